Source: an optimization exercise on an open RTL-to-GDS flow (aim: small area). Production flows keep margins and buffers that such runs may drop. Function was checked by simulation only, so behaviour that the tests miss may differ from the original. Runs are listed by start time; runs that overlapped did not see each other's results, and the first one shown may already differ from the original design. Some runs may be left out. An edit can pass the tests and still lose a function that they never use. No driver is modelled on the clock port, so clocking that relies on it looks cheaper here than on a real chip. No activity file was given, so power comes from the tool's default toggle rates.

==> flow/design.v <==
`timescale 1ns / 10ps
module tx(
	clock, reset, SYN_GEN_LD, halt_tx_shift, TX_LOAD, TX_DATA, CRC_16, 
        TX_LAST_BYTE, TDO, TCS, TX_READY_LD, T_lastbit, 
        shift_tx_crc16, shift_tx_crc5);
input CRC_16 ;                    
input clock; 			 
input reset;			 
input SYN_GEN_LD;		 
input TX_LOAD;		         
input halt_tx_shift;		 
input [7:0] TX_DATA;	         
input TX_LAST_BYTE;              
output  shift_tx_crc16, shift_tx_crc5;
output T_lastbit;              
output TDO;		 
output TCS;  
output TX_READY_LD;
wire TCS;
wire T_lastbit1; 
reg  T_lastbit2;
reg [7:0] shifter1;		 
reg [7:0] shifter2;		 
reg[4:0] cnt_shift1;             
reg[4:0] cnt_shift2;             
wire TX_READY_LD ;               
reg last_byte_flag;
reg[3:0] CRC_cnt;
reg CRC_flag;
wire CRC_done, shift_tx_crc16, shift_tx_crc5;
wire shift1_done;                 
wire shift2_done;                 
wire shift1_active_ser;           
wire shift2_active_ser;           
wire shift1_active_par;           
wire shift2_active_par;           
reg active_ser_shift2_shift1_z;   
reg active_par_shift2_shift1_z;   
reg shift1_wait_shift;           
reg shift2_wait_shift;           
    assign shift1_active_ser = (shift1_wait_shift  & !active_ser_shift2_shift1_z);
    assign shift2_active_ser = (shift2_wait_shift  &  active_ser_shift2_shift1_z);
    assign shift1_active_par = (shift1_wait_shift  & !active_par_shift2_shift1_z);
    assign shift2_active_par = (shift2_wait_shift  &  active_par_shift2_shift1_z);
    assign TX_READY_LD           = ((!shift1_wait_shift | !shift2_wait_shift) & !halt_tx_shift);
     always@(posedge clock or posedge reset)
          begin
            if(reset)
                begin
                  shift1_wait_shift <= 0;
                  shift2_wait_shift <= 0;
                end
            else if((TX_LOAD  | SYN_GEN_LD) & !shift1_wait_shift)      
                begin
                  shift1_wait_shift <= 1;
                  shift2_wait_shift <= shift2_wait_shift;
                end
            else if(TX_LOAD & !shift2_wait_shift)      
                begin
                  shift2_wait_shift <= 1;
                  shift1_wait_shift <= shift1_wait_shift;
                end
            else if(shift1_done)
                begin
                  shift1_wait_shift <= 0;
                  shift2_wait_shift <= shift2_wait_shift;
                end
            else if(shift2_done)
                begin
                  shift2_wait_shift <= 0;
                  shift1_wait_shift <= shift1_wait_shift;
                end
            else
                begin
                  shift1_wait_shift <= shift1_wait_shift;
                  shift2_wait_shift <= shift2_wait_shift;
                end
          end
     always@(posedge clock or posedge reset)
      begin
        if(reset)
           active_ser_shift2_shift1_z <= 0;
        else if(shift2_done)
           active_ser_shift2_shift1_z <= 0;
        else if(shift1_done)
           active_ser_shift2_shift1_z <= 1;
        else active_ser_shift2_shift1_z <= active_ser_shift2_shift1_z;
      end
      always@(negedge clock)
       begin
         active_par_shift2_shift1_z <= active_ser_shift2_shift1_z;
       end
always @(posedge clock or posedge reset)
  if (reset)
         shifter1[7:0] <= 8'h00;
  else if (halt_tx_shift)                           
         shifter1[7:0] <= shifter1;
  else if (SYN_GEN_LD)                             
         shifter1[7:0] <= 8'h80;	            
  else if (TX_LOAD & !shift1_wait_shift)            
         shifter1[7:0] <= TX_DATA;
  else if (shift1_active_par)                           
    shifter1[7:0] <= {1'b0, shifter1[7:1]};		
  else
         shifter1 <= shifter1;
always @(posedge clock or posedge reset)
  if (reset)
         shifter2[7:0] <= 8'h00;
  else if (halt_tx_shift)                           
         shifter2[7:0] <= shifter2;
  else if (TX_LOAD & !shift2_wait_shift & shift1_wait_shift)           
         shifter2[7:0] <= TX_DATA;
  else if (shift2_active_par)                            
    shifter2[7:0] <= {1'b0, shifter2[7:1]};		
  else
         shifter2 <= shifter2;
assign TDO = (active_ser_shift2_shift1_z)? shifter2[0] : shifter1[0];    
always @(negedge clock or posedge reset)      
  if (reset)
      cnt_shift1 <= 4'h0;
  else if(halt_tx_shift)
      cnt_shift1 <= cnt_shift1;                  
  else if(shift1_active_ser)
      cnt_shift1 <= cnt_shift1 + 1;              
  else if(shift1_done)
      cnt_shift1 <= 4'h0;                       
always @(negedge clock or posedge reset)      
  if (reset)
      cnt_shift2 <= 4'h0;
  else if(halt_tx_shift)
      cnt_shift2 <= cnt_shift2;                  
  else if(shift2_active_ser)
      cnt_shift2 <= cnt_shift2 + 1;              
  else if(shift2_done)
      cnt_shift2 <= 4'h0;                       
 assign TCS = (shift1_active_ser | shift2_active_ser);
 assign shift1_done = (cnt_shift1 == 5'h08);
 assign shift2_done = (cnt_shift2 == 5'h08) ;
 always@(posedge clock or posedge reset)
        if(reset)
          begin
             last_byte_flag <= 0;
          end
        else if (TX_LAST_BYTE)
          begin
             last_byte_flag <=  1;
          end
        else if (T_lastbit)               
          begin
             last_byte_flag <= 0;
          end
        else 
          begin
             last_byte_flag <= last_byte_flag;
          end
 assign T_lastbit1 = (last_byte_flag & !(shift1_wait_shift | shift2_wait_shift));
 always @(negedge clock or posedge reset)
   begin
       if (reset)
          T_lastbit2 <= 0;
       else
          T_lastbit2 <=  T_lastbit1;
   end
 assign T_lastbit = (T_lastbit1 | T_lastbit2) ;
 always @ (posedge clock )
     begin
        if(reset)
          CRC_flag <= 0;
        else if (T_lastbit)
          CRC_flag <= 1;
        else if(CRC_done)
          CRC_flag <= 0;
        else CRC_flag <= CRC_flag;
     end
 always @ (posedge clock or posedge reset)
    begin
        if(reset)
          CRC_cnt <= 4'h0;
        else if(CRC_done)
          CRC_cnt <= 4'h0;
        else if (CRC_flag)
          CRC_cnt <= CRC_cnt + 1;
    end
  assign CRC_done = ( (CRC_16 & (CRC_cnt == 4'hE) )  | (!CRC_16 & (CRC_cnt == 4'h3) ));
reg [4:0] pid_crc_cnt;
always @ (posedge clock or posedge reset)
  begin
    if (reset)
      pid_crc_cnt <= 0;
    else begin
      if (TCS & (~CRC_16) & (~halt_tx_shift))
        pid_crc_cnt <= pid_crc_cnt +1;
    end
  end
  assign shift_tx_crc5 = pid_crc_cnt >= 27 & pid_crc_cnt == 31;
  assign shift_tx_crc16 = ( (T_lastbit & CRC_16)  | (CRC_flag & CRC_16) );
endmodule
`timescale 1ns / 10ps
module bit_stuff(
	gclk, reset_l, start_bit_stuff, stuff_din, shift_tx_crc5, 
	shift_tx_crc16, tx_crc5_out, tx_crc16_out, halt_tx_shift, stuff_dout, cs1_l, start_txd);
input gclk;               	 
input reset_l;              	 
input start_bit_stuff;		 
input stuff_din;		 
input shift_tx_crc5;		 
input shift_tx_crc16;		 
input tx_crc5_out;		 
input tx_crc16_out;		 
input cs1_l;                      
output halt_tx_shift;		 
output stuff_dout;		 
output start_txd;
reg [5:0] data_shift;		 
reg start_txd;
always @(posedge gclk )
  if (!reset_l||!cs1_l)
    data_shift <= 6'h0;
  else if (!start_bit_stuff)
    data_shift <= 6'h0;
  else if (halt_tx_shift)			 
    data_shift <= {data_shift[4:0], 1'b0};
  else if (shift_tx_crc5)
    data_shift <= {data_shift[4:0], tx_crc5_out};	 
  else if (shift_tx_crc16)
    data_shift <= {data_shift[4:0],  tx_crc16_out};
  else
      data_shift <= {data_shift[4:0], stuff_din};
always @(posedge gclk )
  if (!reset_l||!cs1_l)
       start_txd <= 0;
  else 
       start_txd <= start_bit_stuff;   
assign halt_tx_shift = (data_shift == 6'b111111);
assign stuff_dout = data_shift[0];
endmodule
`timescale 1ns / 10ps
module nrzi_encode_ap(
	gclk, reset_l, start_txd, tx_data_in, tx_data_out, tx_data_valid);
input gclk;               	 
input reset_l;              	 
input start_txd;		 
input tx_data_in;		 
output tx_data_out;		 
output tx_data_valid;		 
reg tx_data_out;		 
reg tx_data_valid;		 
always @(posedge gclk or negedge reset_l)
begin
  if (!reset_l)
    tx_data_valid <= 1'b0;
  else
    tx_data_valid <= start_txd;
end
always @(posedge gclk or negedge reset_l)
begin
  if (!reset_l)
    tx_data_out <= 1'b1;		 
  else if (!start_txd)			 
    tx_data_out <= 1'b1;
  else if (start_txd && !tx_data_in)	 
    tx_data_out <= !tx_data_out;
  else
    tx_data_out <= tx_data_out;
end
endmodule
`timescale 1ns/10ps
module nrzi_decode_ap(
	rx_data_out, gclk, reset_l, start_rxd, rx_data_in, rx_data_valid,
        idle_or_sync_n, pid_n, dev_address_n, end_point_address_n, crc5_n,
        frame_number_n, data_crc_eop_n, eop_n, error_n,
        idle_or_sync, pid, dev_address, end_point_address, crc5,
        frame_number, data_crc_eop, eop, error);
input gclk;               	 
input reset_l;              	 
input start_rxd;		 
input rx_data_in;		 
input idle_or_sync;             
input pid;                      
input dev_address;              
input end_point_address;        
input crc5;                     
input frame_number;             
input data_crc_eop;             
input eop;                      
input error;                    
output rx_data_out;		 
output rx_data_valid;		 
output idle_or_sync_n;             
output pid_n;                      
output dev_address_n;              
output end_point_address_n;        
output crc5_n;                     
output frame_number_n;             
output data_crc_eop_n;             
output eop_n;                      
output error_n;                    
reg rx_data_out;		 
reg rx_data_valid;		 
reg last_data;			 
reg idle_or_sync_n;             
reg pid_n;                      
reg dev_address_n;              
reg end_point_address_n;        
reg crc5_n;                     
reg frame_number_n;             
reg data_crc_eop_n;             
reg eop_n;             
reg error_n;                    
always @(posedge gclk or negedge reset_l)
begin
  if (!reset_l)
  begin
    rx_data_valid <= 1'b0;
    last_data <= 1'b1;
    idle_or_sync_n <= 1'b0;
    pid_n <= 1'b0;
    dev_address_n <= 1'b0;
    end_point_address_n <= 1'b0;
    crc5_n <= 1'b0;  
    frame_number_n <= 1'b0;
    data_crc_eop_n <= 1'b0;
    eop_n <= 1'b0;
    error_n <= 1'b0;
  end
  else
  begin
    rx_data_valid <= start_rxd;
    last_data <= rx_data_in;
    idle_or_sync_n <= idle_or_sync;
    pid_n <= pid;
    dev_address_n <= dev_address;
    end_point_address_n <= end_point_address;
    crc5_n <= crc5;
    frame_number_n <= frame_number;
    data_crc_eop_n <= data_crc_eop;
    eop_n <= eop;
    error_n <= error;
  end
end
always @(posedge gclk or negedge reset_l)
begin
  if (!reset_l)
    rx_data_out <= 1'b1;	 
  else if (!start_rxd)		 
    rx_data_out <= 1'b1;
  else if (last_data==rx_data_in)	 
    rx_data_out <= 1'b1;
  else
    rx_data_out <= 1'b0;
end
endmodule
`timescale 1ns / 10ps
module bit_unstuff(gclk, reset_l, unstuff_din, halt_rx_shift, 
        	unstuff_dout, cs2_l,cs2_out_l,idle_or_sync,pid,dev_address,end_point_address,crc5,frame_number,data_crc_eop ,error,eop,qualify_out); 
input gclk;               	 
input reset_l;              	 
input unstuff_din;		 
input  cs2_l;
input  idle_or_sync,pid,dev_address,end_point_address,crc5,frame_number,data_crc_eop ,error,eop;  
output cs2_out_l;
output halt_rx_shift;		 
output unstuff_dout;		 
output[8:0]  qualify_out;
wire[8:0]qualify ={idle_or_sync,pid,dev_address,end_point_address,crc5,frame_number,data_crc_eop ,error,eop};
wire halt_rx_shift;
reg [6:0] data_shift;		 
reg cs2_out_l;
reg [8:0] qualify_out;
always@(posedge gclk)
   begin
   cs2_out_l <= cs2_l; 
   qualify_out[8:0] <= qualify[8:0];
   end
always @(posedge gclk)
  if (!reset_l||!cs2_l)
     begin
       data_shift <=  7'h00;
    end
  else
     data_shift <=  {data_shift[5:0], unstuff_din};
assign unstuff_dout =  data_shift[0];
 assign halt_rx_shift =  (data_shift == 7'b111_1110);
endmodule
`timescale 1ns / 10ps
module RX(
	clock, reset, RCS, RDI, halt_rx, 
        RX_LOAD, DATA, RX_READY_LD, RX_LAST_BYTE); 
input clock;
input reset;
input halt_rx;                  
input RCS;                      
input RDI;                      
input RX_LOAD;                  
output[7:0] DATA;                     
output RX_READY_LD;             
output RX_LAST_BYTE;
wire clock, reset, halt_rx, RCS, RDI, RX_LOAD; 
reg RX_READY_LD;
reg RX_LAST_BYTE;
wire[7:0] DATA;  
reg[7:0] rx_shifter;                
reg[3:0] counter;                
reg[7:0] data_out;               
wire qual_zero;
   always@(posedge clock or posedge reset)
       begin
            if(reset)
               rx_shifter <= 8'h00;      
            else if(halt_rx)
               rx_shifter <= rx_shifter;    
            else if(RCS)
                 rx_shifter[7:0] <= {RDI, rx_shifter[7:1]};  
            else
                 rx_shifter <= rx_shifter;    
       end
   always@(negedge clock or posedge reset)
       begin
            if(reset)
               counter <= 4'hF;            
            else if(halt_rx)
                counter <= counter;
            else if(!RCS)
               counter <= 4'hF;            
            else if(qual_zero)
               counter <= 4'h0;            
            else if(RCS)
               counter <= counter + 1;     
            else
               counter <= counter;         
      end
   assign qual_zero = (counter == 4'h7);           
   always @(negedge clock or posedge reset)
       begin
             if( reset)
                begin
                    data_out    <= 8'h00;
                    RX_READY_LD <= 0;              
                end
             else if( qual_zero)
                begin
                    data_out    <= rx_shifter;
                    RX_READY_LD <= 1;              
                end
             else if (RX_LOAD)
                begin
                    data_out    <= data_out;
                    RX_READY_LD <= 0;              
                end
       end
      assign DATA = data_out;         
  reg rcs_d;
  always@(posedge clock or posedge reset)
      begin
             if (reset)
               rcs_d <= 1'b1;
             else
               rcs_d <= RCS;
      end
  always@(*)
      RX_LAST_BYTE = !(RCS & rcs_d);
endmodule
`timescale 1ns / 10ps
module tx_diff(gclk, reset_l, txd_pos, txd_neg, tx_data_valid, nrzi_data);
input gclk;			 
input reset_l;			 
input nrzi_data;		 
input tx_data_valid;		 
output txd_pos;			 
output txd_neg;			 
reg tx_data_valid_d;
reg tx_data_valid_2d;
wire send_eop;
always @(posedge gclk or negedge reset_l)
begin
  if(!reset_l)
  begin
    tx_data_valid_d <= 1'b0;
    tx_data_valid_2d <= 1'b0;
  end
  else
  begin
    tx_data_valid_d <= tx_data_valid;
    tx_data_valid_2d <= tx_data_valid_d;
  end
end
assign send_eop = !tx_data_valid && tx_data_valid_d;
assign txd_pos = !send_eop && nrzi_data;
assign txd_neg = !send_eop && !nrzi_data;
endmodule
`timescale 1ns /10ps
module rx_diff(gclk, reset_l, rxd_pos, rxd_neg, rx_diff_out, rx_diff_valid, idle_or_sync, pid,
               dev_address, end_point_address, crc5, frame_number, data_crc_eop, eop, error);
input gclk;			 
input reset_l;			 
output rx_diff_valid;		 
output rx_diff_out;		 
output idle_or_sync;		 
output pid;			 
output dev_address;		 
output end_point_address;	 
output crc5;			 
output frame_number;		 
output data_crc_eop;		 
output eop;		 
output error;			 
input rxd_pos;			 
input rxd_neg;			 
reg [7:0] sync_detect;		 
reg [7:0] pid_reg;		 
wire sync_found;			 
reg packet_active;		 
wire sof_pid;			 
wire in_pid;			 
wire out_pid;			 
wire setup_pid;			 
wire data0_pid;			 
wire data1_pid;			 
wire ack_pid;			 
wire nak_pid;			 
wire stall_pid;			 
wire preamble_pid;		 
wire error_pid;			 
reg idle_or_sync;             
reg pid;                      
reg dev_address;              
reg end_point_address;        
reg crc5;                     
reg frame_number;             
reg data_crc_eop;             
reg eop;             
reg error;                    
reg [2:0] state;
reg [2:0] next_state;
reg [6:0] go_to_end_address;	 
reg [3:0] go_to_address_crc;	 
reg [10:0] go_to_frame_crc;	 
reg rx_diff_out;		 
reg rx_diff_valid;		 
reg rx_diff_valid_i;		 
reg [7:0] shift_pid_reg;	 
wire shift_pid_eb;		 
reg [6:0] in_reg;                
wire delay_cycle;
wire eop_d = !rxd_pos && !rxd_neg;
always @(posedge gclk or negedge reset_l)
  if (!reset_l)
    in_reg <= 7'b1010101;
  else
    in_reg <= packet_active ? ({in_reg[5:0], rxd_pos}) : 7'b000000;
assign delay_cycle = (dev_address || end_point_address || frame_number) && ((in_reg == 7'b0000000) || (in_reg == 7'b1111111));
always @(posedge gclk or negedge reset_l)
  if (!reset_l)
    rx_diff_valid <= 1'b0;
  else if (eop_d)
    rx_diff_valid <= 1'b0;
  else if ((state == 3'd0) && (next_state != 3'd0))
    rx_diff_valid <= 1'b1;
always @(posedge gclk or negedge reset_l)
  if (!reset_l)
    sync_detect <= 8'b11111111;
  else if (!packet_active)
    sync_detect <= {sync_detect[6:0], rxd_pos};
assign sync_found = ((sync_detect == 8'b01010100) & (!packet_active)) ? 1'b1 : 1'b0;
always @(posedge gclk or negedge reset_l)
  if (!reset_l)
      packet_active <= 1'b0;
  else if (sync_found)
      packet_active <= 1'b1;
  else if (eop)
      packet_active <= 1'b0;
always @(posedge gclk)
  eop <= eop_d;
always @(posedge gclk or negedge reset_l)
  if (!reset_l)
    shift_pid_reg <= 8'b00000000;
  else
  begin
    shift_pid_reg <= {shift_pid_reg[6:0], sync_found};  
  end
assign  shift_pid_eb = (shift_pid_reg[0] || shift_pid_reg[1] || 
       shift_pid_reg[2] || shift_pid_reg[3] || shift_pid_reg[4] ||
       shift_pid_reg[5] || shift_pid_reg[6] );
always @(posedge gclk or negedge reset_l)
  if (!reset_l)
    pid_reg <= 8'b00000000;
  else if (shift_pid_eb || sync_found)
    pid_reg <= {pid_reg[6:0], rxd_pos};
assign sof_pid      = (shift_pid_reg == 8'h80) && (pid_reg == 8'h6c);
assign in_pid       = (shift_pid_reg == 8'h80) && (pid_reg == 8'h4e);
assign out_pid      = (shift_pid_reg == 8'h80) && (pid_reg == 8'h50);
assign setup_pid    = (shift_pid_reg == 8'h80) && (pid_reg == 8'h72);
assign data0_pid    = (shift_pid_reg == 8'h80) && (pid_reg == 8'h28);
assign data1_pid    = (shift_pid_reg == 8'h80) && (pid_reg == 8'h36);
assign ack_pid      = (shift_pid_reg == 8'h80) && (pid_reg == 8'hd8);
assign nak_pid      = (shift_pid_reg == 8'h80) && (pid_reg == 8'hc6);
assign stall_pid    = (shift_pid_reg == 8'h80) && (pid_reg == 8'hfa);
assign preamble_pid = (shift_pid_reg == 8'h80) && (pid_reg == 8'h82);
assign error_pid    = (shift_pid_reg == 8'h80) && ((pid_reg != 8'h6c) 
                                                && (pid_reg != 8'h4e)
                                                && (pid_reg != 8'h50)
                                                && (pid_reg != 8'h72)
                                                && (pid_reg != 8'h28)
                                                && (pid_reg != 8'h36)
                                                && (pid_reg != 8'hd8)
                                                && (pid_reg != 8'hc6)
                                                && (pid_reg != 8'hfa)
                                                && (pid_reg != 8'h82));
always @(posedge gclk or negedge reset_l)
  if (!reset_l)
    go_to_frame_crc <= 11'b00000000000;
  else
    go_to_frame_crc <= ~delay_cycle ? ({go_to_frame_crc[9:0], sof_pid}) : go_to_frame_crc;
always @(posedge gclk or negedge reset_l)
  if (!reset_l)
    go_to_end_address <= 7'b0000000;
  else
    go_to_end_address <= ~delay_cycle ? ({go_to_end_address[5:0], (in_pid || out_pid || setup_pid)}) : go_to_end_address;
always @(posedge gclk or negedge reset_l)
  if (!reset_l)
    go_to_address_crc <= 4'b0000;
  else
    go_to_address_crc <= ~delay_cycle ? ({go_to_address_crc[2:0], go_to_end_address[6]}) : go_to_address_crc;
always @(posedge gclk)
  rx_diff_out <= rxd_pos;
always @(posedge gclk or negedge reset_l)
  if (!reset_l)
    state <= 3'd0;
  else
    state <= next_state;
always @(*)
begin
  case(state)
    3'd0 : begin
                         idle_or_sync = 1'b1;
                         pid = 1'b0;
                         dev_address = 1'b0;
                         end_point_address = 1'b0;
                         crc5 = 1'b0;
                         frame_number = 1'b0;
                         data_crc_eop = 1'b0;
                         error = 1'b0;
                         rx_diff_valid_i = 1'b0;
                       end
    3'd1 : begin
                         idle_or_sync = 1'b0;
                         pid = 1'b1;
                         dev_address = 1'b0;
                         end_point_address = 1'b0;
                         crc5 = 1'b0;
                         frame_number = 1'b0;
                         data_crc_eop = 1'b0;
                         error = 1'b0;
                         rx_diff_valid_i = 1'b1;
                       end
    3'd2 : begin
                         idle_or_sync = 1'b0;
                         pid = 1'b0;
                         dev_address = 1'b0;
                         end_point_address = 1'b0;
                         crc5 = 1'b0;
                         frame_number = 1'b1;
                         data_crc_eop = 1'b0;
                         error = 1'b0;
                         rx_diff_valid_i = 1'b1;
                       end
    3'd3 : begin
                         idle_or_sync = 1'b0;
                         pid = 1'b0;
                         dev_address = 1'b1;
                         end_point_address = 1'b0;
                         crc5 = 1'b0;
                         frame_number = 1'b0;
                         data_crc_eop = 1'b0;
                         error = 1'b0;
                         rx_diff_valid_i = 1'b1;
                       end
    3'd4 : begin
                         idle_or_sync = 1'b0;
                         pid = 1'b0;
                         dev_address = 1'b0;
                         end_point_address = 1'b0;
                         crc5 = 1'b0;
                         frame_number = 1'b0;
                         data_crc_eop = 1'b1;
                         error = 1'b0;
                         rx_diff_valid_i = 1'b1;
                       end
    3'd5 : begin
                         idle_or_sync = 1'b0;
                         pid = 1'b0;
                         dev_address = 1'b0;
                         end_point_address = 1'b1;
                         crc5 = 1'b0;
                         frame_number = 1'b0;
                         data_crc_eop = 1'b0;
                         error = 1'b0;
                         rx_diff_valid_i = 1'b1;
                       end
    3'd6 : begin
                         idle_or_sync = 1'b0;
                         pid = 1'b0;
                         dev_address = 1'b0;
                         end_point_address = 1'b0;
                         crc5 = 1'b1;
                         frame_number = 1'b0;
                         data_crc_eop = 1'b0;
                         error = 1'b0;
                         rx_diff_valid_i = 1'b1;
                       end
    3'd7 : begin
                         idle_or_sync = 1'b0;
                         pid = 1'b0;
                         dev_address = 1'b0;
                         end_point_address = 1'b0;
                         crc5 = 1'b0;
                         frame_number = 1'b0;
                         data_crc_eop = 1'b0;
                         error = 1'b1;
                         rx_diff_valid_i = 1'b1;
                       end
  endcase
end
always @(*)
begin
  if(!reset_l)
    next_state = 3'd0;
  else
    case (state)
      3'd0 : if(sync_found == 1'b1)
                           next_state = 3'd1;
                         else
                           next_state = 3'd0;
      3'd1 : if (eop)
                           next_state = 3'd0;
                         else if (preamble_pid && !eop)
                           next_state = 3'd1;
                         else if (data0_pid || data1_pid)
                           next_state = 3'd4;
                         else if (in_pid || out_pid || setup_pid)
                           next_state = 3'd3;
                         else if (sof_pid)
                           next_state = 3'd2;
                         else if (error_pid)
                           next_state = 3'd7;
                         else
                           next_state = 3'd1;
      3'd3 : if (eop) 
                           next_state = 3'd0;
                         else if (go_to_end_address[6])
                           next_state = 3'd5;
                         else
                           next_state = 3'd3;
      3'd5 : if (eop) 
                           next_state = 3'd0;
                         else if (go_to_address_crc[3])
                           next_state = 3'd6;
                         else
                           next_state = 3'd5;
      3'd2 : if (eop) 
                           next_state = 3'd0;
                         else if (go_to_frame_crc[10])
                           next_state = 3'd6;
                         else
                           next_state = 3'd2;
      3'd4 : if (eop)
                           next_state = 3'd0;
                         else
                           next_state = 3'd4;
      3'd6 : if (eop)
                           next_state = 3'd0;
                         else
                           next_state = 3'd6;
      3'd7 : if (eop)
                           next_state = 3'd0;
                         else
                           next_state = 3'd7;
      default : next_state = 3'd0;
    endcase
end
endmodule
`timescale 1ns / 10ps
module	crc_5(clk_c,reset,halt_tx,cwe_z,chck_enbl,data_in,data_out,error);
input	clk_c;			 
input	reset;			 
input	halt_tx;		 
input	cwe_z;			 
input	chck_enbl;		 
input	data_in;		 
output	data_out;		 
output	error;			 
reg		[4:0] data_q;		 
wire	[4:0] data_d;		 
reg		error_q;
wire	error_d;
wire	shift_in;		 
wire	d0_shift;
wire	d2_shift;
reg     chck_enbl_d;
parameter
TIME		=	1;
assign	data_out = (~data_q[4] & ~cwe_z) | (data_in & cwe_z);	
assign	error_d = (chck_enbl & ((data_q != 5'b01100)));			 
assign	error = error_d;		 
assign shift_in = (data_in ^ data_q[4]) & cwe_z;
assign d0_shift = cwe_z ? shift_in : 1'b1;
assign d2_shift = cwe_z ? (data_q[1] ^ shift_in) : data_q[1];
assign	data_d[0] = (~halt_tx) ?  d0_shift    : data_q[0];
assign	data_d[1] = (~halt_tx) ?  data_q[0]   : data_q[1];
assign	data_d[2] = (~halt_tx) ?  d2_shift    : data_q[2];
assign	data_d[3] = (~halt_tx) ?  data_q[2]   : data_q[3];
assign	data_d[4] = (~halt_tx) ?  data_q[3]    : data_q[4];
always @(posedge clk_c, posedge reset)
begin
	if (reset)
	begin
		data_q <= 5'h1F;		 
		error_q <= 1'b0;
		chck_enbl_d <= 1'b0;
	end
	else
	begin
		data_q  <= data_d;
		error_q <= error_d;
		chck_enbl_d <= chck_enbl;
	end	
end
endmodule
`timescale 1ns / 10ps
module	crc_16(clk_c,reset,halt_tx,cwe_z,chck_enbl,data_in,data_out,error,int_data);
input	clk_c;			 
input	reset;			 
input	halt_tx;		 
input	cwe_z;			 
input	chck_enbl;		 
input	data_in;		 
output	data_out;		 
output	error;			 
output	[15:0] int_data;		
reg	[15:0] data_q;		 
wire	[15:0] data_d;		 
reg	error_q;
wire	error_d;
wire	shift_in;		 
wire	d0_shift;
wire	d2_shift;
wire	d15_shift;
parameter
TIME		=	1;
assign	data_out = (~data_q[15] & ~cwe_z) | (data_in & cwe_z);	
assign	error_d = (chck_enbl & ((data_q != 16'b1000000000001101))) |
			error_q;
assign	error = error_q;		 
assign	int_data = data_q;
assign	shift_in = (data_in ^ data_q[15]) & cwe_z;
assign	d0_shift  = cwe_z ? shift_in : 1'b1;
assign	d2_shift  = cwe_z ? (data_q[1]  ^ shift_in) : data_q[1];
assign	d15_shift = cwe_z ? (data_q[14] ^ shift_in) : data_q[14];
assign	data_d[0]  = (~halt_tx) ?  d0_shift    : data_q[0];
assign	data_d[1]  = (~halt_tx) ?  data_q[0]   : data_q[1];
assign	data_d[2]  = (~halt_tx) ?  d2_shift    : data_q[2];
assign	data_d[3]  = (~halt_tx) ?  data_q[2]   : data_q[3];
assign	data_d[4]  = (~halt_tx) ?  data_q[3]   : data_q[4];
assign	data_d[5]  = (~halt_tx) ?  data_q[4]   : data_q[5];
assign	data_d[6]  = (~halt_tx) ?  data_q[5]   : data_q[6];
assign	data_d[7]  = (~halt_tx) ?  data_q[6]   : data_q[7];
assign	data_d[8]  = (~halt_tx) ?  data_q[7]   : data_q[8];
assign	data_d[9]  = (~halt_tx) ?  data_q[8]   : data_q[9];
assign	data_d[10] = (~halt_tx) ?  data_q[9]   : data_q[10];
assign	data_d[11] = (~halt_tx) ?  data_q[10]  : data_q[11];
assign	data_d[12] = (~halt_tx) ?  data_q[11]  : data_q[12];
assign	data_d[13] = (~halt_tx) ?  data_q[12]  : data_q[13];
assign	data_d[14] = (~halt_tx) ?  data_q[13]  : data_q[14];
assign	data_d[15] = (~halt_tx) ?  d15_shift   : data_q[15];
always @(posedge clk_c , posedge reset)
begin
	if (reset)
	begin
		data_q <= 16'hffff;
		error_q <= 1'b0;
	end
	else
	begin
		data_q  <= data_d;
		error_q <= error_d;
	end	
end
endmodule
`timescale 1ns / 10ps
module  crc_tx(clk_c,reset,halt_tx,cwe_z,data_in,data_out_5bit,
			data_out_16bit);
input   clk_c;                   
input   reset;                   
input   halt_tx;                 
input   cwe_z;                   
input   data_in;                 
output  data_out_5bit;           
output  data_out_16bit;          
wire error_5bit;
wire error_16bit;
wire	[15:0] tx16_int;
crc_5 tx5(
        .clk_c(clk_c),
        .reset(reset),
        .halt_tx(halt_tx),
        .cwe_z(cwe_z),
        .chck_enbl(1'b0),
        .data_in(data_in),
        .data_out(data_out_5bit),
        .error(error_5bit));
crc_16 tx16(
        .clk_c(clk_c),
        .reset(reset),
        .halt_tx(halt_tx),
        .cwe_z(cwe_z),
        .chck_enbl(1'b0),
        .data_in(data_in),
        .data_out(data_out_16bit),
        .int_data(tx16_int),	
        .error(error_16bit));
endmodule
`timescale 1ns / 10ps
module  crc_rx(clk_c,reset,rcs,cwe_z,chck_enbl,data_in,select16,
		error, rx16_int);
input   clk_c;                   
input   reset;                   
input   rcs;                	 
input   cwe_z;                   
input   chck_enbl;               
input   data_in;                 
input	select16;		 
output  error;                   
output	[15:0] rx16_int;
wire	error_5bit;
wire	error_16bit;
wire    [15:0] rx16_int;
assign	error	=	(select16) ? error_16bit : error_5bit;
crc_5 rx5(
        .clk_c(clk_c),
        .reset(reset),
        .halt_tx(~rcs),
        .cwe_z(cwe_z),
        .chck_enbl(chck_enbl),
        .data_in(data_in),
        .data_out(data_out_5bit),
        .error(error_5bit));
crc_16 rx16(
        .clk_c(clk_c),
        .reset(reset),
        .halt_tx(~rcs),
        .cwe_z(cwe_z),
        .chck_enbl(chck_enbl),
        .data_in(data_in),
        .data_out(data_out_16bit),
	.int_data(rx16_int),
        .error(error_16bit));
endmodule
module usb_top  (gclk,
                 reset_l,
                 cs1_l,
                 SYN_GEN_LD,
                 CRC_16,
                 TX_LOAD,
                 TX_DATA,
                 TX_LAST_BYTE,
                 RX_LOAD,
                 error_crc_rx,
                 TX_READY_LD,
                 T_lastbit,
                 qualify_out,
                 DATA,
                 RX_READY_LD,
                 RX_LAST_BYTE 
                );
input gclk;
input reset_l;
input cs1_l;
input SYN_GEN_LD;
input CRC_16;
input TX_LOAD;
input [7:0] TX_DATA;
input TX_LAST_BYTE;
input RX_LOAD;
output TX_READY_LD;
output T_lastbit;
output [8:0] qualify_out;  
output [7:0] DATA;
output RX_READY_LD;
output RX_LAST_BYTE;
output error_crc_rx;
wire gclk;               	
wire reset_l;              	
wire cs1_l;    
wire SYN_GEN_LD;
wire TX_LOAD;
wire CRC_16;
wire [7:0] TX_DATA;
wire TX_LAST_BYTE;
wire            halt_rx_shift;
wire		    halt_tx_shift;
wire            unstuff_dout;
wire 	        stuff_dout;	
wire [8:0]      qualify_out;
wire            cs2_out_l;
wire            rx_data_out;
wire            rx_data_valid;
wire            TDO;
wire            TCS;
wire            tx_data_out ;
wire            tx_data_valid ;
wire            start_txd1;
wire            RX_LOAD;
wire            RX_READY_LD;
wire    [7:0]   DATA;
wire            RX_LAST_BYTE;
wire 			error_crc_rx;
wire            tx_crc5_out;
wire            tx_crc16_out;
wire            shift_tx_crc5;
wire            shift_tx_crc16;
wire 			txd_pos;
wire 			txd_neg;
wire  			rx_diff_valid;
wire 			rx_diff_out;
wire 			idle_or_sync_rx_d;           
wire 			pid_rx_d;  		   	    
wire 			dev_address_rx_d; 	    
wire 			end_point_address_rx_d;  
wire 			crc5_rx_d;  		   	    
wire 			frame_number_rx_d;  	     
wire 			data_crc_eop_rx_d;  	     
wire 			eop_rx_d;  		   	     
wire			error_rx_d;
wire idle_or_sync_n; 
wire pid_n; 
wire dev_address_n; 
wire end_point_address_n; 
wire crc5_n;
wire frame_number_n;
wire data_crc_eop_n; 
wire eop_n; 
wire error_n;
tx         t_x(.clock(gclk),
            .reset(~reset_l),
            .SYN_GEN_LD(SYN_GEN_LD),
            .halt_tx_shift(halt_tx_shift),  
            .CRC_16(CRC_16),			
            .TX_LOAD(TX_LOAD),
            .TX_DATA(TX_DATA),
            .TX_LAST_BYTE(TX_LAST_BYTE),
            .TDO(TDO),   
            .TCS(TCS),  
            .TX_READY_LD(TX_READY_LD),  
            .T_lastbit(T_lastbit), 
            .shift_tx_crc16(shift_tx_crc16), 
            .shift_tx_crc5(shift_tx_crc5)
       		);
			reg [15:0] cwe_z;
always @(posedge gclk or negedge reset_l)
begin
  if (~reset_l)
    cwe_z <= 16'h0000;
  else
    cwe_z <= {cwe_z[14:0],TCS};  
end
crc_tx c_t	(.clk_c(gclk),
		.reset(~reset_l),
		.halt_tx(halt_tx_shift),  
		.cwe_z((cwe_z[15]&TCS)),
		.data_in(TDO),
		.data_out_5bit(tx_crc5_out),  
		.data_out_16bit(tx_crc16_out)
		);  
bit_stuff bit_stuff_inst0(
			.gclk 			(gclk),
	       	.reset_l		(reset_l),
	       	.start_bit_stuff	(TCS|shift_tx_crc16|shift_tx_crc5),
	       	.stuff_din		(TDO),
	       	.shift_tx_crc5		(1'b0), 
			.shift_tx_crc16		(1'b0),
	       	.tx_crc5_out		(tx_crc5_out),
	       	.tx_crc16_out		(tx_crc16_out),
	       	.cs1_l			(cs1_l),
	       	.halt_tx_shift		(halt_tx_shift),
	       	.stuff_dout		(stuff_dout),
	       	.start_txd		(start_txd1)
			);
nrzi_encode_ap nrzi_encode_ap_inst0(
			.gclk			(gclk),
			.reset_l		(reset_l), 
			.start_txd		(start_txd1), 
			.tx_data_in		(stuff_dout), 
			.tx_data_out		(tx_data_out),
			.tx_data_valid		(tx_data_valid)
			);
tx_diff    	tx_d_inst0(
					.gclk			(gclk),
               		.reset_l		(reset_l),
               		.txd_pos		(txd_pos),   		 
                	.txd_neg		(txd_neg),   		 
               		.tx_data_valid		(tx_data_valid),         
               		.nrzi_data		(tx_data_out)
			);
rx_diff 	rx_d_inst0(
			.gclk(gclk),
                	.reset_l(reset_l),
                	.rxd_pos(txd_pos),  		   	      
                	.rxd_neg(txd_neg),  		   	      
                	.rx_diff_out(rx_diff_out),  	   	      
               		.rx_diff_valid(rx_diff_valid),     	      
                	.idle_or_sync(idle_or_sync_rx_d),             
                	.pid(pid_rx_d),  		   	      
                	.dev_address(dev_address_rx_d),    	      
                	.end_point_address(end_point_address_rx_d),   
                	.crc5(crc5_rx_d),  		   	      
                	.frame_number(frame_number_rx_d),  	      
                	.data_crc_eop(data_crc_eop_rx_d),  	      
                	.eop(eop_rx_d),  		   	      
                	.error(error_rx_d)
			);  				    
nrzi_decode_ap nrzi_decode_ap_inst0(
			.gclk			(gclk),
			.reset_l		(reset_l),
			.rx_data_out		(rx_data_out),
			.start_rxd		(rx_diff_valid),
			.rx_data_in		(rx_diff_out),
			.rx_data_valid		(rx_data_valid),
        	.idle_or_sync_n		(idle_or_sync_n),
			.pid_n			(pid_n),
			.dev_address_n		(dev_address_n),
			.end_point_address_n	(end_point_address_n),
			.crc5_n			(crc5_n),
			.frame_number_n 	(frame_number_n),
			.data_crc_eop_n		(data_crc_eop_n), 
			.eop_n			(eop_n),
			.error_n		(error_n),
        	.idle_or_sync		(idle_or_sync_rx_d),
			.pid			(pid_rx_d),
			.dev_address		(dev_address_rx_d),
			.end_point_address	(end_point_address_rx_d),
			.crc5			(crc5_rx_d),
		    .frame_number		(frame_number_rx_d),
			.data_crc_eop		(data_crc_eop_rx_d),
			.eop			(eop_rx_d),
			.error			(error_rx_d)
			 );
bit_unstuff bit_unstuff_inst0(
			.gclk			(gclk),
       		.reset_l		(reset_l),
		    .unstuff_din		(rx_data_out),
		    .cs2_l			(rx_data_valid),
			.idle_or_sync		(idle_or_sync_n),
			.pid			(pid_n),
			.dev_address		(dev_address_n),
			.end_point_address	(end_point_address_n),
			.crc5			(crc5_n),
			.frame_number		(frame_number_n),
			.data_crc_eop		(data_crc_eop_n),
			.error			(error_n),
			.eop			(eop_n),
			.cs2_out_l		(cs2_out_l),
		    .halt_rx_shift		(halt_rx_shift), 
        	.unstuff_dout		(unstuff_dout),
			.qualify_out		(qualify_out)
		         ); 
reg [7:0] rx_cwe_z;
always @(posedge gclk or negedge reset_l)
begin
  if (~reset_l)
    rx_cwe_z <= 8'b0;
  else
    rx_cwe_z <= {rx_cwe_z[6:0],cs2_out_l};
end
crc_rx c_r	(.clk_c(gclk),
		.reset(~reset_l),
		.rcs(~halt_rx_shift),
		.cwe_z((rx_cwe_z[7]&cs2_out_l)),
		.chck_enbl(qualify_out[0]),
		.data_in(unstuff_dout),
		.select16(qualify_out[2]),
		.error(error_crc_rx),
		.rx16_int()
		);
RX        r_x(.clock(gclk),
              .reset(~reset_l),
              .RCS(cs2_out_l),
              .RDI(unstuff_dout),
              .halt_rx(halt_rx_shift),
              .RX_LOAD(RX_LOAD),
              .DATA(DATA),
              .RX_READY_LD(RX_READY_LD),
              .RX_LAST_BYTE(RX_LAST_BYTE)
             );                  
endmodule
==> flow/run.sh <==
#!/bin/bash
# synth_recipe.tcl (not shown) runs the flow's synth.tcl, then flattens the netlist and writes it again
# the make line also repeats each setting of config.mk as NAME=value (left out here)
make -C /OpenROAD-flow-scripts/flow DESIGN_CONFIG=/design/flow/config.mk WORK_HOME=/design/flow/orfs CLKGATE_MAP_FILE= SYNTH_SCRIPT=/design/flow/synth_recipe.tcl finish
==> flow/config.mk <==
export PLATFORM = sky130hd
export DESIGN_NAME = usb_top
export DESIGN_NICKNAME = usb_top
export VERILOG_FILES = /design/flow/design.v
export SDC_FILE = /design/flow/constraint.sdc
export NUM_CORES = 4
export LEC_CHECK = 0
export CAP_MARGIN = 20
export CORE_MARGIN = 2
export CORE_UTILIZATION = 40
export SLEW_MARGIN = 20
==> flow/constraint.sdc <==
create_clock -name core_clock -period 6.0 [get_ports {gclk}]
set_input_delay 1.2000 -clock core_clock [delete_from_list [all_inputs] [get_ports {gclk}]]
set_output_delay 1.2000 -clock core_clock [all_outputs]
set_load 0.01 [all_outputs]
==> results.tsv, run 1 <==
stage	metric	value	unit
run_status	outcome	finished clean	
floorplanning	io-pin-count	38	
synthesis	yosys_warnings	13	
final_layout	top_register	c_r.rx16.data_q	
setup_path	cpMaxStageDelayCell	clkdlybuf4s50_1	
clock_tree	tritoncts	built	
final_layout	largest_reg_flops	16	
clock_tree	cts_resized	0	
synthesis	ys_types	64	
pwr	p_per_area	344	nW/um^2
clock_tree	htree_levels	4	
floorplanning	std_cell_rows	51	
pwr	p_int	2260	uW
setup_path	required	4.80	ns
routing	ant_nets	0	
setup_path	critPathMaxStageDelay	0.53	ns
clock_tree	post-cts-setup-buffers	0	
setup_path	r2r_setup_slack	1.16	ns
setup_path	crit_path_end	T_lastbit	
routing	drc_errors	0	
clock_tree	cts_hold_buf	0	
setup_path	r2r_cells	3	
floorplanning	die_w	144	microns
setup_path	crit_fanout	3	
routing	via_per_inst	4.89	
clock_tree	clkTransAtPathRegs	0.06	ns
setup_path	reg2reg_from	bit_unstuff_inst0.data_shift[0]	
sta	finalClockSkew	0.0633	ns
synthesis	synth.avg_cell_area	12.1	sq um
sta	worst-slew-pin-transition	0.953	ns
final_layout	drive_gt1_share	20.6	%
floorplanning	die_area	20700	sq um
pwr	comb_power_share	13.0	%
synthesis	synth_edf_count	0	
grt	grt_pass1_wl	23300	microns
final_layout	nFillCells	1711	
sta	drv_slew	0	
final_layout	final_cell_mix	104 x dfrtp_1, 97 x nand2_1, 41 x dfstp_2, 38 x mux2_2, 36 x clkdlybuf4s50_1	
pwr	pwr-share-clk	35.8	%
setup_path	r2r_end	r_x.counter[2]	
final_layout	final_common_cell	dfrtp_1	
sta	setup_tns	0	ns
floorplanning	die_y	144	microns
clock_tree	clock_path_buffers	2	
floorplanning	initial_utilization	40.4	%
pwr	p_leak	0.00416	uW
sta	slew_headroom	36.4	%
final_layout	top_regs	c_r.rx16.data_q x16, rx_d_inst0.go_to_frame_crc x11, bit_unstuff_inst0.qualify_out x9	
grt	grt_max_degree	65	
setup_path	worstPathArrival	4.48	ns
final_layout	stdcell_area	8990	sq um
synthesis	synth.net_count	673	
placed_design	place_hpwl	8830	microns
setup_path	setup.worst_path.class	flop to output pin	
grt	antenna_found_initial	0	
sta	rsz0062_at_grt	false	
sta	setup_viol	0	
sta	finalHoldViolCount	0	
pwr	ir_drop	0.222	mV
routing	drtIter0Drc	207	
run	maxCapViolCount	0	
clock_tree	cts_made_buffers	17	
routing	num_vias	4683	
clock_tree	cts.sinks	193	
grt	grt.total_usage	14.1	%
floorplanning	core	19300	sq um
grt	overflow	0	
setup_path	end_kind	output pin	
pwr	seqPwrFrac	51.3	%
grt	grt_pass1_vias	4819	
synthesis	ys_ff_latch	193	
placed_design	portBuffers	37	
min_path	min_path_type	flop to flop	
routing	firstDrtPassIters	5	
final_layout	areaGrowthSynthToFinish	15.1	%
setup_path	startpoint	t_x.T_lastbit2	
synthesis	syn_area	7810	sq um
final_layout	antenna_cells	0	
clock_tree	cts-root-buf	clkbuf_16	
synthesis	synth_ff_type	dfrtp_1	
synthesis	syn_inst	648	
pwr	p_total	3090	uW
setup_path	crit_chain	nor2_1 > inv_1 > clkdlybuf4s50_1	
synthesis	seq_area_frac_synth	60.7	%
placed_design	routabilityCongestion	0.786	
synthesis	async_reset_ff_share	85.5	%
clock_tree	worstSkewPairLatency	0.46	ns
placed_design	place_area	8400	sq um
routing	avgRoutedWirePerCell	13.8	microns
setup_path	crit_path_start_kind	flop	
pwr	swShare	26.9	%
final_layout	nets	705	
routing	routed_wirelength	13300	microns
pwr	power_switching	832	uW
[logic make-up after synthesis]
family	count (synthesis)	share of synthesized area (%)
compound gates	82	7.09
flops	193	60.7
xor+xnor	17	1.91
buf+inv	51	2.82
simple gates	222	14.7
mux	74	11.4
fa+ha+maj	9	1.44
[per-stage QoR]
stage          util [%]  setup slack [ns]  hold WS [ns]  cells
4_1_cts            46.5             0.303         0.326    958
3_5_place_dp       43.5             0.742         0.322    922
5_1_grt            46.5             0.247         0.330    958
2_1_floorplan         -              1.25         0.306    648
6_report           46.5             0.319         0.322    958
3_3_place_gp       43.5             0.743         0.314    922
[cell usage after synthesis (7+ instances only)]
library cell  number  area [sq um]
dfrtp_1          104          2600
nand2_1           97           364
dfstp_2           41          1080
mux2_2            38           428
dfxtp_1           28           561
nor2_1            24          90.1
clkbuf_1          23          86.3
o21ai_0           23           115
dfrtn_1           20           500
mux2_4            20           300
inv_1             19          71.3
and2_1            17           106
mux2i_1           16           160
and3_1            11          68.8
a21oi_1           10          50.1
o31ai_1           10          75.1
a31oi_1            9          56.3
ha_1               9           113
nand3_1            9          45.0
nand4_1            9          56.3
xnor2_1            9          78.8
xor2_1             8          70.1
nor2b_1            7          43.8
[worst min-delay path by stage]
stage                           startpoint                              to  depth (start not counted)
2_1_floorplan  bit_unstuff_inst0.cs2_out_l                       r_x.rcs_d                          0
3_3_place_gp        rx_d_inst0.rx_diff_out  nrzi_decode_ap_inst0.last_data                          0
3_5_place_dp        rx_d_inst0.rx_diff_out  nrzi_decode_ap_inst0.last_data                          0
4_1_cts             rx_d_inst0.rx_diff_out  nrzi_decode_ap_inst0.last_data                          0
5_1_grt             rx_d_inst0.rx_diff_out  nrzi_decode_ap_inst0.last_data                          0
6_report            rx_d_inst0.rx_diff_out  nrzi_decode_ap_inst0.last_data                          0
[final cells by class]
type,count,area (sq um),share of cell area (%)
flip-flops and latches,193,4740,52.7
well taps,265,332,3.69
clock buffers,22,485,5.40
clock inverters,15,105,1.17
repair buffers,41,402,4.47
inverters,18,67.6,0.752
multi-input cells,404,2860,31.8
[power by group through the flow]
stage / sequential [uW] / clock (uW) / combinational (uW)
after global placement: 1600 / 6.22 / 385
final: 1590 / 1110 / 401
after detailed placement: 1610 / 6.22 / 408
after CTS: 1580 / 1140 / 410
after floorplan: 1560 / 6.22 / 318
after global routing: 1610 / 1190 / 462
[critical path: cells and delay by family (launching register included)]
kind          cells  cell delay [ns]
buf+inv           2             0.60
flops             1             0.41
simple gates      1             0.07
[metal layers]
layer	track usage, %	wire length, microns	vias to the layer above
met5	0	0	-
met4	5.11	196	0
met3	3.10	349	13
met2	22.3	6260	57
met1	19.2	6450	2306
li1	-	-	2307
==> inputs of run 2 (changes only) <==
==> flow/design.v (replaced) <==
module usb_top (gclk, reset_l, cs1_l, SYN_GEN_LD, CRC_16, TX_LOAD, TX_DATA,
                TX_LAST_BYTE, RX_LOAD, error_crc_rx, TX_READY_LD, T_lastbit,
                qualify_out, DATA, RX_READY_LD, RX_LAST_BYTE);
input        gclk;
input        reset_l;
input        cs1_l;
input        SYN_GEN_LD;
input        CRC_16;
input        TX_LOAD;
input  [7:0] TX_DATA;
input        TX_LAST_BYTE;
input        RX_LOAD;
output       error_crc_rx;
output       TX_READY_LD;
output       T_lastbit;
output [8:0] qualify_out;
output [7:0] DATA;
output       RX_READY_LD;
output       RX_LAST_BYTE;
reg        w1, w2, act2;           
reg  [7:0] sh1, sh2;
reg  [4:0] c1, c2;                 
reg        lbf, crcf;
reg  [3:0] crccnt;
reg  [4:0] pcc;
reg  [5:0] ds;                     
wire       halt = &ds;
wire       done1 = (c1 == 5'd8);
wire       done2 = (c2 == 5'd8);
wire       a1 = w1 & ~act2;
wire       a2 = w2 & act2;
wire       tcs = a1 | a2;
wire       tdo_bit = act2 ? sh2[0] : sh1[0];
wire       crc_done = CRC_16 ? (crccnt == 4'd14) : (crccnt == 4'd3);
assign     T_lastbit = lbf & ~(w1 | w2);
assign     TX_READY_LD = ~(w1 & w2) & ~halt;
wire       start = tcs | (CRC_16 & (T_lastbit | crcf)) | (&pcc);
always @(posedge gclk or negedge reset_l)
  if (!reset_l) begin
    w1 <= 1'b0; w2 <= 1'b0;
  end else if ((TX_LOAD | SYN_GEN_LD) & ~w1) w1 <= 1'b1;
  else if (TX_LOAD & ~w2) w2 <= 1'b1;
  else if (done1) w1 <= 1'b0;
  else if (done2) w2 <= 1'b0;
always @(posedge gclk or negedge reset_l)
  if (!reset_l) act2 <= 1'b0;
  else if (done2) act2 <= 1'b0;
  else if (done1) act2 <= 1'b1;
always @(posedge gclk or negedge reset_l)
  if (!reset_l) sh1[0] <= 1'b0;
  else if (~halt) begin
    if (SYN_GEN_LD) sh1[0] <= 1'b0;
    else if (TX_LOAD & ~w1) sh1[0] <= TX_DATA[0];
    else if (a1) sh1[0] <= sh1[1];
  end
always @(posedge gclk)
  if (~halt) begin
    if (SYN_GEN_LD) sh1[7:1] <= 7'h40;
    else if (TX_LOAD & ~w1) sh1[7:1] <= TX_DATA[7:1];
    else if (a1) sh1[7:1] <= {1'b0, sh1[7:2]};
  end
always @(posedge gclk or negedge reset_l)
  if (!reset_l) sh2 <= 8'h00;
  else if (~halt) begin
    if (TX_LOAD & ~w2 & w1) sh2 <= TX_DATA;
    else if (a2) sh2 <= {1'b0, sh2[7:1]};
  end
always @(negedge gclk or negedge reset_l)
  if (!reset_l) c1 <= 5'd0;
  else if (~halt) begin
    if (a1) c1 <= c1 + 5'd1;
    else if (done1) c1 <= 5'd0;
  end
always @(negedge gclk or negedge reset_l)
  if (!reset_l) c2 <= 5'd0;
  else if (~halt) begin
    if (a2) c2 <= c2 + 5'd1;
    else if (done2) c2 <= 5'd0;
  end
always @(posedge gclk or negedge reset_l)
  if (!reset_l) lbf <= 1'b0;
  else if (TX_LAST_BYTE) lbf <= 1'b1;
  else if (T_lastbit) lbf <= 1'b0;
always @(posedge gclk or negedge reset_l)
  if (!reset_l) crcf <= 1'b0;
  else if (T_lastbit) crcf <= 1'b1;
  else if (crc_done) crcf <= 1'b0;
always @(posedge gclk or negedge reset_l)
  if (!reset_l) crccnt <= 4'd0;
  else if (crc_done) crccnt <= 4'd0;
  else if (crcf) crccnt <= crccnt + 4'd1;
always @(posedge gclk or negedge reset_l)
  if (!reset_l) pcc <= 5'd0;
  else if (tcs & ~CRC_16 & ~halt) pcc <= pcc + 5'd1;
reg start_txd, tdv, tdo, vd;
always @(posedge gclk) begin
  if (~cs1_l | ~start) ds <= 6'd0;
  else ds <= {ds[4:0], tdo_bit & ~halt};
  start_txd <= cs1_l & start;
  tdv <= start_txd;
  if (~start_txd) tdo <= 1'b1;
  else if (~ds[0]) tdo <= ~tdo;
end
always @(posedge gclk or negedge reset_l)
  if (!reset_l) vd <= 1'b0;
  else vd <= tdv;
wire send_eop = vd & ~tdv;
wire rxd = tdo & ~send_eop;
localparam S_WAIT = 3'd0, S_PID = 3'd1, S_FRAME = 3'd2, S_DEV = 3'd3,
           S_DATA = 3'd4, S_EP = 3'd5, S_CRC5 = 3'd6, S_ERR = 3'd7;
reg  [7:0] in8;                    
reg  [7:0] sync_detect;
reg        eop;
reg  [2:0] state, next_state;
reg  [3:0] xc;                     
reg        js;                     
reg  [1:0] gg;                     
wire       pa = (state != S_WAIT);
wire       sync_found = ~pa & (sync_detect == 8'h54);
wire       kmode = (state == S_DEV) | (state == S_EP) | (state == S_FRAME);
wire       dc = kmode & ((in8[6:0] == 7'h00) | (in8[6:0] == 7'h7f));
wire       dec = (xc == 4'd8) & ~kmode;
wire       p_sof = (in8 == 8'h6c);
wire       p_ios = (in8 == 8'h4e) | (in8 == 8'h50) | (in8 == 8'h72);
wire       p_dat = (in8 == 8'h28) | (in8 == 8'h36);
wire       p_pre = (in8 == 8'h82);
wire       p_known = p_sof | p_ios | p_dat | p_pre | (in8 == 8'hd8) | (in8 == 8'hc6) | (in8 == 8'hfa);
wire       jfire = (xc == (4'd2 - {2'b00, gg}));
wire       rdv = pa & ~eop;
always @(posedge gclk) begin
  in8 <= {in8[6:0], rxd};
  eop <= send_eop;
end
always @(posedge gclk or negedge reset_l)
  if (!reset_l) sync_detect <= 8'hff;
  else if (~pa) sync_detect <= {sync_detect[6:0], rxd};
always @(*) begin
  next_state = state;
  case (state)
    S_WAIT:  if (sync_found) next_state = S_PID;
    S_PID:   if (eop) next_state = S_WAIT;
             else if (dec) begin
               if (p_pre) next_state = S_PID;
               else if (p_dat) next_state = S_DATA;
               else if (p_ios) next_state = S_DEV;
               else if (p_sof) next_state = S_FRAME;
               else if (~p_known) next_state = S_ERR;
             end
    S_DEV:   if (eop) next_state = S_WAIT; else if (xc == 4'd6) next_state = S_EP;
    S_EP:    if (eop) next_state = S_WAIT; else if (xc == 4'd10) next_state = S_CRC5;
    S_FRAME: if (eop) next_state = S_WAIT; else if ((xc == 4'd10) | jfire) next_state = S_CRC5;
    default: if (eop) next_state = S_WAIT;
  endcase
end
always @(posedge gclk or negedge reset_l)
  if (!reset_l) state <= S_WAIT;
  else state <= next_state;
always @(posedge gclk or negedge reset_l)
  if (!reset_l) xc <= 4'd0;
  else if (sync_found) xc <= 4'd1;
  else if (kmode) xc <= eop ? 4'd0 : (dc ? xc : xc + 4'd1);
  else if ((state == S_PID) & dec & ~eop & (p_sof | p_ios)) xc <= 4'd0;
  else if (xc != 4'd0) xc <= xc + 4'd1;
always @(posedge gclk) begin
  if (dec) js <= p_sof;
  if (sync_found)
    gg <= (dec & p_sof) ? 2'd0 : ((xc == 4'd9) & js) ? 2'd1 : ((xc == 4'd10) & js) ? 2'd2 : 2'd3;
end
reg  [2:0] sd1, sd2;
reg        v1, v2, en1, q0;
always @(posedge gclk) begin
  sd1 <= state; sd2 <= sd1;
  en1 <= eop; q0 <= en1;
end
always @(posedge gclk or negedge reset_l)
  if (!reset_l) begin v1 <= 1'b0; v2 <= 1'b0; end
  else begin v1 <= 1'b1; v2 <= v1; end
assign qualify_out[8] = v2 & (sd2 == S_WAIT);
assign qualify_out[7] = v2 & (sd2 == S_PID);
assign qualify_out[6] = v2 & (sd2 == S_DEV);
assign qualify_out[5] = v2 & (sd2 == S_EP);
assign qualify_out[4] = v2 & (sd2 == S_CRC5);
assign qualify_out[3] = v2 & (sd2 == S_FRAME);
assign qualify_out[2] = v2 & (sd2 == S_DATA);
assign qualify_out[1] = v2 & (sd2 == S_ERR);
assign qualify_out[0] = q0;
reg        rdv1, rdo, cs2;
reg  [6:0] dsu;
reg  [3:0] wc;                     
always @(posedge gclk) begin
  rdv1 <= rdv;
  rdo <= ~rdv | (in8[0] == in8[1]);
  cs2 <= rdv1;
  dsu <= rdv1 ? {dsu[5:0], rdo} : 7'd0;
  wc <= ~cs2 ? 4'd0 : (wc[3] ? wc : wc + 4'd1);
end
wire halt_rx = (dsu == 7'b1111110);
wire rdi = dsu[0];
wire cwe = cs2 & wc[3];
assign RX_LAST_BYTE = ~(cs2 & (wc != 4'd0));
reg  [4:0]  q5;
reg  [15:0] q16;
reg         err16;
wire        chk = qualify_out[0];
wire        si5 = (rdi ^ q5[4]) & cwe;
wire        si16 = (rdi ^ q16[15]) & cwe;
always @(posedge gclk or negedge reset_l)
  if (!reset_l) begin
    q5 <= 5'h1f; q16 <= 16'hffff; err16 <= 1'b0;
  end else begin
    if (~halt_rx) begin
      q5 <= {q5[3], q5[2], q5[1] ^ si5, q5[0], cwe ? si5 : 1'b1};
      q16 <= {q16[14] ^ si16, q16[13:2], q16[1] ^ si16, q16[0], cwe ? si16 : 1'b1};
    end
    if (chk & (q16 != 16'h800d)) err16 <= 1'b1;
  end
wire err5 = chk & (q5 != 5'b01100);
assign error_crc_rx = qualify_out[2] ? err16 : err5;
reg [7:0] rsh;
reg [3:0] rcnt;
reg [7:0] data_out;
reg       rdy;
always @(posedge gclk)
  if (~halt_rx & cs2) rsh <= {rdi, rsh[7:1]};
always @(negedge gclk)
  if (~halt_rx) begin
    if (~cs2) rcnt <= 4'hf;
    else if (rcnt == 4'd7) rcnt <= 4'd0;
    else rcnt <= rcnt + 4'd1;
  end
always @(negedge gclk or negedge reset_l)
  if (!reset_l) begin
    data_out <= 8'h00; rdy <= 1'b0;
  end else if (rcnt == 4'd7) begin
    data_out <= rsh; rdy <= 1'b1;
  end else if (RX_LOAD) rdy <= 1'b0;
assign DATA = data_out;
assign RX_READY_LD = rdy;
endmodule
==> results.tsv, run 2 <==
stage	metric	value	unit	change
run_status	outcome	finished clean		unchanged
routing	num_vias	4381		was 4683
clock_tree	cts-root-buf	clkbuf_16		unchanged
placed_design	place_hpwl	7850	microns	was 8830 microns
sta	finalClockSkew	0.0569	ns	was 0.0633 ns
placed_design	portBuffers	37		unchanged
sta	timing.final.ws_setup	0.464	ns	was 0.319 ns
synthesis	synth_area_leaders	dfrtp_1 13%, dfxtp_1 13%, dfstp_2 12%		was dfrtp_1 33%, dfstp_2 14%, dfxtp_1 7.2%
setup_path	critPathTopFamily	buffers and inverters		unchanged
floorplanning	std_cell_rows	45		was 51
clock_tree	worstSkewPairLatency	0.45	ns	was 0.46 ns
final_layout	stdcell_area	7510	sq um	was 8990 sq um
clock_tree	tritoncts	built		unchanged
synthesis	synth.net_count	657		was 673
final_layout	final_common_cell	nand2_1		was dfrtp_1
grt	grt_max_degree	56		was 65
pwr	pwr-share-clk	27.6	%	was 35.8%
floorplanning	die_w	130	microns	was 144 microns
setup_path	end_kind	output pin		unchanged
synthesis	synth_area_leader_cell	dfrtp_1		unchanged
synthesis	ys_top_cells_by_count	148 x nand2_1, 40 x dfxtp_1, 37 x nor2_1, 34 x dfrtp_1, 29 x dfstp_2		was 104 x dfrtp_1, 97 x nand2_1, 41 x dfstp_2, 38 x mux2_2, 28 x dfxtp_1
min_path	min_path_type	flop to flop		unchanged
final_layout	nFillCells	1403		was 1711
pwr	swShare	33.0	%	was 26.9%
grt	overflow	0		unchanged
grt	grt_pass1_vias	4363		was 4819
sta	setup_tns	0	ns	unchanged
pwr	p_per_area	523	nW/um^2	was 344 nW/um^2
setup_path	worstPathArrival	4.34	ns	was 4.48 ns
setup_path	setup.worst_path.class	flop to output pin		unchanged
sta	slew_headroom	44.0	%	was 36.4%
synthesis	synth_edf_count	22		was 0
routing	via_per_inst	4.93		was 4.89
sta	worst-slew-pin-transition	0.828	ns	was 0.953 ns
floorplanning	core	15300	sq um	was 19300 sq um
pwr	power_switching	1300	uW	was 832 uW
pwr	p_total	3930	uW	was 3090 uW
grt	grt_pass1_wl	19900	microns	was 23300 microns
clock_tree	cts_hold_buf	0		unchanged
sta	rsz0062_at_grt	false		unchanged
placed_design	routabilityCongestion	0.796		was 0.786
synthesis	ys_types	65		was 64
clock_tree	cts.sinks	144		was 193
pwr	comb_power_share	27.4	%	was 13.0%
routing	drc_errors	0		unchanged
setup_path	crit_chain	clkdlybuf4s50_1		was nor2_1 > inv_1 > clkdlybuf4s50_1
final_layout	largest_reg_flops	16		unchanged
sta	finalHoldViolCount	0		unchanged
run	maxCapViolCount	0		unchanged
final_layout	areaGrowthSynthToFinish	18.8	%	was 15.1%
grt	antenna_found_initial	0		unchanged
final_layout	final_cell_mix	148 x nand2_1, 40 x dfxtp_1, 37 x nor2_1, 36 x clkdlybuf4s50_1, 34 x dfrtp_1		was 104 x dfrtp_1, 97 x nand2_1, 41 x dfstp_2, 38 x mux2_2, 36 x clkdlybuf4s50_1
pwr	p_int	2630	uW	was 2260 uW
synthesis	syn_area	6320	sq um	was 7810 sq um
final_layout	nets	698		was 705
sta	finalHoldWorstSlack	0.327	ns	was 0.322 ns
floorplanning	io-pin-count	38		unchanged
synthesis	yosys_warnings	1		was 13
setup_path	crit_path_start_kind	flop		unchanged
synthesis	synth.avg_cell_area	10.1	sq um	was 12.1 sq um
clock_tree	clkTransAtPathRegs	0.06	ns	about the same
floorplanning	die_y	130	microns	was 144 microns
clock_tree	clock_path_buffers	2		unchanged
synthesis	synth_ff_type	dfxtp_1		was dfrtp_1
clock_tree	htree_levels	4		unchanged
final_layout	drive_gt1_share	12.3	%	was 20.6%
sta	drv_slew	0		unchanged
placed_design	place_area	6870	sq um	was 8400 sq um
setup_path	cpMaxStageDelayCell	clkdlybuf4s50_1		unchanged
final_layout	top_register	q16		was c_r.rx16.data_q
setup_path	critPathMaxStageDelay	0.54	ns	was 0.53 ns
synthesis	syn_inst	623		was 648
setup_path	crit_fanout	2		was 3
routing	ant_nets	0		unchanged
pwr	seqPwrFrac	45.0	%	was 51.3%
setup_path	required	4.80	ns	about the same
floorplanning	initial_utilization	41.3	%	was 40.4%
synthesis	synth.top_cell.area_share	13.5	%	was 33.3%
routing	firstDrtPassIters	4		was 5
pwr	p_leak	0.00323	uW	was 0.00416 uW
synthesis	seq_area_frac_synth	56.1	%	was 60.7%
synthesis	yosysMostFrequentCell	nand2_1		was dfrtp_1
routing	drtIter0Drc	190		was 207
synthesis	async_reset_ff_share	56.9	%	was 85.5%
pwr	ir_drop	0.256	mV	was 0.222 mV
routing	routed_wirelength	11300	microns	was 13300 microns
clock_tree	cts_resized	0		unchanged
placed_design	place_ws	0.863	ns	was 0.742 ns
floorplanning	die_area	16800	sq um	was 20700 sq um
routing	avgRoutedWirePerCell	12.7	microns	was 13.8 microns
final_layout	antenna_cells	0		unchanged
grt	grt.total_usage	15.0	%	was 14.1%
setup_path	timing.critical_path.buf_inv	1		was 2
clock_tree	cts_made_buffers	17		unchanged
clock_tree	post-cts-setup-buffers	0		unchanged
sta	setup_viol	0		unchanged
synthesis	ys_ff_latch	144		was 193
run 2: cell count changes after synthesis, moves of 12 or more:
cell / previous run / this run
dfrtp_1: 104 / 34
nand2_1: 97 / 148
mux2_2: 38 / 6
edfxtp_1: 0 / 22
mux2_4: 20 / 0
nor2_1: 24 / 37
dfstp_2: 41 / 29
dfxtp_1: 28 / 40
run 2: final cells by class:
cell class                 count  area (sq um)  share of cell area, %
sequential                   144          3550                   47.3
multi-input combinational    435          2580                   34.4
clock buffer                  24           569                   7.58
timing repair buffer          41           398                   5.30
tap                          211           264                   3.52
inverter                      21          78.8                   1.05
clock inverter                12          67.6                  0.900
run 2: logic make-up after synthesis:
group	share of synthesized area, %
mux	2.97
xor+xnor	2.91
other cells	0.0593
flops	56.1
buf+inv	3.11
simple gates	22.6
fa+ha+maj	3.56
compound gates	8.67
run 2: final timing paths:
kind,startpoint,depth (start not counted),endpoint,slack [ns]
max reg2reg,c1[0],6,w2,1.16
max,data_out[4],1,DATA[4],0.46
max in group asynchronous,reset_l,1,data_out[7],1.76
min reg2reg,sd1[0],0,sd2[0],0.33
min,sd1[0],0,sd2[0],0.33
min in group asynchronous,reset_l,1,sh1[0],0.84
run 2: per-layer routing:
metal	share of wire [%]	global-route usage [%]	vias to the layer above
met5	0	0	-
li1	-	-	2213
met4	2.1	7.27	0
met2	47	24.1	55
met1	48	18.8	2092
met3	2.8	3.98	21
run 2: per-stage QoR:
step,instances,util (%)
after floorplan,623,-
after global placement,853,44.9
after detailed placement,853,44.9
after CTS,888,49.0
after global routing,888,49.0
final,888,49.0
run 2: power by group through the flow:
stage / Combinational (uW) / Clock, uW / Sequential (uW)
floorplan: 873 / 5.11 / 1650
global placement: 1050 / 5.11 / 1760
detailed placement: 1090 / 5.11 / 1780
CTS: 1090 / 1110 / 1770
global route: 1230 / 1150 / 1840
finish: 1080 / 1080 / 1770
==> inputs of run 3 (changes only) <==
--- a/flow/design.v
+++ b/flow/design.v
@@ -33,5 +33,7 @@
 wire       tdo_bit = act2 ? sh2[0] : sh1[0];
 wire       crc_done = CRC_16 ? (crccnt == 4'd14) : (crccnt == 4'd3);
-assign     T_lastbit = lbf & ~(w1 | w2);
+wire       tl1 = lbf & ~(w1 | w2);
+reg        tl2;
+assign     T_lastbit = tl1 | tl2;
 assign     TX_READY_LD = ~(w1 & w2) & ~halt;
 wire       start = tcs | (CRC_16 & (T_lastbit | crcf)) | (&pcc);
@@ -78,4 +80,7 @@
     else if (done2) c2 <= 5'd0;
   end
+always @(negedge gclk or negedge reset_l)
+  if (!reset_l) tl2 <= 1'b0;
+  else tl2 <= tl1;
 always @(posedge gclk or negedge reset_l)
   if (!reset_l) lbf <= 1'b0;
@@ -109,30 +114,28 @@
 localparam S_WAIT = 3'd0, S_PID = 3'd1, S_FRAME = 3'd2, S_DEV = 3'd3,
            S_DATA = 3'd4, S_EP = 3'd5, S_CRC5 = 3'd6, S_ERR = 3'd7;
-reg  [7:0] in8;                    
-reg  [7:0] sync_detect;
+reg  [9:0] in8;                    
+reg  [7:0] nsync;                  
 reg        eop;
 reg  [2:0] state, next_state;
 reg  [3:0] xc;                     
-reg        js;                     
-reg  [1:0] gg;                     
 wire       pa = (state != S_WAIT);
-wire       sync_found = ~pa & (sync_detect == 8'h54);
+wire       sync_found = ~pa & (nsync == 8'hab);
 wire       kmode = (state == S_DEV) | (state == S_EP) | (state == S_FRAME);
 wire       dc = kmode & ((in8[6:0] == 7'h00) | (in8[6:0] == 7'h7f));
 wire       dec = (xc == 4'd8) & ~kmode;
-wire       p_sof = (in8 == 8'h6c);
-wire       p_ios = (in8 == 8'h4e) | (in8 == 8'h50) | (in8 == 8'h72);
-wire       p_dat = (in8 == 8'h28) | (in8 == 8'h36);
-wire       p_pre = (in8 == 8'h82);
-wire       p_known = p_sof | p_ios | p_dat | p_pre | (in8 == 8'hd8) | (in8 == 8'hc6) | (in8 == 8'hfa);
-wire       jfire = (xc == (4'd2 - {2'b00, gg}));
+wire [7:0] pid = in8[7:0];
+wire       p_sof = (pid == 8'h6c);
+wire       p_ios = (pid == 8'h4e) | (pid == 8'h50) | (pid == 8'h72);
+wire       p_dat = (pid == 8'h28) | (pid == 8'h36);
+wire       p_pre = (pid == 8'h82);
+wire       p_known = p_sof | p_ios | p_dat | p_pre | (pid == 8'hd8) | (pid == 8'hc6) | (pid == 8'hfa);
 wire       rdv = pa & ~eop;
 always @(posedge gclk) begin
-  in8 <= {in8[6:0], rxd};
+  in8 <= {in8[8:0], rxd};
   eop <= send_eop;
 end
 always @(posedge gclk or negedge reset_l)
-  if (!reset_l) sync_detect <= 8'hff;
-  else if (~pa) sync_detect <= {sync_detect[6:0], rxd};
+  if (!reset_l) nsync <= 8'h00;
+  else if (~pa) nsync <= {nsync[6:0], ~rxd};
 always @(*) begin
   next_state = state;
@@ -149,5 +152,5 @@
     S_DEV:   if (eop) next_state = S_WAIT; else if (xc == 4'd6) next_state = S_EP;
     S_EP:    if (eop) next_state = S_WAIT; else if (xc == 4'd10) next_state = S_CRC5;
-    S_FRAME: if (eop) next_state = S_WAIT; else if ((xc == 4'd10) | jfire) next_state = S_CRC5;
+    S_FRAME: if (eop) next_state = S_WAIT; else if (xc == 4'd10) next_state = S_CRC5;
     default: if (eop) next_state = S_WAIT;
   endcase
@@ -162,9 +165,4 @@
   else if ((state == S_PID) & dec & ~eop & (p_sof | p_ios)) xc <= 4'd0;
   else if (xc != 4'd0) xc <= xc + 4'd1;
-always @(posedge gclk) begin
-  if (dec) js <= p_sof;
-  if (sync_found)
-    gg <= (dec & p_sof) ? 2'd0 : ((xc == 4'd9) & js) ? 2'd1 : ((xc == 4'd10) & js) ? 2'd2 : 2'd3;
-end
 reg  [2:0] sd1, sd2;
 reg        v1, v2, en1, q0;
@@ -185,35 +183,33 @@
 assign qualify_out[1] = v2 & (sd2 == S_ERR);
 assign qualify_out[0] = q0;
-reg        rdv1, rdo, cs2;
-reg  [6:0] dsu;
+reg        rdv1, cs2;
 reg  [3:0] wc;                     
 always @(posedge gclk) begin
   rdv1 <= rdv;
-  rdo <= ~rdv | (in8[0] == in8[1]);
   cs2 <= rdv1;
-  dsu <= rdv1 ? {dsu[5:0], rdo} : 7'd0;
   wc <= ~cs2 ? 4'd0 : (wc[3] ? wc : wc + 4'd1);
 end
-wire halt_rx = (dsu == 7'b1111110);
-wire rdi = dsu[0];
+wire halt_rx = cs2 & (wc[3] | (wc[2] & wc[1])) & (in8[2] != in8[3]) &
+               (in8[9:3] == 7'h00 | in8[9:3] == 7'h7f);
+wire rdi = (in8[2] == in8[3]);
 wire cwe = cs2 & wc[3];
 assign RX_LAST_BYTE = ~(cs2 & (wc != 4'd0));
-reg  [4:0]  q5;
-reg  [15:0] q16;
+reg  [4:0]  n5;
+reg  [15:0] n16;
 reg         err16;
 wire        chk = qualify_out[0];
-wire        si5 = (rdi ^ q5[4]) & cwe;
-wire        si16 = (rdi ^ q16[15]) & cwe;
+wire        si5 = ~(rdi ^ n5[4]) & cwe;
+wire        si16 = ~(rdi ^ n16[15]) & cwe;
 always @(posedge gclk or negedge reset_l)
   if (!reset_l) begin
-    q5 <= 5'h1f; q16 <= 16'hffff; err16 <= 1'b0;
+    n5 <= 5'h00; n16 <= 16'h0000; err16 <= 1'b0;
   end else begin
     if (~halt_rx) begin
-      q5 <= {q5[3], q5[2], q5[1] ^ si5, q5[0], cwe ? si5 : 1'b1};
-      q16 <= {q16[14] ^ si16, q16[13:2], q16[1] ^ si16, q16[0], cwe ? si16 : 1'b1};
+      n5 <= {n5[3], n5[2], n5[1] ^ si5, n5[0], cwe & ~si5};
+      n16 <= {n16[14] ^ si16, n16[13:2], n16[1] ^ si16, n16[0], cwe & ~si16};
     end
-    if (chk & (q16 != 16'h800d)) err16 <= 1'b1;
-  end
-wire err5 = chk & (q5 != 5'b01100);
+    if (chk & (n16 != 16'h7ff2)) err16 <= 1'b1;
+  end
+wire err5 = chk & (n5 != 5'b10011);
 assign error_crc_rx = qualify_out[2] ? err16 : err5;
 reg [7:0] rsh;
==> results.tsv, run 3 <==
stage	metric	value	unit	change
floorplanning	io-pin-count	38		unchanged
synthesis	yosysMostFrequentCell	nand2_1		unchanged
sta	worst-slew-pin-transition	0.685	ns	was 0.828 ns
grt	grt_pass1_wl	18900	microns	was 19900 microns
setup_path	worstPathArrival	4.44	ns	was 4.34 ns
routing	drc_errors	0		unchanged
placed_design	portBuffers	37		unchanged
synthesis	synth_area_leader_cell	dfrtp_1		unchanged
synthesis	synth.net_count	578		was 657
sta	slew_headroom	53.7	%	was 44.0%
final_layout	stdcell_area	7160	sq um	was 7510 sq um
clock_tree	cts_hold_buf	0		unchanged
grt	grt.total_usage	14.8	%	was 15.0%
pwr	p_total	3700	uW	was 3930 uW
clock_tree	clkTransAtPathRegs	0.06	ns	about the same
routing	via_per_inst	5.13		was 4.93
final_layout	largest_reg_flops	16		unchanged
routing	avgRoutedWirePerCell	13.6	microns	was 12.7 microns
sta	finalClockSkew	0.0528	ns	was 0.0569 ns
synthesis	synth_edf_count	19		was 22
final_layout	areaGrowthSynthToFinish	18.8	%	about the same
final_layout	fin_util	48.9	%	was 49.0%
synthesis	ys_ff_latch	136		was 144
routing	drtIter0Drc	194		was 190
run_status	outcome	finished clean		unchanged
final_layout	final_common_cell	nand2_1		unchanged
floorplanning	die_w	127	microns	was 130 microns
grt	antenna_found_initial	0		unchanged
floorplanning	die_y	127	microns	was 130 microns
routing	routed_wirelength	10700	microns	was 11300 microns
placed_design	place_area	6540	sq um	was 6870 sq um
routing	num_vias	4022		was 4381
clock_tree	clock_path_buffers	2		unchanged
placed_design	place_hpwl	7210	microns	was 7850 microns
floorplanning	core	14600	sq um	was 15300 sq um
synthesis	ys_types	67		was 65
clock_tree	worstSkewPairLatency	0.44	ns	was 0.45 ns
clock_tree	cts_made_buffers	17		unchanged
pwr	p_per_area	516	nW/um^2	was 523 nW/um^2
grt	overflow	0		unchanged
synthesis	synth.top_cell.area_share	26.1	%	was 13.5%
setup_path	critPathTopFamily	buffers and inverters		unchanged
routing	ant_nets	0		unchanged
synthesis	synth_area_leaders	dfrtp_1 26%, dfxtp_1 11%, edfxtp_1 9.5%		was dfrtp_1 13%, dfxtp_1 13%, dfstp_2 12%
sta	drv_slew	0		unchanged
sta	setup_viol	0		unchanged
final_layout	antenna_cells	0		unchanged
synthesis	seq_area_frac_synth	55.2	%	was 56.1%
min_path	min_path_type	flop to flop		unchanged
sta	setup_tns	0	ns	unchanged
synthesis	ys_top_cells_by_count	75 x nand2_1, 63 x dfrtp_1, 39 x nor2_1, 34 x dfxtp_1, 22 x o21ai_0		was 148 x nand2_1, 40 x dfxtp_1, 37 x nor2_1, 34 x dfrtp_1, 29 x dfstp_2
clock_tree	htree_levels	4		unchanged
setup_path	setup.worst_path.class	flop to output pin		unchanged
floorplanning	initial_utilization	41.2	%	was 41.3%
synthesis	yosys_warnings	1		unchanged
floorplanning	die_area	16100	sq um	was 16800 sq um
setup_path	crit_path_start_kind	flop		unchanged
setup_path	critPathMaxStageDelay	0.47	ns	was 0.54 ns
sta	finalHoldViolCount	0		unchanged
synthesis	syn_area	6030	sq um	was 6320 sq um
synthesis	async_reset_ff_share	61.0	%	was 56.9%
final_layout	final_cell_mix	75 x nand2_1, 63 x dfrtp_1, 39 x nor2_1, 36 x clkdlybuf4s50_1, 34 x dfxtp_1		was 148 x nand2_1, 40 x dfxtp_1, 37 x nor2_1, 36 x clkdlybuf4s50_1, 34 x dfrtp_1
setup_path	timing.critical_path.buf_inv	2		was 1
final_layout	nets	620		was 698
clock_tree	tritoncts	built		unchanged
pwr	ir_drop	0.213	mV	was 0.256 mV
floorplanning	std_cell_rows	44		was 45
run	maxCapViolCount	0		unchanged
clock_tree	post-cts-setup-buffers	0		unchanged
synthesis	synth_ff_type	dfrtp_1		was dfxtp_1
final_layout	drive_gt1_share	13.2	%	was 12.3%
final_layout	top_register	n16		was q16
clock_tree	cts-root-buf	clkbuf_16		unchanged
final_layout	top_regs	n16 x16, in8 x10		
grt	grt_pass1_vias	4029		was 4363
setup_path	crit_fanout	4		was 2
setup_path	end_kind	output pin		unchanged
synthesis	synth.avg_cell_area	11.1	sq um	was 10.1 sq um
clock_tree	cts_resized	0		unchanged
routing	firstDrtPassIters	4		unchanged
pwr	p_leak	0.00310	uW	was 0.00323 uW
grt	grt_max_degree	46		was 56
setup_path	cpMaxStageDelayCell	clkdlybuf4s50_1		unchanged
placed_design	routabilityCongestion	0.797		was 0.796
sta	rsz0062_at_grt	false		unchanged
synthesis	syn_inst	545		was 623
clock_tree	cts.sinks	136		was 144
setup_path	crit_chain	nor2_1 > inv_1 > clkdlybuf4s50_1		was clkdlybuf4s50_1
setup_path	required	4.80	ns	about the same
[run 3: changes by cell type in the layout (fill, tap and decap cells not counted), sizes merged, moves of 6 or more]
cell	delta
clkbuf	-6
nand4	+8
dfstp	-29
nand2	-73
and2	-7
dfxtp	-6
mux2	+23
dfrtp	+29
[run 3: metal layers]
layer  up-vias  track usage (%)  share of wire (%)
met5         -                0                  0
li1       1992                -                  -
met1      1956             18.7                 47
met4         0             5.56                1.3
met3        12             4.39                3.5
met2        62             24.0                 48
[run 3: final timing paths]
path / from / endpoint / slack, ns / depth (start not counted)
min reg2reg: sd1[2] / sd2[2] / 0.33 / 0
min: sd1[2] / sd2[2] / 0.33 / 0
min in group asynchronous: reset_l / v2 / 0.79 / 1
max in group asynchronous: reset_l / c2[0] / 1.85 / 1
max reg2reg: ds[0] / c1[0] / 1.34 / 4
max: tl2 / T_lastbit / 0.36 / 3
[run 3: area by class of cell]
class / count / area [sq um]
Tap cell: 184 / 230
Inverter: 21 / 78.8
Clock buffer: 18 / 450
Sequential cell: 136 / 3330
Fill cell: 1345 / 7480
Clock inverter: 18 / 174
Timing Repair Buffer: 40 / 390
Multi-Input combinational cell: 367 / 2510
[run 3: kinds of logic (layout without fill, tap and decap cells)]
logic type,after synthesis,count (layout),synth area share (%)
AO/OA/AOI/OAI,75,75,8.65
XOR/XNOR,18,18,2.61
adder cells (fa/ha/maj),17,17,3.53
buffers and inverters,42,97,3.15
flip-flops,136,136,55.2
multiplexers,39,39,7.64
other,1,1,0.0622
AND/OR/NAND/NOR,217,217,19.2
[run 3: where the power goes]
| group | internal (uW) | total [uW] | switching, uW |
|---|---|---|---|
| registers | 1300 | 1620 | 319 |
| clock network | 651 | 1080 | 424 |
| logic | 515 | 1000 | 488 |
[run 3: metrics by stage]
step	setup WS [ns]	instances	hold WS [ns]
after floorplan	1.24	545	0.310
after global placement	0.773	749	0.314
after detailed placement	0.768	749	0.313
after CTS	0.334	784	0.327
after global routing	0.240	784	0.335
final	0.361	784	0.327
==> inputs of run 4 (changes only) <==
--- a/flow/config.mk
+++ b/flow/config.mk
@@ -6,4 +6,5 @@
 export NUM_CORES = 4
 export LEC_CHECK = 0
+export ABC_AREA = 1
 export CAP_MARGIN = 20
 export CORE_MARGIN = 2
==> results.tsv, run 4 <==
stage	metric	value	unit	change
clock_tree	cts.sinks	136		unchanged
synthesis	synth_area_leader_cell	dfrtp_1		unchanged
synthesis	yosys_warnings	1		unchanged
synthesis	ys_ff_latch	136		unchanged
final_layout	stdcell_area	7220	sq um	was 7160 sq um
pwr	p_total	3710	uW	was 3700 uW
final_layout	areaGrowthSynthToFinish	18.7	%	was 18.8%
setup_path	worstPathArrival	4.51	ns	was 4.44 ns
synthesis	syn_inst	674		was 545
final_layout	regArea	3330	sq um	unchanged
final_layout	drive_gt1_share	11.0	%	was 13.2%
sta	drv_slew	0		unchanged
synthesis	ys_types	47		was 67
pwr	p_per_area	514	nW/um^2	was 516 nW/um^2
sta	setup_viol	0		unchanged
synthesis	synth_edf_count	19		unchanged
final_layout	final_cell_mix	159 x nand2_1, 81 x inv_1, 73 x nor2_1, 63 x dfrtp_1, 36 x clkdlybuf4s50_1		was 75 x nand2_1, 63 x dfrtp_1, 39 x nor2_1, 36 x clkdlybuf4s50_1, 34 x dfxtp_1
clock_tree	clkTransAtPathRegs	0.05	ns	was 0.06 ns
setup_path	reg2reg_from	in8[3]		was ds[0]
run_status	outcome	finished clean		unchanged
placed_design	routabilityCongestion	0.841		was 0.797
floorplanning	die_y	127	microns	about the same
synthesis	syn_area	6080	sq um	was 6030 sq um
clock_tree	cts-root-buf	clkbuf_16		unchanged
clock_tree	cts_made_buffers	17		unchanged
synthesis	synth_area_leaders	dfrtp_1 26%, dfxtp_1 11%, nand2_1 9.8%		was dfrtp_1 26%, dfxtp_1 11%, edfxtp_1 9.5%
sta	finalHoldWorstSlack	0.325	ns	was 0.327 ns
setup_path	r2r_cells	5		was 4
routing	via_per_inst	4.85		was 5.13
synthesis	synth.net_count	707		was 578
synthesis	seq_area_frac_synth	54.7	%	was 55.2%
synthesis	synth_ff_type	dfrtp_1		unchanged
floorplanning	die_area	16200	sq um	was 16100 sq um
clock_tree	worstSkewPairLatency	0.44	ns	about the same
min_path	min_path_type	flop to flop		unchanged
placed_design	portBuffers	37		unchanged
placed_design	place_ws	0.686	ns	was 0.768 ns
setup_path	crit_path_start_kind	flop		unchanged
floorplanning	die_w	127	microns	about the same
synthesis	ys_top_cells_by_count	159 x nand2_1, 78 x inv_1, 73 x nor2_1, 63 x dfrtp_1, 34 x dfxtp_1		was 75 x nand2_1, 63 x dfrtp_1, 39 x nor2_1, 34 x dfxtp_1, 22 x o21ai_0
setup_path	r2r_setup_slack	1.18	ns	was 1.34 ns
grt	grt_max_degree	48		was 46
final_layout	largest_reg_flops	16		unchanged
grt	antenna_found_initial	0		unchanged
final_layout	final_common_cell	nand2_1		unchanged
routing	avgRoutedWirePerCell	12.1	microns	was 13.6 microns
synthesis	synth.avg_cell_area	9.02	sq um	was 11.1 sq um
grt	grt_pass1_vias	4456		was 4029
clock_tree	clock_path_buffers	2		unchanged
sta	slew_headroom	48.8	%	was 53.7%
clock_tree	cts_hold_buf	0		unchanged
min_path	worstHoldPathCells	0		unchanged
grt	overflow	0		unchanged
synthesis	synth.top_cell.area_share	25.9	%	was 26.1%
setup_path	setup.worst_path.class	flop to output pin		unchanged
synthesis	async_reset_ff_share	61.0	%	unchanged
min_path	whs_endpoint	cs2		was sd2[2]
floorplanning	core	15000	sq um	was 14600 sq um
routing	routed_wirelength	11200	microns	was 10700 microns
setup_path	crit_fanout	4		unchanged
setup_path	required	4.80	ns	about the same
floorplanning	initial_utilization	40.4	%	was 41.2%
routing	ant_nets	0		unchanged
routing	drc_errors	0		unchanged
min_path	hp-start	rdv1		was sd1[2]
final_layout	nFillCells	1386		was 1345
floorplanning	io-pin-count	38		unchanged
final_layout	antenna_cells	0		unchanged
clock_tree	htree_levels	4		unchanged
routing	firstDrtPassIters	7		was 4
final_layout	top_register	n16		unchanged
clock_tree	tritoncts	built		unchanged
pwr	p_leak	0.00327	uW	was 0.00310 uW
final_layout	multi_input_area	2340	sq um	was 2510 sq um
setup_path	r2r_end	rcnt[3]		was c1[0]
grt	grt.total_usage	15.0	%	was 14.8%
routing	drtIter0Drc	288		was 194
placed_design	place_area	6610	sq um	was 6540 sq um
floorplanning	std_cell_rows	45		was 44
grt	grt_pass1_wl	19700	microns	was 18900 microns
setup_path	end_kind	output pin		unchanged
placed_design	place_hpwl	7980	microns	was 7210 microns
sta	setup_tns	0	ns	unchanged
sta	finalHoldViolCount	0		unchanged
clock_tree	cts_resized	0		unchanged
routing	num_vias	4491		was 4022
run	maxCapViolCount	0		unchanged
sta	finalClockSkew	0.0461	ns	was 0.0528 ns
pwr	ir_drop	0.201	mV	was 0.213 mV
synthesis	yosysMostFrequentCell	nand2_1		unchanged
sta	worst-slew-pin-transition	0.768	ns	was 0.685 ns
sta	rsz0062_at_grt	false		unchanged
final_layout	nets	758		was 620
clock_tree	post-cts-setup-buffers	0		unchanged
sta	timing.final.ws_setup	0.289	ns	was 0.361 ns
final_layout	top_regs	n16 x16, in8 x10		unchanged
## run 4: changes by cell type after synthesis, moves of 20 or more
cell	change
inv_1	+57
nor2_1	+34
nand3_1	+20
mux2_2	-20
nand2_1	+84
## run 4: critical path, stage by stage (launching register included)
cell	delay [ns]
dfrtn_1	0.31
or2_2	0.32
clkdlybuf4s50_1	0.49
## run 4: area by class of cell
| class | count | share of cell area (%) |
|---|---|---|
| clock buffers | 21 | 6.24 |
| clock inverters | 15 | 2.25 |
| inverters | 85 | 4.42 |
| multi-input cells | 442 | 32.4 |
| flip-flops and latches | 136 | 46.1 |
| well taps | 188 | 3.26 |
| repair buffers | 39 | 5.31 |
## run 4: cell families after synthesis
| logic type | count (synthesis) | synth area share, % |
|---|---|---|
| compound gates | 88 | 9.43 |
| xor+xnor | 14 | 2.02 |
| fa+ha+maj | 17 | 3.50 |
| buf+inv | 96 | 6.81 |
| flops | 136 | 54.7 |
| mux | 2 | 0.494 |
| other cells | 1 | 0.0617 |
| simple gates | 320 | 22.9 |
## run 4: worst max-delay path by stage
stage / startpoint / end / slack [ns]
2_1_floorplan: tl2 / T_lastbit / 1.17
5_1_grt: tl2 / T_lastbit / 0.23
6_report: tl2 / T_lastbit / 0.29
3_5_place_dp: tl2 / T_lastbit / 0.69
4_1_cts: tl2 / T_lastbit / 0.27
3_3_place_gp: tl2 / T_lastbit / 0.69
## run 4: report_power, final
part           internal [uW]  total (uW)  switching (uW)
registers               1300        1570             268
clock network            668        1060             388
logic                    450        1090             639
total                   2420        3710            1300
## run 4: layer usage
layer | GRT usage [%] | wire (microns)
met1 | 19.0 | 5300
met2 | 24.5 | 5250
met3 | 4.27 | 460
met4 | 5.82 | 194
met5 | 0 | 0
## run 4: metrics by stage
stage | util [%] | instances
floorplan | - | 674
CTS | 48.0 | 926
global placement | 43.9 | 891
global route | 48.0 | 926
finish | 48.0 | 926
detailed placement | 43.9 | 891
==> inputs of run 5 (changes only) <==
--- a/flow/design.v
+++ b/flow/design.v
@@ -130,5 +130,4 @@
 wire       p_pre = (pid == 8'h82);
 wire       p_known = p_sof | p_ios | p_dat | p_pre | (pid == 8'hd8) | (pid == 8'hc6) | (pid == 8'hfa);
-wire       rdv = pa & ~eop;
 always @(posedge gclk) begin
   in8 <= {in8[8:0], rxd};
@@ -175,17 +174,15 @@
   else begin v1 <= 1'b1; v2 <= v1; end
 assign qualify_out[8] = v2 & (sd2 == S_WAIT);
-assign qualify_out[7] = v2 & (sd2 == S_PID);
-assign qualify_out[6] = v2 & (sd2 == S_DEV);
-assign qualify_out[5] = v2 & (sd2 == S_EP);
-assign qualify_out[4] = v2 & (sd2 == S_CRC5);
-assign qualify_out[3] = v2 & (sd2 == S_FRAME);
-assign qualify_out[2] = v2 & (sd2 == S_DATA);
-assign qualify_out[1] = v2 & (sd2 == S_ERR);
+assign qualify_out[7] = (sd2 == S_PID);
+assign qualify_out[6] = (sd2 == S_DEV);
+assign qualify_out[5] = (sd2 == S_EP);
+assign qualify_out[4] = (sd2 == S_CRC5);
+assign qualify_out[3] = (sd2 == S_FRAME);
+assign qualify_out[2] = (sd2 == S_DATA);
+assign qualify_out[1] = (sd2 == S_ERR);
 assign qualify_out[0] = q0;
-reg        rdv1, cs2;
+wire       cs2 = (sd2 != S_WAIT) & ~q0;
 reg  [3:0] wc;                     
 always @(posedge gclk) begin
-  rdv1 <= rdv;
-  cs2 <= rdv1;
   wc <= ~cs2 ? 4'd0 : (wc[3] ? wc : wc + 4'd1);
 end
--- a/flow/config.mk
+++ b/flow/config.mk
@@ -6,5 +6,4 @@
 export NUM_CORES = 4
 export LEC_CHECK = 0
-export ABC_AREA = 1
 export CAP_MARGIN = 20
 export CORE_MARGIN = 2
==> results.tsv, run 5 <==
stage	metric	value	unit	change
final_layout	drive_gt1_share	12.7	%	was 11.0%
setup_path	worstPathArrival	4.47	ns	was 4.51 ns
final_layout	top_regs	n16 x16, in8 x10		unchanged
setup_path	required	4.80	ns	about the same
sta	rsz0062_at_grt	false		unchanged
final_layout	final_cell_mix	74 x nand2_1, 63 x dfrtp_1, 36 x clkdlybuf4s50_1, 32 x nor2_1, 32 x dfxtp_1		was 159 x nand2_1, 81 x inv_1, 73 x nor2_1, 63 x dfrtp_1, 36 x clkdlybuf4s50_1
pwr	ir_drop	0.215	mV	was 0.201 mV
floorplanning	die_y	126	microns	was 127 microns
floorplanning	io-pin-count	38		unchanged
clock_tree	worstSkewPairLatency	0.44	ns	about the same
synthesis	seq_area_frac_synth	55.3	%	was 54.7%
synthesis	syn_area	5950	sq um	was 6080 sq um
placed_design	routabilityCongestion	0.756		was 0.841
pwr	p_leak	0.00311	uW	was 0.00327 uW
final_layout	final_common_cell	nand2_1		unchanged
placed_design	dp.cells	741		was 891
grt	antenna_found_initial	0		unchanged
clock_tree	cts-root-buf	clkbuf_16		unchanged
grt	grt_max_degree	52		was 48
routing	ant_nets	0		unchanged
setup_path	crit_path_start_kind	flop		unchanged
routing	drc_errors	0		unchanged
floorplanning	std_cell_rows	44		was 45
placed_design	place_hpwl	7220	microns	was 7980 microns
clock_tree	htree_levels	4		unchanged
grt	grt_pass1_wl	18300	microns	was 19700 microns
final_layout	top_register	n16		unchanged
synthesis	synth.avg_cell_area	11.1	sq um	was 9.02 sq um
setup_path	critPathMaxStageDelay	0.47	ns	was 0.49 ns
final_layout	antenna_cells	0		unchanged
grt	grt.total_usage	14.2	%	was 15.0%
run_status	outcome	finished clean		unchanged
routing	avgRoutedWirePerCell	13.7	microns	was 12.1 microns
pwr	p_per_area	522	nW/um^2	was 514 nW/um^2
setup_path	crit_fanout	4		unchanged
routing	routed_wirelength	10600	microns	was 11200 microns
clock_tree	cts_hold_buf	0		unchanged
clock_tree	cts_resized	0		unchanged
setup_path	crit_chain	nor2_1 > inv_1 > clkdlybuf4s50_1		was or2_2 > clkdlybuf4s50_1
floorplanning	core	14500	sq um	was 15000 sq um
synthesis	yosys_warnings	1		unchanged
placed_design	portBuffers	37		unchanged
synthesis	syn_inst	534		was 674
setup_path	end_kind	output pin		unchanged
synthesis	synth.net_count	567		was 707
routing	via_per_inst	5.11		was 4.85
floorplanning	die_area	15900	sq um	was 16200 sq um
synthesis	ys_types	64		was 47
sta	setup_tns	0	ns	unchanged
setup_path	r2r_setup_slack	1.10	ns	was 1.18 ns
synthesis	yosysMostFrequentCell	nand2_1		unchanged
final_layout	areaGrowthSynthToFinish	18.1	%	was 18.7%
final_layout	nets	612		was 758
clock_tree	cts.sinks	134		was 136
clock_tree	cts_made_buffers	17		unchanged
final_layout	largest_reg_flops	16		unchanged
synthesis	synth_area_leader_cell	dfrtp_1		unchanged
sta	worst-slew-pin-transition	0.754	ns	was 0.768 ns
routing	firstDrtPassIters	4		was 7
setup_path	setup.worst_path.class	flop to output pin		unchanged
synthesis	async_reset_ff_share	61.9	%	was 61.0%
min_path	min_path_type	flop to flop		unchanged
floorplanning	die_w	126	microns	was 127 microns
routing	drtIter0Drc	195		was 288
run	maxCapViolCount	0		unchanged
clock_tree	tritoncts	built		unchanged
sta	finalClockSkew	0.0489	ns	was 0.0461 ns
synthesis	ys_top_cells_by_count	74 x nand2_1, 63 x dfrtp_1, 32 x dfxtp_1, 32 x nor2_1, 21 x o21ai_0		was 159 x nand2_1, 78 x inv_1, 73 x nor2_1, 63 x dfrtp_1, 34 x dfxtp_1
synthesis	synth.top_cell.area_share	26.5	%	was 25.9%
setup_path	cpMaxStageDelayCell	clkdlybuf4s50_1		unchanged
sta	finalHoldViolCount	0		unchanged
sta	slew_headroom	49.0	%	was 48.8%
final_layout	final-instance-count-excl-fill	776		was 926
routing	num_vias	3963		was 4491
sta	drv_slew	0		unchanged
clock_tree	post-cts-setup-buffers	0		unchanged
synthesis	synth_ff_type	dfrtp_1		unchanged
clock_tree	clkTransAtPathRegs	0.05	ns	about the same
clock_tree	clock_path_buffers	2		unchanged
synthesis	synth_edf_count	19		unchanged
synthesis	ys_ff_latch	134		was 136
grt	overflow	0		unchanged
floorplanning	initial_utilization	40.9	%	was 40.4%
synthesis	synth_area_leaders	dfrtp_1 27%, dfxtp_1 11%, edfxtp_1 9.6%		was dfrtp_1 26%, dfxtp_1 11%, nand2_1 9.8%
grt	grt_pass1_vias	3966		was 4456
sta	setup_viol	0		unchanged
## run 5: changes by cell type after synthesis, moves of 13 or more
cell,change
nand3_1,-17
nand2_1,-85
mux2i_1,+13
inv_1,-58
nor2_1,-41
mux2_2,+17
## run 5: cell type report
class,count,area [sq um]
clock inverter,16,88.8
multi-input combinational,361,2480
tap,184,230
sequential,134,3290
fill,1333,7510
inverter,20,75.1
clock buffer,20,458
timing repair buffer,41,398
## run 5: where the power goes
part | internal [uW] | total (uW) | switching, uW
combinational | 556 | 1080 | 529
sequential | 1310 | 1640 | 332
clock | 553 | 942 | 389
total | 2420 | 3670 | 1250
## run 5: final timing paths
check	startpoint	endpoint	depth (start not counted)
worst max-delay path	tl2	T_lastbit	3
worst min-delay path	sd1[0]	sd2[0]	0
worst max register to register	c2[0]	w2	6
worst min register to register	sd1[0]	sd2[0]	0
max in group asynchronous	reset_l	c1[3]	1
min in group asynchronous	reset_l	n16[9]	1
## run 5: kinds of logic (layout without fill, tap and decap cells)
group | after synthesis | count (layout) | share of synthesized area, %
flops | 134 | 134 | 55.3
simple gates | 204 | 204 | 18.2
mux | 43 | 43 | 8.69
buf+inv | 39 | 97 | 2.97
fa+ha+maj | 17 | 17 | 3.58
other cells | 1 | 1 | 0.0631
compound gates | 78 | 78 | 8.61
xor+xnor | 18 | 18 | 2.65
## run 5: metrics by stage
| step | hold WS, ns | worst slack [ns] | total power (uW) | instance area [sq um] | util [%] |
|---|---|---|---|---|---|
| 2_1_floorplan | 0.310 | 1.20 | 2390 | 5950 | - |
| 3_3_place_gp | 0.310 | 0.762 | 2700 | 6480 | 44.6 |
| 3_5_place_dp | 0.312 | 0.718 | 2760 | 6480 | 44.6 |
| 4_1_cts | 0.326 | 0.292 | 3710 | 7020 | 48.3 |
| 5_1_grt | 0.332 | 0.243 | 3940 | 7020 | 48.3 |
| 6_report | 0.324 | 0.330 | 3670 | 7020 | 48.3 |
## run 5: per-layer routing
layer  GRT usage [%]  up-vias  part of all wire (%)
li1                -     1978                     -
met4            5.43        0                   1.2
met5               0        -                     0
met3            4.12       10                   3.9
met2            22.8       61                    46
met1            18.1     1914                    49
## run 5: critical path: cells and delay by family (launching register included)
| family | cells | cell delay, ns |
|---|---|---|
| and+or+nand+nor | 1 | 0.22 |
| buffers and inverters | 2 | 0.53 |
| DFF | 1 | 0.33 |
==> inputs of run 6 (changes only) <==
--- a/flow/config.mk
+++ b/flow/config.mk
@@ -9,3 +9,5 @@
 export CORE_MARGIN = 2
 export CORE_UTILIZATION = 40
+export CTS_CLUSTER_DIAMETER = 500
+export CTS_CLUSTER_SIZE = 100
 export SLEW_MARGIN = 20
==> results.tsv, run 6 <==
stage	metric	value	unit	change
final_layout	fin_util	48.3	%	unchanged
grt	antenna_found_initial	0		unchanged
pwr	p_per_area	522	nW/um^2	unchanged
final_layout	nets	612		unchanged
placed_design	place_hpwl	7220	microns	unchanged
clock_tree	htree_levels	4		unchanged
routing	firstDrtPassIters	4		unchanged
setup_path	setup.worst_path.class	flop to output pin		unchanged
floorplanning	io-pin-count	38		unchanged
synthesis	synth.avg_cell_area	11.1	sq um	unchanged
floorplanning	die_y	126	microns	unchanged
run_status	outcome	finished clean		unchanged
sta	rsz0062_at_grt	false		unchanged
setup_path	critPathMaxStageDelay	0.47	ns	about the same
synthesis	synthXorXnorAreaFrac	2.65	%	unchanged
routing	via_per_inst	5.11		unchanged
synthesis	yosysMostFrequentCell	nand2_1		unchanged
clock_tree	clkTransAtPathRegs	0.05	ns	about the same
routing	drc_errors	0		unchanged
setup_path	crit_chain	nor2_1 > inv_1 > clkdlybuf4s50_1		unchanged
setup_path	worstPathArrival	4.47	ns	about the same
routing	avgRoutedWirePerCell	13.7	microns	unchanged
setup_path	crit_path_start_kind	flop		unchanged
final_layout	final_common_cell	nand2_1		unchanged
grt	grt_pass1_wl	18300	microns	unchanged
clock_tree	cts-root-buf	clkbuf_16		unchanged
synthesis	synth_fa_ha_area_share	3.58	%	unchanged
sta	setup_viol	0		unchanged
floorplanning	die_area	15900	sq um	unchanged
setup_path	crit_fanout	4		unchanged
clock_tree	tritoncts	built		unchanged
clock_tree	cts.sinks	134		unchanged
setup_path	startpoint	tl2		unchanged
min_path	min_path_type	flop to flop		unchanged
grt	grt_max_degree	52		unchanged
synthesis	synth_top_family_by_area	simple AND/OR/NAND/NOR gates		unchanged
final_layout	drive_gt1_share	12.7	%	unchanged
floorplanning	die_w	126	microns	unchanged
final_layout	areaGrowthSynthToFinish	18.1	%	unchanged
grt	overflow	0		unchanged
setup_path	reg2reg_from	c2[0]		unchanged
final_layout	top_regs	n16 x16, in8 x10		unchanged
synthesis	syn_inst	534		unchanged
clock_tree	cts_resized	0		unchanged
synthesis	synth_ff_type	dfrtp_1		unchanged
sta	slew_headroom	49.0	%	unchanged
final_layout	largest_reg_flops	16		unchanged
synthesis	synth_edf_count	19		unchanged
routing	num_vias	3963		unchanged
final_layout	final_cell_mix	74 x nand2_1, 63 x dfrtp_1, 36 x clkdlybuf4s50_1, 32 x nor2_1, 32 x dfxtp_1		unchanged
sta	finalHoldWorstSlack	0.324	ns	unchanged
placed_design	portBuffers	37		unchanged
pwr	p_leak	0.00311	uW	unchanged
setup_path	required	4.80	ns	about the same
synthesis	ys_types	64		unchanged
synthesis	synth-simple-area-share	18.2	%	unchanged
clock_tree	worstSkewPairLatency	0.44	ns	about the same
synthesis	synth.area.mux_share	8.69	%	unchanged
sta	setup_tns	0	ns	unchanged
synthesis	synth_compound_area_share	8.61	%	unchanged
sta	finalClockSkew	0.0489	ns	unchanged
synthesis	syn_area	5950	sq um	unchanged
run	maxCapViolCount	0		unchanged
sta	finalHoldViolCount	0		unchanged
floorplanning	std_cell_rows	44		unchanged
routing	ant_nets	0		unchanged
final_layout	top_register	n16		unchanged
sta	worst-slew-pin-transition	0.754	ns	unchanged
min_path	hp-start	sd1[0]		unchanged
clock_tree	cts_made_buffers	17		unchanged
floorplanning	initial_utilization	40.9	%	unchanged
floorplanning	core	14500	sq um	unchanged
clock_tree	clock_path_buffers	2		unchanged
clock_tree	post-cts-setup-buffers	0		unchanged
setup_path	end_kind	output pin		unchanged
clock_tree	cts_hold_buf	0		unchanged
grt	grt_pass1_vias	3966		unchanged
sta	drv_slew	0		unchanged
routing	routed_wirelength	10600	microns	unchanged
final_layout	antenna_cells	0		unchanged
placed_design	routabilityCongestion	0.756		unchanged
synthesis	ys_ff_latch	134		unchanged
setup_path	cpMaxStageDelayCell	clkdlybuf4s50_1		unchanged
synthesis	synth.net_count	567		unchanged
synthesis	synth_area_leaders	dfrtp_1 27%, dfxtp_1 11%, edfxtp_1 9.6%		unchanged
synthesis	synth_area_leader_cell	dfrtp_1		unchanged
synthesis	seq_area_frac_synth	55.3	%	unchanged
routing	drtIter0Drc	195		unchanged
synthesis	ys_top_cells_by_count	74 x nand2_1, 63 x dfrtp_1, 32 x dfxtp_1, 32 x nor2_1, 21 x o21ai_0		unchanged
synthesis	synth.top_cell.area_share	26.5	%	unchanged
pwr	ir_drop	0.215	mV	unchanged
synthesis	yosys_warnings	1		unchanged
synthesis	async_reset_ff_share	61.9	%	unchanged
grt	grt.total_usage	14.2	%	unchanged
[run 6: cell counts in the layout (fill, tap and decap cells not counted)]
No cell type changed its count.
[run 6: worst max-delay path: cells and delay by family (launching register included)]
family                 cells  cell delay, ns
AND/OR/NAND/NOR            1            0.22
flip-flops                 1            0.33
buffers and inverters      2            0.53
[run 6: report_power, final]
| group | internal [uW] | switching (uW) |
|---|---|---|
| sequential | 1310 | 332 |
| clock | 553 | 389 |
| combinational | 556 | 529 |
| total | 2420 | 1250 |
[run 6: area by class of cell]
class | instances | area (sq um)
inverters | 20 | 75.1
well taps | 184 | 230
fillers | 1333 | 7510
flip-flops and latches | 134 | 3290
repair buffers | 41 | 398
multi-input cells | 361 | 2480
clock buffers | 20 | 458
clock inverters | 16 | 88.8
[run 6: layer usage]
| layer | track usage (%) | vias to the layer above | share of wire (%) |
|---|---|---|---|
| met2 | 22.8 | 61 | 46 |
| met1 | 18.1 | 1914 | 49 |
| met3 | 4.12 | 10 | 3.9 |
| met4 | 5.43 | 0 | 1.2 |
| li1 | - | 1978 | - |
| met5 | 0 | - | 0 |
[run 6: cells by family after synthesis]
| family | after synthesis |
|---|---|
| other | 1 |
| and+or+nand+nor | 204 |
| DFF | 134 |
| xor gates and xnor gates | 18 |
| muxes | 43 |
| adders and majority gates | 17 |
| buffers and inverters | 39 |
| AOI/OAI and AO/OA | 78 |
[run 6: final timing paths]
path / endpoint / slack, ns / cells after the start
max: T_lastbit / 0.33 / 3
min: sd2[0] / 0.32 / 0
max reg2reg: w2 / 1.10 / 6
min reg2reg: sd2[0] / 0.32 / 0
max in group asynchronous: c1[3] / 1.80 / 1
min in group asynchronous: n16[9] / 0.83 / 1
[run 6: through the flow]
| step | cells | power [uW] | setup slack (ns) | area [sq um] |
|---|---|---|---|---|
| global placement | 741 | 2700 | 0.762 | 6480 |
| global route | 776 | 3940 | 0.243 | 7020 |
| floorplan | 534 | 2390 | 1.20 | 5950 |
| detailed placement | 741 | 2760 | 0.718 | 6480 |
| finish | 776 | 3670 | 0.330 | 7020 |
| CTS | 776 | 3710 | 0.292 | 7020 |
==> inputs of run 7 (changes only) <==
==> flow/flow/run.sh (new file) <==
#!/bin/bash
# Standard synthesis and layout, with two changes after synthesis:
# port buffers use the smallest buffer cell, and clock tree synthesis
# inserts no dummy loads.
set -euo pipefail
bash standard.sh synth > synth.log 2>&1
export BUFFER_PORTS_ARGS="-buffer_cell sky130_fd_sc_hd__buf_1"
export CTS_ARGS="-sink_clustering_enable -repair_clock_nets -dont_use_dummy_load"
bash standard.sh finish > layout.log 2>&1
==> flow/standard.sh (new file) <==
#!/bin/bash
# synth_recipe.tcl (not shown) runs the flow's synth.tcl, then flattens the netlist and writes it again
# the make line also repeats each setting of config.mk as NAME=value (left out here)
make -C /OpenROAD-flow-scripts/flow DESIGN_CONFIG=/design/flow/config.mk WORK_HOME=/design/flow/orfs CLKGATE_MAP_FILE= SYNTH_SCRIPT=/design/flow/synth_recipe.tcl "${@:-finish}"
--- a/flow/config.mk
+++ b/flow/config.mk
@@ -9,5 +9,3 @@
 export CORE_MARGIN = 2
 export CORE_UTILIZATION = 40
-export CTS_CLUSTER_DIAMETER = 500
-export CTS_CLUSTER_SIZE = 100
 export SLEW_MARGIN = 20
removed: flow/run.sh
==> results.tsv, run 7 <==
stage	metric	value	unit	change
synthesis	synth_edf_count	19		unchanged
synthesis	synth_ff_type	dfrtp_1		unchanged
setup_path	worstPathArrival	4.13	ns	was 4.47 ns
synthesis	seq_area_frac_synth	55.3	%	unchanged
synthesis	synth_compound_area_share	8.61	%	unchanged
grt	grt_pass1_vias	4015		was 3966
floorplanning	die_w	126	microns	unchanged
sta	finalClockSkew	0.0488	ns	was 0.0489 ns
synthesis	synthXorXnorAreaFrac	2.65	%	unchanged
grt	antenna_found_initial	0		unchanged
floorplanning	std_cell_rows	44		unchanged
clock_tree	cts_resized	0		unchanged
synthesis	synth.area.mux_share	8.69	%	unchanged
clock_tree	cts-root-buf	clkbuf_16		unchanged
grt	grt_pass1_wl	18500	microns	was 18300 microns
run	maxCapViolCount	0		unchanged
routing	drtIter0Drc	241		was 195
floorplanning	io-pin-count	38		unchanged
synthesis	syn_area	5950	sq um	unchanged
sta	rsz0062_at_grt	false		unchanged
routing	num_vias	3909		was 3963
placed_design	portBuffers	37		unchanged
synthesis	synth-simple-area-share	18.2	%	unchanged
synthesis	ys_top_cells_by_count	74 x nand2_1, 63 x dfrtp_1, 32 x dfxtp_1, 32 x nor2_1, 21 x o21ai_0		unchanged
clock_tree	cts_hold_buf	0		unchanged
sta	drv_slew	0		unchanged
final_layout	largest_reg_flops	16		unchanged
final_layout	final_common_cell	nand2_1		unchanged
synthesis	async_reset_ff_share	61.9	%	unchanged
synthesis	yosysMostFrequentCell	nand2_1		unchanged
placed_design	routabilityCongestion	0.822		was 0.756
synthesis	synth.net_count	567		unchanged
setup_path	setup.worst_path.class	flop to output pin		unchanged
routing	drc_errors	0		unchanged
clock_tree	tritoncts	built		unchanged
floorplanning	core	14500	sq um	unchanged
routing	ant_nets	0		unchanged
routing	firstDrtPassIters	4		unchanged
synthesis	synth_top_family_by_area	simple AND/OR/NAND/NOR gates		unchanged
clock_tree	worstSkewPairLatency	0.43	ns	was 0.44 ns
synthesis	synth.avg_cell_area	11.1	sq um	unchanged
final_layout	drive_gt1_share	10.7	%	was 12.7%
min_path	min_path_type	flop to flop		unchanged
floorplanning	die_area	15900	sq um	unchanged
grt	overflow	0		unchanged
synthesis	syn_inst	534		unchanged
sta	setup_viol	0		unchanged
synthesis	synth_area_leaders	dfrtp_1 27%, dfxtp_1 11%, edfxtp_1 9.6%		unchanged
pwr	p_total	3460	uW	was 3670 uW
routing	via_per_inst	5.14		was 5.11
final_layout	antenna_cells	0		unchanged
routing	routed_wirelength	10600	microns	about the same
clock_tree	post-cts-setup-buffers	0		unchanged
clock_tree	cts.sinks	134		unchanged
sta	finalHoldWorstSlack	0.323	ns	was 0.324 ns
final_layout	fin_util	46.0	%	was 48.3%
setup_path	end_kind	output pin		unchanged
sta	worst-slew-pin-transition	0.762	ns	was 0.754 ns
pwr	ir_drop	0.216	mV	was 0.215 mV
floorplanning	die_y	126	microns	unchanged
sta	slew_headroom	48.5	%	was 49.0%
synthesis	ys_types	64		unchanged
setup_path	crit_fanout	4		unchanged
synthesis	synth_area_leader_cell	dfrtp_1		unchanged
run_status	outcome	finished clean		unchanged
synthesis	yosys_warnings	1		unchanged
setup_path	crit_path_start_kind	flop		unchanged
final_layout	final_cell_mix	74 x nand2_1, 63 x dfrtp_1, 36 x buf_1, 32 x nor2_1, 32 x dfxtp_1		was 74 x nand2_1, 63 x dfrtp_1, 36 x clkdlybuf4s50_1, 32 x nor2_1, 32 x dfxtp_1
setup_path	required	4.80	ns	about the same
synthesis	synth.top_cell.area_share	26.5	%	unchanged
sta	setup_tns	0	ns	unchanged
synthesis	synth_fa_ha_area_share	3.58	%	unchanged
clock_tree	clkTransAtPathRegs	0.05	ns	about the same
clock_tree	cts_made_buffers	17		unchanged
final_layout	top_regs	n16 x16, in8 x10		unchanged
clock_tree	htree_levels	4		unchanged
final_layout	areaGrowthSynthToFinish	12.5	%	was 18.1%
synthesis	ys_ff_latch	134		unchanged
floorplanning	initial_utilization	40.9	%	unchanged
routing	avgRoutedWirePerCell	14.0	microns	was 13.7 microns
clock_tree	clock_path_buffers	2		unchanged
pwr	p_per_area	517	nW/um^2	was 522 nW/um^2
sta	finalHoldViolCount	0		unchanged
grt	grt_max_degree	45		was 52
final_layout	top_register	n16		unchanged
final_layout	nets	612		unchanged
grt	grt.total_usage	14.3	%	was 14.2%
placed_design	place_hpwl	7370	microns	was 7220 microns
pwr	p_leak	0.00295	uW	was 0.00311 uW
==> run 7: cell counts after synthesis <==
No cell type changed its count.
==> run 7: logic make-up (layout without fill, tap and decap cells) <==
logic type / after synthesis / in the layout
simple gates: 204 / 204
flops: 134 / 134
compound gates: 78 / 78
mux: 43 / 43
buf+inv: 39 / 82
xor+xnor: 18 / 18
fa+ha+maj: 17 / 17
other cells: 1 / 1
==> run 7: report_power, final <==
group	internal [uW]	total [uW]	switching, uW
combinational	472	1010	537
clock	492	815	323
sequential	1310	1640	327
==> run 7: final timing paths <==
check	from	to	slack (ns)	cells after the start
min	sd1[1]	sd2[1]	0.32	0
max reg2reg	in8[3]	rcnt[1]	1.05	6
min in group asynchronous	reset_l	pcc[4]	0.84	1
max in group asynchronous	reset_l	c1[0]	1.80	1
max	tl2	T_lastbit	0.67	3
min reg2reg	sd1[1]	sd2[1]	0.32	0
==> run 7: metrics by stage <==
step                instances  worst slack (ns)  area, sq um
floorplan                 534              1.20         5950
global placement          741              1.10         6250
detailed placement        741              1.02         6250
CTS                       761             0.650         6690
global route              761             0.602         6690
finish                    761             0.674         6690
==> run 7: area by class of cell <==
type,instances,area [sq um]
sequential,134,3290
clock buffer,17,425
clock inverter,4,15.0
tap,184,230
inverter,20,75.1
timing repair buffer,41,173
fill,1390,7850
multi-input combinational,361,2480
==> run 7: critical path, stage by stage (launching register included) <==
cell	delay, ns
dfrtn_1	0.32
nor2_1	0.22
inv_1	0.07
buf_1	0.13
==> run 7: per-layer routing <==
metal	wire length, microns	vias up	track usage (%)
met1	5170	1889	18.3
met2	5010	51	23.3
met4	168	0	5.43
met5	0	-	0
li1	-	1956	-
met3	297	13	3.70
==> inputs of run 8 (changes only) <==
--- a/flow/flow/run.sh
+++ b/flow/flow/run.sh
@@ -6,4 +6,4 @@
 bash standard.sh synth > synth.log 2>&1
 export BUFFER_PORTS_ARGS="-buffer_cell sky130_fd_sc_hd__buf_1"
-export CTS_ARGS="-sink_clustering_enable -repair_clock_nets -dont_use_dummy_load"
+export CTS_ARGS="-sink_clustering_enable -repair_clock_nets -dont_use_dummy_load -buf_list sky130_fd_sc_hd__clkbuf_4"
 bash standard.sh finish > layout.log 2>&1
==> results.tsv, run 8 <==
stage	metric	value	unit	change
synthesis	syn_inst	534		unchanged
clock_tree	tritoncts	built		unchanged
clock_tree	htree_levels	4		unchanged
final_layout	stdcell_area	6390	sq um	was 6690 sq um
setup_path	reg2reg_from	in8[3]		unchanged
synthesis	seq_area_frac_synth	55.3	%	unchanged
final_layout	final_common_cell	nand2_1		unchanged
pwr	p_leak	0.00282	uW	was 0.00295 uW
synthesis	synth-simple-area-share	18.2	%	unchanged
sta	rsz0062_at_grt	false		unchanged
routing	num_vias	3923		was 3909
floorplanning	die_y	126	microns	unchanged
setup_path	r2r_end	rcnt[2]		was rcnt[1]
synthesis	synth.top_cell.area_share	26.5	%	unchanged
final_layout	nets	612		unchanged
setup_path	r2r_cells	6		unchanged
final_layout	areaGrowthSynthToFinish	7.47	%	was 12.5%
clock_tree	cts_made_buffers	17		unchanged
routing	firstDrtPassIters	4		unchanged
synthesis	async_reset_ff_share	61.9	%	unchanged
sta	finalHoldWorstSlack	0.332	ns	was 0.323 ns
setup_path	setup.worst_path.class	flop to output pin		unchanged
clock_tree	cts.sinks	134		unchanged
synthesis	synth.net_count	567		unchanged
setup_path	r2r_setup_slack	1.01	ns	was 1.05 ns
synthesis	synth.avg_cell_area	11.1	sq um	unchanged
final_layout	final-instance-count-excl-fill	761		unchanged
setup_path	end_kind	output pin		unchanged
synthesis	synth_edf_count	19		unchanged
floorplanning	std_cell_rows	44		unchanged
setup_path	crit_fanout	4		unchanged
final_layout	drive_gt1_share	10.7	%	unchanged
placed_design	dp.cells	741		unchanged
setup_path	crit_path_end	T_lastbit		unchanged
sta	worst-slew-pin-transition	0.751	ns	was 0.762 ns
sta	setup_viol	0		unchanged
setup_path	startpoint	tl2		unchanged
synthesis	synth.area.mux_share	8.69	%	unchanged
routing	avgRoutedWirePerCell	13.9	microns	was 14.0 microns
clock_tree	clkTransAtPathRegs	0.09	ns	was 0.05 ns
routing	drtIter0Drc	209		was 241
grt	grt_max_degree	45		unchanged
floorplanning	core	14500	sq um	unchanged
pwr	p_per_area	476	nW/um^2	was 517 nW/um^2
pwr	ir_drop	0.179	mV	was 0.216 mV
synthesis	yosys_warnings	1		unchanged
routing	ant_nets	0		unchanged
run_status	outcome	finished clean		unchanged
final_layout	final_cell_mix	74 x nand2_1, 63 x dfrtp_1, 36 x buf_1, 32 x nor2_1, 32 x dfxtp_1		unchanged
floorplanning	die_w	126	microns	unchanged
synthesis	yosysMostFrequentCell	nand2_1		unchanged
routing	routed_wirelength	10500	microns	was 10600 microns
placed_design	place_area	6250	sq um	unchanged
synthesis	synthXorXnorAreaFrac	2.65	%	unchanged
setup_path	worstPathArrival	4.20	ns	was 4.13 ns
routing	drc_errors	0		unchanged
synthesis	synth_compound_area_share	8.61	%	unchanged
synthesis	synth_area_leaders	dfrtp_1 27%, dfxtp_1 11%, edfxtp_1 9.6%		unchanged
final_layout	top_regs	n16 x16, in8 x10		unchanged
synthesis	synth_area_leader_cell	dfrtp_1		unchanged
placed_design	portBuffers	37		unchanged
sta	finalHoldViolCount	0		unchanged
setup_path	required	4.80	ns	about the same
clock_tree	clock_path_buffers	2		unchanged
sta	finalClockSkew	0.0737	ns	was 0.0488 ns
final_layout	largest_reg_flops	16		unchanged
min_path	min_path_type	flop to flop		unchanged
grt	grt_pass1_wl	18400	microns	was 18500 microns
final_layout	nFillCells	1422		was 1390
final_layout	top_register	n16		unchanged
synthesis	synth_ff_type	dfrtp_1		unchanged
clock_tree	cts_resized	0		unchanged
synthesis	syn_area	5950	sq um	unchanged
setup_path	crit_path_start_kind	flop		unchanged
synthesis	synth_fa_ha_area_share	3.58	%	unchanged
placed_design	routabilityCongestion	0.822		unchanged
grt	grt_pass1_vias	3986		was 4015
clock_tree	cts_hold_buf	0		unchanged
synthesis	ys_ff_latch	134		unchanged
clock_tree	worstSkewPairLatency	0.51	ns	was 0.43 ns
sta	drv_slew	0		unchanged
routing	via_per_inst	5.16		was 5.14
placed_design	place_hpwl	7370	microns	unchanged
grt	antenna_found_initial	0		unchanged
run	maxCapViolCount	0		unchanged
clock_tree	cts-root-buf	clkbuf_4		was clkbuf_16
grt	grt.total_usage	14.3	%	about the same
sta	slew_headroom	49.2	%	was 48.5%
sta	setup_tns	0	ns	unchanged
floorplanning	die_area	15900	sq um	unchanged
clock_tree	post-cts-setup-buffers	0		unchanged
synthesis	synth_top_family_by_area	simple AND/OR/NAND/NOR gates		unchanged
final_layout	antenna_cells	0		unchanged
grt	overflow	0		unchanged
synthesis	ys_top_cells_by_count	74 x nand2_1, 63 x dfrtp_1, 32 x dfxtp_1, 32 x nor2_1, 21 x o21ai_0		unchanged
synthesis	ys_types	64		unchanged
floorplanning	initial_utilization	40.9	%	unchanged
floorplanning	io-pin-count	38		unchanged
run 8: cell counts after synthesis:
No cell type changed its count.
run 8: final cells by class:
class	count	area (sq um)	share of cell area, %
multi-input combinational	361	2480	38.8
sequential	134	3290	51.4
clock buffer	17	128	2.00
inverter	20	75.1	1.17
tap	184	230	3.60
clock inverter	4	15.0	0.235
timing repair buffer	41	173	2.70
run 8: kinds of logic (layout without fill, tap and decap cells):
| logic type | after synthesis | after routing |
|---|---|---|
| AOI/OAI and AO/OA | 78 | 78 |
| xor gates and xnor gates | 18 | 18 |
| adders and majority gates | 17 | 17 |
| buffers and inverters | 39 | 82 |
| DFF | 134 | 134 |
| muxes | 43 | 43 |
| other | 1 | 1 |
| and+or+nand+nor | 204 | 204 |
run 8: critical path, cell delays in order, from the launching register on:
cell and delay [ns]:
dfrtn_1 0.34, nor2_1 0.22, inv_1 0.07, buf_1 0.13
run 8: stage by stage:
stage               worst slack (ns)  utilization [%]  total power [uW]
finish                         0.599             44.0              3040
floorplan                       1.20                -              2390
global placement                1.10             43.0              2620
global route                   0.485             44.0              3330
detailed placement              1.02             43.0              2680
CTS                            0.543             44.0              3090
run 8: where the power goes:
part / switching, uW / total (uW) / internal, uW
Combinational: 536 / 1010 / 471
Sequential: 326 / 1630 / 1310
Clock: 271 / 404 / 133
run 8: worst min path at each step:
stage / end / slack (ns) / from / depth (start not counted)
3_5_place_dp: sd2[2] / 0.31 / sd1[2] / 0
4_1_cts: sd2[2] / 0.33 / sd1[2] / 0
2_1_floorplan: q0 / 0.31 / en1 / 0
5_1_grt: q0 / 0.35 / en1 / 0
3_3_place_gp: q0 / 0.31 / en1 / 0
6_report: sd2[1] / 0.33 / sd1[1] / 0
run 8: routing by layer:
| layer | global-route usage, % | vias up | share of wire (%) |
|---|---|---|---|
| li1 | - | 1957 | - |
| met1 | 18.3 | 1900 | 48 |
| met2 | 23.1 | 57 | 47 |
| met3 | 3.82 | 9 | 3.0 |
| met4 | 5.62 | 0 | 1.2 |
| met5 | 0 | - | 0 |
==> inputs of run 9 (changes only) <==
--- a/flow/flow/run.sh
+++ b/flow/flow/run.sh
@@ -6,4 +6,5 @@
 bash standard.sh synth > synth.log 2>&1
 export BUFFER_PORTS_ARGS="-buffer_cell sky130_fd_sc_hd__buf_1"
-export CTS_ARGS="-sink_clustering_enable -repair_clock_nets -dont_use_dummy_load -buf_list sky130_fd_sc_hd__clkbuf_4"
+export CTS_ARGS="-sink_clustering_enable -repair_clock_nets -dont_use_dummy_load -buf_list \"sky130_fd_sc_hd__clkbuf_2 sky130_fd_sc_hd__clkbuf_4\""
+export RECOVER_POWER=100
 bash standard.sh finish > layout.log 2>&1
==> results.tsv, run 9 <==
stage	metric	value	unit	change
setup_path	worstPathArrival	4.19	ns	was 4.20 ns
grt	grt_pass1_wl	18400	microns	unchanged
floorplanning	die_y	126	microns	unchanged
grt	grt.total_usage	14.3	%	unchanged
final_layout	antenna_cells	0		unchanged
setup_path	cpMaxStageDelayCell	dfrtn_1		unchanged
synthesis	synth.avg_cell_area	11.1	sq um	unchanged
synthesis	syn_inst	534		unchanged
sta	finalClockSkew	0.0744	ns	was 0.0737 ns
synthesis	synth_ff_type	dfrtp_1		unchanged
routing	firstDrtPassIters	4		unchanged
sta	drv_slew	41		was 0
sta	setup_viol	0		unchanged
floorplanning	core	14500	sq um	unchanged
setup_path	crit_fanout	4		unchanged
floorplanning	die_w	126	microns	unchanged
setup_path	reg2reg_from	in8[3]		unchanged
sta	rsz0062_at_grt	false		unchanged
routing	avgRoutedWirePerCell	13.8	microns	was 13.9 microns
clock_tree	clkTransAtPathRegs	0.09	ns	about the same
placed_design	portBuffers	37		unchanged
grt	antenna_found_initial	0		unchanged
setup_path	crit_path_start_kind	flop		unchanged
setup_path	r2r_setup_slack	1.01	ns	about the same
placed_design	place_hpwl	7370	microns	unchanged
clock_tree	cts_made_buffers	17		unchanged
synthesis	synth.top_cell.area_share	26.5	%	unchanged
setup_path	critPathMaxStageDelay	0.34	ns	about the same
final_layout	largest_reg_flops	16		unchanged
sta	finalHoldWorstSlack	0.332	ns	about the same
pwr	p_leak	0.00276	uW	was 0.00282 uW
final_layout	top_regs	n16 x16, in8 x10		unchanged
floorplanning	die_area	15900	sq um	unchanged
final_layout	drive_gt1_share	7.45	%	was 10.7%
sta	slew_headroom	-49.8	%	was 49.2%
run_status	outcome	failed layout checks		was finished clean
run	maxCapViolCount	1		was 0
synthesis	synth_area_leaders	dfrtp_1 27%, dfxtp_1 11%, edfxtp_1 9.6%		unchanged
grt	grt_max_degree	45		unchanged
clock_tree	clock_path_buffers	2		unchanged
synthesis	ys_top_cells_by_count	74 x nand2_1, 63 x dfrtp_1, 32 x dfxtp_1, 32 x nor2_1, 21 x o21ai_0		unchanged
synthesis	synth.net_count	567		unchanged
synthesis	synth_edf_count	19		unchanged
final_layout	areaGrowthSynthToFinish	6.14	%	was 7.47%
synthesis	synth_area_leader_cell	dfrtp_1		unchanged
pwr	p_per_area	477	nW/um^2	was 476 nW/um^2
routing	drtIter0Drc	173		was 209
floorplanning	std_cell_rows	44		unchanged
synthesis	ys_types	64		unchanged
clock_tree	htree_levels	4		unchanged
setup_path	setup.worst_path.class	flop to output pin		unchanged
run_status	failed_checks	capacitance limit, slew limit		
grt	overflow	0		unchanged
synthesis	ys_ff_latch	134		unchanged
grt	grt_pass1_vias	3986		unchanged
routing	routed_wirelength	10500	microns	about the same
final_layout	nets	612		unchanged
clock_tree	cts.sinks	134		unchanged
sta	setup_tns	0	ns	unchanged
clock_tree	cts_resized	0		unchanged
floorplanning	io-pin-count	38		unchanged
clock_tree	cts_hold_buf	0		unchanged
synthesis	seq_area_frac_synth	55.3	%	unchanged
clock_tree	cts-root-buf	clkbuf_4		unchanged
synthesis	syn_area	5950	sq um	unchanged
setup_path	end_kind	output pin		unchanged
setup_path	crit_chain	nor2_1 > inv_1 > buf_1		unchanged
synthesis	yosysMostFrequentCell	nand2_1		unchanged
sta	worst-slew-pin-transition	2.25	ns	was 0.751 ns
clock_tree	tritoncts	built		unchanged
routing	via_per_inst	5.12		was 5.16
setup_path	startpoint	tl2		unchanged
final_layout	final_cell_mix	74 x nand2_1, 63 x dfrtp_1, 34 x buf_1, 32 x nor2_1, 32 x dfxtp_1		was 74 x nand2_1, 63 x dfrtp_1, 36 x buf_1, 32 x nor2_1, 32 x dfxtp_1
setup_path	required	4.80	ns	about the same
min_path	min_path_type	flop to flop		unchanged
clock_tree	post-cts-setup-buffers	0		unchanged
final_layout	top_register	n16		unchanged
final_layout	final_common_cell	nand2_1		unchanged
pwr	ir_drop	0.180	mV	was 0.179 mV
routing	drc_errors	0		unchanged
placed_design	routabilityCongestion	0.822		unchanged
routing	ant_nets	0		unchanged
synthesis	yosys_warnings	1		unchanged
final_layout	nFillCells	1442		was 1422
sta	finalHoldViolCount	0		unchanged
synthesis	async_reset_ff_share	61.9	%	unchanged
clock_tree	worstSkewPairLatency	0.52	ns	was 0.51 ns
routing	num_vias	3899		was 3923
min_path	hp-start	sd1[1]		unchanged
floorplanning	initial_utilization	40.9	%	unchanged
-- run 9: changes by cell type in the layout (fill, tap and decap cells not counted), sizes merged --
cell	before	now
clkbuf	18	23
buf	40	35
-- run 9: through the flow --
stage / instances / worst slack (ns) / power (uW) / util [%] / instance area (sq um)
2_1_floorplan: 534 / 1.20 / 2390 / - / 5950
3_3_place_gp: 741 / 1.10 / 2620 / 43.0 / 6250
3_5_place_dp: 741 / 1.02 / 2680 / 43.0 / 6250
4_1_cts: 761 / 0.543 / 3090 / 44.0 / 6390
5_1_grt: 761 / 0.495 / 3300 / 43.4 / 6310
6_report: 761 / 0.605 / 3010 / 43.4 / 6310
-- run 9: worst paths after layout --
path / cells after the start / to
max in group asynchronous: 1 / c1[0]
worst min register to register: 0 / sd2[1]
worst max-delay path: 3 / T_lastbit
worst min-delay path: 0 / sd2[1]
min in group asynchronous: 1 / pcc[0]
worst max register to register: 6 / rcnt[2]
-- run 9: kinds of logic after synthesis --
| group | share of synthesized area (%) |
|---|---|
| AO/OA/AOI/OAI | 8.61 |
| multiplexers | 8.69 |
| XOR/XNOR | 2.65 |
| flip-flops | 55.3 |
| adder cells (fa/ha/maj) | 3.58 |
| other | 0.0631 |
| AND/OR/NAND/NOR | 18.2 |
| buffers and inverters | 2.97 |
-- run 9: layout make-up --
class	count	area (sq um)	area share, %
sequential	134	3290	52.1
multi-input combinational	361	2410	38.3
tap	184	230	3.65
timing repair buffer	41	161	2.56
clock buffer	17	128	2.02
inverter	20	75.1	1.19
clock inverter	4	15.0	0.238
-- run 9: metal layers --
metal  share of wire [%]  global-route usage, %  vias to the layer above  wire, microns
li1                    -                      -                     1954              -
met1                  49                   18.3                     1877           5120
met2                  47                   23.1                       57           4920
met3                 3.0                   3.82                       11            316
met4                 1.4                   5.62                        0            144
met5                   0                      0                        -              0
-- run 9: critical path, delay by kind of cell, from the launching register on --
family | cells | cell delay, ns
DFF | 1 | 0.34
buffers and inverters | 2 | 0.19
and+or+nand+nor | 1 | 0.22
-- run 9: where the power goes --
| part | total (uW) | switching, uW | leakage [uW] | internal (uW) |
|---|---|---|---|---|
| logic | 980 | 529 | 0.00116 | 451 |
| registers | 1630 | 322 | 0.00151 | 1310 |
| clock network | 405 | 272 | 0.0000995 | 133 |
| total | 3010 | 1120 | 0.00276 | 1890 |
==> inputs of run 10 (changes only) <==
==> flow/flow/run.sh (replaced) <==
#!/bin/bash
# Standard synthesis and layout, with two changes after synthesis:
# port buffers use the smallest buffer cell, and clock tree synthesis
# inserts no dummy loads.
set -euo pipefail
bash standard.sh synth > synth.log 2>&1
export BUFFER_PORTS_ARGS="-buffer_cell sky130_fd_sc_hd__buf_1"
export CTS_ARGS="-sink_clustering_enable -repair_clock_nets -dont_use_dummy_load -buf_list sky130_fd_sc_hd__clkbuf_4"
export RECOVER_POWER=100
bash standard.sh finish > layout.log 2>&1
==> results.tsv, run 10 <==
stage	metric	value	unit	change
grt	grt.busiest_layer	met2		unchanged
grt	grt_pass1_vias	3986		unchanged
final_layout	fin_util	43.4	%	unchanged
sta	finalHoldWorstSlack	0.332	ns	unchanged
sta	finalClockSkew	0.0744	ns	unchanged
routing	ant_nets	0		unchanged
floorplanning	die_w	126	microns	unchanged
synthesis	synth_compound_area_share	8.61	%	unchanged
synthesis	synth.avg_cell_area	11.1	sq um	unchanged
pwr	power_switching	1120	uW	unchanged
setup_path	critPathTopFamily	flip-flops		unchanged
sta	setup_tns	0	ns	unchanged
placed_design	portBuffers	37		unchanged
synthesis	synth-simple-area-share	18.2	%	unchanged
synthesis	syn_inst	534		unchanged
final_layout	top_register	n16		unchanged
grt	gr-usage-met3	3.82	%	unchanged
synthesis	synth_area_leader_cell	dfrtp_1		unchanged
grt	use_met2	23.1	%	unchanged
sta	rsz0062_at_grt	false		unchanged
pwr	p_int	1890	uW	unchanged
final_layout	areaGrowthSynthToFinish	6.14	%	unchanged
final_layout	largest_reg_flops	16		unchanged
routing	num_vias	3899		unchanged
synthesis	yosys_warnings	1		unchanged
min_path	min_path_type	flop to flop		unchanged
sta	drv_slew	41		unchanged
synthesis	synth.top_cell.area_share	26.5	%	unchanged
clock_tree	clock_path_buffers	2		unchanged
run_status	outcome	failed layout checks		unchanged
setup_path	cpMaxStageDelayCell	dfrtn_1		unchanged
clock_tree	htree_levels	4		unchanged
routing	drc_errors	0		unchanged
synthesis	synth.net_count	567		unchanged
setup_path	required	4.80	ns	about the same
clock_tree	cts_hold_buf	0		unchanged
grt	grt_max_degree	45		unchanged
final_layout	drive_gt1_share	7.45	%	unchanged
synthesis	ys_top_cells_by_count	74 x nand2_1, 63 x dfrtp_1, 32 x dfxtp_1, 32 x nor2_1, 21 x o21ai_0		unchanged
synthesis	seq_area_frac_synth	55.3	%	unchanged
setup_path	worstPathArrival	4.19	ns	about the same
synthesis	synthXorXnorAreaFrac	2.65	%	unchanged
setup_path	crit_chain	nor2_1 > inv_1 > buf_1		unchanged
floorplanning	io-pin-count	38		unchanged
routing	firstDrtPassIters	4		unchanged
floorplanning	die_area	15900	sq um	unchanged
floorplanning	core	14500	sq um	unchanged
routing	routed_wirelength	10500	microns	unchanged
setup_path	crit_path_start_kind	flop		unchanged
final_layout	nets	612		unchanged
synthesis	synth_area_leaders	dfrtp_1 27%, dfxtp_1 11%, edfxtp_1 9.6%		unchanged
setup_path	setup.worst_path.class	flop to output pin		unchanged
setup_path	end_kind	output pin		unchanged
synthesis	synth_fa_ha_area_share	3.58	%	unchanged
pwr	p_per_area	477	nW/um^2	unchanged
synthesis	ys_types	64		unchanged
clock_tree	cts_made_buffers	17		unchanged
floorplanning	die_y	126	microns	unchanged
sta	setup_viol	0		unchanged
clock_tree	worstSkewPairLatency	0.52	ns	about the same
final_layout	top_regs	n16 x16, in8 x10		unchanged
run	maxCapViolCount	1		unchanged
run_status	failed_checks	capacitance limit, slew limit		unchanged
routing	avgRoutedWirePerCell	13.8	microns	unchanged
pwr	comb_power_share	32.5	%	about the same
synthesis	synth.area.mux_share	8.69	%	unchanged
clock_tree	clkTransAtPathRegs	0.09	ns	about the same
setup_path	critPathMaxStageDelay	0.34	ns	about the same
clock_tree	cts-root-buf	clkbuf_4		unchanged
setup_path	crit_fanout	4		unchanged
synthesis	ys_ff_latch	134		unchanged
sta	worst-slew-pin-transition	2.25	ns	unchanged
grt	met1_usage	18.3	%	unchanged
grt	antenna_found_initial	0		unchanged
floorplanning	std_cell_rows	44		unchanged
pwr	ir_drop	0.180	mV	unchanged
grt	grt_pass1_wl	18400	microns	unchanged
synthesis	syn_area	5950	sq um	unchanged
final_layout	final_cell_mix	74 x nand2_1, 63 x dfrtp_1, 34 x buf_1, 32 x nor2_1, 32 x dfxtp_1		unchanged
grt	grt.total_usage	14.3	%	unchanged
clock_tree	cts_resized	0		unchanged
clock_tree	post-cts-setup-buffers	0		unchanged
pwr	pwr-share-clk	13.4	%	about the same
routing	via_per_inst	5.12		unchanged
pwr	p_leak	0.00276	uW	unchanged
sta	finalHoldViolCount	0		unchanged
placed_design	routabilityCongestion	0.822		unchanged
synthesis	async_reset_ff_share	61.9	%	unchanged
final_layout	antenna_cells	0		unchanged
clock_tree	tritoncts	built		unchanged
synthesis	synth_edf_count	19		unchanged
synthesis	synth_top_family_by_area	simple AND/OR/NAND/NOR gates		unchanged
pwr	swShare	37.3	%	unchanged
grt	overflow	0		unchanged
placed_design	place_hpwl	7370	microns	unchanged
synthesis	yosysMostFrequentCell	nand2_1		unchanged
synthesis	synth_ff_type	dfrtp_1		unchanged
final_layout	final_common_cell	nand2_1		unchanged
floorplanning	initial_utilization	40.9	%	unchanged
setup_path	timing.critical_path.buf_inv	2		unchanged
pwr	seqPwrFrac	54.0	%	about the same
sta	slew_headroom	-49.8	%	unchanged
routing	drtIter0Drc	173		unchanged
clock_tree	cts.sinks	134		unchanged
-- run 10: cell counts in the layout (fill, tap and decap cells not counted) --
No cell type changed its count.
-- run 10: per-layer routing --
layer	wire, microns	part of all wire [%]	up-vias
li1	-	-	1954
met2	4920	47	57
met1	5120	49	1877
met5	0	0	-
met3	316	3.0	11
met4	144	1.4	0
-- run 10: logic make-up after synthesis --
group                      Yosys count
DFF                                134
adders and majority gates           17
muxes                               43
buffers and inverters               39
AOI/OAI and AO/OA                   78
other                                1
xor gates and xnor gates            18
and+or+nand+nor                    204
-- run 10: power by group through the flow --
| stage | Clock (uW) | Combinational (uW) | Sequential, uW |
|---|---|---|---|
| finish | 405 | 980 | 1630 |
| global route | 467 | 1140 | 1690 |
| CTS | 430 | 1030 | 1630 |
| detailed placement | 5.11 | 1020 | 1650 |
| global placement | 5.11 | 987 | 1630 |
| floorplan | 5.11 | 848 | 1540 |
-- run 10: final timing paths --
kind | endpoint | start | cells past startpoint | slack [ns]
min reg2reg | sd2[1] | sd1[1] | 0 | 0.33
min in group asynchronous | pcc[0] | reset_l | 1 | 0.72
max in group asynchronous | c1[0] | reset_l | 1 | 1.88
max reg2reg | rcnt[2] | in8[3] | 6 | 1.01
max | T_lastbit | tl2 | 3 | 0.61
min | sd2[1] | sd1[1] | 0 | 0.33
-- run 10: worst reg2reg max path: stages (launching register included) --
cell     delay (ns)
dfxtp_1        0.47
inv_1          0.10
ha_1           0.40
inv_1          0.09
nor4_1         0.32
o21ai_2        0.08
buf_4          0.25
-- run 10: per-stage QoR --
stage                     setup WS [ns]  total power (uW)  area [sq um]  cells
final                             0.605              3010          6310    761
after global routing              0.495              3300          6310    761
after CTS                         0.543              3090          6390    761
after detailed placement           1.02              2680          6250    741
after global placement             1.10              2620          6250    741
after floorplan                    1.20              2390          5950    534
-- run 10: layout make-up --
class                   instances  area [sq um]
flip-flops and latches        134          3290
clock inverters                 4          15.0
repair buffers                 41           161
well taps                     184           230
fillers                      1442          8220
multi-input cells             361          2410
inverters                      20          75.1
clock buffers                  17           128
==> inputs of run 11 (changes only) <==
--- a/flow/flow/run.sh
+++ b/flow/flow/run.sh
@@ -7,4 +7,3 @@
 export BUFFER_PORTS_ARGS="-buffer_cell sky130_fd_sc_hd__buf_1"
 export CTS_ARGS="-sink_clustering_enable -repair_clock_nets -dont_use_dummy_load -buf_list sky130_fd_sc_hd__clkbuf_4"
-export RECOVER_POWER=100
 bash standard.sh finish > layout.log 2>&1
--- a/flow/config.mk
+++ b/flow/config.mk
@@ -8,4 +8,4 @@
 export CAP_MARGIN = 20
 export CORE_MARGIN = 2
-export CORE_UTILIZATION = 40
+export CORE_UTILIZATION = 70
 export SLEW_MARGIN = 20
==> results.tsv, run 11 <==
stage	metric	value	unit	change
clock_tree	post-cts-setup-buffers	0		unchanged
grt	overflow	0		unchanged
routing	drtIter0Drc	113		was 173
synthesis	async_reset_ff_share	61.9	%	unchanged
synthesis	syn_inst	534		unchanged
routing	routed_wirelength	10300	microns	was 10500 microns
setup_path	crit_fanout	4		unchanged
clock_tree	cts.sinks	134		unchanged
sta	rsz0062_at_grt	false		unchanged
pwr	pwr-share-clk	13.0	%	was 13.4%
pwr	power_switching	1150	uW	was 1120 uW
run	maxCapViolCount	0		was 1
floorplanning	die_w	96.2	microns	was 126 microns
routing	ant_nets	0		unchanged
synthesis	yosys_warnings	1		unchanged
placed_design	routabilityCongestion	0.830		was 0.822
min_path	min_path_type	flop to flop		unchanged
sta	setup_viol	0		unchanged
floorplanning	die_area	9250	sq um	was 15900 sq um
synthesis	synth.net_count	567		unchanged
run_status	outcome	finished clean		was failed layout checks
final_layout	final_cell_mix	74 x nand2_1, 63 x dfrtp_1, 36 x buf_1, 32 x nor2_1, 32 x dfxtp_1		was 74 x nand2_1, 63 x dfrtp_1, 34 x buf_1, 32 x nor2_1, 32 x dfxtp_1
pwr	p_per_area	486	nW/um^2	was 477 nW/um^2
pwr	p_int	1910	uW	was 1890 uW
floorplanning	initial_utilization	72.4	%	was 40.9%
routing	num_vias	3944		was 3899
pwr	swShare	37.5	%	was 37.3%
synthesis	synth_ff_type	dfrtp_1		unchanged
final_layout	nets	613		was 612
floorplanning	die_y	96.2	microns	was 126 microns
clock_tree	cts_resized	0		unchanged
routing	avgRoutedWirePerCell	15.1	microns	was 13.8 microns
routing	drc_errors	0		unchanged
grt	grt.total_usage	24.6	%	was 14.3%
clock_tree	cts-root-buf	clkbuf_4		unchanged
routing	firstDrtPassIters	4		unchanged
synthesis	ys_top_cells_by_count	74 x nand2_1, 63 x dfrtp_1, 32 x dfxtp_1, 32 x nor2_1, 21 x o21ai_0		unchanged
floorplanning	std_cell_rows	33		was 44
clock_tree	worstSkewPairLatency	0.48	ns	was 0.52 ns
sta	slew_headroom	46.4	%	was -49.8%
final_layout	top_register	n16		unchanged
final_layout	largest_reg_flops	16		unchanged
grt	grt_pass1_vias	3812		was 3986
clock_tree	clkTransAtPathRegs	0.12	ns	was 0.09 ns
placed_design	portBuffers	37		unchanged
sta	finalHoldViolCount	0		unchanged
setup_path	setup.worst_path.class	flop to output pin		unchanged
final_layout	fin_util	76.7	%	was 43.4%
synthesis	yosysMostFrequentCell	nand2_1		unchanged
final_layout	nFillCells	570		was 1442
final_layout	areaGrowthSynthToFinish	5.93	%	was 6.14%
sta	finalClockSkew	0.0683	ns	was 0.0744 ns
grt	grt_pass1_wl	17400	microns	was 18400 microns
placed_design	dp.cells	663		was 741
clock_tree	htree_levels	4		unchanged
synthesis	seq_area_frac_synth	55.3	%	unchanged
sta	drv_slew	0		was 41
synthesis	syn_area	5950	sq um	unchanged
grt	antenna_found_initial	0		unchanged
setup_path	worstPathArrival	4.14	ns	was 4.19 ns
floorplanning	io-pin-count	38		unchanged
clock_tree	tritoncts	built		unchanged
clock_tree	clock_path_buffers	2		unchanged
setup_path	required	4.80	ns	about the same
placed_design	place_hpwl	7280	microns	was 7370 microns
final_layout	top_regs	n16 x16, in8 x10		unchanged
final_layout	drive_gt1_share	10.9	%	was 7.45%
sta	worst-slew-pin-transition	0.793	ns	was 2.25 ns
final_layout	antenna_cells	0		unchanged
clock_tree	cts_hold_buf	0		unchanged
grt	grt_max_degree	46		was 45
synthesis	synth.avg_cell_area	11.1	sq um	unchanged
routing	via_per_inst	5.77		was 5.12
floorplanning	core	8220	sq um	was 14500 sq um
final_layout	final_common_cell	nand2_1		unchanged
min_path	hp-start	tdv		was sd1[1]
pwr	comb_power_share	33.2	%	was 32.5%
pwr	p_leak	0.00283	uW	was 0.00276 uW
clock_tree	cts_made_buffers	17		unchanged
synthesis	synth.top_cell.area_share	26.5	%	unchanged
synthesis	ys_ff_latch	134		unchanged
pwr	ir_drop	0.332	mV	was 0.180 mV
synthesis	ys_types	64		unchanged
setup_path	crit_path_start_kind	flop		unchanged
pwr	seqPwrFrac	53.8	%	was 54.0%
synthesis	synth_edf_count	19		unchanged
synthesis	synth_area_leaders	dfrtp_1 27%, dfxtp_1 11%, edfxtp_1 9.6%		unchanged
setup_path	reg2reg_from	c2[0]		was in8[3]
final_layout	final-instance-count-excl-fill	683		was 761
synthesis	synth_area_leader_cell	dfrtp_1		unchanged
setup_path	end_kind	output pin		unchanged
sta	setup_tns	0	ns	unchanged
setup_path	startpoint	tl2		unchanged
## run 11: changes by cell type in the layout (fill, tap and decap cells not counted), sizes merged
cell / before / now
buf: 35 / 41
clkbuf: 23 / 18
## run 11: final timing paths
kind                        endpoint  slack [ns]  cells after the start
hold reg to reg                   vd        0.32                      0
setup / recovery           T_lastbit        0.66                      3
max in group asynchronous      c2[4]        1.85                      1
min in group asynchronous     sh2[0]        0.74                      1
hold / removal                    vd        0.32                      0
setup reg to reg                  w2        1.08                      6
## run 11: cells by family after synthesis
family | Yosys count | share of synthesized area (%)
other cells | 1 | 0.0631
compound gates | 78 | 8.61
buf+inv | 39 | 2.97
mux | 43 | 8.69
flops | 134 | 55.3
simple gates | 204 | 18.2
fa+ha+maj | 17 | 3.58
xor+xnor | 18 | 2.65
## run 11: metal layers
metal	share of wire [%]	vias to the layer above	global-route usage (%)
met5	0	-	0
met4	1.1	0	8.81
met3	3.0	12	6.34
met2	50	68	40.0
met1	46	1911	31.9
li1	-	1953	-
## run 11: layout make-up
class	count	area, sq um	area share (%)
Clock inverter	4	15.0	0.238
Clock buffer	17	128	2.03
Multi-Input combinational cell	361	2480	39.4
Tap cell	105	131	2.09
Timing Repair Buffer	42	180	2.86
Inverter	20	75.1	1.19
Sequential cell	134	3290	52.2
## run 11: power groups by stage
stage	Sequential (uW)	Clock, uW	Combinational [uW]
floorplan	1540	5.11	848
global placement	1620	5.11	974
detailed placement	1660	5.11	1020
CTS	1640	409	1030
global route	1700	453	1160
finish	1640	399	1020
## run 11: worst max-delay path, stage by stage (launching register included)
cell     delay [ns]
dfrtn_1        0.33
nor2_1         0.20
inv_1          0.06
buf_1          0.13
## run 11: stage by stage
stage	total power (uW)	instance area, sq um	setup WS, ns	hold slack, ns
5_1_grt	3310	6300	0.553	0.340
4_1_cts	3080	6300	0.628	0.322
2_1_floorplan	2390	5950	1.20	0.310
3_5_place_dp	2680	6160	1.08	0.314
3_3_place_gp	2600	6160	1.13	0.311
6_report	3060	6300	0.655	0.324
==> inputs of run 12 (changes only) <==
--- a/flow/config.mk
+++ b/flow/config.mk
@@ -8,4 +8,4 @@
 export CAP_MARGIN = 20
 export CORE_MARGIN = 2
-export CORE_UTILIZATION = 70
+export CORE_UTILIZATION = 55
 export SLEW_MARGIN = 20
==> results.tsv, run 12 <==
stage	metric	value	unit	change
floorplanning	initial_utilization	57.1	%	was 72.4%
setup_path	cp_num_cells	3		unchanged
synthesis	ys_types	64		unchanged
synthesis	synth.avg_cell_area	11.1	sq um	unchanged
clock_tree	worstSkewPairLatency	0.53	ns	was 0.48 ns
setup_path	timing.critical_path.buf_inv	2		unchanged
setup_path	crit_fanout	4		unchanged
placed_design	routabilityCongestion	0.801		was 0.830
synthesis	yosysMostFrequentCell	nand2_1		unchanged
setup_path	r2r_setup_slack	1.13	ns	was 1.08 ns
pwr	ir_drop	0.268	mV	was 0.332 mV
synthesis	syn_inst	534		unchanged
sta	finalHoldViolCount	0		unchanged
sta	worst-slew-pin-transition	0.783	ns	was 0.793 ns
grt	grt_pass1_wl	18000	microns	was 17400 microns
setup_path	critPathTopFamily	flip-flops		unchanged
synthesis	synth.top_cell.area_share	26.5	%	unchanged
final_layout	top_register	n16		unchanged
synthesis	yosys_warnings	1		unchanged
synthesis	synth_area_leader_cell	dfrtp_1		unchanged
setup_path	r2r_cells	6		unchanged
synthesis	syn_area	5950	sq um	unchanged
pwr	p_per_area	483	nW/um^2	was 486 nW/um^2
setup_path	startpoint	tl2		unchanged
min_path	min_path_type	flop to flop		unchanged
routing	drtIter0Drc	199		was 113
routing	avgRoutedWirePerCell	14.8	microns	was 15.1 microns
synthesis	synth.net_count	567		unchanged
pwr	pwr-share-clk	13.2	%	was 13.0%
sta	rsz0062_at_grt	false		unchanged
grt	grt_pass1_vias	3975		was 3812
clock_tree	clock_path_buffers	2		unchanged
pwr	p_leak	0.00283	uW	unchanged
final_layout	antenna_cells	0		unchanged
pwr	comb_power_share	33.2	%	about the same
clock_tree	cts_made_buffers	17		unchanged
pwr	power_switching	1150	uW	about the same
grt	grt_max_degree	52		was 46
setup_path	required	4.80	ns	about the same
final_layout	fin_util	60.9	%	was 76.7%
floorplanning	die_area	11700	sq um	was 9250 sq um
final_layout	areaGrowthSynthToFinish	6.59	%	was 5.93%
floorplanning	core	10400	sq um	was 8220 sq um
final_layout	final_cell_mix	74 x nand2_1, 63 x dfrtp_1, 36 x buf_1, 32 x nor2_1, 32 x dfxtp_1		unchanged
setup_path	reg2reg_from	c2[0]		unchanged
setup_path	crit_path_end	T_lastbit		unchanged
sta	timing.final.ws_setup	0.623	ns	was 0.655 ns
routing	num_vias	3952		was 3944
clock_tree	cts_hold_buf	0		unchanged
setup_path	crit_chain	nor2_1 > inv_1 > buf_1		unchanged
setup_path	end_kind	output pin		unchanged
placed_design	place_ws	1.09	ns	was 1.08 ns
setup_path	cpMaxStageDelayCell	dfrtn_1		unchanged
synthesis	synth_ff_type	dfrtp_1		unchanged
setup_path	setup.worst_path.class	flop to output pin		unchanged
sta	setup_viol	0		unchanged
final_layout	final_common_cell	nand2_1		unchanged
floorplanning	die_w	108	microns	was 96.2 microns
pwr	seqPwrFrac	53.5	%	was 53.8%
setup_path	critPathMaxStageDelay	0.33	ns	about the same
final_layout	top_regs	n16 x16, in8 x10		unchanged
clock_tree	tritoncts	built		unchanged
grt	overflow	0		unchanged
run_status	outcome	finished clean		unchanged
pwr	p_int	1910	uW	about the same
clock_tree	post-cts-setup-buffers	0		unchanged
sta	finalClockSkew	0.0877	ns	was 0.0683 ns
routing	ant_nets	0		unchanged
placed_design	portBuffers	37		unchanged
routing	via_per_inst	5.54		was 5.77
routing	firstDrtPassIters	5		was 4
synthesis	async_reset_ff_share	61.9	%	unchanged
sta	slew_headroom	47.1	%	was 46.4%
clock_tree	clkTransAtPathRegs	0.09	ns	was 0.12 ns
synthesis	seq_area_frac_synth	55.3	%	unchanged
synthesis	ys_ff_latch	134		unchanged
final_layout	drive_gt1_share	10.9	%	unchanged
final_layout	nets	613		unchanged
placed_design	place_hpwl	7330	microns	was 7280 microns
final_layout	nFillCells	925		was 570
clock_tree	cts_resized	0		unchanged
pwr	swShare	37.6	%	was 37.5%
floorplanning	std_cell_rows	37		was 33
setup_path	crit_path_start_kind	flop		unchanged
synthesis	synth_area_leaders	dfrtp_1 27%, dfxtp_1 11%, edfxtp_1 9.6%		unchanged
grt	antenna_found_initial	0		unchanged
final_layout	multi_input_area	2480	sq um	unchanged
clock_tree	cts.sinks	134		unchanged
setup_path	worstPathArrival	4.18	ns	was 4.14 ns
synthesis	synth_edf_count	19		unchanged
setup_path	r2r_end	w2		unchanged
floorplanning	io-pin-count	38		unchanged
grt	grt.total_usage	20.0	%	was 24.6%
routing	routed_wirelength	10600	microns	was 10300 microns
routing	drc_errors	0		unchanged
synthesis	ys_top_cells_by_count	74 x nand2_1, 63 x dfrtp_1, 32 x dfxtp_1, 32 x nor2_1, 21 x o21ai_0		unchanged
run	maxCapViolCount	0		unchanged
clock_tree	htree_levels	4		unchanged
sta	drv_slew	0		unchanged
final_layout	largest_reg_flops	16		unchanged
final_layout	regArea	3290	sq um	unchanged
floorplanning	die_y	108	microns	was 96.2 microns
sta	setup_tns	0	ns	unchanged
clock_tree	cts-root-buf	clkbuf_4		unchanged
-- run 12: how the worst min path moves through the flow --
stage	cells past startpoint	start	endpoint	slack (ns)
after floorplan	0	en1	q0	0.31
after global placement	0	sd1[0]	sd2[0]	0.31
after detailed placement	0	sd1[0]	sd2[0]	0.31
after CTS	0	en1	q0	0.33
after global routing	0	en1	q0	0.34
final	0	en1	q0	0.33
-- run 12: cells by family after synthesis --
family	Yosys count	synth area share, %
compound gates	78	8.61
xor+xnor	18	2.65
fa+ha+maj	17	3.58
buf+inv	39	2.97
flops	134	55.3
mux	43	8.69
other cells	1	0.0631
simple gates	204	18.2
-- run 12: power by group through the flow --
stage | clock network, uW | logic [uW] | registers, uW
final | 405 | 1020 | 1640
after CTS | 422 | 1040 | 1640
after detailed placement | 5.11 | 1030 | 1650
after global placement | 5.11 | 987 | 1630
after global routing | 464 | 1170 | 1700
after floorplan | 5.11 | 848 | 1540
-- run 12: area by class of cell --
type | count | share of cell area (%)
Sequential cell | 134 | 51.9
Multi-Input combinational cell | 361 | 39.2
Timing Repair Buffer | 42 | 2.84
Tap cell | 136 | 2.68
Clock buffer | 17 | 2.01
Inverter | 20 | 1.18
Clock inverter | 4 | 0.237
-- run 12: through the flow --
stage	instance area, sq um	hold WS [ns]	power, uW	cells
finish	6340	0.328	3060	714
global route	6340	0.337	3330	714
CTS	6340	0.331	3090	714
detailed placement	6200	0.312	2690	694
global placement	6200	0.312	2620	694
floorplan	5950	0.310	2390	534
-- run 12: layer usage --
layer	up-vias	track usage, %	wire length, microns
met4	0	8.70	164
met2	62	32.8	5140
met1	1925	24.8	4960
met3	14	5.79	326
li1	1951	-	-
met5	-	0	0
==> inputs of run 13 (changes only) <==
==> flow/flow/run.sh (replaced) <==
#!/bin/bash
# Layout flow: ORFS synthesis with an area-oriented ABC mapping (the
# registers are the standard synthesis's: only combinational mapping
# changes), then the standard layout with the smallest port buffer
# cell and a clock tree of small buffers without dummy loads.
set -euo pipefail
W="$PWD"
make -C "$FLOW_HOME" DESIGN_CONFIG="$W/config.mk" WORK_HOME="$W/orfs" CLKGATE_MAP_FILE= \
  SYNTH_SCRIPT="$W/flow/synth.tcl" synth > "$W/synth.log" 2>&1
export BUFFER_PORTS_ARGS="-buffer_cell sky130_fd_sc_hd__buf_1"
export CTS_ARGS="-sink_clustering_enable -repair_clock_nets -dont_use_dummy_load -buf_list sky130_fd_sc_hd__clkbuf_4"
bash standard.sh finish > "$W/layout.log" 2>&1
==> flow/flow/synth.tcl (new file) <==
# Standard ORFS synthesis (as synth_recipe.tcl) with two changes to the
# combinational mapping only: ABC runs its default area-oriented script
# without the speed script, delay target and drive constraints, and adders
# are left to ABC instead of the half/full adder cells.
proc synth {args} { yosys synth -nofsm -noshare {*}$args }
proc abc {args} {
  set out {}
  set skip 0
  foreach a $args {
    if {$skip} { set skip 0; continue }
    if {$a eq "-script" || $a eq "-constr" || $a eq "-D"} { set skip 1; continue }
    lappend out $a
  }
  yosys abc {*}$out
}
set ::env(ADDER_MAP_FILE) ""
source $::env(SCRIPTS_DIR)/synth.tcl
# left out here: clear keep_hierarchy, flatten, clean up, hide names made inside functions, write 1_2_yosys.v
--- a/flow/config.mk
+++ b/flow/config.mk
@@ -6,6 +6,6 @@
 export NUM_CORES = 4
 export LEC_CHECK = 0
-export CAP_MARGIN = 20
+export CAP_MARGIN = 5
 export CORE_MARGIN = 2
-export CORE_UTILIZATION = 55
-export SLEW_MARGIN = 20
+export CORE_UTILIZATION = 40
+export SLEW_MARGIN = 5
==> results.tsv, run 13 <==
stage	metric	value	unit	change
clock_tree	cts-root-buf	clkbuf_4		unchanged
synthesis	seq_area_frac_synth	60.4	%	was 55.3%
synthesis	yosys_warnings	1		unchanged
clock_tree	htree_levels	4		unchanged
sta	finalClockSkew	0.0806	ns	was 0.0877 ns
final_layout	final_common_cell	dfrtp_1		was nand2_1
setup_path	crit_fanout	3		was 4
clock_tree	cts_made_buffers	17		unchanged
synthesis	async_reset_ff_share	61.9	%	unchanged
sta	setup_tns	0	ns	unchanged
final_layout	drive_gt1_share	3.95	%	was 10.9%
clock_tree	clkTransAtPathRegs	0.12	ns	was 0.09 ns
synthesis	ys_types	52		was 64
routing	num_vias	3736		was 3952
routing	ant_nets	0		unchanged
clock_tree	cts.sinks	134		unchanged
placed_design	place_area	5820	sq um	was 6200 sq um
floorplanning	core	13200	sq um	was 10400 sq um
placed_design	routabilityCongestion	0.891		was 0.801
sta	setup_viol	0		unchanged
clock_tree	cts_hold_buf	0		unchanged
sta	finalHoldWorstSlack	0.323	ns	was 0.328 ns
routing	routed_wirelength	9820	microns	was 10600 microns
setup_path	worstPathArrival	4.20	ns	was 4.18 ns
grt	overflow	0		unchanged
setup_path	r2r_end	c2[3]		was w2
synthesis	yosysMostFrequentCell	dfrtp_1		was nand2_1
grt	grt_pass1_wl	17000	microns	was 18000 microns
setup_path	required	4.80	ns	about the same
setup_path	reg2reg_from	ds[4]		was c2[0]
sta	finalHoldViolCount	0		unchanged
routing	via_per_inst	5.28		was 5.54
grt	grt_pass1_vias	3651		was 3975
setup_path	crit_path_start_kind	flop		unchanged
synthesis	syn_inst	472		was 534
floorplanning	die_y	121	microns	was 108 microns
floorplanning	io-pin-count	38		unchanged
clock_tree	post-cts-setup-buffers	0		unchanged
routing	firstDrtPassIters	5		unchanged
run_status	outcome	finished clean		unchanged
final_layout	largest_reg_flops	16		unchanged
synthesis	synth_ff_type	dfrtp_1		unchanged
setup_path	r2r_setup_slack	1.03	ns	was 1.13 ns
pwr	p_per_area	493	nW/um^2	was 483 nW/um^2
synthesis	synth.top_cell.area_share	29.0	%	was 26.5%
routing	avgRoutedWirePerCell	13.9	microns	was 14.8 microns
grt	grt.total_usage	14.6	%	was 20.0%
setup_path	r2r_cells	6		unchanged
final_layout	nets	549		was 613
synthesis	synth_edf_count	19		unchanged
clock_tree	cts_resized	0		unchanged
grt	antenna_found_initial	1		was 0
synthesis	synth_area_leader_cell	dfrtp_1		unchanged
floorplanning	initial_utilization	41.1	%	was 57.1%
placed_design	place_hpwl	6940	microns	was 7330 microns
min_path	worstHoldPathCells	0		unchanged
routing	drtIter0Drc	244		was 199
final_layout	areaGrowthSynthToFinish	9.54	%	was 6.59%
clock_tree	clock_path_buffers	2		unchanged
floorplanning	std_cell_rows	42		was 37
routing	drc_errors	0		unchanged
pwr	p_leak	0.00250	uW	was 0.00283 uW
clock_tree	worstSkewPairLatency	0.51	ns	was 0.53 ns
placed_design	portBuffers	37		unchanged
min_path	min_path_type	flop to flop		unchanged
sta	rsz0062_at_grt	false		unchanged
final_layout	top_regs	n16 x16, in8 x10		unchanged
final_layout	top_register	n16		unchanged
final_layout	final_cell_mix	63 x dfrtp_1, 45 x nand2_1, 36 x mux2_1, 36 x buf_1		was 74 x nand2_1, 63 x dfrtp_1, 36 x buf_1, 32 x nor2_1, 32 x dfxtp_1
synthesis	ys_top_cells_by_count	63 x dfrtp_1, 45 x nand2_1, 36 x mux2_1, 32 x dfxtp_1, 32 x nor2_1		was 74 x nand2_1, 63 x dfrtp_1, 32 x dfxtp_1, 32 x nor2_1, 21 x o21ai_0
grt	grt_max_degree	52		unchanged
synthesis	synth.net_count	488		was 567
synthesis	synth_area_leaders	dfrtp_1 29%, dfxtp_1 12%, edfxtp_1 10%		was dfrtp_1 27%, dfxtp_1 11%, edfxtp_1 9.6%
min_path	whs_endpoint	sd2[1]		was q0
sta	worst-slew-pin-transition	0.963	ns	was 0.783 ns
final_layout	fin_util	45.0	%	was 60.9%
pwr	ir_drop	0.288	mV	was 0.268 mV
synthesis	syn_area	5440	sq um	was 5950 sq um
setup_path	end_kind	output pin		unchanged
floorplanning	die_w	121	microns	was 108 microns
clock_tree	tritoncts	built		unchanged
synthesis	ys_ff_latch	134		unchanged
synthesis	synth.avg_cell_area	11.5	sq um	was 11.1 sq um
pwr	p_total	2940	uW	was 3060 uW
sta	slew_headroom	35.5	%	was 47.1%
setup_path	setup.worst_path.class	flop to output pin		unchanged
sta	drv_slew	0		unchanged
final_layout	stdcell_area	5960	sq um	was 6340 sq um
min_path	hp-start	sd1[1]		was en1
floorplanning	die_area	14600	sq um	was 11700 sq um
run	maxCapViolCount	0		unchanged
-- run 13: cell count changes in the layout (fill, tap and decap cells not counted), sizes merged, moves of 6 or more --
cell	delta
nand2	-29
inv	-23
ha	-17
clkinv	+14
a21oi	+11
and3	+7
mux2	+6
nand3b	-6
-- run 13: layout make-up --
cell class,instances,area [sq um]
fill,1285,7280
clock buffer,17,128
timing repair buffer,40,165
multi-input combinational,325,2100
clock inverter,4,15.0
inverter,11,41.3
sequential,134,3290
antenna,1,2.50
tap,176,220
-- run 13: kinds of logic (layout without fill, tap and decap cells) --
logic type / after synthesis / in the layout / synth area share [%]
AOI/OAI and AO/OA: 89 / 89 / 10.1
xor gates and xnor gates: 19 / 19 / 3.06
buffers and inverters: 13 / 72 / 0.965
DFF: 134 / 134 / 60.4
muxes: 45 / 45 / 9.10
other: 1 / 2 / 0.0689
and+or+nand+nor: 171 / 171 / 16.3
-- run 13: routing by layer --
| layer | up-vias | GRT usage (%) | routed length, microns |
|---|---|---|---|
| met1 | 1817 | 18.8 | 4750 |
| li1 | 1824 | - | - |
| met3 | 12 | 4.86 | 469 |
| met4 | 0 | 5.96 | 143 |
| met5 | - | 0 | 0 |
| met2 | 83 | 22.7 | 4450 |
-- run 13: stage by stage --
stage	cells	setup WS [ns]
2_1_floorplan	472	1.21
3_3_place_gp	687	1.08
3_5_place_dp	687	1.06
4_1_cts	707	0.547
5_1_grt	708	0.448
6_report	708	0.596
-- run 13: critical path, stage by stage (launching register included) --
cell	delay (ns)
dfrtn_1	0.33
nor2_1	0.18
clkinv_1	0.12
buf_1	0.14
-- run 13: power by group --
part	internal (uW)	switching [uW]	leakage [uW]
logic	408	515	0.000922
clock network	133	268	0.0000845
registers	1300	311	0.00150
total	1850	1090	0.00250
-- run 13: worst max-delay path by stage --
stage               start   endpoint  slack [ns]  cells after the start
global route          tl2  T_lastbit        0.45                      3
finish                tl2  T_lastbit        0.60                      3
detailed placement    tl2  T_lastbit        1.06                      3
global placement      tl2  T_lastbit        1.08                      3
CTS                   tl2  T_lastbit        0.55                      3
floorplan             tl2  T_lastbit        1.21                      2
==> inputs of run 14 (changes only) <==
--- a/flow/config.mk
+++ b/flow/config.mk
@@ -6,6 +6,6 @@
 export NUM_CORES = 4
 export LEC_CHECK = 0
-export CAP_MARGIN = 5
+export CAP_MARGIN = 20
 export CORE_MARGIN = 2
 export CORE_UTILIZATION = 40
-export SLEW_MARGIN = 5
+export SLEW_MARGIN = 20
==> results.tsv, run 14 <==
stage	metric	value	unit	change
run_status	outcome	finished clean		unchanged
floorplanning	initial_utilization	41.1	%	unchanged
sta	worst-slew-pin-transition	0.963	ns	unchanged
final_layout	nets	549		unchanged
routing	routed_wirelength	9820	microns	unchanged
synthesis	synth_area_leaders	dfrtp_1 29%, dfxtp_1 12%, edfxtp_1 10%		unchanged
sta	finalClockSkew	0.0806	ns	unchanged
sta	setup_viol	0		unchanged
floorplanning	io-pin-count	38		unchanged
placed_design	routabilityCongestion	0.891		unchanged
floorplanning	std_cell_rows	42		unchanged
routing	ant_nets	0		unchanged
synthesis	synth_ff_type	dfrtp_1		unchanged
setup_path	reg2reg_from	ds[4]		unchanged
placed_design	dp.cells	687		unchanged
routing	drtIter0Drc	244		unchanged
grt	overflow	0		unchanged
synthesis	synth.net_count	488		unchanged
routing	firstDrtPassIters	5		unchanged
synthesis	syn_area	5440	sq um	unchanged
floorplanning	die_y	121	microns	unchanged
clock_tree	cts-root-buf	clkbuf_4		unchanged
floorplanning	die_w	121	microns	unchanged
synthesis	yosysMostFrequentCell	dfrtp_1		unchanged
min_path	hp-start	sd1[1]		unchanged
clock_tree	tritoncts	built		unchanged
setup_path	end_kind	output pin		unchanged
sta	setup_tns	0	ns	unchanged
final_layout	areaGrowthSynthToFinish	9.54	%	unchanged
sta	timing.final.ws_setup	0.596	ns	unchanged
synthesis	yosys_warnings	1		unchanged
routing	via_per_inst	5.28		unchanged
placed_design	place_hpwl	6940	microns	unchanged
min_path	min_path_type	flop to flop		unchanged
placed_design	portBuffers	37		unchanged
grt	grt_pass1_wl	17000	microns	unchanged
clock_tree	cts_made_buffers	17		unchanged
pwr	p_per_area	493	nW/um^2	unchanged
final_layout	top_register	n16		unchanged
final_layout	final_common_cell	dfrtp_1		unchanged
sta	slew_headroom	35.5	%	unchanged
clock_tree	cts_hold_buf	0		unchanged
grt	grt_pass1_vias	3651		unchanged
setup_path	crit_path_start_kind	flop		unchanged
synthesis	ys_ff_latch	134		unchanged
sta	finalHoldViolCount	0		unchanged
final_layout	nFillCells	1285		unchanged
sta	finalHoldWorstSlack	0.323	ns	unchanged
synthesis	ys_top_cells_by_count	63 x dfrtp_1, 45 x nand2_1, 36 x mux2_1, 32 x dfxtp_1, 32 x nor2_1		unchanged
final_layout	final_cell_mix	63 x dfrtp_1, 45 x nand2_1, 36 x mux2_1, 36 x buf_1		unchanged
synthesis	seq_area_frac_synth	60.4	%	unchanged
synthesis	synth.avg_cell_area	11.5	sq um	unchanged
clock_tree	post-cts-setup-buffers	0		unchanged
pwr	p_total	2940	uW	unchanged
setup_path	crit_fanout	3		unchanged
synthesis	synth.top_cell.area_share	29.0	%	unchanged
clock_tree	clkTransAtPathRegs	0.12	ns	about the same
final_layout	top_regs	n16 x16, in8 x10		unchanged
setup_path	required	4.80	ns	about the same
synthesis	async_reset_ff_share	61.9	%	unchanged
floorplanning	die_area	14600	sq um	unchanged
floorplanning	core	13200	sq um	unchanged
grt	grt_max_degree	52		unchanged
synthesis	syn_inst	472		unchanged
grt	antenna_found_initial	1		unchanged
setup_path	setup.worst_path.class	flop to output pin		unchanged
synthesis	synth_area_leader_cell	dfrtp_1		unchanged
routing	num_vias	3736		unchanged
pwr	ir_drop	0.288	mV	unchanged
clock_tree	cts.sinks	134		unchanged
placed_design	place_ws	1.06	ns	unchanged
setup_path	worstPathArrival	4.20	ns	about the same
clock_tree	worstSkewPairLatency	0.51	ns	about the same
clock_tree	htree_levels	4		unchanged
clock_tree	clock_path_buffers	2		unchanged
grt	grt.total_usage	14.6	%	unchanged
final_layout	final-instance-count-excl-fill	708		unchanged
setup_path	startpoint	tl2		unchanged
routing	drc_errors	0		unchanged
run	maxCapViolCount	0		unchanged
synthesis	synth_edf_count	19		unchanged
synthesis	ys_types	52		unchanged
clock_tree	cts_resized	0		unchanged
sta	rsz0062_at_grt	false		unchanged
sta	drv_slew	0		unchanged
final_layout	drive_gt1_share	3.95	%	unchanged
routing	avgRoutedWirePerCell	13.9	microns	unchanged
pwr	p_leak	0.00250	uW	unchanged
final_layout	largest_reg_flops	16		unchanged
[run 14: routing by layer]
layer  global-route usage, %  share of wire (%)  up-vias
li1                        -                  -     1824
met1                    18.8                 48     1817
met2                    22.7                 45       83
met3                    4.86                4.8       12
met4                    5.96                1.5        0
met5                       0                  0        -
[run 14: final timing paths]
kind / endpoint / slack [ns] / depth (start not counted)
worst max-delay path: T_lastbit / 0.60 / 3
worst min-delay path: sd2[1] / 0.32 / 0
worst max register to register: c2[3] / 1.03 / 6
worst min register to register: sd2[1] / 0.32 / 0
max in group asynchronous: c2[3] / 1.78 / 1
min in group asynchronous: n16[11] / 0.76 / 1
[run 14: cell families (layout without fill, tap and decap cells)]
kind of cell           count (synthesis)  count (layout)  share of synthesized area (%)
flip-flops                           134             134                           60.4
XOR/XNOR                              19              19                           3.06
AND/OR/NAND/NOR                      171             171                           16.3
buffers and inverters                 13              72                          0.965
multiplexers                          45              45                           9.10
other                                  1               2                         0.0689
AO/OA/AOI/OAI                         89              89                           10.1
[run 14: where the power goes]
group / leakage, uW / switching, uW / total, uW / internal, uW
Clock: 0.0000845 / 268 / 402 / 133
Combinational: 0.000922 / 515 / 923 / 408
Sequential: 0.00150 / 311 / 1610 / 1300
Total: 0.00250 / 1090 / 2940 / 1850
[run 14: final cells by class]
class | count | area [sq um] | area share [%]
flip-flops and latches | 134 | 3290 | 55.1
repair buffers | 40 | 165 | 2.77
clock inverters | 4 | 15.0 | 0.252
inverters | 11 | 41.3 | 0.692
multi-input cells | 325 | 2100 | 35.3
diodes | 1 | 2.50 | 0.0420
clock buffers | 17 | 128 | 2.14
well taps | 176 | 220 | 3.69
[run 14: worst max-delay path, cell delays in order (launching register included)]
cell,delay (ns)
dfrtn_1,0.33
nor2_1,0.18
clkinv_1,0.12
buf_1,0.14
[run 14: through the flow]
step | utilization, % | area, sq um
after global placement | 44.0 | 5820
after CTS | 45.0 | 5960
after floorplan | - | 5440
after global routing | 45.0 | 5960
final | 45.0 | 5960
after detailed placement | 44.0 | 5820
==> inputs of run 15 (changes only) <==
--- a/flow/flow/run.sh
+++ b/flow/flow/run.sh
@@ -9,4 +9,4 @@
   SYNTH_SCRIPT="$W/flow/synth.tcl" synth > "$W/synth.log" 2>&1
 export BUFFER_PORTS_ARGS="-buffer_cell sky130_fd_sc_hd__buf_1"
-export CTS_ARGS="-sink_clustering_enable -repair_clock_nets -dont_use_dummy_load -buf_list sky130_fd_sc_hd__clkbuf_4"
+export CTS_ARGS="-sink_clustering_enable -repair_clock_nets -dont_use_dummy_load -buf_list sky130_fd_sc_hd__clkbuf_4 -sink_clustering_size 10 -sink_clustering_max_diameter 60"
 bash standard.sh finish > "$W/layout.log" 2>&1
==> results.tsv, run 15 <==
stage	metric	value	unit	change
sta	finalHoldWorstSlack	0.323	ns	unchanged
clock_tree	cts_resized	0		unchanged
placed_design	dp.cells	687		unchanged
synthesis	synth_compound_area_share	10.1	%	unchanged
sta	setup_viol	0		unchanged
clock_tree	cts_made_buffers	17		unchanged
final_layout	final_cell_mix	63 x dfrtp_1, 45 x nand2_1, 36 x mux2_1, 36 x buf_1		unchanged
synthesis	syn_inst	472		unchanged
min_path	min_path_type	flop to flop		unchanged
final_layout	top_register	n16		unchanged
synthesis	yosys_warnings	1		unchanged
grt	use_met2	22.7	%	unchanged
synthesis	seq_area_frac_synth	60.4	%	unchanged
synthesis	synth_area_leaders	dfrtp_1 29%, dfxtp_1 12%, edfxtp_1 10%		unchanged
grt	grt_pass1_vias	3651		unchanged
routing	avgRoutedWirePerCell	13.9	microns	unchanged
routing	num_vias	3736		unchanged
clock_tree	tritoncts	built		unchanged
setup_path	required	4.80	ns	about the same
sta	setup_tns	0	ns	unchanged
placed_design	place_hpwl	6940	microns	unchanged
final_layout	final_common_cell	dfrtp_1		unchanged
grt	grt.busiest_layer	met2		unchanged
synthesis	async_reset_ff_share	61.9	%	unchanged
synthesis	synth_fa_ha_area_share	0	%	unchanged
grt	antenna_found_initial	1		unchanged
synthesis	synth_top_family_by_area	simple AND/OR/NAND/NOR gates		unchanged
final_layout	drive_gt1_share	3.95	%	unchanged
setup_path	setup.worst_path.class	flop to output pin		unchanged
synthesis	synth_area_leader_cell	dfrtp_1		unchanged
run	maxCapViolCount	0		unchanged
synthesis	yosysMostFrequentCell	dfrtp_1		unchanged
floorplanning	core	13200	sq um	unchanged
routing	drc_errors	0		unchanged
synthesis	synth.top_cell.area_share	29.0	%	unchanged
sta	finalHoldViolCount	0		unchanged
clock_tree	cts.sinks	134		unchanged
grt	gr-usage-met3	4.86	%	unchanged
clock_tree	worstSkewPairLatency	0.51	ns	about the same
synthesis	synth.avg_cell_area	11.5	sq um	unchanged
sta	slew_headroom	35.5	%	unchanged
sta	worst-slew-pin-transition	0.963	ns	unchanged
sta	drv_slew	0		unchanged
synthesis	ys_types	52		unchanged
clock_tree	htree_levels	4		unchanged
setup_path	r2r_setup_slack	1.03	ns	about the same
final_layout	areaGrowthSynthToFinish	9.54	%	unchanged
synthesis	synth_edf_count	19		unchanged
run_status	outcome	finished clean		unchanged
floorplanning	die_y	121	microns	unchanged
sta	finalClockSkew	0.0806	ns	unchanged
setup_path	end_kind	output pin		unchanged
synthesis	synthXorXnorAreaFrac	3.06	%	unchanged
placed_design	routabilityCongestion	0.891		unchanged
floorplanning	io-pin-count	38		unchanged
setup_path	crit_fanout	3		unchanged
pwr	ir_drop	0.288	mV	unchanged
pwr	p_leak	0.00250	uW	unchanged
routing	firstDrtPassIters	5		unchanged
final_layout	largest_reg_flops	16		unchanged
floorplanning	die_area	14600	sq um	unchanged
final_layout	final-instance-count-excl-fill	708		unchanged
synthesis	synth_ff_type	dfrtp_1		unchanged
clock_tree	cts_hold_buf	0		unchanged
floorplanning	initial_utilization	41.1	%	unchanged
synthesis	ys_top_cells_by_count	63 x dfrtp_1, 45 x nand2_1, 36 x mux2_1, 32 x dfxtp_1, 32 x nor2_1		unchanged
placed_design	portBuffers	37		unchanged
setup_path	worstPathArrival	4.20	ns	about the same
clock_tree	cts-root-buf	clkbuf_4		unchanged
sta	rsz0062_at_grt	false		unchanged
routing	via_per_inst	5.28		unchanged
clock_tree	clkTransAtPathRegs	0.12	ns	about the same
synthesis	ys_ff_latch	134		unchanged
synthesis	syn_area	5440	sq um	unchanged
floorplanning	std_cell_rows	42		unchanged
routing	ant_nets	0		unchanged
synthesis	synth.area.mux_share	9.10	%	unchanged
clock_tree	post-cts-setup-buffers	0		unchanged
grt	grt_max_degree	52		unchanged
setup_path	crit_path_start_kind	flop		unchanged
floorplanning	die_w	121	microns	unchanged
final_layout	nets	549		unchanged
final_layout	top_regs	n16 x16, in8 x10		unchanged
grt	grt.total_usage	14.6	%	unchanged
grt	overflow	0		unchanged
synthesis	synth.net_count	488		unchanged
synthesis	synth-simple-area-share	16.3	%	unchanged
pwr	p_per_area	493	nW/um^2	unchanged
clock_tree	clock_path_buffers	2		unchanged
grt	met1_usage	18.8	%	unchanged
routing	drtIter0Drc	244		unchanged
grt	grt_pass1_wl	17000	microns	unchanged
routing	routed_wirelength	9820	microns	unchanged
-- run 15: final cells by class --
type	instances	area, sq um
Fill cell	1285	7280
Sequential cell	134	3290
Multi-Input combinational cell	325	2100
Tap cell	176	220
Timing Repair Buffer	40	165
Clock buffer	17	128
Inverter	11	41.3
Clock inverter	4	15.0
Antenna cell	1	2.50
-- run 15: report_power, final --
group          total [uW]  switching [uW]  internal [uW]
combinational         923             515            408
sequential           1610             311           1300
clock                 402             268            133
total                2940            1090           1850
-- run 15: logic make-up after synthesis --
kind of cell | Yosys count
other | 1
flip-flops | 134
multiplexers | 45
buffers and inverters | 13
XOR/XNOR | 19
AO/OA/AOI/OAI | 89
AND/OR/NAND/NOR | 171
-- run 15: worst paths after layout --
check | startpoint | end | cells past startpoint
max | tl2 | T_lastbit | 3
min | sd1[1] | sd2[1] | 0
min reg2reg | sd1[1] | sd2[1] | 0
max in group asynchronous | reset_l | c2[3] | 1
min in group asynchronous | reset_l | n16[11] | 1
max reg2reg | ds[4] | c2[3] | 6
-- run 15: metal layers --
layer / share of wire (%) / vias to the layer above / routed length (microns)
li1: - / 1824 / -
met1: 48 / 1817 / 4750
met2: 45 / 83 / 4450
met3: 4.8 / 12 / 469
met4: 1.5 / 0 / 143
met5: 0 / - / 0
-- run 15: stage by stage --
| step | setup slack [ns] | power, uW | instance area [sq um] | util, % |
|---|---|---|---|---|
| floorplan | 1.21 | 2270 | 5440 | - |
| global placement | 1.08 | 2510 | 5820 | 44.0 |
| detailed placement | 1.06 | 2570 | 5820 | 44.0 |
| CTS | 0.547 | 2970 | 5960 | 45.0 |
| global route | 0.448 | 3200 | 5960 | 45.0 |
| finish | 0.596 | 2940 | 5960 | 45.0 |
-- run 15: worst max-delay path, cell delays in order (launching register included) --
cell and delay [ns]:
dfrtn_1 0.33, nor2_1 0.18, clkinv_1 0.12, buf_1 0.14
==> inputs of run 16 (changes only) <==
--- a/flow/flow/run.sh
+++ b/flow/flow/run.sh
@@ -9,4 +9,4 @@
   SYNTH_SCRIPT="$W/flow/synth.tcl" synth > "$W/synth.log" 2>&1
 export BUFFER_PORTS_ARGS="-buffer_cell sky130_fd_sc_hd__buf_1"
-export CTS_ARGS="-sink_clustering_enable -repair_clock_nets -dont_use_dummy_load -buf_list sky130_fd_sc_hd__clkbuf_4 -sink_clustering_size 10 -sink_clustering_max_diameter 60"
+export CTS_ARGS="-sink_clustering_enable -repair_clock_nets -dont_use_dummy_load -buf_list sky130_fd_sc_hd__clkbuf_8"
 bash standard.sh finish > "$W/layout.log" 2>&1
==> results.tsv, run 16 <==
stage	metric	value	unit	change
run_status	outcome	finished clean		unchanged
pwr	ir_drop	0.250	mV	was 0.288 mV
sta	worst-slew-pin-transition	0.940	ns	was 0.963 ns
synthesis	synth_area_leader_cell	dfrtp_1		unchanged
synthesis	synth_top_family_by_area	simple AND/OR/NAND/NOR gates		unchanged
grt	overflow	0		unchanged
final_layout	antenna_cells	0		was 1
clock_tree	worstSkewPairLatency	0.43	ns	was 0.51 ns
clock_tree	cts_resized	0		unchanged
grt	grt_pass1_wl	17000	microns	about the same
placed_design	routabilityCongestion	0.891		unchanged
floorplanning	initial_utilization	41.1	%	unchanged
final_layout	areaGrowthSynthToFinish	11.4	%	was 9.54%
synthesis	syn_area	5440	sq um	unchanged
synthesis	synth.area.mux_share	9.10	%	unchanged
synthesis	yosysMostFrequentCell	dfrtp_1		unchanged
setup_path	timing.critical_path.buf_inv	2		unchanged
sta	drv_slew	0		unchanged
clock_tree	clkTransAtPathRegs	0.07	ns	was 0.12 ns
clock_tree	cts_hold_buf	0		unchanged
run	maxCapViolCount	0		unchanged
grt	met1_usage	18.8	%	about the same
synthesis	synth_area_leaders	dfrtp_1 29%, dfxtp_1 12%, edfxtp_1 10%		unchanged
min_path	min_path_type	flop to flop		unchanged
final_layout	nFillCells	1271		was 1285
sta	setup_tns	0	ns	unchanged
synthesis	synth_edf_count	19		unchanged
synthesis	synth_compound_area_share	10.1	%	unchanged
grt	gr-usage-met3	5.14	%	was 4.86%
synthesis	synth.net_count	488		unchanged
routing	via_per_inst	5.25		was 5.28
pwr	p_leak	0.00255	uW	was 0.00250 uW
setup_path	critPathTopFamily	flip-flops		unchanged
synthesis	seq_area_frac_synth	60.4	%	unchanged
sta	finalHoldViolCount	0		unchanged
synthesis	synth_ff_type	dfrtp_1		unchanged
grt	grt_max_degree	52		unchanged
setup_path	critPathMaxStageDelay	0.32	ns	was 0.33 ns
floorplanning	die_y	121	microns	unchanged
synthesis	synthXorXnorAreaFrac	3.06	%	unchanged
synthesis	async_reset_ff_share	61.9	%	unchanged
final_layout	final_cell_mix	63 x dfrtp_1, 45 x nand2_1, 36 x mux2_1, 36 x buf_1		unchanged
final_layout	largest_reg_flops	16		unchanged
synthesis	synth-simple-area-share	16.3	%	unchanged
placed_design	portBuffers	37		unchanged
placed_design	dp.cells	687		unchanged
final_layout	nets	549		unchanged
routing	drc_errors	0		unchanged
routing	ant_nets	0		unchanged
grt	antenna_found_initial	0		was 1
floorplanning	io-pin-count	38		unchanged
synthesis	syn_inst	472		unchanged
grt	grt.total_usage	14.8	%	was 14.6%
final_layout	drive_gt1_share	3.95	%	unchanged
pwr	p_per_area	508	nW/um^2	was 493 nW/um^2
setup_path	crit_path_start_kind	flop		unchanged
final_layout	final-instance-count-excl-fill	707		was 708
final_layout	top_regs	n16 x16, in8 x10		unchanged
setup_path	end_kind	output pin		unchanged
routing	avgRoutedWirePerCell	13.9	microns	about the same
sta	finalHoldWorstSlack	0.323	ns	about the same
sta	finalClockSkew	0.0560	ns	was 0.0806 ns
floorplanning	die_w	121	microns	unchanged
final_layout	final_common_cell	dfrtp_1		unchanged
floorplanning	std_cell_rows	42		unchanged
setup_path	cpMaxStageDelayCell	dfrtn_1		unchanged
grt	use_met2	22.8	%	was 22.7%
synthesis	synth_fa_ha_area_share	0	%	unchanged
setup_path	required	4.80	ns	about the same
setup_path	reg2reg_from	ds[4]		unchanged
placed_design	place_hpwl	6940	microns	unchanged
sta	rsz0062_at_grt	false		unchanged
sta	timing.final.ws_setup	0.661	ns	was 0.596 ns
setup_path	crit_chain	nor2_1 > clkinv_1 > buf_1		unchanged
clock_tree	htree_levels	4		unchanged
routing	firstDrtPassIters	4		was 5
floorplanning	core	13200	sq um	unchanged
min_path	hp-start	sd1[1]		unchanged
grt	grt_pass1_vias	3689		was 3651
setup_path	worstPathArrival	4.14	ns	was 4.20 ns
routing	num_vias	3712		was 3736
setup_path	startpoint	tl2		unchanged
final_layout	top_register	n16		unchanged
synthesis	ys_top_cells_by_count	63 x dfrtp_1, 45 x nand2_1, 36 x mux2_1, 32 x dfxtp_1, 32 x nor2_1		unchanged
synthesis	ys_ff_latch	134		unchanged
final_layout	fin_util	45.8	%	was 45.0%
synthesis	ys_types	52		unchanged
routing	drtIter0Drc	257		was 244
placed_design	place_ws	1.06	ns	unchanged
setup_path	crit_fanout	3		unchanged
clock_tree	cts.sinks	134		unchanged
clock_tree	clock_path_buffers	2		unchanged
clock_tree	tritoncts	built		unchanged
clock_tree	cts_made_buffers	17		unchanged
synthesis	synth.top_cell.area_share	29.0	%	unchanged
floorplanning	die_area	14600	sq um	unchanged
setup_path	setup.worst_path.class	flop to output pin		unchanged
sta	setup_viol	0		unchanged
routing	routed_wirelength	9860	microns	was 9820 microns
clock_tree	cts-root-buf	clkbuf_8		was clkbuf_4
synthesis	yosys_warnings	1		unchanged
grt	grt.busiest_layer	met2		unchanged
clock_tree	post-cts-setup-buffers	0		unchanged
sta	slew_headroom	37.4	%	was 35.5%
synthesis	synth.avg_cell_area	11.5	sq um	unchanged
## run 16: cell counts after synthesis
No cell type changed its count.
## run 16: path summary, 6_finish.rpt
kind | endpoint | slack [ns] | cells after the start
worst max-delay path | T_lastbit | 0.66 | 3
worst min register to register | sd2[1] | 0.32 | 0
worst min-delay path | sd2[1] | 0.32 | 0
min in group asynchronous | n16[13] | 0.85 | 1
worst max register to register | c2[3] | 1.04 | 6
max in group asynchronous | c2[3] | 1.72 | 1
## run 16: layout make-up
class | instances | area [sq um] | share of cell area [%]
flip-flops and latches | 134 | 3290 | 54.2
multi-input cells | 325 | 2100 | 34.7
clock buffers | 17 | 234 | 3.86
well taps | 176 | 220 | 3.63
repair buffers | 40 | 165 | 2.72
inverters | 11 | 41.3 | 0.681
clock inverters | 4 | 15.0 | 0.247
## run 16: power by group
part	switching [uW]	total [uW]	internal, uW
sequential	310	1620	1310
clock	289	542	253
combinational	516	925	408
## run 16: stage by stage
| stage | total power, uW | cell area (sq um) |
|---|---|---|
| 2_1_floorplan | 2270 | 5440 |
| 3_3_place_gp | 2510 | 5820 |
| 3_5_place_dp | 2570 | 5820 |
| 4_1_cts | 3120 | 6070 |
| 5_1_grt | 3340 | 6070 |
| 6_report | 3080 | 6070 |
## run 16: kinds of logic after synthesis
group / count (synthesis)
multiplexers: 45
other: 1
AND/OR/NAND/NOR: 171
XOR/XNOR: 19
AO/OA/AOI/OAI: 89
flip-flops: 134
buffers and inverters: 13
## run 16: per-layer routing
| metal | wire (microns) | up-vias |
|---|---|---|
| li1 | - | 1812 |
| met1 | 4740 | 1798 |
| met2 | 4430 | 81 |
| met3 | 473 | 21 |
| met4 | 217 | 0 |
| met5 | 0 | - |
## run 16: worst register-to-register path, cell delays in order (launching register included)
cell,delay (ns)
dfxtp_1,0.32
and3_1,0.15
nand4_1,0.38
nor2b_1,0.33
and3_1,0.24
and3_1,0.21
a311oi_1,0.28
==> inputs of run 17 (changes only) <==
--- a/flow/flow/run.sh
+++ b/flow/flow/run.sh
@@ -9,4 +9,4 @@
   SYNTH_SCRIPT="$W/flow/synth.tcl" synth > "$W/synth.log" 2>&1
 export BUFFER_PORTS_ARGS="-buffer_cell sky130_fd_sc_hd__buf_1"
-export CTS_ARGS="-sink_clustering_enable -repair_clock_nets -dont_use_dummy_load -buf_list sky130_fd_sc_hd__clkbuf_8"
+export CTS_ARGS="-sink_clustering_enable -repair_clock_nets -dont_use_dummy_load -buf_list \"sky130_fd_sc_hd__clkbuf_2 sky130_fd_sc_hd__clkbuf_4 sky130_fd_sc_hd__clkbuf_8\" -sink_buffer_max_cap_derate 0.5"
 bash standard.sh finish > "$W/layout.log" 2>&1
==> results.tsv, run 17 <==
stage	metric	value	unit	change
sta	drv_slew	0		unchanged
setup_path	r2r_end	c2[3]		unchanged
grt	grt_pass1_vias	3689		unchanged
floorplanning	core	13200	sq um	unchanged
placed_design	place_hpwl	6940	microns	unchanged
clock_tree	clock_path_buffers	2		unchanged
synthesis	synth.top_cell.area_share	29.0	%	unchanged
final_layout	areaGrowthSynthToFinish	11.3	%	was 11.4%
final_layout	drive_gt1_share	3.95	%	unchanged
run	maxCapViolCount	0		unchanged
setup_path	r2r_setup_slack	0.98	ns	was 1.04 ns
routing	num_vias	3706		was 3712
sta	setup_viol	0		unchanged
routing	ant_nets	0		unchanged
run_status	outcome	finished clean		unchanged
final_layout	top_regs	n16 x16, in8 x10		unchanged
setup_path	worstPathArrival	4.42	ns	was 4.14 ns
sta	finalClockSkew	0.115	ns	was 0.0560 ns
setup_path	crit_fanout	3		unchanged
synthesis	syn_inst	472		unchanged
setup_path	r2r_cells	6		unchanged
floorplanning	die_w	121	microns	unchanged
routing	routed_wirelength	9860	microns	about the same
setup_path	required	4.80	ns	about the same
final_layout	top_register	n16		unchanged
synthesis	synth_ff_type	dfrtp_1		unchanged
final_layout	nets	549		unchanged
setup_path	crit_path_start_kind	flop		unchanged
clock_tree	cts_resized	0		unchanged
synthesis	synth.avg_cell_area	11.5	sq um	unchanged
grt	grt_pass1_wl	17000	microns	unchanged
synthesis	synth_area_leaders	dfrtp_1 29%, dfxtp_1 12%, edfxtp_1 10%		unchanged
grt	overflow	0		unchanged
sta	slew_headroom	37.3	%	was 37.4%
clock_tree	worstSkewPairLatency	0.76	ns	was 0.43 ns
min_path	min_path_type	flop to flop		unchanged
placed_design	portBuffers	37		unchanged
routing	firstDrtPassIters	4		unchanged
sta	rsz0062_at_grt	false		unchanged
setup_path	reg2reg_from	ds[4]		unchanged
clock_tree	tritoncts	built		unchanged
clock_tree	clkTransAtPathRegs	0.08	ns	was 0.07 ns
clock_tree	cts_made_buffers	17		unchanged
routing	via_per_inst	5.23		was 5.25
pwr	ir_drop	0.250	mV	about the same
synthesis	synth_edf_count	19		unchanged
pwr	p_leak	0.00254	uW	was 0.00255 uW
final_layout	stdcell_area	6060	sq um	was 6070 sq um
floorplanning	io-pin-count	38		unchanged
clock_tree	cts_hold_buf	0		unchanged
grt	grt_max_degree	52		unchanged
setup_path	end_kind	output pin		unchanged
routing	avgRoutedWirePerCell	13.9	microns	about the same
placed_design	place_area	5820	sq um	unchanged
sta	finalHoldViolCount	0		unchanged
synthesis	syn_area	5440	sq um	unchanged
synthesis	async_reset_ff_share	61.9	%	unchanged
synthesis	yosys_warnings	1		unchanged
clock_tree	cts-root-buf	clkbuf_2		was clkbuf_8
min_path	worstHoldPathCells	0		unchanged
synthesis	yosysMostFrequentCell	dfrtp_1		unchanged
synthesis	ys_top_cells_by_count	63 x dfrtp_1, 45 x nand2_1, 36 x mux2_1, 32 x dfxtp_1, 32 x nor2_1		unchanged
synthesis	synth.net_count	488		unchanged
floorplanning	die_y	121	microns	unchanged
clock_tree	cts.sinks	134		unchanged
final_layout	largest_reg_flops	16		unchanged
final_layout	nFillCells	1275		was 1271
sta	setup_tns	0	ns	unchanged
clock_tree	htree_levels	4		unchanged
min_path	whs_endpoint	sd2[1]		unchanged
synthesis	seq_area_frac_synth	60.4	%	unchanged
clock_tree	post-cts-setup-buffers	0		unchanged
grt	antenna_found_initial	1		was 0
routing	drc_errors	0		unchanged
floorplanning	initial_utilization	41.1	%	unchanged
synthesis	synth_area_leader_cell	dfrtp_1		unchanged
floorplanning	std_cell_rows	42		unchanged
synthesis	ys_types	52		unchanged
setup_path	startpoint	tl2		unchanged
synthesis	ys_ff_latch	134		unchanged
grt	grt.total_usage	14.8	%	unchanged
min_path	hp-start	sd1[1]		unchanged
placed_design	routabilityCongestion	0.891		unchanged
sta	worst-slew-pin-transition	0.940	ns	about the same
routing	drtIter0Drc	278		was 257
final_layout	final_cell_mix	63 x dfrtp_1, 45 x nand2_1, 36 x mux2_1, 36 x buf_1		unchanged
final_layout	fin_util	45.8	%	about the same
setup_path	setup.worst_path.class	flop to output pin		unchanged
final_layout	final_common_cell	dfrtp_1		unchanged
pwr	p_per_area	506	nW/um^2	was 508 nW/um^2
floorplanning	die_area	14600	sq um	unchanged
==> run 17: worst max-delay path by stage <==
stage,end,slack (ns)
2_1_floorplan,T_lastbit,1.21
3_3_place_gp,T_lastbit,1.08
3_5_place_dp,T_lastbit,1.06
4_1_cts,T_lastbit,0.30
5_1_grt,T_lastbit,0.20
6_report,T_lastbit,0.38
==> run 17: kinds of logic after synthesis <==
logic type      after synthesis  share of synthesized area, %
compound gates               89                          10.1
xor+xnor                     19                          3.06
buf+inv                      13                         0.965
flops                       134                          60.4
mux                          45                          9.10
other cells                   1                        0.0689
simple gates                171                          16.3
==> run 17: report_power, final <==
| part | internal [uW] | switching [uW] | total [uW] | leakage (uW) |
|---|---|---|---|---|
| combinational | 408 | 515 | 923 | 0.000922 |
| sequential | 1310 | 310 | 1610 | 0.00150 |
| clock | 241 | 289 | 530 | 0.000125 |
==> run 17: per-stage QoR <==
| stage | power, uW | setup WS (ns) | hold WS [ns] | std cells |
|---|---|---|---|---|
| after floorplan | 2270 | 1.21 | 0.310 | 472 |
| after global placement | 2510 | 1.08 | 0.312 | 687 |
| after detailed placement | 2570 | 1.06 | 0.314 | 687 |
| after CTS | 3110 | 0.302 | 0.328 | 707 |
| after global routing | 3330 | 0.198 | 0.341 | 708 |
| final | 3070 | 0.379 | 0.325 | 708 |
==> run 17: critical path, stage by stage, from the launching register on <==
cell and delay [ns]:
dfrtn_1 0.32, nor2_1 0.18, clkinv_1 0.12, buf_1 0.14
==> run 17: area by class of cell <==
class                      count  area (sq um)  area share, %
inverter                      11          41.3          0.681
tap                          176           220           3.63
timing repair buffer          40           165           2.73
antenna                        1          2.50         0.0413
sequential                   134          3290           54.3
clock buffer                  17           225           3.72
multi-input combinational    325          2100           34.7
clock inverter                 4          15.0          0.248
==> run 17: per-layer routing <==
metal	global-route usage (%)	part of all wire, %
met1	18.8	48
met2	22.8	45
met3	5.14	4.6
met4	6.40	2.1
met5	0	0
==> inputs of run 18 (changes only) <==
--- a/flow/design.v
+++ b/flow/design.v
@@ -80,7 +80,6 @@
     else if (done2) c2 <= 5'd0;
   end
-always @(negedge gclk or negedge reset_l)
-  if (!reset_l) tl2 <= 1'b0;
-  else tl2 <= tl1;
+always @(negedge gclk)
+  tl2 <= tl1;
 always @(posedge gclk or negedge reset_l)
   if (!reset_l) lbf <= 1'b0;
@@ -115,10 +114,13 @@
            S_DATA = 3'd4, S_EP = 3'd5, S_CRC5 = 3'd6, S_ERR = 3'd7;
 reg  [9:0] in8;                    
-reg  [7:0] nsync;                  
+reg  [3:0] jc;                     
+reg        sb;                     
 reg        eop;
 reg  [2:0] state, next_state;
 reg  [3:0] xc;                     
 wire       pa = (state != S_WAIT);
-wire       sync_found = ~pa & (nsync == 8'hab);
+wire       sync_found = ~pa & ((jc[3] & (in8[7:0] == 8'h54)) |
+                               ((jc == 4'd6) & sb & (in8[5:0] == 6'b010100)) |
+                               ((jc == 4'd7) & ~sb & (in8[6:0] == 7'b1010100)));
 wire       kmode = (state == S_DEV) | (state == S_EP) | (state == S_FRAME);
 wire       dc = kmode & ((in8[6:0] == 7'h00) | (in8[6:0] == 7'h7f));
@@ -135,6 +137,9 @@
 end
 always @(posedge gclk or negedge reset_l)
-  if (!reset_l) nsync <= 8'h00;
-  else if (~pa) nsync <= {nsync[6:0], ~rxd};
+  if (!reset_l) jc <= 4'd8;
+  else if (pa) jc <= 4'd0;
+  else if (~jc[3]) jc <= jc + 4'd1;
+always @(posedge gclk)
+  if (sync_found) sb <= rxd;
 always @(*) begin
   next_state = state;
@@ -215,5 +220,5 @@
 reg       rdy;
 always @(posedge gclk)
-  if (~halt_rx & cs2) rsh <= {rdi, rsh[7:1]};
+  if (~halt_rx) rsh <= {rdi, rsh[7:1]};
 always @(negedge gclk)
   if (~halt_rx) begin
==> results.tsv, run 18 <==
stage	metric	value	unit	change
synthesis	synth_ff_type	dfrtp_1		unchanged
routing	drtIter0Drc	229		was 278
floorplanning	die_w	119	microns	was 121 microns
clock_tree	cts_made_buffers	17		unchanged
synthesis	synth.net_count	479		was 488
synthesis	syn_area	5300	sq um	was 5440 sq um
routing	num_vias	3604		was 3706
final_layout	top_regs	n16 x16, in8 x10		unchanged
sta	drv_slew	0		unchanged
setup_path	setup.worst_path.class	flop to output pin		unchanged
sta	finalHoldViolCount	0		unchanged
setup_path	r2r_setup_slack	1.14	ns	was 0.98 ns
placed_design	place_hpwl	6520	microns	was 6940 microns
final_layout	drive_gt1_share	4.21	%	was 3.95%
setup_path	r2r_cells	6		unchanged
pwr	p_leak	0.00241	uW	was 0.00254 uW
sta	setup_tns	0	ns	unchanged
synthesis	yosys_warnings	1		unchanged
routing	drc_errors	0		unchanged
setup_path	end_kind	output pin		unchanged
min_path	hp-start	sd1[2]		was sd1[1]
setup_path	crit_path_start_kind	flop		unchanged
min_path	whs_endpoint	sd2[2]		was sd2[1]
routing	routed_wirelength	9120	microns	was 9860 microns
floorplanning	std_cell_rows	42		unchanged
clock_tree	cts-root-buf	clkbuf_2		unchanged
synthesis	synth_edf_count	20		was 19
final_layout	final_common_cell	dfrtp_1		unchanged
clock_tree	htree_levels	4		unchanged
synthesis	synth_area_leader_cell	dfrtp_1		unchanged
pwr	p_per_area	492	nW/um^2	was 506 nW/um^2
synthesis	seq_area_frac_synth	60.6	%	was 60.4%
clock_tree	clkTransAtPathRegs	0.08	ns	about the same
setup_path	worstPathArrival	4.36	ns	was 4.42 ns
final_layout	largest_reg_flops	16		unchanged
setup_path	timing.critical_path.buf_inv	2		unchanged
final_layout	areaGrowthSynthToFinish	11.7	%	was 11.3%
clock_tree	post-cts-setup-buffers	0		unchanged
routing	avgRoutedWirePerCell	13.0	microns	was 13.9 microns
setup_path	reg2reg_from	w1		was ds[4]
floorplanning	initial_utilization	40.5	%	was 41.1%
pwr	ir_drop	0.227	mV	was 0.250 mV
routing	wl_met1	4360	microns	was 4750 microns
synthesis	syn_inst	463		was 472
synthesis	synth.avg_cell_area	11.5	sq um	about the same
pwr	swShare	35.1	%	was 36.3%
floorplanning	core	13100	sq um	was 13200 sq um
floorplanning	die_y	119	microns	was 121 microns
final_layout	nFillCells	1238		was 1275
grt	grt.total_usage	13.8	%	was 14.8%
setup_path	r2r_end	c1[3]		was c2[3]
routing	via_per_inst	5.15		was 5.23
clock_tree	cts.sinks	131		was 134
synthesis	ys_ff_latch	131		was 134
grt	antenna_found_initial	1		unchanged
synthesis	synth_area_leaders	dfrtp_1 27%, dfxtp_1 12%, edfxtp_1 11%		was dfrtp_1 29%, dfxtp_1 12%, edfxtp_1 10%
grt	grt_pass1_vias	3398		was 3689
pwr	seqPwrFrac	53.1	%	was 52.6%
routing	dr.max_layer_used	met4		unchanged
pwr	pwr-share-clk	17.9	%	was 17.3%
grt	grt_pass1_wl	15600	microns	was 17000 microns
final_layout	stdcell_area	5920	sq um	was 6060 sq um
clock_tree	tritoncts	built		unchanged
placed_design	portBuffers	37		unchanged
final_layout	fin_util	45.3	%	was 45.8%
synthesis	async_reset_ff_share	59.5	%	was 61.9%
final_layout	multi_input_area	2030	sq um	was 2100 sq um
placed_design	place_area	5680	sq um	was 5820 sq um
clock_tree	cts_hold_buf	0		unchanged
sta	finalClockSkew	0.112	ns	was 0.115 ns
routing	ant_nets	0		unchanged
grt	overflow	0		unchanged
run	maxCapViolCount	0		unchanged
setup_path	crit_chain	nor2_1 > clkinv_1 > buf_1		unchanged
pwr	power_switching	1020	uW	was 1110 uW
routing	firstDrtPassIters	4		unchanged
final_layout	final_cell_mix	58 x dfrtp_1, 36 x nor2_1, 36 x buf_1, 34 x nand2_1, 33 x dfxtp_1		was 63 x dfrtp_1, 45 x nand2_1, 36 x mux2_1, 36 x buf_1
grt	grt_max_degree	44		was 52
clock_tree	worstSkewPairLatency	0.75	ns	was 0.76 ns
min_path	min_path_type	flop to flop		unchanged
placed_design	routabilityCongestion	0.846		was 0.891
min_path	worstHoldPathCells	0		unchanged
routing	wl_met2	4300	microns	was 4440 microns
clock_tree	cts_resized	0		unchanged
setup_path	critPathTopFamily	flip-flops		unchanged
floorplanning	die_area	14200	sq um	was 14600 sq um
setup_path	required	4.80	ns	about the same
sta	slew_headroom	42.1	%	was 37.3%
setup_path	critPathMaxStageDelay	0.28	ns	was 0.32 ns
sta	timing.final.ws_setup	0.437	ns	was 0.379 ns
sta	worst-slew-pin-transition	0.869	ns	was 0.940 ns
pwr	comb_power_share	29.1	%	was 30.1%
floorplanning	io-pin-count	38		unchanged
synthesis	ys_top_cells_by_count	58 x dfrtp_1, 36 x nor2_1, 34 x nand2_1, 33 x dfxtp_1		was 63 x dfrtp_1, 45 x nand2_1, 36 x mux2_1, 32 x dfxtp_1, 32 x nor2_1
synthesis	synth.top_cell.area_share	27.4	%	was 29.0%
pwr	p_int	1890	uW	was 1950 uW
final_layout	nets	541		was 549
sta	setup_viol	0		unchanged
run_status	outcome	finished clean		unchanged
setup_path	crit_fanout	3		unchanged
setup_path	cpMaxStageDelayCell	dfxtp_1		was dfrtn_1
synthesis	ys_types	52		unchanged
routing	wl_met3	369	microns	was 454 microns
clock_tree	clock_path_buffers	2		unchanged
final_layout	regArea	3210	sq um	was 3290 sq um
placed_design	place_ws	1.13	ns	was 1.06 ns
sta	rsz0062_at_grt	false		unchanged
final_layout	top_register	n16		unchanged
synthesis	yosysMostFrequentCell	dfrtp_1		unchanged
run 18: cell types whose count changed in the layout (fill, tap and decap cells not counted), sizes merged, moves of 4 or more:
cell	previous run	this run
nand2b	8	4
nor3b	4	8
nand2	45	34
nor2	32	36
dfrtp	63	58
xnor2	7	13
nand3	10	19
mux2	36	28
nor4	5	1
run 18: logic make-up after synthesis:
family	Yosys count	synth area share, %
other	1	0.0707
xor gates and xnor gates	22	3.63
DFF	131	60.6
AOI/OAI and AO/OA	79	9.25
muxes	35	7.27
buffers and inverters	15	1.13
and+or+nand+nor	180	18.0
run 18: per-layer routing:
| layer | track usage (%) | up-vias |
|---|---|---|
| met5 | 0 | - |
| met4 | 4.46 | 0 |
| li1 | - | 1786 |
| met2 | 21.6 | 69 |
| met1 | 17.5 | 1743 |
| met3 | 5.51 | 6 |
run 18: power by group through the flow:
stage	Sequential [uW]	Clock (uW)	Combinational [uW]
after floorplan	1500	6.31	650
after global placement	1540	6.31	829
after detailed placement	1560	6.31	854
after CTS	1550	547	859
after global routing	1600	588	965
final	1550	521	847
run 18: worst max-delay path by stage:
stage,end,start,depth (start not counted),slack [ns]
2_1_floorplan,rcnt[0],in8[4],3,0.32
3_3_place_gp,T_lastbit,tl2,3,1.13
3_5_place_dp,T_lastbit,tl2,3,1.13
4_1_cts,T_lastbit,tl2,3,0.35
5_1_grt,T_lastbit,tl2,3,0.29
6_report,T_lastbit,tl2,3,0.44
run 18: final cells by class:
cell class              count  share of cell area, %
inverters                  13                  0.824
flip-flops and latches    131                   54.3
clock inverters             5                  0.317
repair buffers             40                   2.79
well taps                 176                   3.72
clock buffers              17                   3.80
diodes                      1                 0.0422
multi-input cells         317                   34.2
run 18: stage by stage:
step,hold slack (ns),cells,power (uW)
2_1_floorplan,0.310,463,2160
3_3_place_gp,0.311,678,2380
3_5_place_dp,0.312,678,2420
4_1_cts,0.331,699,2950
5_1_grt,0.338,700,3160
6_report,0.330,700,2920
==> inputs of run 19 (changes only) <==
--- a/flow/design.v
+++ b/flow/design.v
@@ -114,13 +114,17 @@
            S_DATA = 3'd4, S_EP = 3'd5, S_CRC5 = 3'd6, S_ERR = 3'd7;
 reg  [9:0] in8;                    
-reg  [3:0] jc;                     
+reg  [3:0] mc;
 reg        sb;                     
 reg        eop;
+reg        en1, q0;                
+wire       cs2 = (sd2 != S_WAIT) & ~q0;
 reg  [2:0] state, next_state;
+reg  [2:0] sd1, sd2;               
 reg  [3:0] xc;                     
 wire       pa = (state != S_WAIT);
-wire       sync_found = ~pa & ((jc[3] & (in8[7:0] == 8'h54)) |
-                               ((jc == 4'd6) & sb & (in8[5:0] == 6'b010100)) |
-                               ((jc == 4'd7) & ~sb & (in8[6:0] == 7'b1010100)));
+wire       jv = ~pa & (sd1 == S_WAIT);   
+wire       sync_found = jv & ((mc[3] & (in8[7:0] == 8'h54)) |
+                              ((mc == 4'd6) & sb & (in8[5:0] == 6'b010100)) |
+                              ((mc == 4'd7) & ~sb & (in8[6:0] == 7'b1010100)));
 wire       kmode = (state == S_DEV) | (state == S_EP) | (state == S_FRAME);
 wire       dc = kmode & ((in8[6:0] == 7'h00) | (in8[6:0] == 7'h7f));
@@ -137,7 +141,8 @@
 end
 always @(posedge gclk or negedge reset_l)
-  if (!reset_l) jc <= 4'd8;
-  else if (pa) jc <= 4'd0;
-  else if (~jc[3]) jc <= jc + 4'd1;
+  if (!reset_l) mc <= 4'd8;
+  else if (pa & ~cs2) mc <= 4'd0;
+  else if (~pa & (sd1 != S_WAIT)) mc <= 4'd1;
+  else if (~mc[3]) mc <= mc + 4'd1;
 always @(posedge gclk)
   if (sync_found) sb <= rxd;
@@ -169,6 +174,5 @@
   else if ((state == S_PID) & dec & ~eop & (p_sof | p_ios)) xc <= 4'd0;
   else if (xc != 4'd0) xc <= xc + 4'd1;
-reg  [2:0] sd1, sd2;
-reg        v1, v2, en1, q0;
+reg        v1, v2;
 always @(posedge gclk) begin
   sd1 <= state; sd2 <= sd1;
@@ -187,14 +191,9 @@
 assign qualify_out[1] = (sd2 == S_ERR);
 assign qualify_out[0] = q0;
-wire       cs2 = (sd2 != S_WAIT) & ~q0;
-reg  [3:0] wc;                     
-always @(posedge gclk) begin
-  wc <= ~cs2 ? 4'd0 : (wc[3] ? wc : wc + 4'd1);
-end
-wire halt_rx = cs2 & (wc[3] | (wc[2] & wc[1])) & (in8[2] != in8[3]) &
+wire halt_rx = cs2 & (mc[3] | (mc[2] & mc[1])) & (in8[2] != in8[3]) &
                (in8[9:3] == 7'h00 | in8[9:3] == 7'h7f);
 wire rdi = (in8[2] == in8[3]);
-wire cwe = cs2 & wc[3];
-assign RX_LAST_BYTE = ~(cs2 & (wc != 4'd0));
+wire cwe = cs2 & mc[3];
+assign RX_LAST_BYTE = ~(cs2 & (mc != 4'd0));
 reg  [4:0]  n5;
 reg  [15:0] n16;
==> results.tsv, run 19 <==
stage	metric	value	unit	change
clock_tree	cts_made_buffers	17		unchanged
floorplanning	io-pin-count	38		unchanged
run	maxCapViolCount	0		unchanged
grt	grt_pass1_vias	3559		was 3398
setup_path	required	4.80	ns	about the same
final_layout	antenna_cells	0		was 1
sta	timing.final.ws_setup	0.409	ns	was 0.437 ns
grt	grt_max_degree	40		was 44
routing	avgRoutedWirePerCell	13.7	microns	was 13.0 microns
pwr	swShare	36.4	%	was 35.1%
floorplanning	die_area	13900	sq um	was 14200 sq um
sta	finalHoldViolCount	0		unchanged
clock_tree	cts_hold_buf	0		unchanged
floorplanning	initial_utilization	41.0	%	was 40.5%
placed_design	portBuffers	37		unchanged
synthesis	seq_area_frac_synth	60.3	%	was 60.6%
pwr	comb_power_share	29.9	%	was 29.1%
synthesis	syn_area	5200	sq um	was 5300 sq um
grt	gr-usage-met3	5.09	%	was 5.51%
synthesis	yosysMostFrequentCell	dfrtp_1		unchanged
pwr	p_per_area	503	nW/um^2	was 492 nW/um^2
setup_path	end_kind	output pin		unchanged
setup_path	setup.worst_path.class	flop to output pin		unchanged
routing	drtIter0Drc	199		was 229
synthesis	synth.top_cell.area_share	27.9	%	was 27.4%
grt	antenna_found_initial	0		was 1
routing	routed_wirelength	9500	microns	was 9120 microns
synthesis	ys_ff_latch	127		was 131
synthesis	async_reset_ff_share	61.4	%	was 59.5%
synthesis	yosys_warnings	1		unchanged
sta	slew_headroom	34.0	%	was 42.1%
clock_tree	htree_levels	4		unchanged
routing	ant_nets	0		unchanged
clock_tree	worstSkewPairLatency	0.73	ns	was 0.75 ns
routing	firstDrtPassIters	6		was 4
setup_path	crit_path_start_kind	flop		unchanged
pwr	p_total	2930	uW	was 2920 uW
floorplanning	die_w	118	microns	was 119 microns
min_path	min_path_type	flop to flop		unchanged
grt	use_met2	23.1	%	was 21.6%
final_layout	top_register	n16		unchanged
floorplanning	core	12700	sq um	was 13100 sq um
final_layout	fin_util	46.0	%	was 45.3%
routing	drc_errors	0		unchanged
clock_tree	cts-root-buf	clkbuf_2		unchanged
synthesis	syn_inst	461		was 463
placed_design	routabilityCongestion	0.797		was 0.846
placed_design	place_hpwl	6700	microns	was 6520 microns
sta	worst-slew-pin-transition	0.990	ns	was 0.869 ns
sta	setup_tns	0	ns	unchanged
grt	overflow	0		unchanged
sta	rsz0062_at_grt	false		unchanged
floorplanning	std_cell_rows	41		was 42
pwr	ir_drop	0.217	mV	was 0.227 mV
final_layout	largest_reg_flops	16		unchanged
routing	num_vias	3613		was 3604
synthesis	ys_types	53		was 52
synthesis	synth_area_leader_cell	dfrtp_1		unchanged
pwr	power_switching	1070	uW	was 1020 uW
setup_path	worstPathArrival	4.39	ns	was 4.36 ns
clock_tree	cts_resized	0		unchanged
synthesis	synth_area_leaders	dfrtp_1 28%, edfxtp_1 12%, dfxtp_1 11%		was dfrtp_1 27%, dfxtp_1 12%, edfxtp_1 11%
final_layout	final_cell_mix	58 x dfrtp_1, 46 x nand2_1, 37 x nor2_1, 36 x buf_1, 30 x a21oi_1		was 58 x dfrtp_1, 36 x nor2_1, 36 x buf_1, 34 x nand2_1, 33 x dfxtp_1
sta	drv_slew	0		unchanged
setup_path	crit_fanout	3		unchanged
grt	grt.busiest_layer	met2		unchanged
routing	via_per_inst	5.21		was 5.15
pwr	seqPwrFrac	52.5	%	was 53.1%
final_layout	top_regs	n16 x16, in8 x10		unchanged
grt	grt_pass1_wl	16400	microns	was 15600 microns
floorplanning	die_y	118	microns	was 119 microns
clock_tree	clock_path_buffers	2		unchanged
synthesis	synth.net_count	477		was 479
pwr	pwr-share-clk	17.6	%	was 17.9%
clock_tree	post-cts-setup-buffers	0		unchanged
synthesis	ys_top_cells_by_count	58 x dfrtp_1, 46 x nand2_1, 37 x nor2_1, 30 x a21oi_1, 29 x dfxtp_1		was 58 x dfrtp_1, 36 x nor2_1, 34 x nand2_1, 33 x dfxtp_1
run_status	outcome	finished clean		unchanged
synthesis	synth_edf_count	20		unchanged
clock_tree	clkTransAtPathRegs	0.08	ns	about the same
sta	finalClockSkew	0.101	ns	was 0.112 ns
pwr	p_int	1870	uW	was 1890 uW
final_layout	nets	539		was 541
grt	grt.total_usage	14.6	%	was 13.8%
pwr	p_leak	0.00238	uW	was 0.00241 uW
clock_tree	tritoncts	built		unchanged
sta	setup_viol	0		unchanged
final_layout	drive_gt1_share	4.41	%	was 4.21%
synthesis	synth.avg_cell_area	11.3	sq um	was 11.5 sq um
synthesis	synth_ff_type	dfrtp_1		unchanged
placed_design	place_ws	1.11	ns	was 1.13 ns
clock_tree	cts.sinks	127		was 131
final_layout	areaGrowthSynthToFinish	12.1	%	was 11.7%
final_layout	final_common_cell	dfrtp_1		unchanged
grt	met1_usage	18.6	%	was 17.5%
## run 19: cell types whose count changed after synthesis, moves of 3 or more
cell | previous run | this run
nor4_1 | 1 | 6
nand4_1 | 8 | 5
and3_1 | 13 | 8
xor2_1 | 9 | 6
o21ai_0 | 19 | 22
nand3_1 | 19 | 11
nand2_1 | 34 | 46
dfxtp_1 | 33 | 29
## run 19: logic make-up after synthesis
family                 count (synthesis)  synth area share [%]
AO/OA/AOI/OAI                         85                  9.98
buffers and inverters                 15                  1.15
flip-flops                           127                  60.3
AND/OR/NAND/NOR                      179                  17.9
XOR/XNOR                              18                  3.03
other                                  1                0.0721
multiplexers                          36                  7.60
## run 19: cell type report
cell class | count | area [sq um]
clock inverters | 5 | 18.8
multi-input cells | 319 | 2020
fillers | 1194 | 6840
inverters | 13 | 48.8
well taps | 172 | 215
flip-flops and latches | 127 | 3130
clock buffers | 17 | 225
repair buffers | 40 | 165
## run 19: path summary, 6_finish.rpt
kind | start | to | slack (ns) | cells past startpoint
worst min register to register | en1 | q0 | 0.34 | 0
worst max register to register | ds[4] | c1[3] | 1.13 | 6
max in group asynchronous | reset_l | c2[3] | 2.12 | 1
worst min-delay path | en1 | q0 | 0.34 | 0
min in group asynchronous | reset_l | n16[3] | 0.47 | 1
worst max-delay path | tl2 | T_lastbit | 0.41 | 3
## run 19: power groups by stage
| stage | Sequential, uW | Clock (uW) | Combinational (uW) |
|---|---|---|---|
| finish | 1540 | 516 | 878 |
| global route | 1600 | 577 | 1000 |
| CTS | 1540 | 542 | 891 |
| detailed placement | 1550 | 6.31 | 889 |
| global placement | 1540 | 6.31 | 862 |
| floorplan | 1480 | 6.31 | 668 |
## run 19: layer usage
| layer | wire (microns) | vias up | share of wire, % |
|---|---|---|---|
| met5 | 0 | - | 0 |
| met1 | 4530 | 1750 | 48 |
| met3 | 488 | 8 | 5.1 |
| li1 | - | 1772 | - |
| met2 | 4380 | 83 | 46 |
| met4 | 104 | 0 | 1.1 |
## run 19: critical path, stage by stage (launching register included)
cell	delay (ns)
dfxtp_1	0.29
nor2_1	0.18
clkinv_1	0.11
buf_1	0.13
## run 19: per-stage QoR
stage	hold slack (ns)	cell area, sq um	cells
floorplan	0.310	5200	461
global placement	0.314	5590	672
detailed placement	0.317	5590	672
CTS	0.337	5830	693
global route	0.352	5830	693
finish	0.337	5830	693
==> inputs of run 20 (changes only) <==
--- a/flow/design.v
+++ b/flow/design.v
@@ -115,4 +115,5 @@
 reg  [9:0] in8;                    
 reg  [3:0] mc;
+wire       mc_init = mc[3] & mc[2] & mc[1];
 reg        sb;                     
 reg        eop;
@@ -141,8 +142,9 @@
 end
 always @(posedge gclk or negedge reset_l)
-  if (!reset_l) mc <= 4'd8;
+  if (!reset_l) mc <= 4'd14;
   else if (pa & ~cs2) mc <= 4'd0;
   else if (~pa & (sd1 != S_WAIT)) mc <= 4'd1;
-  else if (~mc[3]) mc <= mc + 4'd1;
+  else if (mc == 4'd15) mc <= 4'd8;
+  else if (mc != 4'd8) mc <= mc + 4'd1;
 always @(posedge gclk)
   if (sync_found) sb <= rxd;
@@ -174,13 +176,9 @@
   else if ((state == S_PID) & dec & ~eop & (p_sof | p_ios)) xc <= 4'd0;
   else if (xc != 4'd0) xc <= xc + 4'd1;
-reg        v1, v2;
 always @(posedge gclk) begin
   sd1 <= state; sd2 <= sd1;
   en1 <= eop; q0 <= en1;
 end
-always @(posedge gclk or negedge reset_l)
-  if (!reset_l) begin v1 <= 1'b0; v2 <= 1'b0; end
-  else begin v1 <= 1'b1; v2 <= v1; end
-assign qualify_out[8] = v2 & (sd2 == S_WAIT);
+assign qualify_out[8] = ~mc_init & (sd2 == S_WAIT);
 assign qualify_out[7] = (sd2 == S_PID);
 assign qualify_out[6] = (sd2 == S_DEV);
==> results.tsv, run 20 <==
stage	metric	value	unit	change
final_layout	nets	535		was 539
routing	num_vias	3557		was 3613
pwr	ir_drop	0.267	mV	was 0.217 mV
routing	firstDrtPassIters	4		was 6
synthesis	synth.top_cell.area_share	26.1	%	was 27.9%
setup_path	setup.worst_path.class	flop to output pin		unchanged
min_path	whs_endpoint	vd		was q0
placed_design	place_hpwl	6460	microns	was 6700 microns
clock_tree	cts_resized	0		unchanged
routing	ant_nets	0		unchanged
synthesis	seq_area_frac_synth	59.6	%	was 60.3%
sta	finalHoldViolCount	0		unchanged
pwr	p_leak	0.00241	uW	was 0.00238 uW
sta	timing.final.ws_setup	0.411	ns	was 0.409 ns
sta	slew_headroom	41.2	%	was 34.0%
floorplanning	core	12600	sq um	was 12700 sq um
clock_tree	cts_hold_buf	0		unchanged
setup_path	r2r_end	rcnt[1]		was c1[3]
final_layout	largest_reg_flops	16		unchanged
routing	dr.max_layer_used	met4		unchanged
setup_path	required	4.80	ns	about the same
setup_path	worstPathArrival	4.39	ns	about the same
routing	drtIter0Drc	158		was 199
synthesis	ys_ff_latch	125		was 127
synthesis	synth_area_leaders	dfrtp_1 26%, edfxtp_1 12%, dfxtp_1 11%		was dfrtp_1 28%, edfxtp_1 12%, dfxtp_1 11%
sta	finalClockSkew	0.108	ns	was 0.101 ns
synthesis	yosysMostFrequentCell	dfrtp_1		unchanged
final_layout	final_cell_mix	54 x dfrtp_1, 46 x nand2_1, 38 x nor2_1, 36 x buf_1, 32 x a21oi_1		was 58 x dfrtp_1, 46 x nand2_1, 37 x nor2_1, 36 x buf_1, 30 x a21oi_1
synthesis	synth_ff_type	dfrtp_1		unchanged
min_path	hp-start	tdv		was en1
clock_tree	cts_made_buffers	17		unchanged
sta	drv_slew	0		unchanged
synthesis	synth_edf_count	20		unchanged
clock_tree	cts.sinks	125		was 127
grt	grt_pass1_vias	3566		was 3559
final_layout	final_common_cell	dfrtp_1		unchanged
run_status	outcome	finished clean		unchanged
clock_tree	post-cts-setup-buffers	0		unchanged
placed_design	routabilityCongestion	0.848		was 0.797
setup_path	r2r_cells	3		was 6
synthesis	synth.avg_cell_area	11.3	sq um	about the same
final_layout	antenna_cells	0		unchanged
grt	overflow	0		unchanged
clock_tree	clkTransAtPathRegs	0.07	ns	was 0.08 ns
routing	routed_wirelength	9270	microns	was 9500 microns
clock_tree	tritoncts	built		unchanged
floorplanning	die_y	118	microns	about the same
synthesis	ys_types	54		was 53
run	maxCapViolCount	0		unchanged
synthesis	synth_area_leader_cell	dfrtp_1		unchanged
floorplanning	io-pin-count	38		unchanged
min_path	min_path_type	flop to flop		unchanged
floorplanning	die_area	13900	sq um	about the same
routing	wl_met3	371	microns	was 488 microns
floorplanning	std_cell_rows	41		unchanged
min_path	worstHoldPathCells	0		unchanged
setup_path	reg2reg_from	in8[5]		was ds[4]
placed_design	portBuffers	37		unchanged
setup_path	crit_fanout	3		unchanged
synthesis	synth.net_count	473		was 477
clock_tree	htree_levels	4		unchanged
final_layout	areaGrowthSynthToFinish	12.2	%	was 12.1%
clock_tree	clock_path_buffers	2		unchanged
floorplanning	die_w	118	microns	about the same
grt	grt.total_usage	14.7	%	was 14.6%
routing	wl_met1	4460	microns	was 4530 microns
routing	avgRoutedWirePerCell	13.5	microns	was 13.7 microns
setup_path	crit_path_start_kind	flop		unchanged
pwr	p_per_area	500	nW/um^2	was 503 nW/um^2
synthesis	syn_inst	457		was 461
placed_design	place_ws	1.09	ns	was 1.11 ns
setup_path	end_kind	output pin		unchanged
sta	rsz0062_at_grt	false		unchanged
synthesis	async_reset_ff_share	60.8	%	was 61.4%
grt	grt_pass1_wl	16500	microns	was 16400 microns
final_layout	top_regs	n16 x16, in8 x10		unchanged
grt	antenna_found_initial	0		unchanged
final_layout	top_register	n16		unchanged
setup_path	r2r_setup_slack	0.96	ns	was 1.13 ns
routing	drc_errors	0		unchanged
synthesis	ys_top_cells_by_count	54 x dfrtp_1, 46 x nand2_1, 38 x nor2_1, 32 x a21oi_1, 29 x dfxtp_1		was 58 x dfrtp_1, 46 x nand2_1, 37 x nor2_1, 30 x a21oi_1, 29 x dfxtp_1
clock_tree	worstSkewPairLatency	0.75	ns	was 0.73 ns
sta	setup_tns	0	ns	unchanged
routing	wl_met2	4270	microns	was 4380 microns
clock_tree	cts-root-buf	clkbuf_2		unchanged
grt	grt_max_degree	53		was 40
synthesis	yosys_warnings	1		unchanged
synthesis	syn_area	5180	sq um	was 5200 sq um
floorplanning	initial_utilization	41.0	%	about the same
sta	setup_viol	0		unchanged
sta	worst-slew-pin-transition	0.882	ns	was 0.990 ns
final_layout	drive_gt1_share	4.84	%	was 4.41%
routing	via_per_inst	5.16		was 5.21
==> run 20: changes by cell type after synthesis, moves of 4 or more <==
| cell | before | now |
|---|---|---|
| nor2b_1 | 11 | 6 |
| dfrtp_1 | 58 | 54 |
| and4b_1 | 0 | 5 |
| nand3b_1 | 1 | 5 |
==> run 20: logic make-up (layout without fill, tap and decap cells) <==
group	after synthesis	count (layout)	share of synthesized area [%]
AND/OR/NAND/NOR	175	175	17.9
multiplexers	36	36	7.61
AO/OA/AOI/OAI	88	88	10.4
XOR/XNOR	21	21	3.55
flip-flops	125	125	59.6
buffers and inverters	12	72	0.942
==> run 20: critical path, cell delays in order, from the launching register on <==
cell	delay, ns
dfxtp_1	0.28
nor2_1	0.18
clkinv_1	0.11
buf_1	0.13
==> run 20: area by class of cell <==
| class | count | area (sq um) |
|---|---|---|
| fillers | 1211 | 6810 |
| multi-input cells | 320 | 2060 |
| well taps | 172 | 215 |
| inverters | 10 | 37.5 |
| clock inverters | 5 | 18.8 |
| clock buffers | 17 | 225 |
| flip-flops and latches | 125 | 3090 |
| repair buffers | 40 | 165 |
==> run 20: worst max-delay path by stage <==
stage                     cells past startpoint        end  slack [ns]  startpoint
final                                         3  T_lastbit        0.41         tl2
after global routing                          3  T_lastbit        0.23         tl2
after CTS                                     3  T_lastbit        0.31         tl2
after detailed placement                      3  T_lastbit        1.09         tl2
after global placement                        3  T_lastbit        1.11         tl2
after floorplan                               3    rcnt[0]        0.01      in8[4]
==> run 20: metal layers <==
layer	track usage [%]	up-vias
li1	-	1776
met3	4.12	15
met1	19.0	1696
met5	0	-
met2	22.9	70
met4	6.63	0
==> run 20: through the flow <==
stage	power (uW)	hold slack [ns]	instances	util, %	cell area (sq um)
floorplan	2130	0.310	457	-	5180
global placement	2370	0.318	668	44.1	5570
detailed placement	2410	0.330	668	44.1	5570
CTS	2940	0.352	689	46.0	5810
global route	3160	0.359	689	46.0	5810
finish	2910	0.349	689	46.0	5810
==> run 20: where the power goes <==
group	switching (uW)	total, uW	internal, uW
combinational	454	845	391
clock	275	518	242
sequential	324	1540	1220
==> inputs of run 21 (changes only) <==
--- a/flow/design.v
+++ b/flow/design.v
@@ -114,6 +114,7 @@
            S_DATA = 3'd4, S_EP = 3'd5, S_CRC5 = 3'd6, S_ERR = 3'd7;
 reg  [9:0] in8;                    
-reg  [3:0] mc;
-wire       mc_init = mc[3] & mc[2] & mc[1];
+reg  [3:0] xc;
+wire       xc_init = xc[3] & xc[2] & xc[1];
+reg  [1:0] pc;
 reg        sb;                     
 reg        eop;
@@ -122,10 +123,9 @@
 reg  [2:0] state, next_state;
 reg  [2:0] sd1, sd2;               
-reg  [3:0] xc;                     
 wire       pa = (state != S_WAIT);
 wire       jv = ~pa & (sd1 == S_WAIT);   
-wire       sync_found = jv & ((mc[3] & (in8[7:0] == 8'h54)) |
-                              ((mc == 4'd6) & sb & (in8[5:0] == 6'b010100)) |
-                              ((mc == 4'd7) & ~sb & (in8[6:0] == 7'b1010100)));
+wire       sync_found = jv & ((xc[3] & (in8[7:0] == 8'h54)) |
+                              ((xc == 4'd6) & sb & (in8[5:0] == 6'b010100)) |
+                              ((xc == 4'd7) & ~sb & (in8[6:0] == 7'b1010100)));
 wire       kmode = (state == S_DEV) | (state == S_EP) | (state == S_FRAME);
 wire       dc = kmode & ((in8[6:0] == 7'h00) | (in8[6:0] == 7'h7f));
@@ -141,10 +141,8 @@
   eop <= send_eop;
 end
-always @(posedge gclk or negedge reset_l)
-  if (!reset_l) mc <= 4'd14;
-  else if (pa & ~cs2) mc <= 4'd0;
-  else if (~pa & (sd1 != S_WAIT)) mc <= 4'd1;
-  else if (mc == 4'd15) mc <= 4'd8;
-  else if (mc != 4'd8) mc <= mc + 4'd1;
+always @(posedge gclk)
+  if (sync_found) pc <= 2'd0;
+  else if (pc != 2'd0) pc <= (pc == 2'd3) ? pc : pc + 2'd1;
+  else if ((state == S_PID) & dec) pc <= 2'd1;
 always @(posedge gclk)
   if (sync_found) sb <= rxd;
@@ -171,14 +169,19 @@
   else state <= next_state;
 always @(posedge gclk or negedge reset_l)
-  if (!reset_l) xc <= 4'd0;
+  if (!reset_l) xc <= 4'd14;
   else if (sync_found) xc <= 4'd1;
-  else if (kmode) xc <= eop ? 4'd0 : (dc ? xc : xc + 4'd1);
-  else if ((state == S_PID) & dec & ~eop & (p_sof | p_ios)) xc <= 4'd0;
-  else if (xc != 4'd0) xc <= xc + 4'd1;
+  else if (pa) begin
+    if (kmode) xc <= eop ? 4'd0 : (dc ? xc : xc + 4'd1);
+    else if ((state == S_PID) & dec & ~eop & (p_sof | p_ios)) xc <= 4'd0;
+    else if (xc != 4'd0) xc <= xc + 4'd1;
+  end
+  else if (sd1 != S_WAIT) xc <= 4'd1;
+  else if (xc == 4'd15) xc <= 4'd8;
+  else if (xc != 4'd8) xc <= xc + 4'd1;
 always @(posedge gclk) begin
   sd1 <= state; sd2 <= sd1;
   en1 <= eop; q0 <= en1;
 end
-assign qualify_out[8] = ~mc_init & (sd2 == S_WAIT);
+assign qualify_out[8] = ~xc_init & (sd2 == S_WAIT);
 assign qualify_out[7] = (sd2 == S_PID);
 assign qualify_out[6] = (sd2 == S_DEV);
@@ -189,9 +192,12 @@
 assign qualify_out[1] = (sd2 == S_ERR);
 assign qualify_out[0] = q0;
-wire halt_rx = cs2 & (mc[3] | (mc[2] & mc[1])) & (in8[2] != in8[3]) &
+wire rx_t4 = (pc != 2'd0) | xc[3] | xc[2];    
+wire rx_t9 = (pc != 2'd0);                    
+wire rx_t11 = (pc == 2'd3);                   
+wire halt_rx = cs2 & rx_t9 & (in8[2] != in8[3]) &
                (in8[9:3] == 7'h00 | in8[9:3] == 7'h7f);
 wire rdi = (in8[2] == in8[3]);
-wire cwe = cs2 & mc[3];
-assign RX_LAST_BYTE = ~(cs2 & (mc != 4'd0));
+wire cwe = cs2 & rx_t11;
+assign RX_LAST_BYTE = ~(cs2 & rx_t4);
 reg  [4:0]  n5;
 reg  [15:0] n16;
==> results.tsv, run 21 <==
stage	metric	value	unit	change
run_status	outcome	finished clean		unchanged
sta	drv_slew	0		unchanged
synthesis	synth_area_leader_cell	dfrtp_1		unchanged
final_layout	areaGrowthSynthToFinish	11.9	%	was 12.2%
pwr	p_int	1960	uW	was 1850 uW
routing	routed_wirelength	9160	microns	was 9270 microns
pwr	p_total	3080	uW	was 2910 uW
synthesis	synth.top_cell.area_share	24.5	%	was 26.1%
floorplanning	die_w	117	microns	was 118 microns
placed_design	place_area	5480	sq um	was 5570 sq um
synthesis	synth_area_leaders	dfrtp_1 24%, dfxtp_1 12%, edfxtp_1 12%		was dfrtp_1 26%, edfxtp_1 12%, dfxtp_1 11%
routing	drc_errors	0		unchanged
final_layout	final-instance-count-excl-fill	685		was 689
synthesis	synth_ff_type	dfrtp_1		unchanged
synthesis	synth_edf_count	20		unchanged
pwr	swShare	36.3	%	was 36.2%
setup_path	end_kind	output pin		unchanged
grt	antenna_found_initial	0		unchanged
synthesis	synth.net_count	469		was 473
setup_path	crit_path_start_kind	flop		unchanged
sta	finalHoldViolCount	0		unchanged
clock_tree	htree_levels	4		unchanged
final_layout	top_register	n16		unchanged
placed_design	dp.cells	664		was 668
setup_path	worstPathArrival	4.41	ns	was 4.39 ns
setup_path	r2r_setup_slack	1.24	ns	was 0.96 ns
placed_design	routabilityCongestion	0.878		was 0.848
synthesis	ys_types	56		was 54
floorplanning	core	12600	sq um	about the same
clock_tree	cts_hold_buf	0		unchanged
floorplanning	std_cell_rows	41		unchanged
setup_path	startpoint	tl2		unchanged
grt	grt_pass1_wl	15700	microns	was 16500 microns
placed_design	portBuffers	37		unchanged
routing	firstDrtPassIters	4		unchanged
sta	worst-slew-pin-transition	0.931	ns	was 0.882 ns
clock_tree	cts_made_buffers	17		unchanged
routing	ant_nets	0		unchanged
final_layout	top_regs	n16 x16, in8 x10		unchanged
clock_tree	cts.sinks	123		was 125
sta	setup_tns	0	ns	unchanged
final_layout	drive_gt1_share	4.68	%	was 4.84%
final_layout	final_cell_mix	50 x dfrtp_1, 42 x nor2_1, 39 x nand2_1, 36 x buf_1, 31 x dfxtp_1		was 54 x dfrtp_1, 46 x nand2_1, 38 x nor2_1, 36 x buf_1, 32 x a21oi_1
clock_tree	tritoncts	built		unchanged
setup_path	r2r_end	c2[3]		was rcnt[1]
pwr	seqPwrFrac	51.5	%	was 53.1%
sta	finalClockSkew	0.109	ns	was 0.108 ns
synthesis	yosys_warnings	1		unchanged
grt	overflow	0		unchanged
pwr	ir_drop	0.170	mV	was 0.267 mV
setup_path	r2r_cells	6		was 3
sta	finalHoldWorstSlack	0.322	ns	was 0.349 ns
floorplanning	die_area	13700	sq um	was 13900 sq um
pwr	comb_power_share	31.7	%	was 29.1%
routing	num_vias	3539		was 3557
routing	via_per_inst	5.17		was 5.16
grt	grt_max_degree	35		was 53
setup_path	crit_fanout	3		unchanged
clock_tree	cts-root-buf	clkbuf_2		unchanged
pwr	p_per_area	538	nW/um^2	was 500 nW/um^2
min_path	worstHoldPathCells	0		unchanged
synthesis	ys_ff_latch	123		was 125
setup_path	crit_path_end	T_lastbit		unchanged
pwr	pwr-share-clk	16.8	%	was 17.8%
placed_design	place_hpwl	6470	microns	was 6460 microns
sta	rsz0062_at_grt	false		unchanged
clock_tree	post-cts-setup-buffers	0		unchanged
clock_tree	cts_resized	0		unchanged
synthesis	synth.avg_cell_area	11.3	sq um	about the same
final_layout	final_common_cell	dfrtp_1		unchanged
synthesis	syn_area	5110	sq um	was 5180 sq um
setup_path	reg2reg_from	ds[4]		was in8[5]
clock_tree	clock_path_buffers	2		unchanged
routing	drtIter0Drc	220		was 158
floorplanning	io-pin-count	38		unchanged
setup_path	required	4.80	ns	about the same
sta	setup_viol	0		unchanged
final_layout	nFillCells	1186		was 1211
final_layout	largest_reg_flops	16		unchanged
pwr	power_switching	1120	uW	was 1050 uW
final_layout	nets	531		was 535
floorplanning	initial_utilization	40.7	%	was 41.0%
grt	grt.total_usage	15.0	%	was 14.7%
min_path	min_path_type	flop to flop		unchanged
routing	avgRoutedWirePerCell	13.4	microns	was 13.5 microns
sta	slew_headroom	37.9	%	was 41.2%
synthesis	seq_area_frac_synth	59.2	%	was 59.6%
clock_tree	clkTransAtPathRegs	0.08	ns	was 0.07 ns
clock_tree	worstSkewPairLatency	0.77	ns	was 0.75 ns
grt	grt_pass1_vias	3362		was 3566
setup_path	setup.worst_path.class	flop to output pin		unchanged
pwr	p_leak	0.00222	uW	was 0.00241 uW
final_layout	stdcell_area	5720	sq um	was 5810 sq um
synthesis	ys_top_cells_by_count	50 x dfrtp_1, 42 x nor2_1, 39 x nand2_1, 31 x dfxtp_1, 30 x a21oi_1		was 54 x dfrtp_1, 46 x nand2_1, 38 x nor2_1, 32 x a21oi_1, 29 x dfxtp_1
synthesis	yosysMostFrequentCell	dfrtp_1		unchanged
min_path	hp-start	start_txd		was tdv
synthesis	syn_inst	453		was 457
final_layout	antenna_cells	0		unchanged
run	maxCapViolCount	0		unchanged
floorplanning	die_y	117	microns	was 118 microns
synthesis	async_reset_ff_share	58.5	%	was 60.8%
[run 21: cell types whose count changed after synthesis, sizes merged, moves of 3 or more]
cell	delta
nand4	+3
nand2	-7
o311ai	+3
nand4b	+3
and4b	-4
nand3b	-4
o21ai	-5
nor4bb	-3
nor2b	+7
dfrtp	-4
nor2	+4
a211oi	-3
[run 21: final cells by class]
| type | instances | area (sq um) | share of cell area [%] |
|---|---|---|---|
| Clock buffer | 17 | 225 | 3.94 |
| Clock inverter | 5 | 18.8 | 0.328 |
| Inverter | 12 | 45.0 | 0.787 |
| Multi-Input combinational cell | 316 | 2030 | 35.4 |
| Sequential cell | 123 | 3030 | 52.9 |
| Tap cell | 172 | 215 | 3.76 |
| Timing Repair Buffer | 40 | 163 | 2.84 |
[run 21: cell families (layout without fill, tap and decap cells)]
kind of cell | Yosys count | in the layout | synth area share, %
AOI/OAI and AO/OA | 78 | 78 | 9.40
buffers and inverters | 14 | 74 | 1.10
xor gates and xnor gates | 19 | 19 | 3.26
and+or+nand+nor | 180 | 180 | 18.7
DFF | 123 | 123 | 59.2
muxes | 39 | 39 | 8.33
[run 21: power by group through the flow]
stage,logic (uW),registers [uW],clock network (uW)
after global routing,1120,1650,580
after global placement,962,1590,6.31
after detailed placement,982,1600,6.31
after CTS,986,1590,538
final,975,1590,517
after floorplan,773,1520,6.31
[run 21: metrics by stage]
stage               setup slack, ns  utilization (%)
finish                        0.391             45.5
global route                  0.197             45.5
CTS                           0.305             45.5
detailed placement             1.08             43.6
global placement               1.11             43.6
floorplan                     0.456                -
[run 21: worst min path at each step]
| stage | endpoint | slack [ns] |
|---|---|---|
| after floorplan | q0 | 0.31 |
| after global placement | q0 | 0.31 |
| after detailed placement | q0 | 0.31 |
| after CTS | tdv | 0.33 |
| after global routing | tdv | 0.33 |
| final | tdv | 0.32 |
[run 21: metal layers]
layer	up-vias	global-route usage, %	wire (microns)
met5	-	0	0
met4	0	7.22	155
met3	12	4.79	497
met2	90	23.4	4190
met1	1677	19.0	4320
li1	1760	-	-
[run 21: critical path, stage by stage (launching register included)]
cell	delay, ns
dfxtp_1	0.29
nor2_1	0.17
clkinv_1	0.12
buf_1	0.14
==> inputs of run 22 (changes only) <==
--- a/flow/flow/run.sh
+++ b/flow/flow/run.sh
@@ -9,4 +9,4 @@
   SYNTH_SCRIPT="$W/flow/synth.tcl" synth > "$W/synth.log" 2>&1
 export BUFFER_PORTS_ARGS="-buffer_cell sky130_fd_sc_hd__buf_1"
-export CTS_ARGS="-sink_clustering_enable -repair_clock_nets -dont_use_dummy_load -buf_list \"sky130_fd_sc_hd__clkbuf_2 sky130_fd_sc_hd__clkbuf_4 sky130_fd_sc_hd__clkbuf_8\" -sink_buffer_max_cap_derate 0.5"
+export CTS_ARGS="-sink_clustering_enable -repair_clock_nets -dont_use_dummy_load -buf_list sky130_fd_sc_hd__clkbuf_16 -root_buf sky130_fd_sc_hd__clkbuf_16 -sink_clustering_size 100 -sink_clustering_max_diameter 500 -sink_buffer_max_cap_derate 1.0"
 bash standard.sh finish > "$W/layout.log" 2>&1
==> results.tsv, run 22 <==
stage	metric	value	unit	change
pwr	ir_drop	0.210	mV	was 0.170 mV
floorplanning	std_cell_rows	41		unchanged
sta	finalHoldWorstSlack	0.322	ns	about the same
setup_path	crit_fanout	3		unchanged
synthesis	yosys_warnings	1		unchanged
final_layout	nFillCells	1165		was 1186
final_layout	top_register	n16		unchanged
synthesis	synth_ff_type	dfrtp_1		unchanged
routing	drc_errors	0		unchanged
synthesis	async_reset_ff_share	58.5	%	unchanged
placed_design	routabilityCongestion	0.878		unchanged
clock_tree	cts_resized	0		unchanged
synthesis	synth_fa_ha_area_share	0	%	unchanged
grt	grt_pass1_vias	3356		was 3362
routing	firstDrtPassIters	4		unchanged
grt	grt_max_degree	35		unchanged
synthesis	ys_types	56		unchanged
run	maxCapViolCount	0		unchanged
synthesis	ys_ff_latch	123		unchanged
clock_tree	cts-root-buf	clkbuf_16		was clkbuf_2
routing	drtIter0Drc	245		was 220
clock_tree	tritoncts	built		unchanged
routing	routed_wirelength	9200	microns	was 9160 microns
synthesis	synth_area_leaders	dfrtp_1 24%, dfxtp_1 12%, edfxtp_1 12%		unchanged
placed_design	place_ws	1.08	ns	unchanged
final_layout	areaGrowthSynthToFinish	15.9	%	was 11.9%
clock_tree	cts.sinks	123		unchanged
floorplanning	die_area	13700	sq um	unchanged
routing	avgRoutedWirePerCell	13.4	microns	about the same
placed_design	place_area	5480	sq um	unchanged
routing	via_per_inst	5.14		was 5.17
final_layout	top_regs	n16 x16, in8 x10		unchanged
final_layout	largest_reg_flops	16		unchanged
synthesis	ys_top_cells_by_count	50 x dfrtp_1, 42 x nor2_1, 39 x nand2_1, 31 x dfxtp_1, 30 x a21oi_1		unchanged
synthesis	seq_area_frac_synth	59.2	%	unchanged
grt	overflow	0		unchanged
synthesis	yosysMostFrequentCell	dfrtp_1		unchanged
synthesis	synth.net_count	469		unchanged
pwr	p_per_area	568	nW/um^2	was 538 nW/um^2
final_layout	antenna_cells	0		unchanged
placed_design	place_hpwl	6470	microns	unchanged
clock_tree	cts_made_buffers	17		unchanged
grt	antenna_found_initial	0		unchanged
sta	setup_tns	0	ns	unchanged
synthesis	synth-simple-area-share	18.7	%	unchanged
floorplanning	core	12600	sq um	unchanged
sta	finalClockSkew	0.0483	ns	was 0.109 ns
synthesis	synth_top_family_by_area	simple AND/OR/NAND/NOR gates		unchanged
floorplanning	io-pin-count	38		unchanged
clock_tree	worstSkewPairLatency	0.43	ns	was 0.77 ns
final_layout	final_cell_mix	50 x dfrtp_1, 42 x nor2_1, 39 x nand2_1, 36 x buf_1, 31 x dfxtp_1		unchanged
floorplanning	die_w	117	microns	unchanged
sta	timing.final.ws_setup	0.677	ns	was 0.391 ns
synthesis	synth_edf_count	20		unchanged
setup_path	setup.worst_path.class	flop to output pin		unchanged
setup_path	crit_path_start_kind	flop		unchanged
setup_path	end_kind	output pin		unchanged
pwr	p_leak	0.00231	uW	was 0.00222 uW
final_layout	drive_gt1_share	4.68	%	unchanged
clock_tree	cts_hold_buf	0		unchanged
clock_tree	clkTransAtPathRegs	0.05	ns	was 0.08 ns
min_path	min_path_type	flop to flop		unchanged
final_layout	final_common_cell	dfrtp_1		unchanged
sta	worst-slew-pin-transition	0.938	ns	was 0.931 ns
final_layout	stdcell_area	5920	sq um	was 5720 sq um
synthesis	synth_compound_area_share	9.40	%	unchanged
clock_tree	clock_path_buffers	2		unchanged
setup_path	required	4.80	ns	about the same
floorplanning	initial_utilization	40.7	%	unchanged
sta	finalHoldViolCount	0		unchanged
run_status	outcome	finished clean		unchanged
clock_tree	post-cts-setup-buffers	0		unchanged
pwr	p_total	3370	uW	was 3080 uW
synthesis	synth.area.mux_share	8.33	%	unchanged
final_layout	nets	531		unchanged
sta	rsz0062_at_grt	false		unchanged
routing	ant_nets	0		unchanged
synthesis	synthXorXnorAreaFrac	3.26	%	unchanged
sta	slew_headroom	37.4	%	was 37.9%
setup_path	worstPathArrival	4.12	ns	was 4.41 ns
clock_tree	htree_levels	4		unchanged
sta	drv_slew	0		unchanged
grt	grt.total_usage	15.1	%	was 15.0%
grt	grt_pass1_wl	15800	microns	was 15700 microns
floorplanning	die_y	117	microns	unchanged
synthesis	syn_area	5110	sq um	unchanged
routing	num_vias	3519		was 3539
sta	setup_viol	0		unchanged
synthesis	synth.top_cell.area_share	24.5	%	unchanged
synthesis	syn_inst	453		unchanged
placed_design	portBuffers	37		unchanged
synthesis	synth_area_leader_cell	dfrtp_1		unchanged
synthesis	synth.avg_cell_area	11.3	sq um	unchanged
run 22: cell count changes in the layout (fill, tap and decap cells not counted):
| cell | delta |
|---|---|
| clkbuf_16 | +17 |
| clkbuf_8 | -16 |
| clkbuf_2 | -1 |
run 22: critical path, stage by stage (launching register included):
cell,delay [ns]
dfxtp_1,0.28
nor2_1,0.17
clkinv_1,0.12
buf_1,0.14
run 22: layer usage:
layer | vias to the layer above | GRT usage [%] | routed length (microns)
met4 | 0 | 8.08 | 140
met2 | 80 | 23.5 | 4230
li1 | 1758 | - | -
met5 | - | 0 | 0
met1 | 1672 | 19.0 | 4350
met3 | 9 | 4.38 | 476
run 22: area by class of cell:
class | count | area (sq um) | area share [%]
clock buffer | 17 | 425 | 7.19
clock inverter | 5 | 18.8 | 0.317
inverter | 12 | 45.0 | 0.761
multi-input combinational | 316 | 2030 | 34.2
sequential | 123 | 3030 | 51.1
tap | 172 | 215 | 3.63
timing repair buffer | 40 | 163 | 2.75
run 22: logic make-up (layout without fill, tap and decap cells):
| family | after synthesis | count (layout) |
|---|---|---|
| AO/OA/AOI/OAI | 78 | 78 |
| XOR/XNOR | 19 | 19 |
| buffers and inverters | 14 | 74 |
| flip-flops | 123 | 123 |
| multiplexers | 39 | 39 |
| AND/OR/NAND/NOR | 180 | 180 |
run 22: final timing paths:
| check | from | to | slack [ns] | cells past startpoint |
|---|---|---|---|---|
| min | en1 | q0 | 0.32 | 0 |
| min in group asynchronous | reset_l | sh2[0] | 0.88 | 1 |
| min reg2reg | en1 | q0 | 0.32 | 0 |
| max reg2reg | ds[2] | c2[3] | 1.32 | 6 |
| max in group asynchronous | reset_l | c2[1] | 1.70 | 1 |
| max | tl2 | T_lastbit | 0.68 | 3 |
run 22: metrics by stage:
stage | util (%) | instances
after floorplan | - | 453
after global placement | 43.6 | 664
after detailed placement | 43.6 | 664
after CTS | 47.1 | 685
after global routing | 47.1 | 685
final | 47.1 | 685
run 22: power by group:
| group | internal, uW | leakage (uW) | switching (uW) |
|---|---|---|---|
| clock network | 492 | 0.000217 | 310 |
| registers | 1260 | 0.00132 | 326 |
| logic | 459 | 0.000776 | 517 |
==> inputs of run 23 (changes only) <==
--- a/flow/flow/run.sh
+++ b/flow/flow/run.sh
@@ -9,4 +9,5 @@
   SYNTH_SCRIPT="$W/flow/synth.tcl" synth > "$W/synth.log" 2>&1
 export BUFFER_PORTS_ARGS="-buffer_cell sky130_fd_sc_hd__buf_1"
-export CTS_ARGS="-sink_clustering_enable -repair_clock_nets -dont_use_dummy_load -buf_list sky130_fd_sc_hd__clkbuf_16 -root_buf sky130_fd_sc_hd__clkbuf_16 -sink_clustering_size 100 -sink_clustering_max_diameter 500 -sink_buffer_max_cap_derate 1.0"
+export CTS_ARGS="-sink_clustering_enable -repair_clock_nets -dont_use_dummy_load -buf_list \"sky130_fd_sc_hd__clkbuf_2 sky130_fd_sc_hd__clkbuf_4 sky130_fd_sc_hd__clkbuf_8\" -sink_buffer_max_cap_derate 0.5"
+export PRE_CTS_TCL="$W/flow/pre_cts.tcl"
 bash standard.sh finish > "$W/layout.log" 2>&1
==> flow/flow/pre_cts.tcl (new file) <==
# Let the clock tree use larger leaf clusters.
set_max_fanout 24 [current_design]
==> results.tsv, run 23 <==
stage	metric	value	unit	change
grt	grt_pass1_wl	15700	microns	was 15800 microns
pwr	p_total	3090	uW	was 3370 uW
routing	routed_wirelength	9270	microns	was 9200 microns
routing	drc_errors	0		unchanged
setup_path	critPathTopFamily	flip-flops		unchanged
sta	drv_slew	0		unchanged
synthesis	yosysMostFrequentCell	dfrtp_1		unchanged
synthesis	synth.avg_cell_area	11.3	sq um	unchanged
clock_tree	cts.sinks	123		unchanged
sta	rsz0062_at_grt	false		unchanged
final_layout	areaGrowthSynthToFinish	13.1	%	was 15.9%
sta	finalClockSkew	0.109	ns	was 0.0483 ns
pwr	swShare	36.3	%	was 34.2%
setup_path	timing.critical_path.buf_inv	2		unchanged
floorplanning	die_y	117	microns	unchanged
pwr	pwr-share-clk	16.7	%	was 23.8%
setup_path	setup.worst_path.class	flop to output pin		unchanged
floorplanning	std_cell_rows	41		unchanged
synthesis	synth_edf_count	20		unchanged
synthesis	async_reset_ff_share	58.5	%	unchanged
setup_path	crit_chain	nor2_1 > clkinv_1 > buf_1		unchanged
synthesis	ys_top_cells_by_count	50 x dfrtp_1, 42 x nor2_1, 39 x nand2_1, 31 x dfxtp_1, 30 x a21oi_1		unchanged
pwr	ir_drop	0.170	mV	was 0.210 mV
clock_tree	cts_hold_buf	0		unchanged
synthesis	synth_area_leader_cell	dfrtp_1		unchanged
pwr	seqPwrFrac	51.4	%	was 47.2%
routing	num_vias	3531		was 3519
synthesis	ys_types	56		unchanged
pwr	comb_power_share	31.9	%	was 29.0%
routing	drtIter0Drc	194		was 245
synthesis	synth_ff_type	dfrtp_1		unchanged
floorplanning	core	12600	sq um	unchanged
run	maxCapViolCount	0		unchanged
synthesis	syn_inst	453		unchanged
setup_path	critPathMaxStageDelay	0.29	ns	was 0.28 ns
sta	slew_headroom	35.5	%	was 37.4%
routing	via_per_inst	5.12		was 5.14
placed_design	routabilityCongestion	0.878		unchanged
floorplanning	io-pin-count	38		unchanged
min_path	min_path_type	flop to flop		unchanged
final_layout	top_register	n16		unchanged
grt	overflow	0		unchanged
pwr	p_int	1970	uW	was 2210 uW
sta	worst-slew-pin-transition	0.964	ns	was 0.938 ns
pwr	power_switching	1120	uW	was 1150 uW
sta	setup_tns	0	ns	unchanged
clock_tree	cts_made_buffers	17		unchanged
final_layout	largest_reg_flops	16		unchanged
final_layout	nFillCells	1183		was 1165
grt	grt_max_degree	35		unchanged
final_layout	fin_util	46.0	%	was 47.1%
sta	finalHoldViolCount	0		unchanged
floorplanning	initial_utilization	40.7	%	unchanged
routing	ant_nets	0		unchanged
floorplanning	die_w	117	microns	unchanged
clock_tree	worstSkewPairLatency	0.78	ns	was 0.43 ns
grt	antenna_found_initial	0		unchanged
final_layout	final_common_cell	dfrtp_1		unchanged
floorplanning	die_area	13700	sq um	unchanged
setup_path	worstPathArrival	4.41	ns	was 4.12 ns
final_layout	top_regs	n16 x16, in8 x10		unchanged
final_layout	drive_gt1_share	5.02	%	was 4.68%
clock_tree	tritoncts	built		unchanged
final_layout	final_cell_mix	50 x dfrtp_1, 42 x nor2_1, 39 x nand2_1, 36 x buf_1, 31 x dfxtp_1		unchanged
sta	setup_viol	0		unchanged
setup_path	crit_fanout	3		unchanged
clock_tree	clkTransAtPathRegs	0.08	ns	was 0.05 ns
synthesis	syn_area	5110	sq um	unchanged
placed_design	portBuffers	37		unchanged
synthesis	synth.net_count	469		unchanged
run_status	outcome	finished clean		unchanged
grt	grt.total_usage	15.0	%	was 15.1%
final_layout	regArea	3030	sq um	unchanged
setup_path	crit_path_start_kind	flop		unchanged
setup_path	end_kind	output pin		unchanged
routing	avgRoutedWirePerCell	13.4	microns	about the same
clock_tree	post-cts-setup-buffers	0		unchanged
pwr	p_per_area	535	nW/um^2	was 568 nW/um^2
synthesis	ys_ff_latch	123		unchanged
routing	firstDrtPassIters	5		was 4
final_layout	nets	536		was 531
synthesis	seq_area_frac_synth	59.2	%	unchanged
setup_path	required	4.80	ns	about the same
clock_tree	cts_resized	0		unchanged
synthesis	yosys_warnings	1		unchanged
placed_design	place_hpwl	6470	microns	unchanged
synthesis	synth_area_leaders	dfrtp_1 24%, dfxtp_1 12%, edfxtp_1 12%		unchanged
grt	grt_pass1_vias	3362		was 3356
final_layout	multi_input_area	2030	sq um	unchanged
synthesis	synth.top_cell.area_share	24.5	%	unchanged
final_layout	antenna_cells	0		unchanged
pwr	p_leak	0.00225	uW	was 0.00231 uW
setup_path	cpMaxStageDelayCell	dfxtp_1		unchanged
==> run 23: changes by cell type in the layout (fill, tap and decap cells not counted) <==
cell / before / now
buf_8: 0 / 1
clkbuf_2: 0 / 1
clkbuf_16: 17 / 0
clkdlybuf4s50_1: 0 / 3
clkbuf_8: 0 / 16
buf_6: 0 / 1
==> run 23: worst paths after layout <==
path | start | to | slack, ns | cells after the start
min in group asynchronous | reset_l | n5[3] | 0.53 | 2
max in group asynchronous | reset_l | c1[1] | 1.28 | 3
min | start_txd | tdv | 0.32 | 0
max | tl2 | T_lastbit | 0.39 | 3
max reg2reg | ds[4] | c2[3] | 1.24 | 6
min reg2reg | start_txd | tdv | 0.32 | 0
==> run 23: cell families after synthesis <==
kind of cell	synth area share, %
xor+xnor	3.26
mux	8.33
buf+inv	1.10
simple gates	18.7
flops	59.2
compound gates	9.40
==> run 23: layout make-up <==
cell class / count / share of cell area, %
inverter: 12 / 0.780
timing repair buffer: 45 / 3.79
sequential: 123 / 52.4
clock inverter: 5 / 0.325
multi-input combinational: 316 / 35.1
clock buffer: 17 / 3.90
tap: 172 / 3.73
==> run 23: power by group through the flow <==
stage                     Clock (uW)  Sequential, uW  Combinational [uW]
after floorplan                 6.31            1520                 773
final                            516            1590                 986
after CTS                        538            1590                 986
after detailed placement        6.31            1600                 982
after global routing             580            1650                1130
after global placement          6.31            1590                 962
==> run 23: through the flow <==
step                worst slack [ns]  cell area (sq um)  instances  hold WS, ns
floorplan                      0.456               5110        453        0.310
finish                         0.389               5780        690        0.322
CTS                            0.305               5720        685        0.325
global route                   0.197               5780        690        0.330
global placement                1.11               5480        664        0.310
detailed placement              1.08               5480        664        0.314
==> run 23: metal layers <==
metal	routed length, microns	track usage (%)
met1	4340	19.0
met2	4310	23.4
met3	464	4.79
met4	155	7.22
met5	0	0
==> inputs of run 24 (changes only) <==
==> flow/flow/pre_cts.tcl (replaced) <==
# Let the clock tree use larger leaf clusters.
set_max_fanout 40 [current_design]
==> results.tsv, run 24 <==
stage	metric	value	unit	change
floorplanning	die_y	117	microns	unchanged
synthesis	synth.net_count	469		unchanged
grt	overflow	0		unchanged
floorplanning	initial_utilization	40.7	%	unchanged
run_status	outcome	finished clean		unchanged
pwr	ir_drop	0.170	mV	about the same
floorplanning	std_cell_rows	41		unchanged
setup_path	crit_path_start_kind	flop		unchanged
routing	wl_met3	497	microns	was 464 microns
sta	setup_tns	0	ns	unchanged
run	maxCapViolCount	0		unchanged
synthesis	yosysMostFrequentCell	dfrtp_1		unchanged
synthesis	synth_area_leaders	dfrtp_1 24%, dfxtp_1 12%, edfxtp_1 12%		unchanged
synthesis	ys_types	56		unchanged
pwr	p_total	3080	uW	was 3090 uW
clock_tree	cts_made_buffers	17		unchanged
setup_path	required	4.80	ns	about the same
routing	num_vias	3539		was 3531
final_layout	drive_gt1_share	4.68	%	was 5.02%
routing	drc_errors	0		unchanged
synthesis	synth_edf_count	20		unchanged
synthesis	async_reset_ff_share	58.5	%	unchanged
synthesis	seq_area_frac_synth	59.2	%	unchanged
floorplanning	die_w	117	microns	unchanged
min_path	min_path_type	flop to flop		unchanged
clock_tree	post-cts-setup-buffers	0		unchanged
pwr	p_leak	0.00222	uW	was 0.00225 uW
final_layout	nets	531		was 536
synthesis	synth_ff_type	dfrtp_1		unchanged
grt	grt_pass1_vias	3362		unchanged
placed_design	routabilityCongestion	0.878		unchanged
sta	finalClockSkew	0.109	ns	about the same
final_layout	antenna_cells	0		unchanged
routing	via_per_inst	5.17		was 5.12
clock_tree	clkTransAtPathRegs	0.08	ns	about the same
grt	grt_pass1_wl	15700	microns	unchanged
min_path	hp-start	start_txd		unchanged
synthesis	yosys_warnings	1		unchanged
floorplanning	core	12600	sq um	unchanged
grt	antenna_found_initial	0		unchanged
setup_path	worstPathArrival	4.41	ns	about the same
final_layout	nFillCells	1186		was 1183
clock_tree	worstSkewPairLatency	0.77	ns	was 0.78 ns
placed_design	place_hpwl	6470	microns	unchanged
synthesis	synth.top_cell.area_share	24.5	%	unchanged
sta	drv_slew	0		unchanged
grt	grt.total_usage	15.0	%	unchanged
setup_path	setup.worst_path.class	flop to output pin		unchanged
final_layout	final_cell_mix	50 x dfrtp_1, 42 x nor2_1, 39 x nand2_1, 36 x buf_1, 31 x dfxtp_1		unchanged
sta	setup_viol	0		unchanged
final_layout	top_regs	n16 x16, in8 x10		unchanged
routing	wl_met2	4190	microns	was 4310 microns
floorplanning	die_area	13700	sq um	unchanged
synthesis	syn_inst	453		unchanged
routing	firstDrtPassIters	4		was 5
routing	wl_met1	4320	microns	was 4340 microns
clock_tree	cts_resized	0		unchanged
synthesis	ys_top_cells_by_count	50 x dfrtp_1, 42 x nor2_1, 39 x nand2_1, 31 x dfxtp_1, 30 x a21oi_1		unchanged
sta	finalHoldWorstSlack	0.322	ns	about the same
grt	grt_max_degree	35		unchanged
sta	finalHoldViolCount	0		unchanged
sta	worst-slew-pin-transition	0.931	ns	was 0.964 ns
pwr	p_per_area	538	nW/um^2	was 535 nW/um^2
final_layout	top_register	n16		unchanged
final_layout	areaGrowthSynthToFinish	11.9	%	was 13.1%
sta	timing.final.ws_setup	0.391	ns	was 0.389 ns
clock_tree	cts_hold_buf	0		unchanged
floorplanning	io-pin-count	38		unchanged
routing	dr.max_layer_used	met4		unchanged
setup_path	startpoint	tl2		unchanged
setup_path	crit_fanout	3		unchanged
setup_path	end_kind	output pin		unchanged
routing	routed_wirelength	9160	microns	was 9270 microns
synthesis	synth_area_leader_cell	dfrtp_1		unchanged
placed_design	dp.cells	664		unchanged
final_layout	final-instance-count-excl-fill	685		was 690
synthesis	syn_area	5110	sq um	unchanged
routing	avgRoutedWirePerCell	13.4	microns	about the same
synthesis	ys_ff_latch	123		unchanged
sta	slew_headroom	37.9	%	was 35.5%
sta	rsz0062_at_grt	false		unchanged
placed_design	place_ws	1.08	ns	unchanged
final_layout	largest_reg_flops	16		unchanged
setup_path	reg2reg_from	ds[4]		unchanged
synthesis	synth.avg_cell_area	11.3	sq um	unchanged
routing	ant_nets	0		unchanged
clock_tree	cts.sinks	123		unchanged
clock_tree	tritoncts	built		unchanged
placed_design	portBuffers	37		unchanged
routing	drtIter0Drc	220		was 194
final_layout	final_common_cell	dfrtp_1		unchanged
run 24: cell counts after synthesis:
Identical to the previous run, type by type.
run 24: worst paths after layout:
kind | to | slack, ns | cells after the start
worst max-delay path | T_lastbit | 0.39 | 3
worst min-delay path | tdv | 0.32 | 0
worst max register to register | c2[3] | 1.24 | 6
worst min register to register | tdv | 0.32 | 0
max in group asynchronous | c2[1] | 1.98 | 1
min in group asynchronous | sh2[0] | 0.51 | 1
run 24: area by class of cell:
class                      instances  area [sq um]  area share [%]
sequential                       123          3030            52.9
multi-input combinational        316          2030            35.4
clock buffer                      17           225            3.94
tap                              172           215            3.76
timing repair buffer              40           163            2.84
inverter                          12          45.0           0.787
clock inverter                     5          18.8           0.328
run 24: power by group:
group	internal, uW	switching, uW	leakage (uW)
logic	459	516	0.000776
clock network	242	275	0.000127
registers	1260	328	0.00132
total	1960	1120	0.00222
run 24: stage by stage:
step,util [%],cell area (sq um)
4_1_cts,45.5,5720
2_1_floorplan,-,5110
3_5_place_dp,43.6,5480
6_report,45.5,5720
5_1_grt,45.5,5720
3_3_place_gp,43.6,5480
run 24: routing by layer:
layer | global-route usage (%) | vias to the layer above
met5 | 0 | -
met4 | 7.22 | 0
met3 | 4.79 | 12
met2 | 23.4 | 90
met1 | 19.0 | 1677
li1 | - | 1760
run 24: cell families (layout without fill, tap and decap cells):
logic type / Yosys count / in the layout / synth area share (%)
simple gates: 180 / 180 / 18.7
flops: 123 / 123 / 59.2
compound gates: 78 / 78 / 9.40
mux: 39 / 39 / 8.33
xor+xnor: 19 / 19 / 3.26
buf+inv: 14 / 74 / 1.10
run 24: critical path, cell delays in order, from the launching register on:
cell	delay, ns
dfxtp_1	0.29
nor2_1	0.17
clkinv_1	0.12
buf_1	0.14
==> inputs of run 25 (changes only) <==
--- a/flow/flow/run.sh
+++ b/flow/flow/run.sh
@@ -6,8 +6,8 @@
 set -euo pipefail
 W="$PWD"
+export FLOW_ABC_SCRIPT="$W/flow/abc.script"
 make -C "$FLOW_HOME" DESIGN_CONFIG="$W/config.mk" WORK_HOME="$W/orfs" CLKGATE_MAP_FILE= \
   SYNTH_SCRIPT="$W/flow/synth.tcl" synth > "$W/synth.log" 2>&1
 export BUFFER_PORTS_ARGS="-buffer_cell sky130_fd_sc_hd__buf_1"
 export CTS_ARGS="-sink_clustering_enable -repair_clock_nets -dont_use_dummy_load -buf_list \"sky130_fd_sc_hd__clkbuf_2 sky130_fd_sc_hd__clkbuf_4 sky130_fd_sc_hd__clkbuf_8\" -sink_buffer_max_cap_derate 0.5"
-export PRE_CTS_TCL="$W/flow/pre_cts.tcl"
 bash standard.sh finish > "$W/layout.log" 2>&1
==> flow/flow/abc.script (new file) <==
strash; &get -n; &deepsyn -T 30; &put; dch -f; map -a; strash; dch -f; map -a; topo
==> flow/flow/synth.tcl (replaced) <==
# Standard ORFS synthesis (as synth_recipe.tcl) with two changes to the
# combinational mapping only: ABC runs an area-oriented script (flow/abc.script,
# named by FLOW_ABC_SCRIPT) without the speed script, delay target and drive
# constraints, and adders are left to ABC instead of the half/full adder cells.
# The registers are the same as the standard synthesis's.
proc synth {args} { yosys synth -nofsm -noshare {*}$args }
proc abc {args} {
  set out {}
  set skip 0
  foreach a $args {
    if {$skip} { set skip 0; continue }
    if {$a eq "-script" || $a eq "-constr" || $a eq "-D"} { set skip 1; continue }
    lappend out $a
  }
  yosys abc -script $::env(FLOW_ABC_SCRIPT) {*}$out
}
set ::env(ADDER_MAP_FILE) ""
source $::env(SCRIPTS_DIR)/synth.tcl
# left out here: clear keep_hierarchy, flatten, clean up, hide names made inside functions, write 1_2_yosys.v
removed: flow/flow/pre_cts.tcl
==> results.tsv, run 25 <==
stage	metric	value	unit	change
sta	finalClockSkew	0.113	ns	was 0.109 ns
grt	grt.total_usage	15.7	%	was 15.0%
synthesis	synth_edf_count	20		unchanged
synthesis	synth_compound_area_share	11.8	%	was 9.40%
synthesis	ys_top_cells_by_count	82 x clkinv_1, 75 x nand2_1, 69 x nor2_1, 50 x dfrtp_1, 42 x o21ai_0		was 50 x dfrtp_1, 42 x nor2_1, 39 x nand2_1, 31 x dfxtp_1, 30 x a21oi_1
synthesis	async_reset_ff_share	58.5	%	unchanged
floorplanning	die_area	13300	sq um	was 13700 sq um
setup_path	crit_path_end	T_lastbit		unchanged
placed_design	place_area	5290	sq um	was 5480 sq um
pwr	p_leak	0.00221	uW	was 0.00222 uW
clock_tree	cts.sinks	123		unchanged
synthesis	yosysMostFrequentCell	clkinv_1		was dfrtp_1
synthesis	synth.area.mux_share	2.03	%	was 8.33%
setup_path	required	4.80	ns	about the same
floorplanning	initial_utilization	41.1	%	was 40.7%
floorplanning	io-pin-count	38		unchanged
routing	firstDrtPassIters	4		unchanged
clock_tree	cts_hold_buf	0		unchanged
grt	antenna_found_initial	0		unchanged
synthesis	synth_fa_ha_area_share	0	%	unchanged
routing	avgRoutedWirePerCell	13.1	microns	was 13.4 microns
min_path	min_path_type	flop to flop		unchanged
synthesis	synth.net_count	537		was 469
synthesis	syn_area	4940	sq um	was 5110 sq um
clock_tree	cts_resized	0		unchanged
setup_path	cpMaxStageDelayCell	dfxtp_1		unchanged
synthesis	seq_area_frac_synth	61.2	%	was 59.2%
sta	worst-slew-pin-transition	0.834	ns	was 0.931 ns
synthesis	synth_area_leader_cell	dfrtp_1		unchanged
grt	overflow	0		unchanged
synthesis	syn_inst	521		was 453
final_layout	final_common_cell	clkinv_1		was dfrtp_1
synthesis	yosys_warnings	1		unchanged
routing	routed_wirelength	9560	microns	was 9160 microns
routing	num_vias	3735		was 3539
final_layout	stdcell_area	5530	sq um	was 5720 sq um
synthesis	ys_ff_latch	123		unchanged
synthesis	ys_types	34		was 56
setup_path	crit_chain	nor2_1 > clkinv_1 > buf_1		unchanged
setup_path	r2r_setup_slack	0.96	ns	was 1.24 ns
sta	rsz0062_at_grt	false		unchanged
placed_design	routabilityCongestion	0.830		was 0.878
setup_path	reg2reg_from	sd2[1]		was ds[4]
setup_path	startpoint	tl2		unchanged
sta	finalHoldViolCount	0		unchanged
routing	via_per_inst	5.12		was 5.17
routing	ant_nets	0		unchanged
clock_tree	cts_made_buffers	17		unchanged
final_layout	antenna_cells	0		unchanged
synthesis	synth_ff_type	dfrtp_1		unchanged
floorplanning	std_cell_rows	40		was 41
clock_tree	tritoncts	built		unchanged
synthesis	synth.avg_cell_area	9.49	sq um	was 11.3 sq um
synthesis	synth_top_family_by_area	simple AND/OR/NAND/NOR gates		unchanged
final_layout	top_regs	n16 x16, in8 x10		unchanged
final_layout	final_cell_mix	86 x clkinv_1, 75 x nand2_1, 68 x nor2_1, 50 x dfrtp_1, 42 x o21ai_0		was 50 x dfrtp_1, 42 x nor2_1, 39 x nand2_1, 36 x buf_1, 31 x dfxtp_1
final_layout	nFillCells	1145		was 1186
setup_path	crit_fanout	3		unchanged
run_status	outcome	finished clean		unchanged
routing	drc_errors	0		unchanged
sta	drv_slew	0		unchanged
sta	setup_tns	0	ns	unchanged
clock_tree	htree_levels	4		
final_layout	areaGrowthSynthToFinish	11.9	%	about the same
grt	grt_pass1_wl	16100	microns	was 15700 microns
synthesis	synth_area_leaders	dfrtp_1 25%, dfxtp_1 13%, edfxtp_1 12%		was dfrtp_1 24%, dfxtp_1 12%, edfxtp_1 12%
placed_design	portBuffers	37		unchanged
clock_tree	worstSkewPairLatency	0.78	ns	was 0.77 ns
run	maxCapViolCount	0		unchanged
clock_tree	clkTransAtPathRegs	0.07	ns	was 0.08 ns
placed_design	place_hpwl	6960	microns	was 6470 microns
final_layout	largest_reg_flops	16		unchanged
setup_path	end_kind	output pin		unchanged
synthesis	synth.top_cell.area_share	25.3	%	was 24.5%
pwr	ir_drop	0.167	mV	was 0.170 mV
floorplanning	die_w	115	microns	was 117 microns
synthesis	synthXorXnorAreaFrac	1.95	%	was 3.26%
setup_path	setup.worst_path.class	flop to output pin		unchanged
clock_tree	cts-root-buf	clkbuf_2		
sta	setup_viol	0		unchanged
clock_tree	clock_path_buffers	2		
grt	grt_max_degree	34		was 35
sta	slew_headroom	44.4	%	was 37.9%
final_layout	nets	600		was 531
setup_path	worstPathArrival	4.43	ns	was 4.41 ns
routing	drtIter0Drc	308		was 220
setup_path	r2r_end	rcnt[1]		was c2[3]
clock_tree	post-cts-setup-buffers	0		unchanged
grt	grt_pass1_vias	3622		was 3362
synthesis	synth-simple-area-share	16.6	%	was 18.7%
floorplanning	die_y	115	microns	was 117 microns
floorplanning	core	12000	sq um	was 12600 sq um
setup_path	critPathMaxStageDelay	0.29	ns	about the same
final_layout	drive_gt1_share	6.87	%	was 4.68%
pwr	p_per_area	536	nW/um^2	was 538 nW/um^2
setup_path	crit_path_start_kind	flop		unchanged
final_layout	top_register	n16		unchanged
setup_path	r2r_cells	6		unchanged
run 25: cell types whose count changed after synthesis, moves of 11 or more:
cell      previous run  this run
nor2b_1             13         0
nand2_1             39        75
mux2_1              28         0
clkinv_1            13        82
xnor2_1             14         3
nor2_1              42        69
o21ai_0             17        42
run 25: report_power, final:
part	internal, uW	total (uW)	switching, uW
Combinational	346	959	613
Clock	242	516	273
Sequential	1240	1490	251
Total	1830	2960	1140
run 25: cell families after synthesis:
kind of cell,count (synthesis)
mux,9
flops,123
xor+xnor,11
buf+inv,83
simple gates,194
compound gates,101
run 25: cell type report:
type / count / area [sq um] / area share (%)
Clock buffer: 17 / 225 / 4.07
Clock inverter: 5 / 18.8 / 0.339
Inverter: 81 / 304 / 5.50
Multi-Input combinational cell: 315 / 1600 / 29.0
Sequential cell: 123 / 3030 / 54.7
Tap cell: 147 / 184 / 3.33
Timing Repair Buffer: 41 / 170 / 3.08
run 25: worst min-delay path by stage:
stage | start | endpoint | slack (ns) | depth (start not counted)
global placement | en1 | q0 | 0.31 | 0
global route | en1 | q0 | 0.35 | 0
floorplan | en1 | q0 | 0.31 | 0
CTS | en1 | q0 | 0.35 | 0
finish | en1 | q0 | 0.34 | 0
detailed placement | en1 | q0 | 0.33 | 0
run 25: layer usage:
| layer | track usage [%] | wire length, microns |
|---|---|---|
| met1 | 18.7 | 4410 |
| met2 | 25.8 | 4560 |
| met3 | 5.22 | 451 |
| met4 | 7.07 | 145 |
| met5 | 0 | 0 |
run 25: worst max-delay path: cells and delay by family (launching register included):
kind                   cells  cell delay [ns]
DFF                        1             0.29
buffers and inverters      2             0.25
and+or+nand+nor            1             0.18
run 25: metrics by stage:
stage | total power (uW) | std cells | setup WS [ns] | hold slack [ns] | utilization, %
final | 2960 | 729 | 0.371 | 0.339 | 46.1
after global routing | 3210 | 729 | 0.178 | 0.350 | 46.1
after CTS | 3000 | 729 | 0.303 | 0.346 | 46.1
after detailed placement | 2470 | 708 | 1.03 | 0.328 | 44.1
after global placement | 2440 | 708 | 1.13 | 0.311 | 44.1
after floorplan | 2180 | 521 | 0.319 | 0.310 | -
